Context: an optimization exercise on an open-source flow, tuned for small area and a short achievable clock period. The choices shown serve that exercise and are no tape-out recipe.
At most, simulation tests tie the RTL to the original design; equivalence was not proved.
Runs are listed by start time; runs that overlapped did not see each other's results, and the first one shown may already differ from the original design.
The series may have gaps, and a smaller design here may also do less where the tests do not look.
No functional check of the RTL was part of runs 2 to 4.
No activity file was given, so power comes from the tool's default toggle rates.

===== flow/config.mk =====
export PLATFORM = sky130hd
export DESIGN_NAME = Ques3
export DESIGN_NICKNAME = Ques3
export VERILOG_FILES = /design/flow/design.v
export SDC_FILE = /design/flow/constraint.sdc
export NUM_CORES = 4
export LEC_CHECK = 0
export CAP_MARGIN = 20
export CORE_MARGIN = 2
export CORE_UTILIZATION = 40
export SLEW_MARGIN = 20

===== flow/constraint.sdc =====
create_clock -name core_clock -period 11.0 [get_ports {Clock}]
set_input_delay 2.2000 -clock core_clock [delete_from_list [all_inputs] [get_ports {Clock}]]
set_output_delay 2.2000 -clock core_clock [all_outputs]
set_load 0.01 [all_outputs]

===== flow/design.v =====
module Ques3 (out,zero,Data_in, Read_Addr_1, Read_Addr_2, Write_Addr, Write_Enable, Clock, Mux_ctrl,opcode);
output [31:0] out;
output zero;
input [31:0] Data_in;
input [4:0] Read_Addr_1, Read_Addr_2, Write_Addr;
input [2:0] opcode;
input Write_Enable,Clock,Mux_ctrl; 
wire [31:0] r2a1, r2a2, m2r;
mux_behav1 MUX(m2r,Data_in,out,Mux_ctrl);
Register_File1 RF(r2a1,r2a2,m2r, Read_Addr_1, Read_Addr_2, Write_Addr, Write_Enable, Clock);
ALU1 ALU(out,zero,opcode,r2a1,r2a2);
endmodule
module mux_behav1(out, in1,in2,sel );   
output [31:0] out;                           
input [31:0] in1,in2;
input sel;
reg [31:0] out;
always@(in1 or in2 or sel)
begin
	if (sel) 
out =in2;
           else	
	out=in1;
end
endmodule
module Register_File1 (Data_Out_1, Data_Out_2, Data_in, Read_Addr_1, Read_Addr_2, Write_Addr, Write_Enable, Clock); 
output [31: 0] Data_Out_1, Data_Out_2; 
input [31: 0] Data_in; 
input [4: 0] Read_Addr_1, Read_Addr_2, Write_Addr; 
input Write_Enable, Clock; 
reg [31: 0] Reg_File [31: 0];  
assign Data_Out_1 = Reg_File[Read_Addr_1]; 
assign Data_Out_2 = Reg_File[Read_Addr_2]; 
always @ (posedge Clock) begin 
if (Write_Enable) 
Reg_File[Write_Addr] <= Data_in; 
end 
endmodule 
module ALU1(Result,zero,opcode,A,B);
output[31:0] Result;
input [31:0] A,B;
input [2:0] opcode;
reg   [31:0] Result;
output zero;
always @ (*)
       case (opcode)
      3'd0:  Result = A+B;
      3'd1:  Result = A-B;
      3'd2:  Result = A &B;
      3'd3:  Result = A^B;
      3'd4:  Result = A|B;
      3'd5:  Result = A+1;
      3'd6:  Result = A<<<B;
      3'd7:  Result = A>>>B;
      default:	Result = 32'd0;
    endcase
	assign zero = (Result == 32'b0);
endmodule

===== flow/run.sh =====
#!/bin/bash
# synth_recipe.tcl (not shown) runs the flow's synth.tcl, then flattens the netlist and writes it again
# the make line also repeats each setting of config.mk as NAME=value (left out here)
make -C /OpenROAD-flow-scripts/flow DESIGN_CONFIG=/design/flow/config.mk WORK_HOME=/design/flow/orfs CLKGATE_MAP_FILE= SYNTH_SCRIPT=/design/flow/synth_recipe.tcl finish

==> reports/results.txt, run 1 <==
CP Capture Type: primary output
Most frequent cell after synthesis: edfxtp_1
Initial Utilization: 40.39%
Final Core Density: 47.90%
Slew margin rel.: 28.54%
Routed length on met1: 85440 um
Critical path class: input port to primary output
Post-synth EDFFs: 1024
Post-Layout Cell Count: 6565
Largest Register: RF.Reg_File
WP data required: 8.80 ns
Met2 wire length: 99420 um
Total of max-cap violations: 0
Fillers: 12340
CP max-delay cell: ha_2
Final min period: 10.67 ns
Vias in the first global route: 41510
Critical path fanouts, max: 17
DR vias: 42260
Pwr Total: 10.71 mW
Worst path top cell family by delay: compound AO/OA/AOI/OAI gates
Worst-case clock skew: 0.05804 ns
Clk slew on worst S/H paths: 0.06 ns
Drt total wl: 217900 um
Post-synthesis cell count: 4139
FFs w/ async S/R, synth: 0%
Endpoints failing setup: 0
Main area contributors after synthesis: edfxtp_1, mux4_2, mux2i_1
Ports: 86
#FFs+latches synth: 1024
Placer Congestion: 0.9723
Largest register FFs: 1024
Worst slack at placement: -0.5441 ns
Largest regs: RF.Reg_File: 1024 flops
Post-CTS Hold Buffers: 0
First-pass GRT wire length: 306800 um
Synthesized net count: 4296
Detailed Route Iter0 Violations: 6028
Run status: complete, no violations
Arrival time of the worst setup path: 8.47 ns
Worst Setup Slack, final: 0.3287 ns
Setup TNS: 0 ns
Slew @ Worst Pin: 1.072 ns
CP peak stage delay: 0.34 ns
Vias per cell: 6.436
Remaining antenna violation count: 0
Nets@finish: 4742
CTS tree: yes
LEAKAGE: 24.35 nW
Gr usage total: 29.30%
WL per Instance: 33.19 um
Hold Violations, Final: 0
Worst hold path type: flop to flop
Largest net degree at the start of global routing: 86
# clock sinks: 1024
Design area: 0.06798 sq mm
Fmax: 93.71 MHz
Max IR drop VDD: 0.1463 mV
Primary FF master, synth: edfxtp_1
H-Tree Depth: 3
Placed insts: 6356
Synth warn: 3
Core region area: 0.1419 sq mm
Chip width: 382.6 um
Routed met3 length: 22800 um
CTS Buf Count: 107
Die area: 0.1463 sq mm
Most frequent cells after synthesis: edfxtp_1, mux2i_1, mux4_2, a22oi_1, nor2_1
Clock root buffer: clkbuf_16
Top cell type's share of synthesized area: 53.64%
Clock latency (worst-skew pair): 0.76 ns
DRC viols: 0
Die height: 382.6 um
Critical path startpoint category: input port
Final cycle utilization of the critical path: 97.01%
DP Area: 0.06405 sq mm
Pwr dens: 157.5 mW/mm^2
Initial antenna violation count: 3
GRT overflow: 0
Sequential fraction of the synthesis area: 53.64%
Final Slew Violations: 0
Critical path buffer and inverter count: 9
Drt pass-1 iters: 8
Mean Syn Cell Area: 13.85 sq um
DPL Wire Length: 145000 um
Port bufs: 85
Layout cells sized above 1: 25.92%
Rows: 138
Mapped cell area: 0.05732 sq mm
Cell taking the most area after synthesis: edfxtp_1
CTS Buffer Depth: 3
Uppermost layer routed: met5
Fin Hold WS: 2.152 ns
Yosys cell types: 89
Layout area overhead: 18.60%
kinds of logic after synthesis:
family / synth area share [%]
multiplexers: 23.69
AND/OR/NAND/NOR: 7.092
XOR/XNOR: 0.5653
AO/OA/AOI/OAI: 9.340
flip-flops: 53.64
buffers and inverters: 3.390
adder cells (fa/ha/maj): 2.283
final timing paths:
path | slack, ns | cells after the start | from | endpoint
max | 0.33 | 31 | Read_Addr_2[1] | zero
min | 2.15 | 12 | RF.Reg_File[20][30] | RF.Reg_File[14][30]
max reg2reg | 4.30 | 32 | RF.Reg_File[11][2] | RF.Reg_File[17][31]
min reg2reg | 2.15 | 12 | RF.Reg_File[20][30] | RF.Reg_File[14][30]
layout make-up:
| cell class | instances | area (sq um) | area share, % |
|---|---|---|---|
| diodes | 3 | 7.507 | 0.01104 |
| flip-flops and latches | 1024 | 30750 | 45.23 |
| repair buffers | 642 | 5589 | 8.222 |
| multi-input cells | 2709 | 25240 | 37.12 |
| clock inverters | 79 | 933.4 | 1.373 |
| inverters | 101 | 384.1 | 0.5650 |
| well taps | 1890 | 2365 | 3.479 |
| clock buffers | 117 | 2715 | 3.994 |
metal layers:
layer	up-vias	global-route usage (%)
met2	2572	46.07
met1	21570	39.49
met3	495	6.008
met4	2	12.39
met5	-	0
li1	17620	-
timing repair:
| action | 4_1_cts | 5_1_grt |
|---|---|---|
| setup endpoints to repair | 3 | 5 |
| hold endpoints to repair | 0 | 0 |
| pin swaps | 4 | 10 |
| cloned | 0 | 1 |
| setup buffers | 3 | 6 |
| gates resized for setup | 22 | 31 |
cell usage in the layout (no fill, tap or decap), types with 24 or more instances in the layout:
| master | n |
|---|---|
| a211oi_1 | 24 |
| a21oi_1 | 116 |
| a221oi_1 | 25 |
| a22oi_1 | 240 |
| buf_12 | 41 |
| buf_4 | 512 |
| clkbuf_16 | 108 |
| clkdlybuf4s50_1 | 71 |
| clkinv_1 | 30 |
| edfxtp_1 | 1024 |
| ha_1 | 101 |
| inv_1 | 96 |
| mux2_2 | 46 |
| mux2i_1 | 612 |
| mux4_2 | 305 |
| nand2_1 | 146 |
| nand3_1 | 132 |
| nand4_1 | 44 |
| nor2_1 | 183 |
| nor2_4 | 36 |
| nor2b_1 | 30 |
| nor3_1 | 70 |
| o21ai_0 | 124 |
| o22ai_1 | 48 |
| xnor2_1 | 29 |
power breakdown:
group | switching [mW] | total [mW] | internal [mW] | leakage [nW]
Combinational | 1.47 | 2.42 | 0.945 | 13.3
Sequential | 0.0167 | 4.51 | 4.49 | 9.23
Clock | 1.59 | 3.78 | 2.19 | 1.77
Total | 3.09 | 10.7 | 7.62 | 24.3
worst register-to-register path: cells and delay by family (launching register included):
family	cells	cell delay, ns
and+or+nand+nor	8	1.36
adders and majority gates	1	0.28
buffers and inverters	10	1.82
xor gates and xnor gates	1	0.14
muxes	2	0.63
DFF	1	0.42
AOI/OAI and AO/OA	10	1.75
==> run 2, diff against run 1 <==
==> flow/design.v (replaced) <==
module Ques3 (out, zero, Data_in, Read_Addr_1, Read_Addr_2, Write_Addr, Write_Enable, Clock, Mux_ctrl, opcode);
  output [31:0] out;
  output zero;
  input  [31:0] Data_in;
  input  [4:0]  Read_Addr_1, Read_Addr_2, Write_Addr;
  input  [2:0]  opcode;
  input         Write_Enable, Clock, Mux_ctrl;
  reg  [31:0] Reg_File [0:31];
  wire [31:0] sel1 = 32'd1 << Read_Addr_1;
  wire [31:0] sel2 = 32'd1 << Read_Addr_2;
  wire [31:0] wsel = 32'd1 << Write_Addr;
  reg  [31:0] A, B;
  integer i;
  always @(*) begin
    A = 32'd0;
    B = 32'd0;
    for (i = 0; i < 32; i = i + 1) begin
      A = A | ({32{sel1[i]}} & Reg_File[i]);
      B = B | ({32{sel2[i]}} & Reg_File[i]);
    end
  end
  wire [31:0] wdata = Mux_ctrl ? out : Data_in;
  genvar g;
  generate
    for (g = 0; g < 32; g = g + 1) begin : row
      always @(posedge Clock)
        if (Write_Enable & wsel[g])
          Reg_File[g] <= wdata;
    end
  endgenerate
  wire        sub  = (opcode == 3'd1);
  wire        inc  = (opcode == 3'd5);
  wire [31:0] b2   = inc ? 32'd0 : (sub ? ~B : B);
  wire        cin  = sub | inc;
  wire [32:0] s33  = {A, 1'b1} + {b2, cin};
  wire [31:0] sum  = s33[32:1];
  wire        big  = |B[31:5];
  wire [4:0]  sh   = B[4:0];
  wire [31:0] shl  = big ? 32'd0 : (A << sh);
  wire [31:0] shr  = big ? 32'd0 : (A >> sh);
  wire [31:0] x_ab = A ^ B;
  reg  [31:0] res;
  always @(*)
    case (opcode)
      3'd0, 3'd1, 3'd5: res = sum;
      3'd2: res = A & B;
      3'd3: res = x_ab;
      3'd4: res = A | B;
      3'd6: res = shl;
      default: res = shr;
    endcase
  assign out = res;
  wire [31:0] orab  = A | B;
  wire        z_add = ~|(x_ab ^ {orab[30:0], 1'b0});
  wire        z_eq  = ~|x_ab;
  wire        z_and = ~|(A & B);
  wire        z_or  = ~|orab;
  wire        z_inc = &A;
  wire [31:0] mskl  = 32'hFFFFFFFF >> sh;
  wire [31:0] mskr  = 32'hFFFFFFFF << sh;
  wire        z_shl = big | ~|(A & mskl);
  wire        z_shr = big | ~|(A & mskr);
  reg z;
  always @(*)
    case (opcode)
      3'd0: z = z_add;
      3'd1, 3'd3: z = z_eq;
      3'd2: z = z_and;
      3'd4: z = z_or;
      3'd5: z = z_inc;
      3'd6: z = z_shl;
      default: z = z_shr;
    endcase
  assign zero = z;
endmodule
==> reports/results.txt, run 2 <==
Run status: complete, no violations (unchanged)
Gr usage total: 48.24% (was 29.30%)
Core region area: 0.1412 sq mm (was 0.1419 sq mm)
Ports: 86 (unchanged)
Pwr dens: 167.4 mW/mm^2 (was 157.5 mW/mm^2)
Final Slew Violations: 0 (unchanged)
Rows: 138 (unchanged)
Pwr Total: 11.72 mW (was 10.71 mW)
Most frequent cell after synthesis: edfxtp_1 (unchanged)
Final min period: 10.86 ns (was 10.67 ns)
Remaining antenna violation count: 0 (unchanged)
CP max-delay cell: or4_1 (was ha_2)
Detailed Route Iter0 Violations: 11580 (was 6028)
CTS Buffer Depth: 3 (unchanged)
DR vias: 57080 (was 42260)
CP Capture Type: primary output (unchanged)
Placer Congestion: 1.067 (was 0.9723)
WP data required: 8.80 ns (about the same)
Most frequent cells in the layout: edfxtp_1, buf_4, and3_1 (was edfxtp_1, mux2i_1, buf_4)
DRC viols: 0 (unchanged)
Critical path fanouts, max: 18 (was 17)
#FFs+latches synth: 1024 (unchanged)
Fmax: 92.12 MHz (was 93.71 MHz)
Nets@finish: 5776 (was 4742)
Port bufs: 85 (unchanged)
Clock latency (worst-skew pair): 0.74 ns (was 0.76 ns)
Design area: 0.06999 sq mm (was 0.06798 sq mm)
Largest Register: Reg_File (was RF.Reg_File)
Most used cell, CP: buf_4
DP Area: 0.06611 sq mm (was 0.06405 sq mm)
Die height: 380.9 um (was 382.6 um)
Hold Violations, Final: 0 (unchanged)
Initial antenna violation count: 30 (was 3)
Critical path class: input port to primary output (unchanged)
Post-synth EDFFs: 1024 (unchanged)
Setup TNS: 0 ns (unchanged)
Total of max-cap violations: 0 (unchanged)
# clock sinks: 1024 (unchanged)
GRT overflow: 0 (unchanged)
Arrival time of the worst setup path: 8.66 ns (was 8.47 ns)
Initial Utilization: 40.23% (was 40.39%)
Most frequent cells after synthesis: edfxtp_1, and3_1, a22oi_1, nor2_1, nand3_1 (was edfxtp_1, mux2i_1, mux4_2, a22oi_1, nor2_1)
Post-synthesis cell count: 5030 (was 4139)
Drt pass-1 iters: 10 (was 8)
Slew @ Worst Pin: 1.277 ns (was 1.072 ns)
FF/Latch Area: 0.03075 sq mm (unchanged)
CP peak stage delay: 0.56 ns (was 0.34 ns)
Largest register FFs: 1024 (unchanged)
Primary FF master, synth: edfxtp_1 (unchanged)
CTS Buf Count: 102 (was 107)
Vias in the first global route: 52750 (was 41510)
FFs w/ async S/R, synth: 0% (unchanged)
Yosys cell types: 104 (was 89)
Max IR drop VDD: 0.1311 mV (was 0.1463 mV)
Largest regs: Reg_File: 1024 flops (was RF.Reg_File: 1024 flops)
Critical path buffer and inverter count: 10 (was 9)
Top cell type's share of synthesized area: 54.12% (was 53.64%)
Clk slew on worst S/H paths: 0.07 ns (was 0.06 ns)
Mapped cell area: 0.05682 sq mm (was 0.05732 sq mm)
Main area contributors after synthesis: edfxtp_1, and3_1, a22oi_1 (was edfxtp_1, mux4_2, mux2i_1)
Mean Syn Cell Area: 11.30 sq um (was 13.85 sq um)
Layout cells sized above 1: 22.97% (was 25.92%)
CTS tree: yes (unchanged)
Layout area overhead: 23.19% (was 18.60%)
Fillers: 12730 (was 12340)
LEAKAGE: 27.37 nW (was 24.35 nW)
Die area: 0.1451 sq mm (was 0.1463 sq mm)
Synth warn: 2 (was 3)
Vias per cell: 7.485 (was 6.436)
Slew margin rel.: 14.71% (was 28.54%)
Sequential fraction of the synthesis area: 54.12% (was 53.64%)
Final cycle utilization of the critical path: 98.69% (was 97.01%)
Critical path startpoint category: input port (unchanged)
Clock root buffer: clkbuf_16 (unchanged)
Fin Hold WS: 1.895 ns (was 2.152 ns)
Drt total wl: 361700 um (was 217900 um)
Worst-case clock skew: 0.03526 ns (was 0.05804 ns)
H-Tree Depth: 3 (unchanged)
Cell taking the most area after synthesis: edfxtp_1 (unchanged)
Commonest non-fill, non-tap cell in the layout: edfxtp_1 (unchanged)
Largest net degree at the start of global routing: 65 (was 86)
First-pass GRT wire length: 475600 um (was 306800 um)
Endpoints failing setup: 0 (unchanged)
Synthesized net count: 5180 (was 4296)
Chip width: 380.9 um (was 382.6 um)
WL per Instance: 47.44 um (was 33.19 um)
Worst path top cell family by delay: buffers and inverters (was compound AO/OA/AOI/OAI gates)
Post-CTS Hold Buffers: 0 (unchanged)
Worst hold path type: flop to flop (unchanged)
Multi-input logic area: 0.02469 sq mm (was 0.02524 sq mm)
DPL Wire Length: 246300 um (was 145000 um)
==> run 2: tightest hold or removal path: cells and delay by family (launching register included) <==
kind,cells,cell delay (ns)
buf+inv,2,0.43
flops,1,0.35
simple gates,3,0.48
compound gates,3,0.34
==> run 2: final timing paths <==
kind / from / endpoint / slack, ns / cells past startpoint
setup / recovery: Read_Addr_1[4] / out[30] / 0.14 / 25
hold / removal: Reg_File[0][4] / Reg_File[23][10] / 1.89 / 8
setup reg to reg: Reg_File[1][4] / Reg_File[28][28] / 4.81 / 21
hold reg to reg: Reg_File[0][4] / Reg_File[23][10] / 1.89 / 8
==> run 2: timing repair <==
action | CTS | global route
resized for setup | 1 | 40
setup buffers | 0 | 7
setup endpoints to repair | 3 | 8
pin swaps | 2 | 5
==> run 2: area by class of cell <==
class	count	share of cell area (%)
clock buffer	119	3.738
multi-input combinational	3487	35.28
antenna	23	0.08223
clock inverter	72	1.382
tap	1890	3.379
inverter	74	0.3986
timing repair buffer	937	11.81
sequential	1024	43.93
==> run 2: kinds of logic after synthesis <==
logic type | after synthesis | share of synthesized area (%)
fa+ha+maj | 99 | 2.184
xor+xnor | 54 | 0.8324
simple gates | 1983 | 20.08
buf+inv | 519 | 3.966
mux | 160 | 2.889
compound gates | 1191 | 15.93
flops | 1024 | 54.12
==> run 2: metrics by stage <==
step | utilization (%) | setup WS (ns) | std cells
2_1_floorplan | - | 1.474 | 5030
4_1_cts | 49.35 | 0.003616 | 7595
3_5_place_dp | 46.81 | -0.03921 | 7404
6_report | 49.56 | 0.1445 | 7626
5_1_grt | 49.52 | -0.009876 | 7604
3_3_place_gp | 46.78 | -0.1943 | 7402
==> run 2: where the power goes <==
group	switching (mW)	leakage [nW]	total, mW	internal [mW]
Sequential	0.0214	9.24	4.52	4.50
Clock	1.66	1.72	3.85	2.19
Combinational	2.23	16.4	3.34	1.12
==> run 2: layer usage <==
| metal | up-vias | GRT usage (%) | share of wire (%) |
|---|---|---|---|
| li1 | 21470 | - | - |
| met1 | 27920 | 57.28 | 33 |
| met2 | 5919 | 69.29 | 41 |
| met3 | 1756 | 16.96 | 15 |
| met4 | 22 | 41.89 | 11 |
| met5 | - | 0 | 0.044 |
==> run 3, diff against run 2 <==
==> flow/design.v (replaced) <==
module Ques3 (out, zero, Data_in, Read_Addr_1, Read_Addr_2, Write_Addr, Write_Enable, Clock, Mux_ctrl, opcode);
  output [31:0] out;
  output zero;
  input  [31:0] Data_in;
  input  [4:0]  Read_Addr_1, Read_Addr_2, Write_Addr;
  input  [2:0]  opcode;
  input         Write_Enable, Clock, Mux_ctrl;
  reg  [1023:0] Reg_File;
  wire [31:0] sel1 = 32'd1 << Read_Addr_1;
  wire [31:0] sel2 = 32'd1 << Read_Addr_2;
  wire [31:0] nA, nB;
  genvar g, k;
  generate
    for (g = 0; g < 32; g = g + 1) begin : bt
      wire [31:0] col;
      for (k = 0; k < 32; k = k + 1) begin : c
        assign col[k] = Reg_File[32*k + g];
      end
      rd_bit R1 (.q(col), .sel(sel1), .nd(nA[g]));
      rd_bit R2 (.q(col), .sel(sel2), .nd(nB[g]));
    end
  endgenerate
  alu ALU (.nA(nA), .nB(nB), .opcode(opcode), .out(out), .zero(zero));
  wire [31:0] wdata = Mux_ctrl ? out : Data_in;
  wire [31:0] wsel  = 32'd1 << Write_Addr;
  generate
    for (g = 0; g < 32; g = g + 1) begin : row
      always @(posedge Clock)
        if (Write_Enable & wsel[g])
          Reg_File[32*g +: 32] <= wdata;
    end
  endgenerate
endmodule
module alu (nA, nB, opcode, out, zero);
  input  [31:0] nA, nB;
  input  [2:0]  opcode;
  output [31:0] out;
  output        zero;
  wire sub    = (opcode == 3'd1);
  wire inc    = (opcode == 3'd5);
  wire arith  = (opcode == 3'd0) | sub | inc;
  wire is_and = (opcode == 3'd2);
  wire is_xor = (opcode == 3'd3);
  wire is_or  = (opcode == 3'd4);
  wire shl    = (opcode == 3'd6);
  wire shr    = (opcode == 3'd7);
  wire right  = shr;
  wire cin    = sub | inc;
  wire k0     = ~sub & ~inc;    
  wire k1     = sub & ~inc;     
  wire big = ~&nB[31:5];
  wire [4:0] sh = ~nB[4:0];
  wire shk_0 = sh[0], kpk_0 = ~sh[0];
  wire shk_1 = sh[1], kpk_1 = ~sh[1];
  wire shk_2 = sh[2], kpk_2 = ~sh[2];
  wire shk_3 = sh[3] & ~big, kpk_3 = ~sh[3] & ~big;
  wire shk_4 = sh[4], kpk_4 = ~sh[4];
  wire nb2_0;
  wire p_0;
  wire g_0;
  wire t_0;
  wire nb2_1;
  wire p_1;
  wire g_1;
  wire t_1;
  wire nb2_2;
  wire p_2;
  wire g_2;
  wire t_2;
  wire nb2_3;
  wire p_3;
  wire g_3;
  wire t_3;
  wire nb2_4;
  wire p_4;
  wire g_4;
  wire t_4;
  wire nb2_5;
  wire p_5;
  wire g_5;
  wire t_5;
  wire nb2_6;
  wire p_6;
  wire g_6;
  wire t_6;
  wire nb2_7;
  wire p_7;
  wire g_7;
  wire t_7;
  wire nb2_8;
  wire p_8;
  wire g_8;
  wire t_8;
  wire nb2_9;
  wire p_9;
  wire g_9;
  wire t_9;
  wire nb2_10;
  wire p_10;
  wire g_10;
  wire t_10;
  wire nb2_11;
  wire p_11;
  wire g_11;
  wire t_11;
  wire nb2_12;
  wire p_12;
  wire g_12;
  wire t_12;
  wire nb2_13;
  wire p_13;
  wire g_13;
  wire t_13;
  wire nb2_14;
  wire p_14;
  wire g_14;
  wire t_14;
  wire nb2_15;
  wire p_15;
  wire g_15;
  wire t_15;
  wire nb2_16;
  wire p_16;
  wire g_16;
  wire t_16;
  wire nb2_17;
  wire p_17;
  wire g_17;
  wire t_17;
  wire nb2_18;
  wire p_18;
  wire g_18;
  wire t_18;
  wire nb2_19;
  wire p_19;
  wire g_19;
  wire t_19;
  wire nb2_20;
  wire p_20;
  wire g_20;
  wire t_20;
  wire nb2_21;
  wire p_21;
  wire g_21;
  wire t_21;
  wire nb2_22;
  wire p_22;
  wire g_22;
  wire t_22;
  wire nb2_23;
  wire p_23;
  wire g_23;
  wire t_23;
  wire nb2_24;
  wire p_24;
  wire g_24;
  wire t_24;
  wire nb2_25;
  wire p_25;
  wire g_25;
  wire t_25;
  wire nb2_26;
  wire p_26;
  wire g_26;
  wire t_26;
  wire nb2_27;
  wire p_27;
  wire g_27;
  wire t_27;
  wire nb2_28;
  wire p_28;
  wire g_28;
  wire t_28;
  wire nb2_29;
  wire p_29;
  wire g_29;
  wire t_29;
  wire nb2_30;
  wire p_30;
  wire g_30;
  wire t_30;
  wire nb2_31;
  wire p_31;
  wire g_31;
  wire t_31;
  wire G1_1;
  wire G1_2;
  wire T1_2;
  wire G1_3;
  wire T1_3;
  wire G1_4;
  wire T1_4;
  wire G1_5;
  wire T1_5;
  wire G1_6;
  wire T1_6;
  wire G1_7;
  wire T1_7;
  wire G1_8;
  wire T1_8;
  wire G1_9;
  wire T1_9;
  wire G1_10;
  wire T1_10;
  wire G1_11;
  wire T1_11;
  wire G1_12;
  wire T1_12;
  wire G1_13;
  wire T1_13;
  wire G1_14;
  wire T1_14;
  wire G1_15;
  wire T1_15;
  wire G1_16;
  wire T1_16;
  wire G1_17;
  wire T1_17;
  wire G1_18;
  wire T1_18;
  wire G1_19;
  wire T1_19;
  wire G1_20;
  wire T1_20;
  wire G1_21;
  wire T1_21;
  wire G1_22;
  wire T1_22;
  wire G1_23;
  wire T1_23;
  wire G1_24;
  wire T1_24;
  wire G1_25;
  wire T1_25;
  wire G1_26;
  wire T1_26;
  wire G1_27;
  wire T1_27;
  wire G1_28;
  wire T1_28;
  wire G1_29;
  wire T1_29;
  wire G1_30;
  wire T1_30;
  wire G1_31;
  wire T1_31;
  wire i_cin;
  wire G2_2;
  wire G2_3;
  wire G2_4;
  wire T2_4;
  wire G2_5;
  wire T2_5;
  wire G2_6;
  wire T2_6;
  wire G2_7;
  wire T2_7;
  wire G2_8;
  wire T2_8;
  wire G2_9;
  wire T2_9;
  wire G2_10;
  wire T2_10;
  wire G2_11;
  wire T2_11;
  wire G2_12;
  wire T2_12;
  wire G2_13;
  wire T2_13;
  wire G2_14;
  wire T2_14;
  wire G2_15;
  wire T2_15;
  wire G2_16;
  wire T2_16;
  wire G2_17;
  wire T2_17;
  wire G2_18;
  wire T2_18;
  wire G2_19;
  wire T2_19;
  wire G2_20;
  wire T2_20;
  wire G2_21;
  wire T2_21;
  wire G2_22;
  wire T2_22;
  wire G2_23;
  wire T2_23;
  wire G2_24;
  wire T2_24;
  wire G2_25;
  wire T2_25;
  wire G2_26;
  wire T2_26;
  wire G2_27;
  wire T2_27;
  wire G2_28;
  wire T2_28;
  wire G2_29;
  wire T2_29;
  wire G2_30;
  wire T2_30;
  wire G2_31;
  wire T2_31;
  wire G3_4;
  wire i_G1_1;
  wire G3_5;
  wire G3_6;
  wire G3_7;
  wire G3_8;
  wire T3_8;
  wire G3_9;
  wire T3_9;
  wire G3_10;
  wire T3_10;
  wire G3_11;
  wire T3_11;
  wire G3_12;
  wire T3_12;
  wire G3_13;
  wire T3_13;
  wire G3_14;
  wire T3_14;
  wire G3_15;
  wire T3_15;
  wire G3_16;
  wire T3_16;
  wire G3_17;
  wire T3_17;
  wire G3_18;
  wire T3_18;
  wire G3_19;
  wire T3_19;
  wire G3_20;
  wire T3_20;
  wire G3_21;
  wire T3_21;
  wire G3_22;
  wire T3_22;
  wire G3_23;
  wire T3_23;
  wire G3_24;
  wire T3_24;
  wire G3_25;
  wire T3_25;
  wire G3_26;
  wire T3_26;
  wire G3_27;
  wire T3_27;
  wire G3_28;
  wire T3_28;
  wire G3_29;
  wire T3_29;
  wire G3_30;
  wire T3_30;
  wire G3_31;
  wire T3_31;
  wire G4_8;
  wire G4_9;
  wire i_G2_2;
  wire G4_10;
  wire i_G2_3;
  wire G4_11;
  wire G4_12;
  wire G4_13;
  wire G4_14;
  wire G4_15;
  wire G4_16;
  wire T4_16;
  wire G4_17;
  wire T4_17;
  wire G4_18;
  wire T4_18;
  wire G4_19;
  wire T4_19;
  wire G4_20;
  wire T4_20;
  wire G4_21;
  wire T4_21;
  wire G4_22;
  wire T4_22;
  wire G4_23;
  wire T4_23;
  wire G4_24;
  wire T4_24;
  wire G4_25;
  wire T4_25;
  wire G4_26;
  wire T4_26;
  wire G4_27;
  wire T4_27;
  wire G4_28;
  wire T4_28;
  wire G4_29;
  wire T4_29;
  wire G4_30;
  wire T4_30;
  wire G4_31;
  wire T4_31;
  wire G5_16;
  wire G5_17;
  wire G5_18;
  wire G5_19;
  wire i_G3_4;
  wire G5_20;
  wire i_G3_5;
  wire G5_21;
  wire i_G3_6;
  wire G5_22;
  wire i_G3_7;
  wire G5_23;
  wire G5_24;
  wire G5_25;
  wire G5_26;
  wire G5_27;
  wire G5_28;
  wire G5_29;
  wire G5_30;
  wire G5_31;
  wire sum_0;
  wire sum_1;
  wire sum_2;
  wire sum_3;
  wire sum_4;
  wire sum_5;
  wire sum_6;
  wire sum_7;
  wire sum_8;
  wire sum_9;
  wire sum_10;
  wire sum_11;
  wire sum_12;
  wire sum_13;
  wire sum_14;
  wire sum_15;
  wire sum_16;
  wire sum_17;
  wire sum_18;
  wire sum_19;
  wire sum_20;
  wire sum_21;
  wire sum_22;
  wire sum_23;
  wire sum_24;
  wire sum_25;
  wire sum_26;
  wire sum_27;
  wire sum_28;
  wire sum_29;
  wire sum_30;
  wire sum_31;
  wire nai_0;
  wire nai_1;
  wire nai_2;
  wire nai_3;
  wire nai_4;
  wire nai_5;
  wire nai_6;
  wire nai_7;
  wire nai_8;
  wire nai_9;
  wire nai_10;
  wire nai_11;
  wire nai_12;
  wire nai_13;
  wire nai_14;
  wire nai_15;
  wire nai_16;
  wire nai_17;
  wire nai_18;
  wire nai_19;
  wire nai_20;
  wire nai_21;
  wire nai_22;
  wire nai_23;
  wire nai_24;
  wire nai_25;
  wire nai_26;
  wire nai_27;
  wire nai_28;
  wire nai_29;
  wire nai_30;
  wire nai_31;
  wire sh0_0;
  wire sh0_1;
  wire sh0_2;
  wire sh0_3;
  wire sh0_4;
  wire sh0_5;
  wire sh0_6;
  wire sh0_7;
  wire sh0_8;
  wire sh0_9;
  wire sh0_10;
  wire sh0_11;
  wire sh0_12;
  wire sh0_13;
  wire sh0_14;
  wire sh0_15;
  wire sh0_16;
  wire sh0_17;
  wire sh0_18;
  wire sh0_19;
  wire sh0_20;
  wire sh0_21;
  wire sh0_22;
  wire sh0_23;
  wire sh0_24;
  wire sh0_25;
  wire sh0_26;
  wire sh0_27;
  wire sh0_28;
  wire sh0_29;
  wire sh0_30;
  wire sh0_31;
  wire sh1_0;
  wire sh1_1;
  wire sh1_2;
  wire sh1_3;
  wire sh1_4;
  wire sh1_5;
  wire sh1_6;
  wire sh1_7;
  wire sh1_8;
  wire sh1_9;
  wire sh1_10;
  wire sh1_11;
  wire sh1_12;
  wire sh1_13;
  wire sh1_14;
  wire sh1_15;
  wire sh1_16;
  wire sh1_17;
  wire sh1_18;
  wire sh1_19;
  wire sh1_20;
  wire sh1_21;
  wire sh1_22;
  wire sh1_23;
  wire sh1_24;
  wire sh1_25;
  wire sh1_26;
  wire sh1_27;
  wire sh1_28;
  wire sh1_29;
  wire sh1_30;
  wire sh1_31;
  wire sh2_0;
  wire sh2_1;
  wire sh2_2;
  wire sh2_3;
  wire sh2_4;
  wire sh2_5;
  wire sh2_6;
  wire sh2_7;
  wire sh2_8;
  wire sh2_9;
  wire sh2_10;
  wire sh2_11;
  wire sh2_12;
  wire sh2_13;
  wire sh2_14;
  wire sh2_15;
  wire sh2_16;
  wire sh2_17;
  wire sh2_18;
  wire sh2_19;
  wire sh2_20;
  wire sh2_21;
  wire sh2_22;
  wire sh2_23;
  wire sh2_24;
  wire sh2_25;
  wire sh2_26;
  wire sh2_27;
  wire sh2_28;
  wire sh2_29;
  wire sh2_30;
  wire sh2_31;
  wire sh3_0;
  wire sh3_1;
  wire sh3_2;
  wire sh3_3;
  wire sh3_4;
  wire sh3_5;
  wire sh3_6;
  wire sh3_7;
  wire sh3_8;
  wire sh3_9;
  wire sh3_10;
  wire sh3_11;
  wire sh3_12;
  wire sh3_13;
  wire sh3_14;
  wire sh3_15;
  wire sh3_16;
  wire sh3_17;
  wire sh3_18;
  wire sh3_19;
  wire sh3_20;
  wire sh3_21;
  wire sh3_22;
  wire sh3_23;
  wire sh3_24;
  wire sh3_25;
  wire sh3_26;
  wire sh3_27;
  wire sh3_28;
  wire sh3_29;
  wire sh3_30;
  wire sh3_31;
  wire sh4_0;
  wire sh4_1;
  wire sh4_2;
  wire sh4_3;
  wire sh4_4;
  wire sh4_5;
  wire sh4_6;
  wire sh4_7;
  wire sh4_8;
  wire sh4_9;
  wire sh4_10;
  wire sh4_11;
  wire sh4_12;
  wire sh4_13;
  wire sh4_14;
  wire sh4_15;
  wire sh4_16;
  wire sh4_17;
  wire sh4_18;
  wire sh4_19;
  wire sh4_20;
  wire sh4_21;
  wire sh4_22;
  wire sh4_23;
  wire sh4_24;
  wire sh4_25;
  wire sh4_26;
  wire sh4_27;
  wire sh4_28;
  wire sh4_29;
  wire sh4_30;
  wire sh4_31;
  wire n1_0;
  wire n2_0;
  wire n3_0;
  wire n1_1;
  wire n2_1;
  wire n3_1;
  wire n1_2;
  wire n2_2;
  wire n3_2;
  wire n1_3;
  wire n2_3;
  wire n3_3;
  wire n1_4;
  wire n2_4;
  wire n3_4;
  wire n1_5;
  wire n2_5;
  wire n3_5;
  wire n1_6;
  wire n2_6;
  wire n3_6;
  wire n1_7;
  wire n2_7;
  wire n3_7;
  wire n1_8;
  wire n2_8;
  wire n3_8;
  wire n1_9;
  wire n2_9;
  wire n3_9;
  wire n1_10;
  wire n2_10;
  wire n3_10;
  wire n1_11;
  wire n2_11;
  wire n3_11;
  wire n1_12;
  wire n2_12;
  wire n3_12;
  wire n1_13;
  wire n2_13;
  wire n3_13;
  wire n1_14;
  wire n2_14;
  wire n3_14;
  wire n1_15;
  wire n2_15;
  wire n3_15;
  wire n1_16;
  wire n2_16;
  wire n3_16;
  wire n1_17;
  wire n2_17;
  wire n3_17;
  wire n1_18;
  wire n2_18;
  wire n3_18;
  wire n1_19;
  wire n2_19;
  wire n3_19;
  wire n1_20;
  wire n2_20;
  wire n3_20;
  wire n1_21;
  wire n2_21;
  wire n3_21;
  wire n1_22;
  wire n2_22;
  wire n3_22;
  wire n1_23;
  wire n2_23;
  wire n3_23;
  wire n1_24;
  wire n2_24;
  wire n3_24;
  wire n1_25;
  wire n2_25;
  wire n3_25;
  wire n1_26;
  wire n2_26;
  wire n3_26;
  wire n1_27;
  wire n2_27;
  wire n3_27;
  wire n1_28;
  wire n2_28;
  wire n3_28;
  wire n1_29;
  wire n2_29;
  wire n3_29;
  wire n1_30;
  wire n2_30;
  wire n3_30;
  wire n1_31;
  wire n2_31;
  wire n3_31;
  g_mux2i u1 (.a0(k0), .a1(k1), .s(nB[0]), .y(nb2_0));
  g_xor2 u2 (.a(nA[0]), .b(nb2_0), .y(p_0));
  g_nor2 u3 (.a(nA[0]), .b(nb2_0), .y(g_0));
  g_nand2 u4 (.a(nA[0]), .b(nb2_0), .y(t_0));
  g_mux2i u5 (.a0(k0), .a1(k1), .s(nB[1]), .y(nb2_1));
  g_xor2 u6 (.a(nA[1]), .b(nb2_1), .y(p_1));
  g_nor2 u7 (.a(nA[1]), .b(nb2_1), .y(g_1));
  g_nand2 u8 (.a(nA[1]), .b(nb2_1), .y(t_1));
  g_mux2i u9 (.a0(k0), .a1(k1), .s(nB[2]), .y(nb2_2));
  g_xor2 u10 (.a(nA[2]), .b(nb2_2), .y(p_2));
  g_nor2 u11 (.a(nA[2]), .b(nb2_2), .y(g_2));
  g_nand2 u12 (.a(nA[2]), .b(nb2_2), .y(t_2));
  g_mux2i u13 (.a0(k0), .a1(k1), .s(nB[3]), .y(nb2_3));
  g_xor2 u14 (.a(nA[3]), .b(nb2_3), .y(p_3));
  g_nor2 u15 (.a(nA[3]), .b(nb2_3), .y(g_3));
  g_nand2 u16 (.a(nA[3]), .b(nb2_3), .y(t_3));
  g_mux2i u17 (.a0(k0), .a1(k1), .s(nB[4]), .y(nb2_4));
  g_xor2 u18 (.a(nA[4]), .b(nb2_4), .y(p_4));
  g_nor2 u19 (.a(nA[4]), .b(nb2_4), .y(g_4));
  g_nand2 u20 (.a(nA[4]), .b(nb2_4), .y(t_4));
  g_mux2i u21 (.a0(k0), .a1(k1), .s(nB[5]), .y(nb2_5));
  g_xor2 u22 (.a(nA[5]), .b(nb2_5), .y(p_5));
  g_nor2 u23 (.a(nA[5]), .b(nb2_5), .y(g_5));
  g_nand2 u24 (.a(nA[5]), .b(nb2_5), .y(t_5));
  g_mux2i u25 (.a0(k0), .a1(k1), .s(nB[6]), .y(nb2_6));
  g_xor2 u26 (.a(nA[6]), .b(nb2_6), .y(p_6));
  g_nor2 u27 (.a(nA[6]), .b(nb2_6), .y(g_6));
  g_nand2 u28 (.a(nA[6]), .b(nb2_6), .y(t_6));
  g_mux2i u29 (.a0(k0), .a1(k1), .s(nB[7]), .y(nb2_7));
  g_xor2 u30 (.a(nA[7]), .b(nb2_7), .y(p_7));
  g_nor2 u31 (.a(nA[7]), .b(nb2_7), .y(g_7));
  g_nand2 u32 (.a(nA[7]), .b(nb2_7), .y(t_7));
  g_mux2i u33 (.a0(k0), .a1(k1), .s(nB[8]), .y(nb2_8));
  g_xor2 u34 (.a(nA[8]), .b(nb2_8), .y(p_8));
  g_nor2 u35 (.a(nA[8]), .b(nb2_8), .y(g_8));
  g_nand2 u36 (.a(nA[8]), .b(nb2_8), .y(t_8));
  g_mux2i u37 (.a0(k0), .a1(k1), .s(nB[9]), .y(nb2_9));
  g_xor2 u38 (.a(nA[9]), .b(nb2_9), .y(p_9));
  g_nor2 u39 (.a(nA[9]), .b(nb2_9), .y(g_9));
  g_nand2 u40 (.a(nA[9]), .b(nb2_9), .y(t_9));
  g_mux2i u41 (.a0(k0), .a1(k1), .s(nB[10]), .y(nb2_10));
  g_xor2 u42 (.a(nA[10]), .b(nb2_10), .y(p_10));
  g_nor2 u43 (.a(nA[10]), .b(nb2_10), .y(g_10));
  g_nand2 u44 (.a(nA[10]), .b(nb2_10), .y(t_10));
  g_mux2i u45 (.a0(k0), .a1(k1), .s(nB[11]), .y(nb2_11));
  g_xor2 u46 (.a(nA[11]), .b(nb2_11), .y(p_11));
  g_nor2 u47 (.a(nA[11]), .b(nb2_11), .y(g_11));
  g_nand2 u48 (.a(nA[11]), .b(nb2_11), .y(t_11));
  g_mux2i u49 (.a0(k0), .a1(k1), .s(nB[12]), .y(nb2_12));
  g_xor2 u50 (.a(nA[12]), .b(nb2_12), .y(p_12));
  g_nor2 u51 (.a(nA[12]), .b(nb2_12), .y(g_12));
  g_nand2 u52 (.a(nA[12]), .b(nb2_12), .y(t_12));
  g_mux2i u53 (.a0(k0), .a1(k1), .s(nB[13]), .y(nb2_13));
  g_xor2 u54 (.a(nA[13]), .b(nb2_13), .y(p_13));
  g_nor2 u55 (.a(nA[13]), .b(nb2_13), .y(g_13));
  g_nand2 u56 (.a(nA[13]), .b(nb2_13), .y(t_13));
  g_mux2i u57 (.a0(k0), .a1(k1), .s(nB[14]), .y(nb2_14));
  g_xor2 u58 (.a(nA[14]), .b(nb2_14), .y(p_14));
  g_nor2 u59 (.a(nA[14]), .b(nb2_14), .y(g_14));
  g_nand2 u60 (.a(nA[14]), .b(nb2_14), .y(t_14));
  g_mux2i u61 (.a0(k0), .a1(k1), .s(nB[15]), .y(nb2_15));
  g_xor2 u62 (.a(nA[15]), .b(nb2_15), .y(p_15));
  g_nor2 u63 (.a(nA[15]), .b(nb2_15), .y(g_15));
  g_nand2 u64 (.a(nA[15]), .b(nb2_15), .y(t_15));
  g_mux2i u65 (.a0(k0), .a1(k1), .s(nB[16]), .y(nb2_16));
  g_xor2 u66 (.a(nA[16]), .b(nb2_16), .y(p_16));
  g_nor2 u67 (.a(nA[16]), .b(nb2_16), .y(g_16));
  g_nand2 u68 (.a(nA[16]), .b(nb2_16), .y(t_16));
  g_mux2i u69 (.a0(k0), .a1(k1), .s(nB[17]), .y(nb2_17));
  g_xor2 u70 (.a(nA[17]), .b(nb2_17), .y(p_17));
  g_nor2 u71 (.a(nA[17]), .b(nb2_17), .y(g_17));
  g_nand2 u72 (.a(nA[17]), .b(nb2_17), .y(t_17));
  g_mux2i u73 (.a0(k0), .a1(k1), .s(nB[18]), .y(nb2_18));
  g_xor2 u74 (.a(nA[18]), .b(nb2_18), .y(p_18));
  g_nor2 u75 (.a(nA[18]), .b(nb2_18), .y(g_18));
  g_nand2 u76 (.a(nA[18]), .b(nb2_18), .y(t_18));
  g_mux2i u77 (.a0(k0), .a1(k1), .s(nB[19]), .y(nb2_19));
  g_xor2 u78 (.a(nA[19]), .b(nb2_19), .y(p_19));
  g_nor2 u79 (.a(nA[19]), .b(nb2_19), .y(g_19));
  g_nand2 u80 (.a(nA[19]), .b(nb2_19), .y(t_19));
  g_mux2i u81 (.a0(k0), .a1(k1), .s(nB[20]), .y(nb2_20));
  g_xor2 u82 (.a(nA[20]), .b(nb2_20), .y(p_20));
  g_nor2 u83 (.a(nA[20]), .b(nb2_20), .y(g_20));
  g_nand2 u84 (.a(nA[20]), .b(nb2_20), .y(t_20));
  g_mux2i u85 (.a0(k0), .a1(k1), .s(nB[21]), .y(nb2_21));
  g_xor2 u86 (.a(nA[21]), .b(nb2_21), .y(p_21));
  g_nor2 u87 (.a(nA[21]), .b(nb2_21), .y(g_21));
  g_nand2 u88 (.a(nA[21]), .b(nb2_21), .y(t_21));
  g_mux2i u89 (.a0(k0), .a1(k1), .s(nB[22]), .y(nb2_22));
  g_xor2 u90 (.a(nA[22]), .b(nb2_22), .y(p_22));
  g_nor2 u91 (.a(nA[22]), .b(nb2_22), .y(g_22));
  g_nand2 u92 (.a(nA[22]), .b(nb2_22), .y(t_22));
  g_mux2i u93 (.a0(k0), .a1(k1), .s(nB[23]), .y(nb2_23));
  g_xor2 u94 (.a(nA[23]), .b(nb2_23), .y(p_23));
  g_nor2 u95 (.a(nA[23]), .b(nb2_23), .y(g_23));
  g_nand2 u96 (.a(nA[23]), .b(nb2_23), .y(t_23));
  g_mux2i u97 (.a0(k0), .a1(k1), .s(nB[24]), .y(nb2_24));
  g_xor2 u98 (.a(nA[24]), .b(nb2_24), .y(p_24));
  g_nor2 u99 (.a(nA[24]), .b(nb2_24), .y(g_24));
  g_nand2 u100 (.a(nA[24]), .b(nb2_24), .y(t_24));
  g_mux2i u101 (.a0(k0), .a1(k1), .s(nB[25]), .y(nb2_25));
  g_xor2 u102 (.a(nA[25]), .b(nb2_25), .y(p_25));
  g_nor2 u103 (.a(nA[25]), .b(nb2_25), .y(g_25));
  g_nand2 u104 (.a(nA[25]), .b(nb2_25), .y(t_25));
  g_mux2i u105 (.a0(k0), .a1(k1), .s(nB[26]), .y(nb2_26));
  g_xor2 u106 (.a(nA[26]), .b(nb2_26), .y(p_26));
  g_nor2 u107 (.a(nA[26]), .b(nb2_26), .y(g_26));
  g_nand2 u108 (.a(nA[26]), .b(nb2_26), .y(t_26));
  g_mux2i u109 (.a0(k0), .a1(k1), .s(nB[27]), .y(nb2_27));
  g_xor2 u110 (.a(nA[27]), .b(nb2_27), .y(p_27));
  g_nor2 u111 (.a(nA[27]), .b(nb2_27), .y(g_27));
  g_nand2 u112 (.a(nA[27]), .b(nb2_27), .y(t_27));
  g_mux2i u113 (.a0(k0), .a1(k1), .s(nB[28]), .y(nb2_28));
  g_xor2 u114 (.a(nA[28]), .b(nb2_28), .y(p_28));
  g_nor2 u115 (.a(nA[28]), .b(nb2_28), .y(g_28));
  g_nand2 u116 (.a(nA[28]), .b(nb2_28), .y(t_28));
  g_mux2i u117 (.a0(k0), .a1(k1), .s(nB[29]), .y(nb2_29));
  g_xor2 u118 (.a(nA[29]), .b(nb2_29), .y(p_29));
  g_nor2 u119 (.a(nA[29]), .b(nb2_29), .y(g_29));
  g_nand2 u120 (.a(nA[29]), .b(nb2_29), .y(t_29));
  g_mux2i u121 (.a0(k0), .a1(k1), .s(nB[30]), .y(nb2_30));
  g_xor2 u122 (.a(nA[30]), .b(nb2_30), .y(p_30));
  g_nor2 u123 (.a(nA[30]), .b(nb2_30), .y(g_30));
  g_nand2 u124 (.a(nA[30]), .b(nb2_30), .y(t_30));
  g_mux2i u125 (.a0(k0), .a1(k1), .s(nB[31]), .y(nb2_31));
  g_xor2 u126 (.a(nA[31]), .b(nb2_31), .y(p_31));
  g_nor2 u127 (.a(nA[31]), .b(nb2_31), .y(g_31));
  g_nand2 u128 (.a(nA[31]), .b(nb2_31), .y(t_31));
  g_a21oi u129 (.a1(t_0), .a2(cin), .b1(g_0), .y(G1_1));
  g_a21oi u130 (.a1(t_1), .a2(g_0), .b1(g_1), .y(G1_2));
  g_nand2 u131 (.a(t_1), .b(t_0), .y(T1_2));
  g_a21oi u132 (.a1(t_2), .a2(g_1), .b1(g_2), .y(G1_3));
  g_nand2 u133 (.a(t_2), .b(t_1), .y(T1_3));
  g_a21oi u134 (.a1(t_3), .a2(g_2), .b1(g_3), .y(G1_4));
  g_nand2 u135 (.a(t_3), .b(t_2), .y(T1_4));
  g_a21oi u136 (.a1(t_4), .a2(g_3), .b1(g_4), .y(G1_5));
  g_nand2 u137 (.a(t_4), .b(t_3), .y(T1_5));
  g_a21oi u138 (.a1(t_5), .a2(g_4), .b1(g_5), .y(G1_6));
  g_nand2 u139 (.a(t_5), .b(t_4), .y(T1_6));
  g_a21oi u140 (.a1(t_6), .a2(g_5), .b1(g_6), .y(G1_7));
  g_nand2 u141 (.a(t_6), .b(t_5), .y(T1_7));
  g_a21oi u142 (.a1(t_7), .a2(g_6), .b1(g_7), .y(G1_8));
  g_nand2 u143 (.a(t_7), .b(t_6), .y(T1_8));
  g_a21oi u144 (.a1(t_8), .a2(g_7), .b1(g_8), .y(G1_9));
  g_nand2 u145 (.a(t_8), .b(t_7), .y(T1_9));
  g_a21oi u146 (.a1(t_9), .a2(g_8), .b1(g_9), .y(G1_10));
  g_nand2 u147 (.a(t_9), .b(t_8), .y(T1_10));
  g_a21oi u148 (.a1(t_10), .a2(g_9), .b1(g_10), .y(G1_11));
  g_nand2 u149 (.a(t_10), .b(t_9), .y(T1_11));
  g_a21oi u150 (.a1(t_11), .a2(g_10), .b1(g_11), .y(G1_12));
  g_nand2 u151 (.a(t_11), .b(t_10), .y(T1_12));
  g_a21oi u152 (.a1(t_12), .a2(g_11), .b1(g_12), .y(G1_13));
  g_nand2 u153 (.a(t_12), .b(t_11), .y(T1_13));
  g_a21oi u154 (.a1(t_13), .a2(g_12), .b1(g_13), .y(G1_14));
  g_nand2 u155 (.a(t_13), .b(t_12), .y(T1_14));
  g_a21oi u156 (.a1(t_14), .a2(g_13), .b1(g_14), .y(G1_15));
  g_nand2 u157 (.a(t_14), .b(t_13), .y(T1_15));
  g_a21oi u158 (.a1(t_15), .a2(g_14), .b1(g_15), .y(G1_16));
  g_nand2 u159 (.a(t_15), .b(t_14), .y(T1_16));
  g_a21oi u160 (.a1(t_16), .a2(g_15), .b1(g_16), .y(G1_17));
  g_nand2 u161 (.a(t_16), .b(t_15), .y(T1_17));
  g_a21oi u162 (.a1(t_17), .a2(g_16), .b1(g_17), .y(G1_18));
  g_nand2 u163 (.a(t_17), .b(t_16), .y(T1_18));
  g_a21oi u164 (.a1(t_18), .a2(g_17), .b1(g_18), .y(G1_19));
  g_nand2 u165 (.a(t_18), .b(t_17), .y(T1_19));
  g_a21oi u166 (.a1(t_19), .a2(g_18), .b1(g_19), .y(G1_20));
  g_nand2 u167 (.a(t_19), .b(t_18), .y(T1_20));
  g_a21oi u168 (.a1(t_20), .a2(g_19), .b1(g_20), .y(G1_21));
  g_nand2 u169 (.a(t_20), .b(t_19), .y(T1_21));
  g_a21oi u170 (.a1(t_21), .a2(g_20), .b1(g_21), .y(G1_22));
  g_nand2 u171 (.a(t_21), .b(t_20), .y(T1_22));
  g_a21oi u172 (.a1(t_22), .a2(g_21), .b1(g_22), .y(G1_23));
  g_nand2 u173 (.a(t_22), .b(t_21), .y(T1_23));
  g_a21oi u174 (.a1(t_23), .a2(g_22), .b1(g_23), .y(G1_24));
  g_nand2 u175 (.a(t_23), .b(t_22), .y(T1_24));
  g_a21oi u176 (.a1(t_24), .a2(g_23), .b1(g_24), .y(G1_25));
  g_nand2 u177 (.a(t_24), .b(t_23), .y(T1_25));
  g_a21oi u178 (.a1(t_25), .a2(g_24), .b1(g_25), .y(G1_26));
  g_nand2 u179 (.a(t_25), .b(t_24), .y(T1_26));
  g_a21oi u180 (.a1(t_26), .a2(g_25), .b1(g_26), .y(G1_27));
  g_nand2 u181 (.a(t_26), .b(t_25), .y(T1_27));
  g_a21oi u182 (.a1(t_27), .a2(g_26), .b1(g_27), .y(G1_28));
  g_nand2 u183 (.a(t_27), .b(t_26), .y(T1_28));
  g_a21oi u184 (.a1(t_28), .a2(g_27), .b1(g_28), .y(G1_29));
  g_nand2 u185 (.a(t_28), .b(t_27), .y(T1_29));
  g_a21oi u186 (.a1(t_29), .a2(g_28), .b1(g_29), .y(G1_30));
  g_nand2 u187 (.a(t_29), .b(t_28), .y(T1_30));
  g_a21oi u188 (.a1(t_30), .a2(g_29), .b1(g_30), .y(G1_31));
  g_nand2 u189 (.a(t_30), .b(t_29), .y(T1_31));
  g_inv u190 (.a(cin), .y(i_cin));
  g_o21ai u191 (.a1(T1_2), .a2(i_cin), .b1(G1_2), .y(G2_2));
  g_o21ai u192 (.a1(T1_3), .a2(G1_1), .b1(G1_3), .y(G2_3));
  g_o21ai u193 (.a1(T1_4), .a2(G1_2), .b1(G1_4), .y(G2_4));
  g_nor2 u194 (.a(T1_4), .b(T1_2), .y(T2_4));
  g_o21ai u195 (.a1(T1_5), .a2(G1_3), .b1(G1_5), .y(G2_5));
  g_nor2 u196 (.a(T1_5), .b(T1_3), .y(T2_5));
  g_o21ai u197 (.a1(T1_6), .a2(G1_4), .b1(G1_6), .y(G2_6));
  g_nor2 u198 (.a(T1_6), .b(T1_4), .y(T2_6));
  g_o21ai u199 (.a1(T1_7), .a2(G1_5), .b1(G1_7), .y(G2_7));
  g_nor2 u200 (.a(T1_7), .b(T1_5), .y(T2_7));
  g_o21ai u201 (.a1(T1_8), .a2(G1_6), .b1(G1_8), .y(G2_8));
  g_nor2 u202 (.a(T1_8), .b(T1_6), .y(T2_8));
  g_o21ai u203 (.a1(T1_9), .a2(G1_7), .b1(G1_9), .y(G2_9));
  g_nor2 u204 (.a(T1_9), .b(T1_7), .y(T2_9));
  g_o21ai u205 (.a1(T1_10), .a2(G1_8), .b1(G1_10), .y(G2_10));
  g_nor2 u206 (.a(T1_10), .b(T1_8), .y(T2_10));
  g_o21ai u207 (.a1(T1_11), .a2(G1_9), .b1(G1_11), .y(G2_11));
  g_nor2 u208 (.a(T1_11), .b(T1_9), .y(T2_11));
  g_o21ai u209 (.a1(T1_12), .a2(G1_10), .b1(G1_12), .y(G2_12));
  g_nor2 u210 (.a(T1_12), .b(T1_10), .y(T2_12));
  g_o21ai u211 (.a1(T1_13), .a2(G1_11), .b1(G1_13), .y(G2_13));
  g_nor2 u212 (.a(T1_13), .b(T1_11), .y(T2_13));
  g_o21ai u213 (.a1(T1_14), .a2(G1_12), .b1(G1_14), .y(G2_14));
  g_nor2 u214 (.a(T1_14), .b(T1_12), .y(T2_14));
  g_o21ai u215 (.a1(T1_15), .a2(G1_13), .b1(G1_15), .y(G2_15));
  g_nor2 u216 (.a(T1_15), .b(T1_13), .y(T2_15));
  g_o21ai u217 (.a1(T1_16), .a2(G1_14), .b1(G1_16), .y(G2_16));
  g_nor2 u218 (.a(T1_16), .b(T1_14), .y(T2_16));
  g_o21ai u219 (.a1(T1_17), .a2(G1_15), .b1(G1_17), .y(G2_17));
  g_nor2 u220 (.a(T1_17), .b(T1_15), .y(T2_17));
  g_o21ai u221 (.a1(T1_18), .a2(G1_16), .b1(G1_18), .y(G2_18));
  g_nor2 u222 (.a(T1_18), .b(T1_16), .y(T2_18));
  g_o21ai u223 (.a1(T1_19), .a2(G1_17), .b1(G1_19), .y(G2_19));
  g_nor2 u224 (.a(T1_19), .b(T1_17), .y(T2_19));
  g_o21ai u225 (.a1(T1_20), .a2(G1_18), .b1(G1_20), .y(G2_20));
  g_nor2 u226 (.a(T1_20), .b(T1_18), .y(T2_20));
  g_o21ai u227 (.a1(T1_21), .a2(G1_19), .b1(G1_21), .y(G2_21));
  g_nor2 u228 (.a(T1_21), .b(T1_19), .y(T2_21));
  g_o21ai u229 (.a1(T1_22), .a2(G1_20), .b1(G1_22), .y(G2_22));
  g_nor2 u230 (.a(T1_22), .b(T1_20), .y(T2_22));
  g_o21ai u231 (.a1(T1_23), .a2(G1_21), .b1(G1_23), .y(G2_23));
  g_nor2 u232 (.a(T1_23), .b(T1_21), .y(T2_23));
  g_o21ai u233 (.a1(T1_24), .a2(G1_22), .b1(G1_24), .y(G2_24));
  g_nor2 u234 (.a(T1_24), .b(T1_22), .y(T2_24));
  g_o21ai u235 (.a1(T1_25), .a2(G1_23), .b1(G1_25), .y(G2_25));
  g_nor2 u236 (.a(T1_25), .b(T1_23), .y(T2_25));
  g_o21ai u237 (.a1(T1_26), .a2(G1_24), .b1(G1_26), .y(G2_26));
  g_nor2 u238 (.a(T1_26), .b(T1_24), .y(T2_26));
  g_o21ai u239 (.a1(T1_27), .a2(G1_25), .b1(G1_27), .y(G2_27));
  g_nor2 u240 (.a(T1_27), .b(T1_25), .y(T2_27));
  g_o21ai u241 (.a1(T1_28), .a2(G1_26), .b1(G1_28), .y(G2_28));
  g_nor2 u242 (.a(T1_28), .b(T1_26), .y(T2_28));
  g_o21ai u243 (.a1(T1_29), .a2(G1_27), .b1(G1_29), .y(G2_29));
  g_nor2 u244 (.a(T1_29), .b(T1_27), .y(T2_29));
  g_o21ai u245 (.a1(T1_30), .a2(G1_28), .b1(G1_30), .y(G2_30));
  g_nor2 u246 (.a(T1_30), .b(T1_28), .y(T2_30));
  g_o21ai u247 (.a1(T1_31), .a2(G1_29), .b1(G1_31), .y(G2_31));
  g_nor2 u248 (.a(T1_31), .b(T1_29), .y(T2_31));
  g_a21oi u249 (.a1(T2_4), .a2(cin), .b1(G2_4), .y(G3_4));
  g_inv u250 (.a(G1_1), .y(i_G1_1));
  g_a21oi u251 (.a1(T2_5), .a2(i_G1_1), .b1(G2_5), .y(G3_5));
  g_a21oi u252 (.a1(T2_6), .a2(G2_2), .b1(G2_6), .y(G3_6));
  g_a21oi u253 (.a1(T2_7), .a2(G2_3), .b1(G2_7), .y(G3_7));
  g_a21oi u254 (.a1(T2_8), .a2(G2_4), .b1(G2_8), .y(G3_8));
  g_nand2 u255 (.a(T2_8), .b(T2_4), .y(T3_8));
  g_a21oi u256 (.a1(T2_9), .a2(G2_5), .b1(G2_9), .y(G3_9));
  g_nand2 u257 (.a(T2_9), .b(T2_5), .y(T3_9));
  g_a21oi u258 (.a1(T2_10), .a2(G2_6), .b1(G2_10), .y(G3_10));
  g_nand2 u259 (.a(T2_10), .b(T2_6), .y(T3_10));
  g_a21oi u260 (.a1(T2_11), .a2(G2_7), .b1(G2_11), .y(G3_11));
  g_nand2 u261 (.a(T2_11), .b(T2_7), .y(T3_11));
  g_a21oi u262 (.a1(T2_12), .a2(G2_8), .b1(G2_12), .y(G3_12));
  g_nand2 u263 (.a(T2_12), .b(T2_8), .y(T3_12));
  g_a21oi u264 (.a1(T2_13), .a2(G2_9), .b1(G2_13), .y(G3_13));
  g_nand2 u265 (.a(T2_13), .b(T2_9), .y(T3_13));
  g_a21oi u266 (.a1(T2_14), .a2(G2_10), .b1(G2_14), .y(G3_14));
  g_nand2 u267 (.a(T2_14), .b(T2_10), .y(T3_14));
  g_a21oi u268 (.a1(T2_15), .a2(G2_11), .b1(G2_15), .y(G3_15));
  g_nand2 u269 (.a(T2_15), .b(T2_11), .y(T3_15));
  g_a21oi u270 (.a1(T2_16), .a2(G2_12), .b1(G2_16), .y(G3_16));
  g_nand2 u271 (.a(T2_16), .b(T2_12), .y(T3_16));
  g_a21oi u272 (.a1(T2_17), .a2(G2_13), .b1(G2_17), .y(G3_17));
  g_nand2 u273 (.a(T2_17), .b(T2_13), .y(T3_17));
  g_a21oi u274 (.a1(T2_18), .a2(G2_14), .b1(G2_18), .y(G3_18));
  g_nand2 u275 (.a(T2_18), .b(T2_14), .y(T3_18));
  g_a21oi u276 (.a1(T2_19), .a2(G2_15), .b1(G2_19), .y(G3_19));
  g_nand2 u277 (.a(T2_19), .b(T2_15), .y(T3_19));
  g_a21oi u278 (.a1(T2_20), .a2(G2_16), .b1(G2_20), .y(G3_20));
  g_nand2 u279 (.a(T2_20), .b(T2_16), .y(T3_20));
  g_a21oi u280 (.a1(T2_21), .a2(G2_17), .b1(G2_21), .y(G3_21));
  g_nand2 u281 (.a(T2_21), .b(T2_17), .y(T3_21));
  g_a21oi u282 (.a1(T2_22), .a2(G2_18), .b1(G2_22), .y(G3_22));
  g_nand2 u283 (.a(T2_22), .b(T2_18), .y(T3_22));
  g_a21oi u284 (.a1(T2_23), .a2(G2_19), .b1(G2_23), .y(G3_23));
  g_nand2 u285 (.a(T2_23), .b(T2_19), .y(T3_23));
  g_a21oi u286 (.a1(T2_24), .a2(G2_20), .b1(G2_24), .y(G3_24));
  g_nand2 u287 (.a(T2_24), .b(T2_20), .y(T3_24));
  g_a21oi u288 (.a1(T2_25), .a2(G2_21), .b1(G2_25), .y(G3_25));
  g_nand2 u289 (.a(T2_25), .b(T2_21), .y(T3_25));
  g_a21oi u290 (.a1(T2_26), .a2(G2_22), .b1(G2_26), .y(G3_26));
  g_nand2 u291 (.a(T2_26), .b(T2_22), .y(T3_26));
  g_a21oi u292 (.a1(T2_27), .a2(G2_23), .b1(G2_27), .y(G3_27));
  g_nand2 u293 (.a(T2_27), .b(T2_23), .y(T3_27));
  g_a21oi u294 (.a1(T2_28), .a2(G2_24), .b1(G2_28), .y(G3_28));
  g_nand2 u295 (.a(T2_28), .b(T2_24), .y(T3_28));
  g_a21oi u296 (.a1(T2_29), .a2(G2_25), .b1(G2_29), .y(G3_29));
  g_nand2 u297 (.a(T2_29), .b(T2_25), .y(T3_29));
  g_a21oi u298 (.a1(T2_30), .a2(G2_26), .b1(G2_30), .y(G3_30));
  g_nand2 u299 (.a(T2_30), .b(T2_26), .y(T3_30));
  g_a21oi u300 (.a1(T2_31), .a2(G2_27), .b1(G2_31), .y(G3_31));
  g_nand2 u301 (.a(T2_31), .b(T2_27), .y(T3_31));
  g_o21ai u302 (.a1(T3_8), .a2(i_cin), .b1(G3_8), .y(G4_8));
  g_o21ai u303 (.a1(T3_9), .a2(G1_1), .b1(G3_9), .y(G4_9));
  g_inv u304 (.a(G2_2), .y(i_G2_2));
  g_o21ai u305 (.a1(T3_10), .a2(i_G2_2), .b1(G3_10), .y(G4_10));
  g_inv u306 (.a(G2_3), .y(i_G2_3));
  g_o21ai u307 (.a1(T3_11), .a2(i_G2_3), .b1(G3_11), .y(G4_11));
  g_o21ai u308 (.a1(T3_12), .a2(G3_4), .b1(G3_12), .y(G4_12));
  g_o21ai u309 (.a1(T3_13), .a2(G3_5), .b1(G3_13), .y(G4_13));
  g_o21ai u310 (.a1(T3_14), .a2(G3_6), .b1(G3_14), .y(G4_14));
  g_o21ai u311 (.a1(T3_15), .a2(G3_7), .b1(G3_15), .y(G4_15));
  g_o21ai u312 (.a1(T3_16), .a2(G3_8), .b1(G3_16), .y(G4_16));
  g_nor2 u313 (.a(T3_16), .b(T3_8), .y(T4_16));
  g_o21ai u314 (.a1(T3_17), .a2(G3_9), .b1(G3_17), .y(G4_17));
  g_nor2 u315 (.a(T3_17), .b(T3_9), .y(T4_17));
  g_o21ai u316 (.a1(T3_18), .a2(G3_10), .b1(G3_18), .y(G4_18));
  g_nor2 u317 (.a(T3_18), .b(T3_10), .y(T4_18));
  g_o21ai u318 (.a1(T3_19), .a2(G3_11), .b1(G3_19), .y(G4_19));
  g_nor2 u319 (.a(T3_19), .b(T3_11), .y(T4_19));
  g_o21ai u320 (.a1(T3_20), .a2(G3_12), .b1(G3_20), .y(G4_20));
  g_nor2 u321 (.a(T3_20), .b(T3_12), .y(T4_20));
  g_o21ai u322 (.a1(T3_21), .a2(G3_13), .b1(G3_21), .y(G4_21));
  g_nor2 u323 (.a(T3_21), .b(T3_13), .y(T4_21));
  g_o21ai u324 (.a1(T3_22), .a2(G3_14), .b1(G3_22), .y(G4_22));
  g_nor2 u325 (.a(T3_22), .b(T3_14), .y(T4_22));
  g_o21ai u326 (.a1(T3_23), .a2(G3_15), .b1(G3_23), .y(G4_23));
  g_nor2 u327 (.a(T3_23), .b(T3_15), .y(T4_23));
  g_o21ai u328 (.a1(T3_24), .a2(G3_16), .b1(G3_24), .y(G4_24));
  g_nor2 u329 (.a(T3_24), .b(T3_16), .y(T4_24));
  g_o21ai u330 (.a1(T3_25), .a2(G3_17), .b1(G3_25), .y(G4_25));
  g_nor2 u331 (.a(T3_25), .b(T3_17), .y(T4_25));
  g_o21ai u332 (.a1(T3_26), .a2(G3_18), .b1(G3_26), .y(G4_26));
  g_nor2 u333 (.a(T3_26), .b(T3_18), .y(T4_26));
  g_o21ai u334 (.a1(T3_27), .a2(G3_19), .b1(G3_27), .y(G4_27));
  g_nor2 u335 (.a(T3_27), .b(T3_19), .y(T4_27));
  g_o21ai u336 (.a1(T3_28), .a2(G3_20), .b1(G3_28), .y(G4_28));
  g_nor2 u337 (.a(T3_28), .b(T3_20), .y(T4_28));
  g_o21ai u338 (.a1(T3_29), .a2(G3_21), .b1(G3_29), .y(G4_29));
  g_nor2 u339 (.a(T3_29), .b(T3_21), .y(T4_29));
  g_o21ai u340 (.a1(T3_30), .a2(G3_22), .b1(G3_30), .y(G4_30));
  g_nor2 u341 (.a(T3_30), .b(T3_22), .y(T4_30));
  g_o21ai u342 (.a1(T3_31), .a2(G3_23), .b1(G3_31), .y(G4_31));
  g_nor2 u343 (.a(T3_31), .b(T3_23), .y(T4_31));
  g_a21oi u344 (.a1(T4_16), .a2(cin), .b1(G4_16), .y(G5_16));
  g_a21oi u345 (.a1(T4_17), .a2(i_G1_1), .b1(G4_17), .y(G5_17));
  g_a21oi u346 (.a1(T4_18), .a2(G2_2), .b1(G4_18), .y(G5_18));
  g_a21oi u347 (.a1(T4_19), .a2(G2_3), .b1(G4_19), .y(G5_19));
  g_inv u348 (.a(G3_4), .y(i_G3_4));
  g_a21oi u349 (.a1(T4_20), .a2(i_G3_4), .b1(G4_20), .y(G5_20));
  g_inv u350 (.a(G3_5), .y(i_G3_5));
  g_a21oi u351 (.a1(T4_21), .a2(i_G3_5), .b1(G4_21), .y(G5_21));
  g_inv u352 (.a(G3_6), .y(i_G3_6));
  g_a21oi u353 (.a1(T4_22), .a2(i_G3_6), .b1(G4_22), .y(G5_22));
  g_inv u354 (.a(G3_7), .y(i_G3_7));
  g_a21oi u355 (.a1(T4_23), .a2(i_G3_7), .b1(G4_23), .y(G5_23));
  g_a21oi u356 (.a1(T4_24), .a2(G4_8), .b1(G4_24), .y(G5_24));
  g_a21oi u357 (.a1(T4_25), .a2(G4_9), .b1(G4_25), .y(G5_25));
  g_a21oi u358 (.a1(T4_26), .a2(G4_10), .b1(G4_26), .y(G5_26));
  g_a21oi u359 (.a1(T4_27), .a2(G4_11), .b1(G4_27), .y(G5_27));
  g_a21oi u360 (.a1(T4_28), .a2(G4_12), .b1(G4_28), .y(G5_28));
  g_a21oi u361 (.a1(T4_29), .a2(G4_13), .b1(G4_29), .y(G5_29));
  g_a21oi u362 (.a1(T4_30), .a2(G4_14), .b1(G4_30), .y(G5_30));
  g_a21oi u363 (.a1(T4_31), .a2(G4_15), .b1(G4_31), .y(G5_31));
  g_xor2 u364 (.a(p_0), .b(cin), .y(sum_0));
  g_xnor2 u365 (.a(p_1), .b(G1_1), .y(sum_1));
  g_xor2 u366 (.a(p_2), .b(G2_2), .y(sum_2));
  g_xor2 u367 (.a(p_3), .b(G2_3), .y(sum_3));
  g_xnor2 u368 (.a(p_4), .b(G3_4), .y(sum_4));
  g_xnor2 u369 (.a(p_5), .b(G3_5), .y(sum_5));
  g_xnor2 u370 (.a(p_6), .b(G3_6), .y(sum_6));
  g_xnor2 u371 (.a(p_7), .b(G3_7), .y(sum_7));
  g_xor2 u372 (.a(p_8), .b(G4_8), .y(sum_8));
  g_xor2 u373 (.a(p_9), .b(G4_9), .y(sum_9));
  g_xor2 u374 (.a(p_10), .b(G4_10), .y(sum_10));
  g_xor2 u375 (.a(p_11), .b(G4_11), .y(sum_11));
  g_xor2 u376 (.a(p_12), .b(G4_12), .y(sum_12));
  g_xor2 u377 (.a(p_13), .b(G4_13), .y(sum_13));
  g_xor2 u378 (.a(p_14), .b(G4_14), .y(sum_14));
  g_xor2 u379 (.a(p_15), .b(G4_15), .y(sum_15));
  g_xnor2 u380 (.a(p_16), .b(G5_16), .y(sum_16));
  g_xnor2 u381 (.a(p_17), .b(G5_17), .y(sum_17));
  g_xnor2 u382 (.a(p_18), .b(G5_18), .y(sum_18));
  g_xnor2 u383 (.a(p_19), .b(G5_19), .y(sum_19));
  g_xnor2 u384 (.a(p_20), .b(G5_20), .y(sum_20));
  g_xnor2 u385 (.a(p_21), .b(G5_21), .y(sum_21));
  g_xnor2 u386 (.a(p_22), .b(G5_22), .y(sum_22));
  g_xnor2 u387 (.a(p_23), .b(G5_23), .y(sum_23));
  g_xnor2 u388 (.a(p_24), .b(G5_24), .y(sum_24));
  g_xnor2 u389 (.a(p_25), .b(G5_25), .y(sum_25));
  g_xnor2 u390 (.a(p_26), .b(G5_26), .y(sum_26));
  g_xnor2 u391 (.a(p_27), .b(G5_27), .y(sum_27));
  g_xnor2 u392 (.a(p_28), .b(G5_28), .y(sum_28));
  g_xnor2 u393 (.a(p_29), .b(G5_29), .y(sum_29));
  g_xnor2 u394 (.a(p_30), .b(G5_30), .y(sum_30));
  g_xnor2 u395 (.a(p_31), .b(G5_31), .y(sum_31));
  g_mux2 u396 (.a0(nA[0]), .a1(nA[31]), .s(right), .y(nai_0));
  g_mux2 u397 (.a0(nA[1]), .a1(nA[30]), .s(right), .y(nai_1));
  g_mux2 u398 (.a0(nA[2]), .a1(nA[29]), .s(right), .y(nai_2));
  g_mux2 u399 (.a0(nA[3]), .a1(nA[28]), .s(right), .y(nai_3));
  g_mux2 u400 (.a0(nA[4]), .a1(nA[27]), .s(right), .y(nai_4));
  g_mux2 u401 (.a0(nA[5]), .a1(nA[26]), .s(right), .y(nai_5));
  g_mux2 u402 (.a0(nA[6]), .a1(nA[25]), .s(right), .y(nai_6));
  g_mux2 u403 (.a0(nA[7]), .a1(nA[24]), .s(right), .y(nai_7));
  g_mux2 u404 (.a0(nA[8]), .a1(nA[23]), .s(right), .y(nai_8));
  g_mux2 u405 (.a0(nA[9]), .a1(nA[22]), .s(right), .y(nai_9));
  g_mux2 u406 (.a0(nA[10]), .a1(nA[21]), .s(right), .y(nai_10));
  g_mux2 u407 (.a0(nA[11]), .a1(nA[20]), .s(right), .y(nai_11));
  g_mux2 u408 (.a0(nA[12]), .a1(nA[19]), .s(right), .y(nai_12));
  g_mux2 u409 (.a0(nA[13]), .a1(nA[18]), .s(right), .y(nai_13));
  g_mux2 u410 (.a0(nA[14]), .a1(nA[17]), .s(right), .y(nai_14));
  g_mux2 u411 (.a0(nA[15]), .a1(nA[16]), .s(right), .y(nai_15));
  g_mux2 u412 (.a0(nA[16]), .a1(nA[15]), .s(right), .y(nai_16));
  g_mux2 u413 (.a0(nA[17]), .a1(nA[14]), .s(right), .y(nai_17));
  g_mux2 u414 (.a0(nA[18]), .a1(nA[13]), .s(right), .y(nai_18));
  g_mux2 u415 (.a0(nA[19]), .a1(nA[12]), .s(right), .y(nai_19));
  g_mux2 u416 (.a0(nA[20]), .a1(nA[11]), .s(right), .y(nai_20));
  g_mux2 u417 (.a0(nA[21]), .a1(nA[10]), .s(right), .y(nai_21));
  g_mux2 u418 (.a0(nA[22]), .a1(nA[9]), .s(right), .y(nai_22));
  g_mux2 u419 (.a0(nA[23]), .a1(nA[8]), .s(right), .y(nai_23));
  g_mux2 u420 (.a0(nA[24]), .a1(nA[7]), .s(right), .y(nai_24));
  g_mux2 u421 (.a0(nA[25]), .a1(nA[6]), .s(right), .y(nai_25));
  g_mux2 u422 (.a0(nA[26]), .a1(nA[5]), .s(right), .y(nai_26));
  g_mux2 u423 (.a0(nA[27]), .a1(nA[4]), .s(right), .y(nai_27));
  g_mux2 u424 (.a0(nA[28]), .a1(nA[3]), .s(right), .y(nai_28));
  g_mux2 u425 (.a0(nA[29]), .a1(nA[2]), .s(right), .y(nai_29));
  g_mux2 u426 (.a0(nA[30]), .a1(nA[1]), .s(right), .y(nai_30));
  g_mux2 u427 (.a0(nA[31]), .a1(nA[0]), .s(right), .y(nai_31));
  g_nor2 u428 (.a(shk_0), .b(nai_0), .y(sh0_0));
  g_a22oi u429 (.a1(nai_0), .a2(shk_0), .b1(nai_1), .b2(kpk_0), .y(sh0_1));
  g_a22oi u430 (.a1(nai_1), .a2(shk_0), .b1(nai_2), .b2(kpk_0), .y(sh0_2));
  g_a22oi u431 (.a1(nai_2), .a2(shk_0), .b1(nai_3), .b2(kpk_0), .y(sh0_3));
  g_a22oi u432 (.a1(nai_3), .a2(shk_0), .b1(nai_4), .b2(kpk_0), .y(sh0_4));
  g_a22oi u433 (.a1(nai_4), .a2(shk_0), .b1(nai_5), .b2(kpk_0), .y(sh0_5));
  g_a22oi u434 (.a1(nai_5), .a2(shk_0), .b1(nai_6), .b2(kpk_0), .y(sh0_6));
  g_a22oi u435 (.a1(nai_6), .a2(shk_0), .b1(nai_7), .b2(kpk_0), .y(sh0_7));
  g_a22oi u436 (.a1(nai_7), .a2(shk_0), .b1(nai_8), .b2(kpk_0), .y(sh0_8));
  g_a22oi u437 (.a1(nai_8), .a2(shk_0), .b1(nai_9), .b2(kpk_0), .y(sh0_9));
  g_a22oi u438 (.a1(nai_9), .a2(shk_0), .b1(nai_10), .b2(kpk_0), .y(sh0_10));
  g_a22oi u439 (.a1(nai_10), .a2(shk_0), .b1(nai_11), .b2(kpk_0), .y(sh0_11));
  g_a22oi u440 (.a1(nai_11), .a2(shk_0), .b1(nai_12), .b2(kpk_0), .y(sh0_12));
  g_a22oi u441 (.a1(nai_12), .a2(shk_0), .b1(nai_13), .b2(kpk_0), .y(sh0_13));
  g_a22oi u442 (.a1(nai_13), .a2(shk_0), .b1(nai_14), .b2(kpk_0), .y(sh0_14));
  g_a22oi u443 (.a1(nai_14), .a2(shk_0), .b1(nai_15), .b2(kpk_0), .y(sh0_15));
  g_a22oi u444 (.a1(nai_15), .a2(shk_0), .b1(nai_16), .b2(kpk_0), .y(sh0_16));
  g_a22oi u445 (.a1(nai_16), .a2(shk_0), .b1(nai_17), .b2(kpk_0), .y(sh0_17));
  g_a22oi u446 (.a1(nai_17), .a2(shk_0), .b1(nai_18), .b2(kpk_0), .y(sh0_18));
  g_a22oi u447 (.a1(nai_18), .a2(shk_0), .b1(nai_19), .b2(kpk_0), .y(sh0_19));
  g_a22oi u448 (.a1(nai_19), .a2(shk_0), .b1(nai_20), .b2(kpk_0), .y(sh0_20));
  g_a22oi u449 (.a1(nai_20), .a2(shk_0), .b1(nai_21), .b2(kpk_0), .y(sh0_21));
  g_a22oi u450 (.a1(nai_21), .a2(shk_0), .b1(nai_22), .b2(kpk_0), .y(sh0_22));
  g_a22oi u451 (.a1(nai_22), .a2(shk_0), .b1(nai_23), .b2(kpk_0), .y(sh0_23));
  g_a22oi u452 (.a1(nai_23), .a2(shk_0), .b1(nai_24), .b2(kpk_0), .y(sh0_24));
  g_a22oi u453 (.a1(nai_24), .a2(shk_0), .b1(nai_25), .b2(kpk_0), .y(sh0_25));
  g_a22oi u454 (.a1(nai_25), .a2(shk_0), .b1(nai_26), .b2(kpk_0), .y(sh0_26));
  g_a22oi u455 (.a1(nai_26), .a2(shk_0), .b1(nai_27), .b2(kpk_0), .y(sh0_27));
  g_a22oi u456 (.a1(nai_27), .a2(shk_0), .b1(nai_28), .b2(kpk_0), .y(sh0_28));
  g_a22oi u457 (.a1(nai_28), .a2(shk_0), .b1(nai_29), .b2(kpk_0), .y(sh0_29));
  g_a22oi u458 (.a1(nai_29), .a2(shk_0), .b1(nai_30), .b2(kpk_0), .y(sh0_30));
  g_a22oi u459 (.a1(nai_30), .a2(shk_0), .b1(nai_31), .b2(kpk_0), .y(sh0_31));
  g_nand2 u460 (.a(sh0_0), .b(kpk_1), .y(sh1_0));
  g_nand2 u461 (.a(sh0_1), .b(kpk_1), .y(sh1_1));
  g_a22oi u462 (.a1(sh0_0), .a2(shk_1), .b1(sh0_2), .b2(kpk_1), .y(sh1_2));
  g_a22oi u463 (.a1(sh0_1), .a2(shk_1), .b1(sh0_3), .b2(kpk_1), .y(sh1_3));
  g_a22oi u464 (.a1(sh0_2), .a2(shk_1), .b1(sh0_4), .b2(kpk_1), .y(sh1_4));
  g_a22oi u465 (.a1(sh0_3), .a2(shk_1), .b1(sh0_5), .b2(kpk_1), .y(sh1_5));
  g_a22oi u466 (.a1(sh0_4), .a2(shk_1), .b1(sh0_6), .b2(kpk_1), .y(sh1_6));
  g_a22oi u467 (.a1(sh0_5), .a2(shk_1), .b1(sh0_7), .b2(kpk_1), .y(sh1_7));
  g_a22oi u468 (.a1(sh0_6), .a2(shk_1), .b1(sh0_8), .b2(kpk_1), .y(sh1_8));
  g_a22oi u469 (.a1(sh0_7), .a2(shk_1), .b1(sh0_9), .b2(kpk_1), .y(sh1_9));
  g_a22oi u470 (.a1(sh0_8), .a2(shk_1), .b1(sh0_10), .b2(kpk_1), .y(sh1_10));
  g_a22oi u471 (.a1(sh0_9), .a2(shk_1), .b1(sh0_11), .b2(kpk_1), .y(sh1_11));
  g_a22oi u472 (.a1(sh0_10), .a2(shk_1), .b1(sh0_12), .b2(kpk_1), .y(sh1_12));
  g_a22oi u473 (.a1(sh0_11), .a2(shk_1), .b1(sh0_13), .b2(kpk_1), .y(sh1_13));
  g_a22oi u474 (.a1(sh0_12), .a2(shk_1), .b1(sh0_14), .b2(kpk_1), .y(sh1_14));
  g_a22oi u475 (.a1(sh0_13), .a2(shk_1), .b1(sh0_15), .b2(kpk_1), .y(sh1_15));
  g_a22oi u476 (.a1(sh0_14), .a2(shk_1), .b1(sh0_16), .b2(kpk_1), .y(sh1_16));
  g_a22oi u477 (.a1(sh0_15), .a2(shk_1), .b1(sh0_17), .b2(kpk_1), .y(sh1_17));
  g_a22oi u478 (.a1(sh0_16), .a2(shk_1), .b1(sh0_18), .b2(kpk_1), .y(sh1_18));
  g_a22oi u479 (.a1(sh0_17), .a2(shk_1), .b1(sh0_19), .b2(kpk_1), .y(sh1_19));
  g_a22oi u480 (.a1(sh0_18), .a2(shk_1), .b1(sh0_20), .b2(kpk_1), .y(sh1_20));
  g_a22oi u481 (.a1(sh0_19), .a2(shk_1), .b1(sh0_21), .b2(kpk_1), .y(sh1_21));
  g_a22oi u482 (.a1(sh0_20), .a2(shk_1), .b1(sh0_22), .b2(kpk_1), .y(sh1_22));
  g_a22oi u483 (.a1(sh0_21), .a2(shk_1), .b1(sh0_23), .b2(kpk_1), .y(sh1_23));
  g_a22oi u484 (.a1(sh0_22), .a2(shk_1), .b1(sh0_24), .b2(kpk_1), .y(sh1_24));
  g_a22oi u485 (.a1(sh0_23), .a2(shk_1), .b1(sh0_25), .b2(kpk_1), .y(sh1_25));
  g_a22oi u486 (.a1(sh0_24), .a2(shk_1), .b1(sh0_26), .b2(kpk_1), .y(sh1_26));
  g_a22oi u487 (.a1(sh0_25), .a2(shk_1), .b1(sh0_27), .b2(kpk_1), .y(sh1_27));
  g_a22oi u488 (.a1(sh0_26), .a2(shk_1), .b1(sh0_28), .b2(kpk_1), .y(sh1_28));
  g_a22oi u489 (.a1(sh0_27), .a2(shk_1), .b1(sh0_29), .b2(kpk_1), .y(sh1_29));
  g_a22oi u490 (.a1(sh0_28), .a2(shk_1), .b1(sh0_30), .b2(kpk_1), .y(sh1_30));
  g_a22oi u491 (.a1(sh0_29), .a2(shk_1), .b1(sh0_31), .b2(kpk_1), .y(sh1_31));
  g_nor2 u492 (.a(shk_2), .b(sh1_0), .y(sh2_0));
  g_nor2 u493 (.a(shk_2), .b(sh1_1), .y(sh2_1));
  g_nor2 u494 (.a(shk_2), .b(sh1_2), .y(sh2_2));
  g_nor2 u495 (.a(shk_2), .b(sh1_3), .y(sh2_3));
  g_a22oi u496 (.a1(sh1_0), .a2(shk_2), .b1(sh1_4), .b2(kpk_2), .y(sh2_4));
  g_a22oi u497 (.a1(sh1_1), .a2(shk_2), .b1(sh1_5), .b2(kpk_2), .y(sh2_5));
  g_a22oi u498 (.a1(sh1_2), .a2(shk_2), .b1(sh1_6), .b2(kpk_2), .y(sh2_6));
  g_a22oi u499 (.a1(sh1_3), .a2(shk_2), .b1(sh1_7), .b2(kpk_2), .y(sh2_7));
  g_a22oi u500 (.a1(sh1_4), .a2(shk_2), .b1(sh1_8), .b2(kpk_2), .y(sh2_8));
  g_a22oi u501 (.a1(sh1_5), .a2(shk_2), .b1(sh1_9), .b2(kpk_2), .y(sh2_9));
  g_a22oi u502 (.a1(sh1_6), .a2(shk_2), .b1(sh1_10), .b2(kpk_2), .y(sh2_10));
  g_a22oi u503 (.a1(sh1_7), .a2(shk_2), .b1(sh1_11), .b2(kpk_2), .y(sh2_11));
  g_a22oi u504 (.a1(sh1_8), .a2(shk_2), .b1(sh1_12), .b2(kpk_2), .y(sh2_12));
  g_a22oi u505 (.a1(sh1_9), .a2(shk_2), .b1(sh1_13), .b2(kpk_2), .y(sh2_13));
  g_a22oi u506 (.a1(sh1_10), .a2(shk_2), .b1(sh1_14), .b2(kpk_2), .y(sh2_14));
  g_a22oi u507 (.a1(sh1_11), .a2(shk_2), .b1(sh1_15), .b2(kpk_2), .y(sh2_15));
  g_a22oi u508 (.a1(sh1_12), .a2(shk_2), .b1(sh1_16), .b2(kpk_2), .y(sh2_16));
  g_a22oi u509 (.a1(sh1_13), .a2(shk_2), .b1(sh1_17), .b2(kpk_2), .y(sh2_17));
  g_a22oi u510 (.a1(sh1_14), .a2(shk_2), .b1(sh1_18), .b2(kpk_2), .y(sh2_18));
  g_a22oi u511 (.a1(sh1_15), .a2(shk_2), .b1(sh1_19), .b2(kpk_2), .y(sh2_19));
  g_a22oi u512 (.a1(sh1_16), .a2(shk_2), .b1(sh1_20), .b2(kpk_2), .y(sh2_20));
  g_a22oi u513 (.a1(sh1_17), .a2(shk_2), .b1(sh1_21), .b2(kpk_2), .y(sh2_21));
  g_a22oi u514 (.a1(sh1_18), .a2(shk_2), .b1(sh1_22), .b2(kpk_2), .y(sh2_22));
  g_a22oi u515 (.a1(sh1_19), .a2(shk_2), .b1(sh1_23), .b2(kpk_2), .y(sh2_23));
  g_a22oi u516 (.a1(sh1_20), .a2(shk_2), .b1(sh1_24), .b2(kpk_2), .y(sh2_24));
  g_a22oi u517 (.a1(sh1_21), .a2(shk_2), .b1(sh1_25), .b2(kpk_2), .y(sh2_25));
  g_a22oi u518 (.a1(sh1_22), .a2(shk_2), .b1(sh1_26), .b2(kpk_2), .y(sh2_26));
  g_a22oi u519 (.a1(sh1_23), .a2(shk_2), .b1(sh1_27), .b2(kpk_2), .y(sh2_27));
  g_a22oi u520 (.a1(sh1_24), .a2(shk_2), .b1(sh1_28), .b2(kpk_2), .y(sh2_28));
  g_a22oi u521 (.a1(sh1_25), .a2(shk_2), .b1(sh1_29), .b2(kpk_2), .y(sh2_29));
  g_a22oi u522 (.a1(sh1_26), .a2(shk_2), .b1(sh1_30), .b2(kpk_2), .y(sh2_30));
  g_a22oi u523 (.a1(sh1_27), .a2(shk_2), .b1(sh1_31), .b2(kpk_2), .y(sh2_31));
  g_nand2 u524 (.a(sh2_0), .b(kpk_3), .y(sh3_0));
  g_nand2 u525 (.a(sh2_1), .b(kpk_3), .y(sh3_1));
  g_nand2 u526 (.a(sh2_2), .b(kpk_3), .y(sh3_2));
  g_nand2 u527 (.a(sh2_3), .b(kpk_3), .y(sh3_3));
  g_nand2 u528 (.a(sh2_4), .b(kpk_3), .y(sh3_4));
  g_nand2 u529 (.a(sh2_5), .b(kpk_3), .y(sh3_5));
  g_nand2 u530 (.a(sh2_6), .b(kpk_3), .y(sh3_6));
  g_nand2 u531 (.a(sh2_7), .b(kpk_3), .y(sh3_7));
  g_a22oi u532 (.a1(sh2_0), .a2(shk_3), .b1(sh2_8), .b2(kpk_3), .y(sh3_8));
  g_a22oi u533 (.a1(sh2_1), .a2(shk_3), .b1(sh2_9), .b2(kpk_3), .y(sh3_9));
  g_a22oi u534 (.a1(sh2_2), .a2(shk_3), .b1(sh2_10), .b2(kpk_3), .y(sh3_10));
  g_a22oi u535 (.a1(sh2_3), .a2(shk_3), .b1(sh2_11), .b2(kpk_3), .y(sh3_11));
  g_a22oi u536 (.a1(sh2_4), .a2(shk_3), .b1(sh2_12), .b2(kpk_3), .y(sh3_12));
  g_a22oi u537 (.a1(sh2_5), .a2(shk_3), .b1(sh2_13), .b2(kpk_3), .y(sh3_13));
  g_a22oi u538 (.a1(sh2_6), .a2(shk_3), .b1(sh2_14), .b2(kpk_3), .y(sh3_14));
  g_a22oi u539 (.a1(sh2_7), .a2(shk_3), .b1(sh2_15), .b2(kpk_3), .y(sh3_15));
  g_a22oi u540 (.a1(sh2_8), .a2(shk_3), .b1(sh2_16), .b2(kpk_3), .y(sh3_16));
  g_a22oi u541 (.a1(sh2_9), .a2(shk_3), .b1(sh2_17), .b2(kpk_3), .y(sh3_17));
  g_a22oi u542 (.a1(sh2_10), .a2(shk_3), .b1(sh2_18), .b2(kpk_3), .y(sh3_18));
  g_a22oi u543 (.a1(sh2_11), .a2(shk_3), .b1(sh2_19), .b2(kpk_3), .y(sh3_19));
  g_a22oi u544 (.a1(sh2_12), .a2(shk_3), .b1(sh2_20), .b2(kpk_3), .y(sh3_20));
  g_a22oi u545 (.a1(sh2_13), .a2(shk_3), .b1(sh2_21), .b2(kpk_3), .y(sh3_21));
  g_a22oi u546 (.a1(sh2_14), .a2(shk_3), .b1(sh2_22), .b2(kpk_3), .y(sh3_22));
  g_a22oi u547 (.a1(sh2_15), .a2(shk_3), .b1(sh2_23), .b2(kpk_3), .y(sh3_23));
  g_a22oi u548 (.a1(sh2_16), .a2(shk_3), .b1(sh2_24), .b2(kpk_3), .y(sh3_24));
  g_a22oi u549 (.a1(sh2_17), .a2(shk_3), .b1(sh2_25), .b2(kpk_3), .y(sh3_25));
  g_a22oi u550 (.a1(sh2_18), .a2(shk_3), .b1(sh2_26), .b2(kpk_3), .y(sh3_26));
  g_a22oi u551 (.a1(sh2_19), .a2(shk_3), .b1(sh2_27), .b2(kpk_3), .y(sh3_27));
  g_a22oi u552 (.a1(sh2_20), .a2(shk_3), .b1(sh2_28), .b2(kpk_3), .y(sh3_28));
  g_a22oi u553 (.a1(sh2_21), .a2(shk_3), .b1(sh2_29), .b2(kpk_3), .y(sh3_29));
  g_a22oi u554 (.a1(sh2_22), .a2(shk_3), .b1(sh2_30), .b2(kpk_3), .y(sh3_30));
  g_a22oi u555 (.a1(sh2_23), .a2(shk_3), .b1(sh2_31), .b2(kpk_3), .y(sh3_31));
  g_nor2 u556 (.a(shk_4), .b(sh3_0), .y(sh4_0));
  g_nor2 u557 (.a(shk_4), .b(sh3_1), .y(sh4_1));
  g_nor2 u558 (.a(shk_4), .b(sh3_2), .y(sh4_2));
  g_nor2 u559 (.a(shk_4), .b(sh3_3), .y(sh4_3));
  g_nor2 u560 (.a(shk_4), .b(sh3_4), .y(sh4_4));
  g_nor2 u561 (.a(shk_4), .b(sh3_5), .y(sh4_5));
  g_nor2 u562 (.a(shk_4), .b(sh3_6), .y(sh4_6));
  g_nor2 u563 (.a(shk_4), .b(sh3_7), .y(sh4_7));
  g_nor2 u564 (.a(shk_4), .b(sh3_8), .y(sh4_8));
  g_nor2 u565 (.a(shk_4), .b(sh3_9), .y(sh4_9));
  g_nor2 u566 (.a(shk_4), .b(sh3_10), .y(sh4_10));
  g_nor2 u567 (.a(shk_4), .b(sh3_11), .y(sh4_11));
  g_nor2 u568 (.a(shk_4), .b(sh3_12), .y(sh4_12));
  g_nor2 u569 (.a(shk_4), .b(sh3_13), .y(sh4_13));
  g_nor2 u570 (.a(shk_4), .b(sh3_14), .y(sh4_14));
  g_nor2 u571 (.a(shk_4), .b(sh3_15), .y(sh4_15));
  g_a22oi u572 (.a1(sh3_0), .a2(shk_4), .b1(sh3_16), .b2(kpk_4), .y(sh4_16));
  g_a22oi u573 (.a1(sh3_1), .a2(shk_4), .b1(sh3_17), .b2(kpk_4), .y(sh4_17));
  g_a22oi u574 (.a1(sh3_2), .a2(shk_4), .b1(sh3_18), .b2(kpk_4), .y(sh4_18));
  g_a22oi u575 (.a1(sh3_3), .a2(shk_4), .b1(sh3_19), .b2(kpk_4), .y(sh4_19));
  g_a22oi u576 (.a1(sh3_4), .a2(shk_4), .b1(sh3_20), .b2(kpk_4), .y(sh4_20));
  g_a22oi u577 (.a1(sh3_5), .a2(shk_4), .b1(sh3_21), .b2(kpk_4), .y(sh4_21));
  g_a22oi u578 (.a1(sh3_6), .a2(shk_4), .b1(sh3_22), .b2(kpk_4), .y(sh4_22));
  g_a22oi u579 (.a1(sh3_7), .a2(shk_4), .b1(sh3_23), .b2(kpk_4), .y(sh4_23));
  g_a22oi u580 (.a1(sh3_8), .a2(shk_4), .b1(sh3_24), .b2(kpk_4), .y(sh4_24));
  g_a22oi u581 (.a1(sh3_9), .a2(shk_4), .b1(sh3_25), .b2(kpk_4), .y(sh4_25));
  g_a22oi u582 (.a1(sh3_10), .a2(shk_4), .b1(sh3_26), .b2(kpk_4), .y(sh4_26));
  g_a22oi u583 (.a1(sh3_11), .a2(shk_4), .b1(sh3_27), .b2(kpk_4), .y(sh4_27));
  g_a22oi u584 (.a1(sh3_12), .a2(shk_4), .b1(sh3_28), .b2(kpk_4), .y(sh4_28));
  g_a22oi u585 (.a1(sh3_13), .a2(shk_4), .b1(sh3_29), .b2(kpk_4), .y(sh4_29));
  g_a22oi u586 (.a1(sh3_14), .a2(shk_4), .b1(sh3_30), .b2(kpk_4), .y(sh4_30));
  g_a22oi u587 (.a1(sh3_15), .a2(shk_4), .b1(sh3_31), .b2(kpk_4), .y(sh4_31));
  g_a222oi u588 (.a1(is_and), .a2(g_0), .b1(is_xor), .b2(p_0), .c1(is_or), .c2(t_0), .y(n1_0));
  g_a22oi u589 (.a1(shl), .a2(sh4_0), .b1(shr), .b2(sh4_31), .y(n2_0));
  g_nand2 u590 (.a(arith), .b(sum_0), .y(n3_0));
  g_nand3 u591 (.a(n1_0), .b(n2_0), .c(n3_0), .y(out[0]));
  g_a222oi u592 (.a1(is_and), .a2(g_1), .b1(is_xor), .b2(p_1), .c1(is_or), .c2(t_1), .y(n1_1));
  g_a22oi u593 (.a1(shl), .a2(sh4_1), .b1(shr), .b2(sh4_30), .y(n2_1));
  g_nand2 u594 (.a(arith), .b(sum_1), .y(n3_1));
  g_nand3 u595 (.a(n1_1), .b(n2_1), .c(n3_1), .y(out[1]));
  g_a222oi u596 (.a1(is_and), .a2(g_2), .b1(is_xor), .b2(p_2), .c1(is_or), .c2(t_2), .y(n1_2));
  g_a22oi u597 (.a1(shl), .a2(sh4_2), .b1(shr), .b2(sh4_29), .y(n2_2));
  g_nand2 u598 (.a(arith), .b(sum_2), .y(n3_2));
  g_nand3 u599 (.a(n1_2), .b(n2_2), .c(n3_2), .y(out[2]));
  g_a222oi u600 (.a1(is_and), .a2(g_3), .b1(is_xor), .b2(p_3), .c1(is_or), .c2(t_3), .y(n1_3));
  g_a22oi u601 (.a1(shl), .a2(sh4_3), .b1(shr), .b2(sh4_28), .y(n2_3));
  g_nand2 u602 (.a(arith), .b(sum_3), .y(n3_3));
  g_nand3 u603 (.a(n1_3), .b(n2_3), .c(n3_3), .y(out[3]));
  g_a222oi u604 (.a1(is_and), .a2(g_4), .b1(is_xor), .b2(p_4), .c1(is_or), .c2(t_4), .y(n1_4));
  g_a22oi u605 (.a1(shl), .a2(sh4_4), .b1(shr), .b2(sh4_27), .y(n2_4));
  g_nand2 u606 (.a(arith), .b(sum_4), .y(n3_4));
  g_nand3 u607 (.a(n1_4), .b(n2_4), .c(n3_4), .y(out[4]));
  g_a222oi u608 (.a1(is_and), .a2(g_5), .b1(is_xor), .b2(p_5), .c1(is_or), .c2(t_5), .y(n1_5));
  g_a22oi u609 (.a1(shl), .a2(sh4_5), .b1(shr), .b2(sh4_26), .y(n2_5));
  g_nand2 u610 (.a(arith), .b(sum_5), .y(n3_5));
  g_nand3 u611 (.a(n1_5), .b(n2_5), .c(n3_5), .y(out[5]));
  g_a222oi u612 (.a1(is_and), .a2(g_6), .b1(is_xor), .b2(p_6), .c1(is_or), .c2(t_6), .y(n1_6));
  g_a22oi u613 (.a1(shl), .a2(sh4_6), .b1(shr), .b2(sh4_25), .y(n2_6));
  g_nand2 u614 (.a(arith), .b(sum_6), .y(n3_6));
  g_nand3 u615 (.a(n1_6), .b(n2_6), .c(n3_6), .y(out[6]));
  g_a222oi u616 (.a1(is_and), .a2(g_7), .b1(is_xor), .b2(p_7), .c1(is_or), .c2(t_7), .y(n1_7));
  g_a22oi u617 (.a1(shl), .a2(sh4_7), .b1(shr), .b2(sh4_24), .y(n2_7));
  g_nand2 u618 (.a(arith), .b(sum_7), .y(n3_7));
  g_nand3 u619 (.a(n1_7), .b(n2_7), .c(n3_7), .y(out[7]));
  g_a222oi u620 (.a1(is_and), .a2(g_8), .b1(is_xor), .b2(p_8), .c1(is_or), .c2(t_8), .y(n1_8));
  g_a22oi u621 (.a1(shl), .a2(sh4_8), .b1(shr), .b2(sh4_23), .y(n2_8));
  g_nand2 u622 (.a(arith), .b(sum_8), .y(n3_8));
  g_nand3 u623 (.a(n1_8), .b(n2_8), .c(n3_8), .y(out[8]));
  g_a222oi u624 (.a1(is_and), .a2(g_9), .b1(is_xor), .b2(p_9), .c1(is_or), .c2(t_9), .y(n1_9));
  g_a22oi u625 (.a1(shl), .a2(sh4_9), .b1(shr), .b2(sh4_22), .y(n2_9));
  g_nand2 u626 (.a(arith), .b(sum_9), .y(n3_9));
  g_nand3 u627 (.a(n1_9), .b(n2_9), .c(n3_9), .y(out[9]));
  g_a222oi u628 (.a1(is_and), .a2(g_10), .b1(is_xor), .b2(p_10), .c1(is_or), .c2(t_10), .y(n1_10));
  g_a22oi u629 (.a1(shl), .a2(sh4_10), .b1(shr), .b2(sh4_21), .y(n2_10));
  g_nand2 u630 (.a(arith), .b(sum_10), .y(n3_10));
  g_nand3 u631 (.a(n1_10), .b(n2_10), .c(n3_10), .y(out[10]));
  g_a222oi u632 (.a1(is_and), .a2(g_11), .b1(is_xor), .b2(p_11), .c1(is_or), .c2(t_11), .y(n1_11));
  g_a22oi u633 (.a1(shl), .a2(sh4_11), .b1(shr), .b2(sh4_20), .y(n2_11));
  g_nand2 u634 (.a(arith), .b(sum_11), .y(n3_11));
  g_nand3 u635 (.a(n1_11), .b(n2_11), .c(n3_11), .y(out[11]));
  g_a222oi u636 (.a1(is_and), .a2(g_12), .b1(is_xor), .b2(p_12), .c1(is_or), .c2(t_12), .y(n1_12));
  g_a22oi u637 (.a1(shl), .a2(sh4_12), .b1(shr), .b2(sh4_19), .y(n2_12));
  g_nand2 u638 (.a(arith), .b(sum_12), .y(n3_12));
  g_nand3 u639 (.a(n1_12), .b(n2_12), .c(n3_12), .y(out[12]));
  g_a222oi u640 (.a1(is_and), .a2(g_13), .b1(is_xor), .b2(p_13), .c1(is_or), .c2(t_13), .y(n1_13));
  g_a22oi u641 (.a1(shl), .a2(sh4_13), .b1(shr), .b2(sh4_18), .y(n2_13));
  g_nand2 u642 (.a(arith), .b(sum_13), .y(n3_13));
  g_nand3 u643 (.a(n1_13), .b(n2_13), .c(n3_13), .y(out[13]));
  g_a222oi u644 (.a1(is_and), .a2(g_14), .b1(is_xor), .b2(p_14), .c1(is_or), .c2(t_14), .y(n1_14));
  g_a22oi u645 (.a1(shl), .a2(sh4_14), .b1(shr), .b2(sh4_17), .y(n2_14));
  g_nand2 u646 (.a(arith), .b(sum_14), .y(n3_14));
  g_nand3 u647 (.a(n1_14), .b(n2_14), .c(n3_14), .y(out[14]));
  g_a222oi u648 (.a1(is_and), .a2(g_15), .b1(is_xor), .b2(p_15), .c1(is_or), .c2(t_15), .y(n1_15));
  g_a22oi u649 (.a1(shl), .a2(sh4_15), .b1(shr), .b2(sh4_16), .y(n2_15));
  g_nand2 u650 (.a(arith), .b(sum_15), .y(n3_15));
  g_nand3 u651 (.a(n1_15), .b(n2_15), .c(n3_15), .y(out[15]));
  g_a222oi u652 (.a1(is_and), .a2(g_16), .b1(is_xor), .b2(p_16), .c1(is_or), .c2(t_16), .y(n1_16));
  g_a22oi u653 (.a1(shl), .a2(sh4_16), .b1(shr), .b2(sh4_15), .y(n2_16));
  g_nand2 u654 (.a(arith), .b(sum_16), .y(n3_16));
  g_nand3 u655 (.a(n1_16), .b(n2_16), .c(n3_16), .y(out[16]));
  g_a222oi u656 (.a1(is_and), .a2(g_17), .b1(is_xor), .b2(p_17), .c1(is_or), .c2(t_17), .y(n1_17));
  g_a22oi u657 (.a1(shl), .a2(sh4_17), .b1(shr), .b2(sh4_14), .y(n2_17));
  g_nand2 u658 (.a(arith), .b(sum_17), .y(n3_17));
  g_nand3 u659 (.a(n1_17), .b(n2_17), .c(n3_17), .y(out[17]));
  g_a222oi u660 (.a1(is_and), .a2(g_18), .b1(is_xor), .b2(p_18), .c1(is_or), .c2(t_18), .y(n1_18));
  g_a22oi u661 (.a1(shl), .a2(sh4_18), .b1(shr), .b2(sh4_13), .y(n2_18));
  g_nand2 u662 (.a(arith), .b(sum_18), .y(n3_18));
  g_nand3 u663 (.a(n1_18), .b(n2_18), .c(n3_18), .y(out[18]));
  g_a222oi u664 (.a1(is_and), .a2(g_19), .b1(is_xor), .b2(p_19), .c1(is_or), .c2(t_19), .y(n1_19));
  g_a22oi u665 (.a1(shl), .a2(sh4_19), .b1(shr), .b2(sh4_12), .y(n2_19));
  g_nand2 u666 (.a(arith), .b(sum_19), .y(n3_19));
  g_nand3 u667 (.a(n1_19), .b(n2_19), .c(n3_19), .y(out[19]));
  g_a222oi u668 (.a1(is_and), .a2(g_20), .b1(is_xor), .b2(p_20), .c1(is_or), .c2(t_20), .y(n1_20));
  g_a22oi u669 (.a1(shl), .a2(sh4_20), .b1(shr), .b2(sh4_11), .y(n2_20));
  g_nand2 u670 (.a(arith), .b(sum_20), .y(n3_20));
  g_nand3 u671 (.a(n1_20), .b(n2_20), .c(n3_20), .y(out[20]));
  g_a222oi u672 (.a1(is_and), .a2(g_21), .b1(is_xor), .b2(p_21), .c1(is_or), .c2(t_21), .y(n1_21));
  g_a22oi u673 (.a1(shl), .a2(sh4_21), .b1(shr), .b2(sh4_10), .y(n2_21));
  g_nand2 u674 (.a(arith), .b(sum_21), .y(n3_21));
  g_nand3 u675 (.a(n1_21), .b(n2_21), .c(n3_21), .y(out[21]));
  g_a222oi u676 (.a1(is_and), .a2(g_22), .b1(is_xor), .b2(p_22), .c1(is_or), .c2(t_22), .y(n1_22));
  g_a22oi u677 (.a1(shl), .a2(sh4_22), .b1(shr), .b2(sh4_9), .y(n2_22));
  g_nand2 u678 (.a(arith), .b(sum_22), .y(n3_22));
  g_nand3 u679 (.a(n1_22), .b(n2_22), .c(n3_22), .y(out[22]));
  g_a222oi u680 (.a1(is_and), .a2(g_23), .b1(is_xor), .b2(p_23), .c1(is_or), .c2(t_23), .y(n1_23));
  g_a22oi u681 (.a1(shl), .a2(sh4_23), .b1(shr), .b2(sh4_8), .y(n2_23));
  g_nand2 u682 (.a(arith), .b(sum_23), .y(n3_23));
  g_nand3 u683 (.a(n1_23), .b(n2_23), .c(n3_23), .y(out[23]));
  g_a222oi u684 (.a1(is_and), .a2(g_24), .b1(is_xor), .b2(p_24), .c1(is_or), .c2(t_24), .y(n1_24));
  g_a22oi u685 (.a1(shl), .a2(sh4_24), .b1(shr), .b2(sh4_7), .y(n2_24));
  g_nand2 u686 (.a(arith), .b(sum_24), .y(n3_24));
  g_nand3 u687 (.a(n1_24), .b(n2_24), .c(n3_24), .y(out[24]));
  g_a222oi u688 (.a1(is_and), .a2(g_25), .b1(is_xor), .b2(p_25), .c1(is_or), .c2(t_25), .y(n1_25));
  g_a22oi u689 (.a1(shl), .a2(sh4_25), .b1(shr), .b2(sh4_6), .y(n2_25));
  g_nand2 u690 (.a(arith), .b(sum_25), .y(n3_25));
  g_nand3 u691 (.a(n1_25), .b(n2_25), .c(n3_25), .y(out[25]));
  g_a222oi u692 (.a1(is_and), .a2(g_26), .b1(is_xor), .b2(p_26), .c1(is_or), .c2(t_26), .y(n1_26));
  g_a22oi u693 (.a1(shl), .a2(sh4_26), .b1(shr), .b2(sh4_5), .y(n2_26));
  g_nand2 u694 (.a(arith), .b(sum_26), .y(n3_26));
  g_nand3 u695 (.a(n1_26), .b(n2_26), .c(n3_26), .y(out[26]));
  g_a222oi u696 (.a1(is_and), .a2(g_27), .b1(is_xor), .b2(p_27), .c1(is_or), .c2(t_27), .y(n1_27));
  g_a22oi u697 (.a1(shl), .a2(sh4_27), .b1(shr), .b2(sh4_4), .y(n2_27));
  g_nand2 u698 (.a(arith), .b(sum_27), .y(n3_27));
  g_nand3 u699 (.a(n1_27), .b(n2_27), .c(n3_27), .y(out[27]));
  g_a222oi u700 (.a1(is_and), .a2(g_28), .b1(is_xor), .b2(p_28), .c1(is_or), .c2(t_28), .y(n1_28));
  g_a22oi u701 (.a1(shl), .a2(sh4_28), .b1(shr), .b2(sh4_3), .y(n2_28));
  g_nand2 u702 (.a(arith), .b(sum_28), .y(n3_28));
  g_nand3 u703 (.a(n1_28), .b(n2_28), .c(n3_28), .y(out[28]));
  g_a222oi u704 (.a1(is_and), .a2(g_29), .b1(is_xor), .b2(p_29), .c1(is_or), .c2(t_29), .y(n1_29));
  g_a22oi u705 (.a1(shl), .a2(sh4_29), .b1(shr), .b2(sh4_2), .y(n2_29));
  g_nand2 u706 (.a(arith), .b(sum_29), .y(n3_29));
  g_nand3 u707 (.a(n1_29), .b(n2_29), .c(n3_29), .y(out[29]));
  g_a222oi u708 (.a1(is_and), .a2(g_30), .b1(is_xor), .b2(p_30), .c1(is_or), .c2(t_30), .y(n1_30));
  g_a22oi u709 (.a1(shl), .a2(sh4_30), .b1(shr), .b2(sh4_1), .y(n2_30));
  g_nand2 u710 (.a(arith), .b(sum_30), .y(n3_30));
  g_nand3 u711 (.a(n1_30), .b(n2_30), .c(n3_30), .y(out[30]));
  g_a222oi u712 (.a1(is_and), .a2(g_31), .b1(is_xor), .b2(p_31), .c1(is_or), .c2(t_31), .y(n1_31));
  g_a22oi u713 (.a1(shl), .a2(sh4_31), .b1(shr), .b2(sh4_0), .y(n2_31));
  g_nand2 u714 (.a(arith), .b(sum_31), .y(n3_31));
  g_nand3 u715 (.a(n1_31), .b(n2_31), .c(n3_31), .y(out[31]));
  wire [31:0] p = {p_31, p_30, p_29, p_28, p_27, p_26, p_25, p_24, p_23, p_22, p_21, p_20, p_19, p_18, p_17, p_16, p_15, p_14, p_13, p_12, p_11, p_10, p_9, p_8, p_7, p_6, p_5, p_4, p_3, p_2, p_1, p_0};
  wire [31:0] t = {t_31, t_30, t_29, t_28, t_27, t_26, t_25, t_24, t_23, t_22, t_21, t_20, t_19, t_18, t_17, t_16, t_15, t_14, t_13, t_12, t_11, t_10, t_9, t_8, t_7, t_6, t_5, t_4, t_3, t_2, t_1, t_0};
  wire [31:0] gg = {g_31, g_30, g_29, g_28, g_27, g_26, g_25, g_24, g_23, g_22, g_21, g_20, g_19, g_18, g_17, g_16, g_15, g_14, g_13, g_12, g_11, g_10, g_9, g_8, g_7, g_6, g_5, g_4, g_3, g_2, g_1, g_0};
  wire [31:0] a_in = ~{nai_31, nai_30, nai_29, nai_28, nai_27, nai_26, nai_25, nai_24, nai_23, nai_22, nai_21, nai_20, nai_19, nai_18, nai_17, nai_16, nai_15, nai_14, nai_13, nai_12, nai_11, nai_10, nai_9, nai_8, nai_7, nai_6, nai_5, nai_4, nai_3, nai_2, nai_1, nai_0};
  wire        z_ar = ~|(p ^ {t[30:0], cin});
  wire [31:0] mask = 32'hFFFFFFFF >> sh;
  wire        z_sh = big | ~|(a_in & mask);
  wire        z_lg = ~|((gg & {32{is_and}}) | (p & {32{is_xor}}) | (t & {32{is_or}}));
  zero_sel ZS (.arith(arith), .shift(shl | shr), .z_ar(z_ar), .z_sh(z_sh), .z_lg(z_lg), .zero(zero));
endmodule
module zero_sel (arith, shift, z_ar, z_sh, z_lg, zero);
  input arith, shift, z_ar, z_sh, z_lg;
  output zero;
  assign zero = arith ? z_ar : (shift ? z_sh : z_lg);
endmodule
module rd_bit (q, sel, nd);
  input  [31:0] q, sel;
  output        nd;
  wire [10:0] l;
  wire h0, h1, h2;
  g_a222oi t0 (.a1(q[0]), .a2(sel[0]), .b1(q[1]), .b2(sel[1]), .c1(q[2]), .c2(sel[2]), .y(l[0]));
  g_a222oi t1 (.a1(q[3]), .a2(sel[3]), .b1(q[4]), .b2(sel[4]), .c1(q[5]), .c2(sel[5]), .y(l[1]));
  g_a222oi t2 (.a1(q[6]), .a2(sel[6]), .b1(q[7]), .b2(sel[7]), .c1(q[8]), .c2(sel[8]), .y(l[2]));
  g_a222oi t3 (.a1(q[9]), .a2(sel[9]), .b1(q[10]), .b2(sel[10]), .c1(q[11]), .c2(sel[11]), .y(l[3]));
  g_a222oi t4 (.a1(q[12]), .a2(sel[12]), .b1(q[13]), .b2(sel[13]), .c1(q[14]), .c2(sel[14]), .y(l[4]));
  g_a222oi t5 (.a1(q[15]), .a2(sel[15]), .b1(q[16]), .b2(sel[16]), .c1(q[17]), .c2(sel[17]), .y(l[5]));
  g_a222oi t6 (.a1(q[18]), .a2(sel[18]), .b1(q[19]), .b2(sel[19]), .c1(q[20]), .c2(sel[20]), .y(l[6]));
  g_a222oi t7 (.a1(q[21]), .a2(sel[21]), .b1(q[22]), .b2(sel[22]), .c1(q[23]), .c2(sel[23]), .y(l[7]));
  g_a222oi t8 (.a1(q[24]), .a2(sel[24]), .b1(q[25]), .b2(sel[25]), .c1(q[26]), .c2(sel[26]), .y(l[8]));
  g_a222oi t9 (.a1(q[27]), .a2(sel[27]), .b1(q[28]), .b2(sel[28]), .c1(q[29]), .c2(sel[29]), .y(l[9]));
  g_a22oi  t10 (.a1(q[30]), .a2(sel[30]), .b1(q[31]), .b2(sel[31]), .y(l[10]));
  g_nand4  n0 (.a(l[0]), .b(l[1]), .c(l[2]), .d(l[3]), .y(h0));
  g_nand4  n1 (.a(l[4]), .b(l[5]), .c(l[6]), .d(l[7]), .y(h1));
  g_nand3  n2 (.a(l[8]), .b(l[9]), .c(l[10]), .y(h2));
  g_nor3   n3 (.a(h0), .b(h1), .c(h2), .y(nd));
endmodule
module g_inv (a, y);
  input a;
  output y;
  assign y = ~a;
endmodule
module g_nand2 (a, b, y);
  input a, b;
  output y;
  assign y = ~(a & b);
endmodule
module g_nor2 (a, b, y);
  input a, b;
  output y;
  assign y = ~(a | b);
endmodule
module g_nand3 (a, b, c, y);
  input a, b, c;
  output y;
  assign y = ~(a & b & c);
endmodule
module g_nor3 (a, b, c, y);
  input a, b, c;
  output y;
  assign y = ~(a | b | c);
endmodule
module g_nand4 (a, b, c, d, y);
  input a, b, c, d;
  output y;
  assign y = ~(a & b & c & d);
endmodule
module g_xor2 (a, b, y);
  input a, b;
  output y;
  assign y = a ^ b;
endmodule
module g_xnor2 (a, b, y);
  input a, b;
  output y;
  assign y = ~(a ^ b);
endmodule
module g_a21oi (a1, a2, b1, y);
  input a1, a2, b1;
  output y;
  assign y = ~((a1 & a2) | b1);
endmodule
module g_o21ai (a1, a2, b1, y);
  input a1, a2, b1;
  output y;
  assign y = ~((a1 | a2) & b1);
endmodule
module g_a22oi (a1, a2, b1, b2, y);
  input a1, a2, b1, b2;
  output y;
  assign y = ~((a1 & a2) | (b1 & b2));
endmodule
module g_a222oi (a1, a2, b1, b2, c1, c2, y);
  input a1, a2, b1, b2, c1, c2;
  output y;
  assign y = ~((a1 & a2) | (b1 & b2) | (c1 & c2));
endmodule
module g_mux2 (a0, a1, s, y);
  input a0, a1, s;
  output y;
  assign y = s ? a1 : a0;
endmodule
module g_mux2i (a0, a1, s, y);
  input a0, a1, s;
  output y;
  assign y = ~(s ? a1 : a0);
endmodule
--- a/flow/config.mk
+++ b/flow/config.mk
@@ -10,2 +10,4 @@
 export CORE_UTILIZATION = 40
 export SLEW_MARGIN = 20
+export SYNTH_HIERARCHICAL = 1
+export SYNTH_MINIMUM_KEEP_SIZE = 0
==> reports/results.txt, run 3 <==
Mean Syn Cell Area: 15.60 sq um (was 11.30 sq um)
Post-cts resize count: 0 (was 1)
Post-synth EDFFs: 1024 (unchanged)
Most frequent cells in the layout: edfxtp_1, a222oi_1, a22oi_2 (was edfxtp_1, buf_4, and3_1)
First-pass GRT wire length: 264800 um (was 475600 um)
Critical path buffer and inverter count: 2 (was 10)
Endpoints failing setup: 0 (unchanged)
Total setup buffers inserted after CTS: 0 (unchanged)
CTS tree: yes (unchanged)
Worst reg-to-reg path cell count: 14 (was 21)
Arrival time of the worst setup path: 8.45 ns (was 8.66 ns)
Worst hold path stage count: 8 (unchanged)
DP Area: 0.05217 sq mm (was 0.06611 sq mm)
Setup TNS: 0 ns (unchanged)
WL per Instance: 38.15 um (was 47.44 um)
Ports: 86 (unchanged)
Design area: 0.05563 sq mm (was 0.06999 sq mm)
Placer Congestion: 1.008 (was 1.067)
Max IR drop VDD: 0.1303 mV (was 0.1311 mV)
Synthesized net count: 3101 (was 5180)
DRC viols: 0 (unchanged)
R2r startpoint: Reg_File[392] (was Reg_File[1][4])
Clock root buffer: clkbuf_16 (unchanged)
Drt total wl: 191200 um (was 361700 um)
CP max-delay cell: nor2_4 (was or4_1)
M3 GR Usage: 7.856% (was 16.96%)
Layout area overhead: 17.02% (was 23.19%)
Sequential fraction of the synthesis area: 64.69% (was 54.12%)
Hold Violations, Final: 0 (unchanged)
Core region area: 0.1179 sq mm (was 0.1412 sq mm)
Gr usage total: 30.51% (was 48.24%)
Met2 usage: 45.81% (was 69.29%)
Primary FF master, synth: edfxtp_1 (unchanged)
Post-CTS Hold Buffers: 0 (unchanged)
CP cell instances: clkdlybuf4s50_1 > or3b_1 > nor2_4 > a222oi_1 > nand4_1 > nor3_2 > mux2i_1 > xor2_1 > xor2_1 > nor4_1 > nand4_1 > nor4_1 > nand2_1 > o21ai_1 > clkdlybuf4s50_1
Most frequent cell after synthesis: edfxtp_1 (unchanged)
Post-synthesis cell count: 3048 (was 5030)
Total of max-cap violations: 0 (unchanged)
Main area contributors after synthesis: edfxtp_1, a222oi_1, a22oi_2 (was edfxtp_1, and3_1, a22oi_1)
Mapped cell area: 0.04754 sq mm (was 0.05682 sq mm)
Largest Register: Reg_File (unchanged)
Port bufs: 85 (unchanged)
Remaining antenna violation count: 0 (unchanged)
Slew margin rel.: 16.27% (was 14.71%)
Fmax: 93.92 MHz (was 92.12 MHz)
CP Capture Type: primary output (unchanged)
Critical path fanouts, max: 32 (was 18)
Clk slew on worst S/H paths: 0.06 ns (was 0.07 ns)
Worst path top cell family by delay: simple AND/OR/NAND/NOR gates (was buffers and inverters)
Run status: complete, no violations (unchanged)
Rows: 126 (was 138)
Largest net degree at the start of global routing: 44 (was 65)
Top cell type's share of synthesized area: 64.69% (was 54.12%)
CTS Buf Count: 102 (unchanged)
LEAKAGE: 17.00 nW (was 27.37 nW)
DR vias: 37240 (was 57080)
Critical path class: input port to primary output (unchanged)
Worst-case clock skew: 0.03374 ns (was 0.03526 ns)
GRT Max-Usage Layer: met2 (unchanged)
Worst hold path type: flop to flop (unchanged)
Vias in the first global route: 34720 (was 52750)
Chip width: 348.7 um (was 380.9 um)
Clock latency (worst-skew pair): 0.70 ns (was 0.74 ns)
FFs w/ async S/R, synth: 0% (unchanged)
WP data required: 8.80 ns (about the same)
Nets@finish: 3432 (was 5776)
Initial Utilization: 40.31% (was 40.23%)
Met1 usage: 40.54% (was 57.28%)
Final min period: 10.65 ns (was 10.86 ns)
Hold path startpoint: Reg_File[918] (was Reg_File[0][4])
Pwr dens: 182.3 mW/mm^2 (was 167.4 mW/mm^2)
Die height: 348.7 um (was 380.9 um)
Largest regs: Reg_File: 1024 flops (unchanged)
Vias per cell: 7.428 (was 7.485)
Drt pass-1 iters: 14 (was 10)
Layout cells sized above 1: 23.57% (was 22.97%)
CP peak stage delay: 1.00 ns (was 0.56 ns)
#FFs+latches synth: 1024 (unchanged)
WHS Endpoint: Reg_File[790] (was Reg_File[23][10])
H-Tree Depth: 3 (unchanged)
GRT overflow: 0 (unchanged)
RSZ-0062 raised after global routing: false
# clock sinks: 1024 (unchanged)
Die area: 0.1216 sq mm (was 0.1451 sq mm)
R2r setup slk: 5.27 ns (was 4.81 ns)
Final cycle utilization of the critical path: 96.79% (was 98.69%)
Slew @ Worst Pin: 1.253 ns (was 1.277 ns)
Commonest non-fill, non-tap cell in the layout: edfxtp_1 (unchanged)
Critical path startpoint category: input port (unchanged)
Synth warn: 7 (was 2)
Final Slew Violations: 0 (unchanged)
Most frequent cells after synthesis: edfxtp_1, a222oi_1, a22oi_2, nor2_1 (was edfxtp_1, and3_1, a22oi_1, nor2_1, nand3_1)
DPL Wire Length: 123200 um (was 246300 um)
Yosys cell types: 54 (was 104)
CTS Buffer Depth: 3 (unchanged)
Largest register FFs: 1024 (unchanged)
Cell taking the most area after synthesis: edfxtp_1 (unchanged)
Detailed Route Iter0 Violations: 8541 (was 11580)
Initial antenna violation count: 14 (was 30)
R2R Path End: Reg_File[496] (was Reg_File[28][28])
run 3: logic make-up after synthesis:
family | Yosys count | share of synthesized area [%]
buffers and inverters | 36 | 0.3290
muxes | 97 | 2.464
DFF | 1024 | 64.69
and+or+nand+nor | 728 | 8.101
AOI/OAI and AO/OA | 1067 | 22.65
xor gates and xnor gates | 96 | 1.769
run 3: layer usage:
metal,vias up,part of all wire (%)
met5,-,0.029
met4,8,6.2
met3,512,14
met2,3092,44
met1,18630,36
li1,15000,-
run 3: modules after synthesis, one instance, submodules excluded, a selection:
| module | copies in the design | flops+latches | area (sq um) | cells inside |
|---|---|---|---|---|
| Ques3 | 1 | 1024 | 31790 | 1201 |
| g_xor2 | 43 | 0 | 8.758 | 1 |
| g_nand4 | 128 | 0 | 6.256 | 1 |
| g_inv | 8 | 0 | 3.754 | 1 |
| g_xnor2 | 21 | 0 | 8.758 | 1 |
| g_a21oi | 75 | 0 | 8.758 | 1 |
| g_nor2 | 97 | 0 | 3.754 | 1 |
| g_a22oi | 225 | 0 | 12.51 | 1 |
| g_mux2i | 32 | 0 | 10.01 | 1 |
| g_o21ai | 54 | 0 | 5.005 | 1 |
| g_nand2 | 128 | 0 | 3.754 | 1 |
| zero_sel | 1 | 0 | 18.77 | 3 |
| alu | 1 | 0 | 1105 | 169 |
run 3: area by class of cell:
type                    count  area [sq um]
well taps                1536          1922
flip-flops and latches   1024         30750
repair buffers            245          2150
fillers                 10190         62300
diodes                     10         25.02
multi-input cells        1988         17410
clock inverters            63         625.6
clock buffers             129          2675
inverters                  18         67.56
run 3: how the worst max path moves through the flow:
stage / start / endpoint / slack [ns] / cells past startpoint
2_1_floorplan: opcode[0] / out[30] / 0.53 / 10
3_3_place_gp: Read_Addr_2[3] / zero / 0.64 / 15
3_5_place_dp: Read_Addr_2[3] / zero / 0.68 / 15
4_1_cts: Read_Addr_2[3] / zero / 0.65 / 15
5_1_grt: Read_Addr_1[2] / zero / 0.32 / 14
6_report: Read_Addr_2[1] / zero / 0.35 / 15
run 3: power by group:
group / internal [mW] / switching (mW)
registers: 4.55 / 0.0173
logic: 0.585 / 1.49
clock network: 1.97 / 1.53
total: 7.10 / 3.04
run 3: worst reg2reg max path, cell delays in order (launching register included):
cell      delay, ns
edfxtp_1       0.40
a222oi_1       0.43
nand4_1        0.46
nor3_2         0.59
nand4_1        0.28
nor4_1         0.39
nand2_1        0.29
nor2_2         0.47
buf_4          0.34
a22oi_2        0.14
nor2_1         0.23
a22oi_2        0.13
nand3_1        0.21
mux2_1         0.88
buf_4          0.35
run 3: metrics by stage:
stage | power [mW] | util [%] | hold WS [ns] | worst slack, ns | std cells
floorplan | 5.786 | - | 1.556 | 0.5297 | 3048
global placement | 6.659 | 44.22 | 1.504 | 0.6392 | 4804
detailed placement | 6.654 | 44.24 | 1.510 | 0.6757 | 4805
CTS | 10.08 | 47.04 | 1.536 | 0.6476 | 4997
global route | 10.38 | 47.17 | 1.649 | 0.3188 | 5010
finish | 10.14 | 47.17 | 1.540 | 0.3526 | 5013
==> run 4, diff against run 3 <==
--- a/flow/config.mk
+++ b/flow/config.mk
@@ -8,5 +8,5 @@
 export CAP_MARGIN = 20
 export CORE_MARGIN = 2
-export CORE_UTILIZATION = 40
+export CORE_UTILIZATION = 65
 export SLEW_MARGIN = 20
 export SYNTH_HIERARCHICAL = 1
==> reports/results.txt, run 4 <==
Run status: failed layout checks (was complete, no violations)
Blocking Checks: setup timing
Main area contributors after synthesis: edfxtp_1, a222oi_1, a22oi_2 (unchanged)
WL per Instance: 45.21 um (was 38.15 um)
Total setup buffers inserted after CTS: 0 (unchanged)
Critical path startpoint category: input port (unchanged)
Post-cts resize count: 0 (unchanged)
R2r setup slk: 4.83 ns (was 5.27 ns)
CTS Buffer Depth: 3 (unchanged)
Drt pass-1 iters: 17 (was 14)
Final Slew Violations: 0 (unchanged)
Worst-case clock skew: 0.06032 ns (was 0.03374 ns)
H-Tree Depth: 3 (unchanged)
Chip width: 274.4 um (was 348.7 um)
R2r startpoint: Reg_File[23] (was Reg_File[392])
Layout cells sized above 1: 24.35% (was 23.57%)
CP cell instances: clkdlybuf4s50_1 > or2_1 > nor2_2 > buf_8 > buf_4 > a222oi_1 > nand4_1 > nor3_2 > nand2_1 > xor2_1 > nor4_1 > nand3_1 > nor4_1 > nand2_1 > o21ai_1 > clkdlybuf4s50_1 (was clkdlybuf4s50_1 > or3b_1 > nor2_4 > a222oi_1 > nand4_1 > nor3_2 > mux2i_1 > xor2_1 > xor2_1 > nor4_1 > nand4_1 > nor4_1 > nand2_1 > o21ai_1 > clkdlybuf4s50_1)
Worst hold path type: flop to flop (unchanged)
Final min period: 11.07 ns (was 10.65 ns)
Critical path class: input port to primary output (unchanged)
Final cycle utilization of the critical path: 100.7% (was 96.79%)
Die height: 274.4 um (was 348.7 um)
Clock root buffer: clkbuf_16 (unchanged)
CP peak stage delay: 0.78 ns (was 1.00 ns)
Largest net degree at the start of global routing: 44 (unchanged)
Slew margin rel.: 13.18% (was 16.27%)
Largest regs: Reg_File: 1024 flops (unchanged)
Worst Setup Slack, final: -0.07355 ns (was 0.3526 ns)
GRT overflow: 0 (unchanged)
Detailed Route Iter0 Violations: 13180 (was 8541)
Initial Utilization: 65.38% (was 40.31%)
Post-synth EDFFs: 1024 (unchanged)
Slew @ Worst Pin: 1.301 ns (was 1.253 ns)
CP max-delay cell: nor3_2 (was nor2_4)
DR vias: 40120 (was 37240)
Post-synthesis cell count: 3048 (unchanged)
Arrival time of the worst setup path: 8.87 ns (was 8.45 ns)
Nets@finish: 3459 (was 3432)
Most frequent cells after synthesis: edfxtp_1, a222oi_1, a22oi_2, nor2_1 (unchanged)
WHS Endpoint: Reg_File[228] (was Reg_File[790])
Hold Violations, Final: 0 (unchanged)
Commonest non-fill, non-tap cell in the layout: edfxtp_1 (unchanged)
Remaining antenna violation count: 0 (unchanged)
Sequential fraction of the synthesis area: 64.69% (unchanged)
Initial antenna violation count: 10 (was 14)
Pwr Total: 9.942 mW (was 10.14 mW)
Critical path fanouts, max: 11 (was 32)
Worst hold path stage count: 9 (was 8)
Worst reg-to-reg path cell count: 14 (unchanged)
Worst slack at placement: 0.7436 ns (was 0.6757 ns)
LEAKAGE: 17.01 nW (was 17.00 nW)
Top cell type's share of synthesized area: 64.69% (unchanged)
DRC viols: 0 (unchanged)
Most frequent cells in the layout: edfxtp_1, a222oi_1, a22oi_2 (unchanged)
RSZ-0062 raised after global routing: false (unchanged)
Gr usage total: 52.74% (was 30.51%)
# clock sinks: 1024 (unchanged)
Vias per cell: 9.041 (was 7.428)
Core region area: 0.07271 sq mm (was 0.1179 sq mm)
Placer Congestion: 1.016 (was 1.008)
Vias in the first global route: 37930 (was 34720)
CTS Buf Count: 97 (was 102)
Post-CTS Hold Buffers: 0 (unchanged)
Fillers: 4261 (was 10190)
Hold path startpoint: Reg_File[900] (was Reg_File[918])
Setup TNS: -0.07355 ns (was 0 ns)
Largest Register: Reg_File (unchanged)
DP Area: 0.05144 sq mm (was 0.05217 sq mm)
CTS tree: yes (unchanged)
Fmax: 90.31 MHz (was 93.92 MHz)
Most frequent cell after synthesis: edfxtp_1 (unchanged)
Largest register FFs: 1024 (unchanged)
DPL Wire Length: 129300 um (was 123200 um)
Clock latency (worst-skew pair): 0.70 ns (about the same)
First-pass GRT wire length: 280000 um (was 264800 um)
Cell taking the most area after synthesis: edfxtp_1 (unchanged)
CP Capture Type: primary output (unchanged)
Total of max-cap violations: 0 (unchanged)
Pwr dens: 182.2 mW/mm^2 (was 182.3 mW/mm^2)
Primary FF master, synth: edfxtp_1 (unchanged)
#FFs+latches synth: 1024 (unchanged)
Die area: 0.07531 sq mm (was 0.1216 sq mm)
Rows: 99 (was 126)
Mean Syn Cell Area: 15.60 sq um (unchanged)
Port bufs: 85 (unchanged)
R2R Path End: Reg_File[430] (was Reg_File[496])
WP data required: 8.80 ns (about the same)
Endpoints failing setup: 1 (was 0)
Clk slew on worst S/H paths: 0.07 ns (was 0.06 ns)
Yosys cell types: 54 (unchanged)
Mapped cell area: 0.04754 sq mm (unchanged)
Layout area overhead: 14.76% (was 17.02%)
Synthesized net count: 3101 (unchanged)
Ports: 86 (unchanged)
Synth warn: 7 (unchanged)
FFs w/ async S/R, synth: 0% (unchanged)
Max IR drop VDD: 0.1593 mV (was 0.1303 mV)
Drt total wl: 200600 um (was 191200 um)
Design area: 0.05455 sq mm (was 0.05563 sq mm)
[run 4: cell count changes in the layout (fill, tap and decap cells not counted), sizes merged]
| cell | before | now |
|---|---|---|
| diode | 10 | 3 |
| clkbuf | 129 | 119 |
| buf | 161 | 193 |
| clkinvlp | 3 | 1 |
| bufinv | 10 | 3 |
| inv | 23 | 21 |
| clkinv | 45 | 42 |
[run 4: critical path, delay by kind of cell]
kind / cells / cell delay [ns]
AND/OR/NAND/NOR: 9 / 4.13
XOR/XNOR: 1 / 0.30
AO/OA/AOI/OAI: 2 / 0.66
buffers and inverters: 4 / 1.56
[run 4: per-stage QoR]
step	util [%]	hold slack (ns)	cells
floorplan	-	1.556	3048
global placement	70.61	1.844	4253
detailed placement	70.74	1.939	4258
CTS	74.79	1.921	4426
global route	75.02	2.085	4435
finish	75.03	2.021	4437
[run 4: modules after synthesis, one instance, submodules excluded, excerpt]
module	area, sq um	flip-flops and latches	cells	times used
Ques3	31790	1024	1201	1
alu	1105	0	169	1
g_a222oi	10.01	0	1	672
g_inv	3.754	0	1	8
g_mux2i	10.01	0	1	32
g_nand4	6.256	0	1	128
g_nor2	3.754	0	1	97
g_xnor2	8.758	0	1	21
g_xor2	8.758	0	1	43
zero_sel	18.77	0	3	1
[run 4: routing by layer]
layer / GRT usage [%] / up-vias / share of wire (%)
met5: 0.5777 / - / 0.028
met4: 36.86 / 8 / 10
met3: 23.23 / 1236 / 19
met2: 76.08 / 4919 / 42
met1: 63.65 / 18950 / 29
li1: - / 15000 / -
[run 4: final cells by class]
class                   count  area, sq um  share of cell area, %
clock buffers             119         2531                  4.640
diodes                      3        7.507                0.01376
well taps                 959         1200                  2.200
repair buffers            277         2466                  4.521
clock inverters            49        407.9                 0.7477
multi-input cells        1988        17120                  31.39
inverters                  18        67.56                 0.1239
flip-flops and latches   1024        30750                  56.37
[run 4: report_power, final]
| group | total, mW | leakage (nW) | internal, mW | switching [mW] |
|---|---|---|---|---|
| registers | 4.58 | 9.28 | 4.55 | 0.0212 |
| logic | 2.17 | 6.28 | 0.591 | 1.58 |
| clock network | 3.20 | 1.45 | 1.71 | 1.49 |
[run 4: cells by family (layout without fill, tap and decap cells)]
group / count (synthesis) / after routing / synth area share, %
AO/OA/AOI/OAI: 1067 / 1067 / 22.65
flip-flops: 1024 / 1024 / 64.69
AND/OR/NAND/NOR: 728 / 728 / 8.101
multiplexers: 97 / 97 / 2.464
XOR/XNOR: 96 / 96 / 1.769
buffers and inverters: 36 / 463 / 0.3290
other: 0 / 3 / 0
[run 4: worst max path at each step]
| stage | from | to |
|---|---|---|
| floorplan | opcode[0] | out[30] |
| global placement | Read_Addr_1[0] | zero |
| detailed placement | Read_Addr_1[0] | zero |
| CTS | Read_Addr_1[0] | out[19] |
| global route | Read_Addr_1[0] | out[31] |
| finish | Read_Addr_1[0] | zero |
==> run 5, diff against run 4 <==
--- a/flow/design.v
+++ b/flow/design.v
@@ -6,32 +6,39 @@
   input  [2:0]  opcode;
   input         Write_Enable, Clock, Mux_ctrl;
-  reg  [1023:0] Reg_File;
+  reg  [31:0] Reg_File [0:31];
+  wire [1023:0] q;
+  genvar g, k;
+  generate
+    for (k = 0; k < 32; k = k + 1) begin : rd
+      assign q[32*k +: 32] = Reg_File[k];
+    end
+  endgenerate
   wire [31:0] sel1 = 32'd1 << Read_Addr_1;
   wire [31:0] sel2 = 32'd1 << Read_Addr_2;
   wire [31:0] nA, nB;
-  genvar g, k;
+  wire [4:0]  nBs;    
   generate
     for (g = 0; g < 32; g = g + 1) begin : bt
       wire [31:0] col;
       for (k = 0; k < 32; k = k + 1) begin : c
-        assign col[k] = Reg_File[32*k + g];
+        assign col[k] = q[32*k + g];
       end
       rd_bit R1 (.q(col), .sel(sel1), .nd(nA[g]));
-      rd_bit R2 (.q(col), .sel(sel2), .nd(nB[g]));
+      if (g < 5) begin : s2
+        rd_bit2 R2 (.q(col), .sel(sel2), .nd(nB[g]), .nd2(nBs[g]));
+      end else begin : n2
+        rd_bit R2 (.q(col), .sel(sel2), .nd(nB[g]));
+      end
     end
   endgenerate
-  alu ALU (.nA(nA), .nB(nB), .opcode(opcode), .out(out), .zero(zero));
+  alu ALU (.nA(nA), .nB(nB), .nBs(nBs), .opcode(opcode), .out(out), .zero(zero));
   wire [31:0] wdata = Mux_ctrl ? out : Data_in;
-  wire [31:0] wsel  = 32'd1 << Write_Addr;
-  generate
-    for (g = 0; g < 32; g = g + 1) begin : row
-      always @(posedge Clock)
-        if (Write_Enable & wsel[g])
-          Reg_File[32*g +: 32] <= wdata;
-    end
-  endgenerate
+  always @(posedge Clock)
+    if (Write_Enable)
+      Reg_File[Write_Addr] <= wdata;
 endmodule
-module alu (nA, nB, opcode, out, zero);
+module alu (nA, nB, nBs, opcode, out, zero);
   input  [31:0] nA, nB;
+  input  [4:0]  nBs;
   input  [2:0]  opcode;
   output [31:0] out;
@@ -45,4 +52,6 @@
   wire shl    = (opcode == 3'd6);
   wire shr    = (opcode == 3'd7);
+  wire ag     = is_and | is_or;
+  wire ap     = is_xor | is_or;
   wire right  = shr;
   wire cin    = sub | inc;
@@ -50,9 +59,9 @@
   wire k1     = sub & ~inc;     
   wire big = ~&nB[31:5];
-  wire [4:0] sh = ~nB[4:0];
+  wire [4:0] sh = ~nBs;
   wire shk_0 = sh[0], kpk_0 = ~sh[0];
   wire shk_1 = sh[1], kpk_1 = ~sh[1];
   wire shk_2 = sh[2], kpk_2 = ~sh[2];
-  wire shk_3 = sh[3] & ~big, kpk_3 = ~sh[3] & ~big;
+  wire shk_3 = sh[3], kpk_3 = ~sh[3];
   wire shk_4 = sh[4], kpk_4 = ~sh[4];
   wire nb2_0;
@@ -739,4 +748,125 @@
   wire n2_31;
   wire n3_31;
+  wire zx_0;
+  wire zx_1;
+  wire zx_2;
+  wire zx_3;
+  wire zx_4;
+  wire zx_5;
+  wire zx_6;
+  wire zx_7;
+  wire zx_8;
+  wire zx_9;
+  wire zx_10;
+  wire zx_11;
+  wire zx_12;
+  wire zx_13;
+  wire zx_14;
+  wire zx_15;
+  wire zx_16;
+  wire zx_17;
+  wire zx_18;
+  wire zx_19;
+  wire zx_20;
+  wire zx_21;
+  wire zx_22;
+  wire zx_23;
+  wire zx_24;
+  wire zx_25;
+  wire zx_26;
+  wire zx_27;
+  wire zx_28;
+  wire zx_29;
+  wire zx_30;
+  wire zx_31;
+  wire zar_a0;
+  wire zar_a1;
+  wire zar_a2;
+  wire zar_a3;
+  wire zar_a4;
+  wire zar_a5;
+  wire zar_a6;
+  wire zar_a7;
+  wire zar_a8;
+  wire zar_a9;
+  wire zar_a10;
+  wire zar_a11;
+  wire zar_a12;
+  wire zar_a13;
+  wire zar_a14;
+  wire zar_a15;
+  wire zar_b0;
+  wire zar_b1;
+  wire zar_b2;
+  wire zar_b3;
+  wire zar_c0;
+  wire zar_c1;
+  wire zar_nz;
+  wire zy_0;
+  wire zy_1;
+  wire zy_2;
+  wire zy_3;
+  wire zy_4;
+  wire zy_5;
+  wire zy_6;
+  wire zy_7;
+  wire zy_8;
+  wire zy_9;
+  wire zy_10;
+  wire zy_11;
+  wire zy_12;
+  wire zy_13;
+  wire zy_14;
+  wire zy_15;
+  wire zy_16;
+  wire zy_17;
+  wire zy_18;
+  wire zy_19;
+  wire zy_20;
+  wire zy_21;
+  wire zy_22;
+  wire zy_23;
+  wire zy_24;
+  wire zy_25;
+  wire zy_26;
+  wire zy_27;
+  wire zy_28;
+  wire zy_29;
+  wire zy_30;
+  wire zy_31;
+  wire zsh_a0;
+  wire zsh_a1;
+  wire zsh_a2;
+  wire zsh_a3;
+  wire zsh_a4;
+  wire zsh_a5;
+  wire zsh_a6;
+  wire zsh_a7;
+  wire zsh_a8;
+  wire zsh_a9;
+  wire zsh_a10;
+  wire zsh_a11;
+  wire zsh_a12;
+  wire zsh_a13;
+  wire zsh_a14;
+  wire zsh_a15;
+  wire zsh_b0;
+  wire zsh_b1;
+  wire zsh_b2;
+  wire zsh_b3;
+  wire zsh_c0;
+  wire zsh_c1;
+  wire zsh_nz;
+  wire zlg_a0;
+  wire zlg_a1;
+  wire zlg_a2;
+  wire zlg_a3;
+  wire zlg_a4;
+  wire zlg_a5;
+  wire zlg_a6;
+  wire zlg_a7;
+  wire zlg_b0;
+  wire zlg_b1;
+  wire nz_lg;
   g_mux2i u1 (.a0(k0), .a1(k1), .s(nB[0]), .y(nb2_0));
   g_xor2 u2 (.a(nA[0]), .b(nb2_0), .y(p_0));
@@ -1326,146 +1456,264 @@
   g_a22oi u586 (.a1(sh3_14), .a2(shk_4), .b1(sh3_30), .b2(kpk_4), .y(sh4_30));
   g_a22oi u587 (.a1(sh3_15), .a2(shk_4), .b1(sh3_31), .b2(kpk_4), .y(sh4_31));
-  g_a222oi u588 (.a1(is_and), .a2(g_0), .b1(is_xor), .b2(p_0), .c1(is_or), .c2(t_0), .y(n1_0));
-  g_a22oi u589 (.a1(shl), .a2(sh4_0), .b1(shr), .b2(sh4_31), .y(n2_0));
+  g_a22oi u588 (.a1(ag), .a2(g_0), .b1(ap), .b2(p_0), .y(n1_0));
+  g_a22oi u589 (.a1(shl_ok), .a2(sh4_0), .b1(shr_ok), .b2(sh4_31), .y(n2_0));
   g_nand2 u590 (.a(arith), .b(sum_0), .y(n3_0));
   g_nand3 u591 (.a(n1_0), .b(n2_0), .c(n3_0), .y(out[0]));
-  g_a222oi u592 (.a1(is_and), .a2(g_1), .b1(is_xor), .b2(p_1), .c1(is_or), .c2(t_1), .y(n1_1));
-  g_a22oi u593 (.a1(shl), .a2(sh4_1), .b1(shr), .b2(sh4_30), .y(n2_1));
+  g_a22oi u592 (.a1(ag), .a2(g_1), .b1(ap), .b2(p_1), .y(n1_1));
+  g_a22oi u593 (.a1(shl_ok), .a2(sh4_1), .b1(shr_ok), .b2(sh4_30), .y(n2_1));
   g_nand2 u594 (.a(arith), .b(sum_1), .y(n3_1));
   g_nand3 u595 (.a(n1_1), .b(n2_1), .c(n3_1), .y(out[1]));
-  g_a222oi u596 (.a1(is_and), .a2(g_2), .b1(is_xor), .b2(p_2), .c1(is_or), .c2(t_2), .y(n1_2));
-  g_a22oi u597 (.a1(shl), .a2(sh4_2), .b1(shr), .b2(sh4_29), .y(n2_2));
+  g_a22oi u596 (.a1(ag), .a2(g_2), .b1(ap), .b2(p_2), .y(n1_2));
+  g_a22oi u597 (.a1(shl_ok), .a2(sh4_2), .b1(shr_ok), .b2(sh4_29), .y(n2_2));
   g_nand2 u598 (.a(arith), .b(sum_2), .y(n3_2));
   g_nand3 u599 (.a(n1_2), .b(n2_2), .c(n3_2), .y(out[2]));
-  g_a222oi u600 (.a1(is_and), .a2(g_3), .b1(is_xor), .b2(p_3), .c1(is_or), .c2(t_3), .y(n1_3));
-  g_a22oi u601 (.a1(shl), .a2(sh4_3), .b1(shr), .b2(sh4_28), .y(n2_3));
+  g_a22oi u600 (.a1(ag), .a2(g_3), .b1(ap), .b2(p_3), .y(n1_3));
+  g_a22oi u601 (.a1(shl_ok), .a2(sh4_3), .b1(shr_ok), .b2(sh4_28), .y(n2_3));
   g_nand2 u602 (.a(arith), .b(sum_3), .y(n3_3));
   g_nand3 u603 (.a(n1_3), .b(n2_3), .c(n3_3), .y(out[3]));
-  g_a222oi u604 (.a1(is_and), .a2(g_4), .b1(is_xor), .b2(p_4), .c1(is_or), .c2(t_4), .y(n1_4));
-  g_a22oi u605 (.a1(shl), .a2(sh4_4), .b1(shr), .b2(sh4_27), .y(n2_4));
+  g_a22oi u604 (.a1(ag), .a2(g_4), .b1(ap), .b2(p_4), .y(n1_4));
+  g_a22oi u605 (.a1(shl_ok), .a2(sh4_4), .b1(shr_ok), .b2(sh4_27), .y(n2_4));
   g_nand2 u606 (.a(arith), .b(sum_4), .y(n3_4));
   g_nand3 u607 (.a(n1_4), .b(n2_4), .c(n3_4), .y(out[4]));
-  g_a222oi u608 (.a1(is_and), .a2(g_5), .b1(is_xor), .b2(p_5), .c1(is_or), .c2(t_5), .y(n1_5));
-  g_a22oi u609 (.a1(shl), .a2(sh4_5), .b1(shr), .b2(sh4_26), .y(n2_5));
+  g_a22oi u608 (.a1(ag), .a2(g_5), .b1(ap), .b2(p_5), .y(n1_5));
+  g_a22oi u609 (.a1(shl_ok), .a2(sh4_5), .b1(shr_ok), .b2(sh4_26), .y(n2_5));
   g_nand2 u610 (.a(arith), .b(sum_5), .y(n3_5));
   g_nand3 u611 (.a(n1_5), .b(n2_5), .c(n3_5), .y(out[5]));
-  g_a222oi u612 (.a1(is_and), .a2(g_6), .b1(is_xor), .b2(p_6), .c1(is_or), .c2(t_6), .y(n1_6));
-  g_a22oi u613 (.a1(shl), .a2(sh4_6), .b1(shr), .b2(sh4_25), .y(n2_6));
+  g_a22oi u612 (.a1(ag), .a2(g_6), .b1(ap), .b2(p_6), .y(n1_6));
+  g_a22oi u613 (.a1(shl_ok), .a2(sh4_6), .b1(shr_ok), .b2(sh4_25), .y(n2_6));
   g_nand2 u614 (.a(arith), .b(sum_6), .y(n3_6));
   g_nand3 u615 (.a(n1_6), .b(n2_6), .c(n3_6), .y(out[6]));
-  g_a222oi u616 (.a1(is_and), .a2(g_7), .b1(is_xor), .b2(p_7), .c1(is_or), .c2(t_7), .y(n1_7));
-  g_a22oi u617 (.a1(shl), .a2(sh4_7), .b1(shr), .b2(sh4_24), .y(n2_7));
+  g_a22oi u616 (.a1(ag), .a2(g_7), .b1(ap), .b2(p_7), .y(n1_7));
+  g_a22oi u617 (.a1(shl_ok), .a2(sh4_7), .b1(shr_ok), .b2(sh4_24), .y(n2_7));
   g_nand2 u618 (.a(arith), .b(sum_7), .y(n3_7));
   g_nand3 u619 (.a(n1_7), .b(n2_7), .c(n3_7), .y(out[7]));
-  g_a222oi u620 (.a1(is_and), .a2(g_8), .b1(is_xor), .b2(p_8), .c1(is_or), .c2(t_8), .y(n1_8));
-  g_a22oi u621 (.a1(shl), .a2(sh4_8), .b1(shr), .b2(sh4_23), .y(n2_8));
+  g_a22oi u620 (.a1(ag), .a2(g_8), .b1(ap), .b2(p_8), .y(n1_8));
+  g_a22oi u621 (.a1(shl_ok), .a2(sh4_8), .b1(shr_ok), .b2(sh4_23), .y(n2_8));
   g_nand2 u622 (.a(arith), .b(sum_8), .y(n3_8));
   g_nand3 u623 (.a(n1_8), .b(n2_8), .c(n3_8), .y(out[8]));
-  g_a222oi u624 (.a1(is_and), .a2(g_9), .b1(is_xor), .b2(p_9), .c1(is_or), .c2(t_9), .y(n1_9));
-  g_a22oi u625 (.a1(shl), .a2(sh4_9), .b1(shr), .b2(sh4_22), .y(n2_9));
+  g_a22oi u624 (.a1(ag), .a2(g_9), .b1(ap), .b2(p_9), .y(n1_9));
+  g_a22oi u625 (.a1(shl_ok), .a2(sh4_9), .b1(shr_ok), .b2(sh4_22), .y(n2_9));
   g_nand2 u626 (.a(arith), .b(sum_9), .y(n3_9));
   g_nand3 u627 (.a(n1_9), .b(n2_9), .c(n3_9), .y(out[9]));
-  g_a222oi u628 (.a1(is_and), .a2(g_10), .b1(is_xor), .b2(p_10), .c1(is_or), .c2(t_10), .y(n1_10));
-  g_a22oi u629 (.a1(shl), .a2(sh4_10), .b1(shr), .b2(sh4_21), .y(n2_10));
+  g_a22oi u628 (.a1(ag), .a2(g_10), .b1(ap), .b2(p_10), .y(n1_10));
+  g_a22oi u629 (.a1(shl_ok), .a2(sh4_10), .b1(shr_ok), .b2(sh4_21), .y(n2_10));
   g_nand2 u630 (.a(arith), .b(sum_10), .y(n3_10));
   g_nand3 u631 (.a(n1_10), .b(n2_10), .c(n3_10), .y(out[10]));
-  g_a222oi u632 (.a1(is_and), .a2(g_11), .b1(is_xor), .b2(p_11), .c1(is_or), .c2(t_11), .y(n1_11));
-  g_a22oi u633 (.a1(shl), .a2(sh4_11), .b1(shr), .b2(sh4_20), .y(n2_11));
+  g_a22oi u632 (.a1(ag), .a2(g_11), .b1(ap), .b2(p_11), .y(n1_11));
+  g_a22oi u633 (.a1(shl_ok), .a2(sh4_11), .b1(shr_ok), .b2(sh4_20), .y(n2_11));
   g_nand2 u634 (.a(arith), .b(sum_11), .y(n3_11));
   g_nand3 u635 (.a(n1_11), .b(n2_11), .c(n3_11), .y(out[11]));
-  g_a222oi u636 (.a1(is_and), .a2(g_12), .b1(is_xor), .b2(p_12), .c1(is_or), .c2(t_12), .y(n1_12));
-  g_a22oi u637 (.a1(shl), .a2(sh4_12), .b1(shr), .b2(sh4_19), .y(n2_12));
+  g_a22oi u636 (.a1(ag), .a2(g_12), .b1(ap), .b2(p_12), .y(n1_12));
+  g_a22oi u637 (.a1(shl_ok), .a2(sh4_12), .b1(shr_ok), .b2(sh4_19), .y(n2_12));
   g_nand2 u638 (.a(arith), .b(sum_12), .y(n3_12));
   g_nand3 u639 (.a(n1_12), .b(n2_12), .c(n3_12), .y(out[12]));
-  g_a222oi u640 (.a1(is_and), .a2(g_13), .b1(is_xor), .b2(p_13), .c1(is_or), .c2(t_13), .y(n1_13));
-  g_a22oi u641 (.a1(shl), .a2(sh4_13), .b1(shr), .b2(sh4_18), .y(n2_13));
+  g_a22oi u640 (.a1(ag), .a2(g_13), .b1(ap), .b2(p_13), .y(n1_13));
+  g_a22oi u641 (.a1(shl_ok), .a2(sh4_13), .b1(shr_ok), .b2(sh4_18), .y(n2_13));
   g_nand2 u642 (.a(arith), .b(sum_13), .y(n3_13));
   g_nand3 u643 (.a(n1_13), .b(n2_13), .c(n3_13), .y(out[13]));
-  g_a222oi u644 (.a1(is_and), .a2(g_14), .b1(is_xor), .b2(p_14), .c1(is_or), .c2(t_14), .y(n1_14));
-  g_a22oi u645 (.a1(shl), .a2(sh4_14), .b1(shr), .b2(sh4_17), .y(n2_14));
+  g_a22oi u644 (.a1(ag), .a2(g_14), .b1(ap), .b2(p_14), .y(n1_14));
+  g_a22oi u645 (.a1(shl_ok), .a2(sh4_14), .b1(shr_ok), .b2(sh4_17), .y(n2_14));
   g_nand2 u646 (.a(arith), .b(sum_14), .y(n3_14));
   g_nand3 u647 (.a(n1_14), .b(n2_14), .c(n3_14), .y(out[14]));
-  g_a222oi u648 (.a1(is_and), .a2(g_15), .b1(is_xor), .b2(p_15), .c1(is_or), .c2(t_15), .y(n1_15));
-  g_a22oi u649 (.a1(shl), .a2(sh4_15), .b1(shr), .b2(sh4_16), .y(n2_15));
+  g_a22oi u648 (.a1(ag), .a2(g_15), .b1(ap), .b2(p_15), .y(n1_15));
+  g_a22oi u649 (.a1(shl_ok), .a2(sh4_15), .b1(shr_ok), .b2(sh4_16), .y(n2_15));
   g_nand2 u650 (.a(arith), .b(sum_15), .y(n3_15));
   g_nand3 u651 (.a(n1_15), .b(n2_15), .c(n3_15), .y(out[15]));
-  g_a222oi u652 (.a1(is_and), .a2(g_16), .b1(is_xor), .b2(p_16), .c1(is_or), .c2(t_16), .y(n1_16));
-  g_a22oi u653 (.a1(shl), .a2(sh4_16), .b1(shr), .b2(sh4_15), .y(n2_16));
+  g_a22oi u652 (.a1(ag), .a2(g_16), .b1(ap), .b2(p_16), .y(n1_16));
+  g_a22oi u653 (.a1(shl_ok), .a2(sh4_16), .b1(shr_ok), .b2(sh4_15), .y(n2_16));
   g_nand2 u654 (.a(arith), .b(sum_16), .y(n3_16));
   g_nand3 u655 (.a(n1_16), .b(n2_16), .c(n3_16), .y(out[16]));
-  g_a222oi u656 (.a1(is_and), .a2(g_17), .b1(is_xor), .b2(p_17), .c1(is_or), .c2(t_17), .y(n1_17));
-  g_a22oi u657 (.a1(shl), .a2(sh4_17), .b1(shr), .b2(sh4_14), .y(n2_17));
+  g_a22oi u656 (.a1(ag), .a2(g_17), .b1(ap), .b2(p_17), .y(n1_17));
+  g_a22oi u657 (.a1(shl_ok), .a2(sh4_17), .b1(shr_ok), .b2(sh4_14), .y(n2_17));
   g_nand2 u658 (.a(arith), .b(sum_17), .y(n3_17));
   g_nand3 u659 (.a(n1_17), .b(n2_17), .c(n3_17), .y(out[17]));
-  g_a222oi u660 (.a1(is_and), .a2(g_18), .b1(is_xor), .b2(p_18), .c1(is_or), .c2(t_18), .y(n1_18));
-  g_a22oi u661 (.a1(shl), .a2(sh4_18), .b1(shr), .b2(sh4_13), .y(n2_18));
+  g_a22oi u660 (.a1(ag), .a2(g_18), .b1(ap), .b2(p_18), .y(n1_18));
+  g_a22oi u661 (.a1(shl_ok), .a2(sh4_18), .b1(shr_ok), .b2(sh4_13), .y(n2_18));
   g_nand2 u662 (.a(arith), .b(sum_18), .y(n3_18));
   g_nand3 u663 (.a(n1_18), .b(n2_18), .c(n3_18), .y(out[18]));
-  g_a222oi u664 (.a1(is_and), .a2(g_19), .b1(is_xor), .b2(p_19), .c1(is_or), .c2(t_19), .y(n1_19));
-  g_a22oi u665 (.a1(shl), .a2(sh4_19), .b1(shr), .b2(sh4_12), .y(n2_19));
+  g_a22oi u664 (.a1(ag), .a2(g_19), .b1(ap), .b2(p_19), .y(n1_19));
+  g_a22oi u665 (.a1(shl_ok), .a2(sh4_19), .b1(shr_ok), .b2(sh4_12), .y(n2_19));
   g_nand2 u666 (.a(arith), .b(sum_19), .y(n3_19));
   g_nand3 u667 (.a(n1_19), .b(n2_19), .c(n3_19), .y(out[19]));
-  g_a222oi u668 (.a1(is_and), .a2(g_20), .b1(is_xor), .b2(p_20), .c1(is_or), .c2(t_20), .y(n1_20));
-  g_a22oi u669 (.a1(shl), .a2(sh4_20), .b1(shr), .b2(sh4_11), .y(n2_20));
+  g_a22oi u668 (.a1(ag), .a2(g_20), .b1(ap), .b2(p_20), .y(n1_20));
+  g_a22oi u669 (.a1(shl_ok), .a2(sh4_20), .b1(shr_ok), .b2(sh4_11), .y(n2_20));
   g_nand2 u670 (.a(arith), .b(sum_20), .y(n3_20));
   g_nand3 u671 (.a(n1_20), .b(n2_20), .c(n3_20), .y(out[20]));
-  g_a222oi u672 (.a1(is_and), .a2(g_21), .b1(is_xor), .b2(p_21), .c1(is_or), .c2(t_21), .y(n1_21));
-  g_a22oi u673 (.a1(shl), .a2(sh4_21), .b1(shr), .b2(sh4_10), .y(n2_21));
+  g_a22oi u672 (.a1(ag), .a2(g_21), .b1(ap), .b2(p_21), .y(n1_21));
+  g_a22oi u673 (.a1(shl_ok), .a2(sh4_21), .b1(shr_ok), .b2(sh4_10), .y(n2_21));
   g_nand2 u674 (.a(arith), .b(sum_21), .y(n3_21));
   g_nand3 u675 (.a(n1_21), .b(n2_21), .c(n3_21), .y(out[21]));
-  g_a222oi u676 (.a1(is_and), .a2(g_22), .b1(is_xor), .b2(p_22), .c1(is_or), .c2(t_22), .y(n1_22));
-  g_a22oi u677 (.a1(shl), .a2(sh4_22), .b1(shr), .b2(sh4_9), .y(n2_22));
+  g_a22oi u676 (.a1(ag), .a2(g_22), .b1(ap), .b2(p_22), .y(n1_22));
+  g_a22oi u677 (.a1(shl_ok), .a2(sh4_22), .b1(shr_ok), .b2(sh4_9), .y(n2_22));
   g_nand2 u678 (.a(arith), .b(sum_22), .y(n3_22));
   g_nand3 u679 (.a(n1_22), .b(n2_22), .c(n3_22), .y(out[22]));
-  g_a222oi u680 (.a1(is_and), .a2(g_23), .b1(is_xor), .b2(p_23), .c1(is_or), .c2(t_23), .y(n1_23));
-  g_a22oi u681 (.a1(shl), .a2(sh4_23), .b1(shr), .b2(sh4_8), .y(n2_23));
+  g_a22oi u680 (.a1(ag), .a2(g_23), .b1(ap), .b2(p_23), .y(n1_23));
+  g_a22oi u681 (.a1(shl_ok), .a2(sh4_23), .b1(shr_ok), .b2(sh4_8), .y(n2_23));
   g_nand2 u682 (.a(arith), .b(sum_23), .y(n3_23));
   g_nand3 u683 (.a(n1_23), .b(n2_23), .c(n3_23), .y(out[23]));
-  g_a222oi u684 (.a1(is_and), .a2(g_24), .b1(is_xor), .b2(p_24), .c1(is_or), .c2(t_24), .y(n1_24));
-  g_a22oi u685 (.a1(shl), .a2(sh4_24), .b1(shr), .b2(sh4_7), .y(n2_24));
+  g_a22oi u684 (.a1(ag), .a2(g_24), .b1(ap), .b2(p_24), .y(n1_24));
+  g_a22oi u685 (.a1(shl_ok), .a2(sh4_24), .b1(shr_ok), .b2(sh4_7), .y(n2_24));
   g_nand2 u686 (.a(arith), .b(sum_24), .y(n3_24));
   g_nand3 u687 (.a(n1_24), .b(n2_24), .c(n3_24), .y(out[24]));
-  g_a222oi u688 (.a1(is_and), .a2(g_25), .b1(is_xor), .b2(p_25), .c1(is_or), .c2(t_25), .y(n1_25));
-  g_a22oi u689 (.a1(shl), .a2(sh4_25), .b1(shr), .b2(sh4_6), .y(n2_25));
+  g_a22oi u688 (.a1(ag), .a2(g_25), .b1(ap), .b2(p_25), .y(n1_25));
+  g_a22oi u689 (.a1(shl_ok), .a2(sh4_25), .b1(shr_ok), .b2(sh4_6), .y(n2_25));
   g_nand2 u690 (.a(arith), .b(sum_25), .y(n3_25));
   g_nand3 u691 (.a(n1_25), .b(n2_25), .c(n3_25), .y(out[25]));
-  g_a222oi u692 (.a1(is_and), .a2(g_26), .b1(is_xor), .b2(p_26), .c1(is_or), .c2(t_26), .y(n1_26));
-  g_a22oi u693 (.a1(shl), .a2(sh4_26), .b1(shr), .b2(sh4_5), .y(n2_26));
+  g_a22oi u692 (.a1(ag), .a2(g_26), .b1(ap), .b2(p_26), .y(n1_26));
+  g_a22oi u693 (.a1(shl_ok), .a2(sh4_26), .b1(shr_ok), .b2(sh4_5), .y(n2_26));
   g_nand2 u694 (.a(arith), .b(sum_26), .y(n3_26));
   g_nand3 u695 (.a(n1_26), .b(n2_26), .c(n3_26), .y(out[26]));
-  g_a222oi u696 (.a1(is_and), .a2(g_27), .b1(is_xor), .b2(p_27), .c1(is_or), .c2(t_27), .y(n1_27));
-  g_a22oi u697 (.a1(shl), .a2(sh4_27), .b1(shr), .b2(sh4_4), .y(n2_27));
+  g_a22oi u696 (.a1(ag), .a2(g_27), .b1(ap), .b2(p_27), .y(n1_27));
+  g_a22oi u697 (.a1(shl_ok), .a2(sh4_27), .b1(shr_ok), .b2(sh4_4), .y(n2_27));
   g_nand2 u698 (.a(arith), .b(sum_27), .y(n3_27));
   g_nand3 u699 (.a(n1_27), .b(n2_27), .c(n3_27), .y(out[27]));
-  g_a222oi u700 (.a1(is_and), .a2(g_28), .b1(is_xor), .b2(p_28), .c1(is_or), .c2(t_28), .y(n1_28));
-  g_a22oi u701 (.a1(shl), .a2(sh4_28), .b1(shr), .b2(sh4_3), .y(n2_28));
+  g_a22oi u700 (.a1(ag), .a2(g_28), .b1(ap), .b2(p_28), .y(n1_28));
+  g_a22oi u701 (.a1(shl_ok), .a2(sh4_28), .b1(shr_ok), .b2(sh4_3), .y(n2_28));
   g_nand2 u702 (.a(arith), .b(sum_28), .y(n3_28));
   g_nand3 u703 (.a(n1_28), .b(n2_28), .c(n3_28), .y(out[28]));
-  g_a222oi u704 (.a1(is_and), .a2(g_29), .b1(is_xor), .b2(p_29), .c1(is_or), .c2(t_29), .y(n1_29));
-  g_a22oi u705 (.a1(shl), .a2(sh4_29), .b1(shr), .b2(sh4_2), .y(n2_29));
+  g_a22oi u704 (.a1(ag), .a2(g_29), .b1(ap), .b2(p_29), .y(n1_29));
+  g_a22oi u705 (.a1(shl_ok), .a2(sh4_29), .b1(shr_ok), .b2(sh4_2), .y(n2_29));
   g_nand2 u706 (.a(arith), .b(sum_29), .y(n3_29));
   g_nand3 u707 (.a(n1_29), .b(n2_29), .c(n3_29), .y(out[29]));
-  g_a222oi u708 (.a1(is_and), .a2(g_30), .b1(is_xor), .b2(p_30), .c1(is_or), .c2(t_30), .y(n1_30));
-  g_a22oi u709 (.a1(shl), .a2(sh4_30), .b1(shr), .b2(sh4_1), .y(n2_30));
+  g_a22oi u708 (.a1(ag), .a2(g_30), .b1(ap), .b2(p_30), .y(n1_30));
+  g_a22oi u709 (.a1(shl_ok), .a2(sh4_30), .b1(shr_ok), .b2(sh4_1), .y(n2_30));
   g_nand2 u710 (.a(arith), .b(sum_30), .y(n3_30));
   g_nand3 u711 (.a(n1_30), .b(n2_30), .c(n3_30), .y(out[30]));
-  g_a222oi u712 (.a1(is_and), .a2(g_31), .b1(is_xor), .b2(p_31), .c1(is_or), .c2(t_31), .y(n1_31));
-  g_a22oi u713 (.a1(shl), .a2(sh4_31), .b1(shr), .b2(sh4_0), .y(n2_31));
+  g_a22oi u712 (.a1(ag), .a2(g_31), .b1(ap), .b2(p_31), .y(n1_31));
+  g_a22oi u713 (.a1(shl_ok), .a2(sh4_31), .b1(shr_ok), .b2(sh4_0), .y(n2_31));
   g_nand2 u714 (.a(arith), .b(sum_31), .y(n3_31));
   g_nand3 u715 (.a(n1_31), .b(n2_31), .c(n3_31), .y(out[31]));
-  wire [31:0] p = {p_31, p_30, p_29, p_28, p_27, p_26, p_25, p_24, p_23, p_22, p_21, p_20, p_19, p_18, p_17, p_16, p_15, p_14, p_13, p_12, p_11, p_10, p_9, p_8, p_7, p_6, p_5, p_4, p_3, p_2, p_1, p_0};
-  wire [31:0] t = {t_31, t_30, t_29, t_28, t_27, t_26, t_25, t_24, t_23, t_22, t_21, t_20, t_19, t_18, t_17, t_16, t_15, t_14, t_13, t_12, t_11, t_10, t_9, t_8, t_7, t_6, t_5, t_4, t_3, t_2, t_1, t_0};
-  wire [31:0] gg = {g_31, g_30, g_29, g_28, g_27, g_26, g_25, g_24, g_23, g_22, g_21, g_20, g_19, g_18, g_17, g_16, g_15, g_14, g_13, g_12, g_11, g_10, g_9, g_8, g_7, g_6, g_5, g_4, g_3, g_2, g_1, g_0};
-  wire [31:0] a_in = ~{nai_31, nai_30, nai_29, nai_28, nai_27, nai_26, nai_25, nai_24, nai_23, nai_22, nai_21, nai_20, nai_19, nai_18, nai_17, nai_16, nai_15, nai_14, nai_13, nai_12, nai_11, nai_10, nai_9, nai_8, nai_7, nai_6, nai_5, nai_4, nai_3, nai_2, nai_1, nai_0};
-  wire        z_ar = ~|(p ^ {t[30:0], cin});
-  wire [31:0] mask = 32'hFFFFFFFF >> sh;
-  wire        z_sh = big | ~|(a_in & mask);
-  wire        z_lg = ~|((gg & {32{is_and}}) | (p & {32{is_xor}}) | (t & {32{is_or}}));
-  zero_sel ZS (.arith(arith), .shift(shl | shr), .z_ar(z_ar), .z_sh(z_sh), .z_lg(z_lg), .zero(zero));
+  g_xor2 u716 (.a(p_0), .b(cin), .y(zx_0));
+  g_xor2 u717 (.a(p_1), .b(t_0), .y(zx_1));
+  g_xor2 u718 (.a(p_2), .b(t_1), .y(zx_2));
+  g_xor2 u719 (.a(p_3), .b(t_2), .y(zx_3));
+  g_xor2 u720 (.a(p_4), .b(t_3), .y(zx_4));
+  g_xor2 u721 (.a(p_5), .b(t_4), .y(zx_5));
+  g_xor2 u722 (.a(p_6), .b(t_5), .y(zx_6));
+  g_xor2 u723 (.a(p_7), .b(t_6), .y(zx_7));
+  g_xor2 u724 (.a(p_8), .b(t_7), .y(zx_8));
+  g_xor2 u725 (.a(p_9), .b(t_8), .y(zx_9));
+  g_xor2 u726 (.a(p_10), .b(t_9), .y(zx_10));
+  g_xor2 u727 (.a(p_11), .b(t_10), .y(zx_11));
+  g_xor2 u728 (.a(p_12), .b(t_11), .y(zx_12));
+  g_xor2 u729 (.a(p_13), .b(t_12), .y(zx_13));
+  g_xor2 u730 (.a(p_14), .b(t_13), .y(zx_14));
+  g_xor2 u731 (.a(p_15), .b(t_14), .y(zx_15));
+  g_xor2 u732 (.a(p_16), .b(t_15), .y(zx_16));
+  g_xor2 u733 (.a(p_17), .b(t_16), .y(zx_17));
+  g_xor2 u734 (.a(p_18), .b(t_17), .y(zx_18));
+  g_xor2 u735 (.a(p_19), .b(t_18), .y(zx_19));
+  g_xor2 u736 (.a(p_20), .b(t_19), .y(zx_20));
+  g_xor2 u737 (.a(p_21), .b(t_20), .y(zx_21));
+  g_xor2 u738 (.a(p_22), .b(t_21), .y(zx_22));
+  g_xor2 u739 (.a(p_23), .b(t_22), .y(zx_23));
+  g_xor2 u740 (.a(p_24), .b(t_23), .y(zx_24));
+  g_xor2 u741 (.a(p_25), .b(t_24), .y(zx_25));
+  g_xor2 u742 (.a(p_26), .b(t_25), .y(zx_26));
+  g_xor2 u743 (.a(p_27), .b(t_26), .y(zx_27));
+  g_xor2 u744 (.a(p_28), .b(t_27), .y(zx_28));
+  g_xor2 u745 (.a(p_29), .b(t_28), .y(zx_29));
+  g_xor2 u746 (.a(p_30), .b(t_29), .y(zx_30));
+  g_xor2 u747 (.a(p_31), .b(t_30), .y(zx_31));
+  g_nor2 u748 (.a(zx_0), .b(zx_1), .y(zar_a0));
+  g_nor2 u749 (.a(zx_2), .b(zx_3), .y(zar_a1));
+  g_nor2 u750 (.a(zx_4), .b(zx_5), .y(zar_a2));
+  g_nor2 u751 (.a(zx_6), .b(zx_7), .y(zar_a3));
+  g_nor2 u752 (.a(zx_8), .b(zx_9), .y(zar_a4));
+  g_nor2 u753 (.a(zx_10), .b(zx_11), .y(zar_a5));
+  g_nor2 u754 (.a(zx_12), .b(zx_13), .y(zar_a6));
+  g_nor2 u755 (.a(zx_14), .b(zx_15), .y(zar_a7));
+  g_nor2 u756 (.a(zx_16), .b(zx_17), .y(zar_a8));
+  g_nor2 u757 (.a(zx_18), .b(zx_19), .y(zar_a9));
+  g_nor2 u758 (.a(zx_20), .b(zx_21), .y(zar_a10));
+  g_nor2 u759 (.a(zx_22), .b(zx_23), .y(zar_a11));
+  g_nor2 u760 (.a(zx_24), .b(zx_25), .y(zar_a12));
+  g_nor2 u761 (.a(zx_26), .b(zx_27), .y(zar_a13));
+  g_nor2 u762 (.a(zx_28), .b(zx_29), .y(zar_a14));
+  g_nor2 u763 (.a(zx_30), .b(zx_31), .y(zar_a15));
+  g_nand4 u764 (.a(zar_a0), .b(zar_a1), .c(zar_a2), .d(zar_a3), .y(zar_b0));
+  g_nand4 u765 (.a(zar_a4), .b(zar_a5), .c(zar_a6), .d(zar_a7), .y(zar_b1));
+  g_nand4 u766 (.a(zar_a8), .b(zar_a9), .c(zar_a10), .d(zar_a11), .y(zar_b2));
+  g_nand4 u767 (.a(zar_a12), .b(zar_a13), .c(zar_a14), .d(zar_a15), .y(zar_b3));
+  g_nor2 u768 (.a(zar_b0), .b(zar_b1), .y(zar_c0));
+  g_nor2 u769 (.a(zar_b2), .b(zar_b3), .y(zar_c1));
+  g_nand2 u770 (.a(zar_c0), .b(zar_c1), .y(zar_nz));
+  g_nor2 u771 (.a(nai_0), .b(nmask[0]), .y(zy_0));
+  g_nor2 u772 (.a(nai_1), .b(nmask[1]), .y(zy_1));
+  g_nor2 u773 (.a(nai_2), .b(nmask[2]), .y(zy_2));
+  g_nor2 u774 (.a(nai_3), .b(nmask[3]), .y(zy_3));
+  g_nor2 u775 (.a(nai_4), .b(nmask[4]), .y(zy_4));
+  g_nor2 u776 (.a(nai_5), .b(nmask[5]), .y(zy_5));
+  g_nor2 u777 (.a(nai_6), .b(nmask[6]), .y(zy_6));
+  g_nor2 u778 (.a(nai_7), .b(nmask[7]), .y(zy_7));
+  g_nor2 u779 (.a(nai_8), .b(nmask[8]), .y(zy_8));
+  g_nor2 u780 (.a(nai_9), .b(nmask[9]), .y(zy_9));
+  g_nor2 u781 (.a(nai_10), .b(nmask[10]), .y(zy_10));
+  g_nor2 u782 (.a(nai_11), .b(nmask[11]), .y(zy_11));
+  g_nor2 u783 (.a(nai_12), .b(nmask[12]), .y(zy_12));
+  g_nor2 u784 (.a(nai_13), .b(nmask[13]), .y(zy_13));
+  g_nor2 u785 (.a(nai_14), .b(nmask[14]), .y(zy_14));
+  g_nor2 u786 (.a(nai_15), .b(nmask[15]), .y(zy_15));
+  g_nor2 u787 (.a(nai_16), .b(nmask[16]), .y(zy_16));
+  g_nor2 u788 (.a(nai_17), .b(nmask[17]), .y(zy_17));
+  g_nor2 u789 (.a(nai_18), .b(nmask[18]), .y(zy_18));
+  g_nor2 u790 (.a(nai_19), .b(nmask[19]), .y(zy_19));
+  g_nor2 u791 (.a(nai_20), .b(nmask[20]), .y(zy_20));
+  g_nor2 u792 (.a(nai_21), .b(nmask[21]), .y(zy_21));
+  g_nor2 u793 (.a(nai_22), .b(nmask[22]), .y(zy_22));
+  g_nor2 u794 (.a(nai_23), .b(nmask[23]), .y(zy_23));
+  g_nor2 u795 (.a(nai_24), .b(nmask[24]), .y(zy_24));
+  g_nor2 u796 (.a(nai_25), .b(nmask[25]), .y(zy_25));
+  g_nor2 u797 (.a(nai_26), .b(nmask[26]), .y(zy_26));
+  g_nor2 u798 (.a(nai_27), .b(nmask[27]), .y(zy_27));
+  g_nor2 u799 (.a(nai_28), .b(nmask[28]), .y(zy_28));
+  g_nor2 u800 (.a(nai_29), .b(nmask[29]), .y(zy_29));
+  g_nor2 u801 (.a(nai_30), .b(nmask[30]), .y(zy_30));
+  g_nor2 u802 (.a(nai_31), .b(nmask[31]), .y(zy_31));
+  g_nor2 u803 (.a(zy_0), .b(zy_1), .y(zsh_a0));
+  g_nor2 u804 (.a(zy_2), .b(zy_3), .y(zsh_a1));
+  g_nor2 u805 (.a(zy_4), .b(zy_5), .y(zsh_a2));
+  g_nor2 u806 (.a(zy_6), .b(zy_7), .y(zsh_a3));
+  g_nor2 u807 (.a(zy_8), .b(zy_9), .y(zsh_a4));
+  g_nor2 u808 (.a(zy_10), .b(zy_11), .y(zsh_a5));
+  g_nor2 u809 (.a(zy_12), .b(zy_13), .y(zsh_a6));
+  g_nor2 u810 (.a(zy_14), .b(zy_15), .y(zsh_a7));
+  g_nor2 u811 (.a(zy_16), .b(zy_17), .y(zsh_a8));
+  g_nor2 u812 (.a(zy_18), .b(zy_19), .y(zsh_a9));
+  g_nor2 u813 (.a(zy_20), .b(zy_21), .y(zsh_a10));
+  g_nor2 u814 (.a(zy_22), .b(zy_23), .y(zsh_a11));
+  g_nor2 u815 (.a(zy_24), .b(zy_25), .y(zsh_a12));
+  g_nor2 u816 (.a(zy_26), .b(zy_27), .y(zsh_a13));
+  g_nor2 u817 (.a(zy_28), .b(zy_29), .y(zsh_a14));
+  g_nor2 u818 (.a(zy_30), .b(zy_31), .y(zsh_a15));
+  g_nand4 u819 (.a(zsh_a0), .b(zsh_a1), .c(zsh_a2), .d(zsh_a3), .y(zsh_b0));
+  g_nand4 u820 (.a(zsh_a4), .b(zsh_a5), .c(zsh_a6), .d(zsh_a7), .y(zsh_b1));
+  g_nand4 u821 (.a(zsh_a8), .b(zsh_a9), .c(zsh_a10), .d(zsh_a11), .y(zsh_b2));
+  g_nand4 u822 (.a(zsh_a12), .b(zsh_a13), .c(zsh_a14), .d(zsh_a15), .y(zsh_b3));
+  g_nor2 u823 (.a(zsh_b0), .b(zsh_b1), .y(zsh_c0));
+  g_nor2 u824 (.a(zsh_b2), .b(zsh_b3), .y(zsh_c1));
+  g_nand2 u825 (.a(zsh_c0), .b(zsh_c1), .y(zsh_nz));
+  g_nand4 u826 (.a(n1_0), .b(n1_1), .c(n1_2), .d(n1_3), .y(zlg_a0));
+  g_nand4 u827 (.a(n1_4), .b(n1_5), .c(n1_6), .d(n1_7), .y(zlg_a1));
+  g_nand4 u828 (.a(n1_8), .b(n1_9), .c(n1_10), .d(n1_11), .y(zlg_a2));
+  g_nand4 u829 (.a(n1_12), .b(n1_13), .c(n1_14), .d(n1_15), .y(zlg_a3));
+  g_nand4 u830 (.a(n1_16), .b(n1_17), .c(n1_18), .d(n1_19), .y(zlg_a4));
+  g_nand4 u831 (.a(n1_20), .b(n1_21), .c(n1_22), .d(n1_23), .y(zlg_a5));
+  g_nand4 u832 (.a(n1_24), .b(n1_25), .c(n1_26), .d(n1_27), .y(zlg_a6));
+  g_nand4 u833 (.a(n1_28), .b(n1_29), .c(n1_30), .d(n1_31), .y(zlg_a7));
+  g_nor4 u834 (.a(zlg_a0), .b(zlg_a1), .c(zlg_a2), .d(zlg_a3), .y(zlg_b0));
+  g_nor4 u835 (.a(zlg_a4), .b(zlg_a5), .c(zlg_a6), .d(zlg_a7), .y(zlg_b1));
+  g_nand2 u836 (.a(zlg_b0), .b(zlg_b1), .y(nz_lg));
+  zero_sel ZS (.arith(arith), .shift(shift), .lgc(lgc), .big(big), .nz_ar(zar_nz), .nz_m(zsh_nz), .nz_lg(nz_lg), .zero(zero));
+  wire shift  = shl | shr;
+  wire lgc    = ~arith & ~shift;
+  wire shl_ok = shl & ~big;
+  wire shr_ok = shr & ~big;
+  wire [31:0] nmask = ~(32'hFFFFFFFF >> sh);
 endmodule
-module zero_sel (arith, shift, z_ar, z_sh, z_lg, zero);
-  input arith, shift, z_ar, z_sh, z_lg;
+module zero_sel (arith, shift, lgc, big, nz_ar, nz_m, nz_lg, zero);
+  input arith, shift, lgc, big, nz_ar, nz_m, nz_lg;
   output zero;
-  assign zero = arith ? z_ar : (shift ? z_sh : z_lg);
+  assign zero = (arith & ~nz_ar) | (shift & (big | ~nz_m)) | (lgc & ~nz_lg);
 endmodule
 module rd_bit (q, sel, nd);
@@ -1490,4 +1738,26 @@
   g_nor3   n3 (.a(h0), .b(h1), .c(h2), .y(nd));
 endmodule
+module rd_bit2 (q, sel, nd, nd2);
+  input  [31:0] q, sel;
+  output        nd, nd2;
+  wire [10:0] l;
+  wire h0, h1, h2;
+  g_a222oi t0 (.a1(q[0]), .a2(sel[0]), .b1(q[1]), .b2(sel[1]), .c1(q[2]), .c2(sel[2]), .y(l[0]));
+  g_a222oi t1 (.a1(q[3]), .a2(sel[3]), .b1(q[4]), .b2(sel[4]), .c1(q[5]), .c2(sel[5]), .y(l[1]));
+  g_a222oi t2 (.a1(q[6]), .a2(sel[6]), .b1(q[7]), .b2(sel[7]), .c1(q[8]), .c2(sel[8]), .y(l[2]));
+  g_a222oi t3 (.a1(q[9]), .a2(sel[9]), .b1(q[10]), .b2(sel[10]), .c1(q[11]), .c2(sel[11]), .y(l[3]));
+  g_a222oi t4 (.a1(q[12]), .a2(sel[12]), .b1(q[13]), .b2(sel[13]), .c1(q[14]), .c2(sel[14]), .y(l[4]));
+  g_a222oi t5 (.a1(q[15]), .a2(sel[15]), .b1(q[16]), .b2(sel[16]), .c1(q[17]), .c2(sel[17]), .y(l[5]));
+  g_a222oi t6 (.a1(q[18]), .a2(sel[18]), .b1(q[19]), .b2(sel[19]), .c1(q[20]), .c2(sel[20]), .y(l[6]));
+  g_a222oi t7 (.a1(q[21]), .a2(sel[21]), .b1(q[22]), .b2(sel[22]), .c1(q[23]), .c2(sel[23]), .y(l[7]));
+  g_a222oi t8 (.a1(q[24]), .a2(sel[24]), .b1(q[25]), .b2(sel[25]), .c1(q[26]), .c2(sel[26]), .y(l[8]));
+  g_a222oi t9 (.a1(q[27]), .a2(sel[27]), .b1(q[28]), .b2(sel[28]), .c1(q[29]), .c2(sel[29]), .y(l[9]));
+  g_a22oi  t10 (.a1(q[30]), .a2(sel[30]), .b1(q[31]), .b2(sel[31]), .y(l[10]));
+  g_nand4  n0 (.a(l[0]), .b(l[1]), .c(l[2]), .d(l[3]), .y(h0));
+  g_nand4  n1 (.a(l[4]), .b(l[5]), .c(l[6]), .d(l[7]), .y(h1));
+  g_nand3  n2 (.a(l[8]), .b(l[9]), .c(l[10]), .y(h2));
+  g_nor3   n3 (.a(h0), .b(h1), .c(h2), .y(nd));
+  g_nor3   n4 (.a(h0), .b(h1), .c(h2), .y(nd2));
+endmodule
 module g_inv (a, y);
   input a;
@@ -1520,4 +1790,9 @@
   assign y = ~(a & b & c & d);
 endmodule
+module g_nor4 (a, b, c, d, y);
+  input a, b, c, d;
+  output y;
+  assign y = ~(a | b | c | d);
+endmodule
 module g_xor2 (a, b, y);
   input a, b;
==> flow/flow/run.sh (new file) <==
#!/bin/bash
set -euo pipefail
bash standard.sh synth > synth.log 2>&1
export PRE_FLOORPLAN_TCL="$PWD/flow/downsize.tcl"
export BUFFER_PORTS_ARGS="-buffer_cell sky130_fd_sc_hd__buf_4"
bash standard.sh finish > layout.log 2>&1
==> flow/flow/downsize.tcl (new file) <==
# Set every combinational cell from synthesis to the _1 drive of its own
# function (ABC maps the design's small gate modules at high drive); the
# flow's timing repair then upsizes the cells that timing needs. Registers
# keep their cell.
set block [ord::get_db_block]
set db [ord::get_db]
set n 0
foreach inst [$block getInsts] {
  set m [$inst getMaster]
  set name [$m getName]
  if {![regexp {^(sky130_fd_sc_hd__[a-z0-9]+)_([0-9]+)$} $name -> base drive]} { continue }
  if {$drive == 1 || $drive == 0} { continue }
  if {[string match "*df*" $base] || [string match "*dl*" $base] || [string match "*conb*" $base]} { continue }
  set small [$db findMaster "${base}_1"]
  if {$small == "NULL"} { continue }
  if {[$small getWidth] >= [$m getWidth]} { continue }
  $inst swapMaster $small
  incr n
}
puts "downsize: $n cells set to drive 1"
==> flow/standard.sh (new file) <==
#!/bin/bash
# synth_recipe.tcl (not shown) runs the flow's synth.tcl, then flattens the netlist and writes it again
# the make line also repeats each setting of config.mk as NAME=value (left out here)
make -C /OpenROAD-flow-scripts/flow DESIGN_CONFIG=/design/flow/config.mk WORK_HOME=/design/flow/orfs CLKGATE_MAP_FILE= SYNTH_SCRIPT=/design/flow/synth_recipe.tcl "${@:-finish}"
--- a/flow/config.mk
+++ b/flow/config.mk
@@ -8,5 +8,9 @@
 export CAP_MARGIN = 20
 export CORE_MARGIN = 2
-export CORE_UTILIZATION = 65
+export CORE_UTILIZATION = 55
+export CTS_CLUSTER_DIAMETER = 100
+export CTS_CLUSTER_SIZE = 24
+export PLACE_DENSITY = 0.72
+export SETUP_SLACK_MARGIN = 2.5
 export SLEW_MARGIN = 20
 export SYNTH_HIERARCHICAL = 1
removed: flow/run.sh
==> reports/results.txt, run 5 <==
CP endpoint: out[22] (was zero)
Placer Congestion: 1.003 (was 1.016)
Final Slew Violations: 0 (unchanged)
Gr usage total: 43.44% (was 52.74%)
Worst hold path type: flop to flop (unchanged)
Largest net degree at the start of global routing: 45 (was 44)
Hold Violations, Final: 0 (unchanged)
Post-synthesis cell count: 3076 (was 3048)
Port bufs: 85 (unchanged)
Start point of the critical path: Read_Addr_2[4] (was Read_Addr_1[0])
Final min period: 8.783 ns (was 11.07 ns)
Critical path fanouts, max: 8 (was 11)
R2r setup slk: 5.56 ns (was 4.83 ns)
Fin Hold WS: 1.910 ns (was 2.021 ns)
Total of max-cap violations: 0 (unchanged)
Endpoints failing setup: 0 (was 1)
Rows: 105 (was 99)
Arrival time of the worst setup path: 6.58 ns (was 8.87 ns)
WL per Instance: 41.50 um (was 45.21 um)
Critical path startpoint category: input port (unchanged)
DR vias: 38940 (was 40120)
Synthesized net count: 3129 (was 3101)
Largest register FFs: 1024 (unchanged)
Fillers: 5764 (was 4261)
H-Tree Depth: 2 (was 3)
Drt total wl: 192200 um (was 200600 um)
Largest Register: Reg_File (unchanged)
Initial Utilization: 55.56% (was 65.38%)
Slew margin rel.: 22.49% (was 13.18%)
Max IR drop VDD: 0.1465 mV (was 0.1593 mV)
Post-CTS Hold Buffers: 0 (unchanged)
Critical path class: input port to primary output (unchanged)
Drt pass-1 iters: 15 (was 17)
CTS Buffer Depth: 3 (unchanged)
Worst-case clock skew: 0.08130 ns (was 0.06032 ns)
CTS tree: yes (unchanged)
Nets@finish: 3603 (was 3459)
Pwr dens: 162.6 mW/mm^2 (was 182.2 mW/mm^2)
Vias in the first global route: 36270 (was 37930)
Die height: 291.8 um (was 274.4 um)
Pwr Total: 8.869 mW (was 9.942 mW)
Initial antenna violation count: 10 (unchanged)
Remaining antenna violation count: 0 (unchanged)
DRC viols: 0 (unchanged)
Ports: 86 (unchanged)
Run status: complete, no violations (was failed layout checks)
Clk slew on worst S/H paths: 0.09 ns (was 0.07 ns)
Core region area: 0.08198 sq mm (was 0.07271 sq mm)
Final cycle utilization of the critical path: 79.84% (was 100.7%)
LEAKAGE: 17.36 nW (was 17.01 nW)
Setup TNS: 0 ns (was -0.07355 ns)
Clock root buffer: clkbuf_16 (unchanged)
Detailed Route Iter0 Violations: 10590 (was 13180)
R2R Path End: Reg_File[18][23] (was Reg_File[430])
WP data required: 8.80 ns (about the same)
Final Core Density: 66.52% (was 75.03%)
GRT overflow: 0 (unchanged)
Clock latency (worst-skew pair): 0.70 ns (about the same)
Fmax: 113.9 MHz (was 90.31 MHz)
Chip width: 291.8 um (was 274.4 um)
RSZ-0062 raised after global routing: true (was false)
Slew @ Worst Pin: 1.163 ns (was 1.301 ns)
CP Capture Type: primary output (unchanged)
First-pass GRT wire length: 264600 um (was 280000 um)
R2r startpoint: Reg_File[18][21] (was Reg_File[23])
Vias per cell: 8.406 (was 9.041)
DPL Wire Length: 121300 um (was 129300 um)
Synth warn: 7 (unchanged)
Worst reg-to-reg path cell count: 16 (was 14)
Commonest non-fill, non-tap cell in the layout: edfxtp_1 (unchanged)
Layout cells sized above 1: 26.00% (was 24.35%)
Most frequent cells in the layout: edfxtp_1, a222oi_1, buf_4 (was edfxtp_1, a222oi_1, a22oi_2)
Largest regs: Reg_File: 1024 flops (unchanged)
Die area: 0.08514 sq mm (was 0.07531 sq mm)
# clock sinks: 1024 (unchanged)
CTS Buf Count: 49 (was 97)
-- run 5: what timing repair did --
action	in CTS	in global routing
cloned	9	5
buffers inserted	122	57
gates resized for setup	210	266
setup endpoints to repair	33	33
pin swaps	123	167
-- run 5: area by class of cell --
cell class,instances,area (sq um),share of cell area (%)
multi-input combinational,2028,17200,31.54
inverter,18,78.83,0.1445
sequential,1024,30750,56.39
timing repair buffer,427,3794,6.956
clock inverter,6,115.1,0.2111
tap,1070,1339,2.455
antenna,8,20.02,0.03671
clock buffer,49,1226,2.248
timing repair inverter,2,15.01,0.02753
-- run 5: routing by layer --
layer,routed length [um],track usage (%),up-vias
li1,-,-,15120
met1,59560,53.64,18690
met2,81690,64.78,4125
met3,33190,16.59,989
met4,17390,26.35,14
met5,402,2.496,-
-- run 5: critical path, cell delays in order --
cell and delay [ns]:
buf_8 0.12, or3b_4 0.33, nor2_4 0.12, a222oi_1 0.57
nand4_1 0.82, nor3_4 0.50, mux2i_4 0.44, nand2_4 0.12
a21oi_4 0.20, o21ai_2 0.10, a21oi_2 0.17, o21ai_1 0.10
a21oi_2 0.21, xnor2_2 0.17, nand2_1 0.08, nand3_1 0.15
buf_4 0.15
-- run 5: worst min-delay path by stage --
stage | from | to | slack [ns] | cells after the start
final | Reg_File[31][31] | Reg_File[29][31] | 1.91 | 9
after CTS | Reg_File[31][31] | Reg_File[29][31] | 1.88 | 9
after floorplan | Reg_File[28][31] | Reg_File[0][31] | 1.57 | 7
after global routing | Reg_File[31][31] | Reg_File[24][31] | 1.99 | 9
after detailed placement | Reg_File[31][31] | Reg_File[30][31] | 1.84 | 8
after global placement | Reg_File[28][3] | Reg_File[24][3] | 1.82 | 8
-- run 5: through the flow --
stage | std cells | setup WS [ns] | area, sq um
5_1_grt | 4625 | 2.261 | 54520
3_3_place_gp | 4368 | 0.9887 | 49240
6_report | 4632 | 2.217 | 54530
2_1_floorplan | 3076 | 2.532 | 45590
4_1_cts | 4561 | 2.445 | 52830
3_5_place_dp | 4375 | 0.9322 | 49430
-- run 5: where the power goes --
| group | switching [mW] | internal (mW) |
|---|---|---|
| clock network | 1.20 | 0.818 |
| logic | 1.59 | 0.690 |
| registers | 0.0186 | 4.55 |
| total | 2.81 | 6.06 |
==> run 6, diff against run 5 <==
--- a/flow/design.v
+++ b/flow/design.v
@@ -65,4 +65,10 @@
   wire shk_3 = sh[3], kpk_3 = ~sh[3];
   wire shk_4 = sh[4], kpk_4 = ~sh[4];
+  wire shift  = shl | shr;
+  wire lgc    = ~arith & ~shift;
+  wire shl_ok = shl & ~big;
+  wire shr_ok = shr & ~big;
+  wire shift_big = shift & big;
+  wire [31:0] nmask = ~(32'hFFFFFFFF >> sh);
   wire nb2_0;
   wire p_0;
@@ -802,5 +808,5 @@
   wire zar_c0;
   wire zar_c1;
-  wire zar_nz;
+  wire t_ar;
   wire zy_0;
   wire zy_1;
@@ -857,5 +863,5 @@
   wire zsh_c0;
   wire zsh_c1;
-  wire zsh_nz;
+  wire t_sh;
   wire zlg_a0;
   wire zlg_a1;
@@ -868,5 +874,5 @@
   wire zlg_b0;
   wire zlg_b1;
-  wire nz_lg;
+  wire t_lg;
   g_mux2i u1 (.a0(k0), .a1(k1), .s(nB[0]), .y(nb2_0));
   g_xor2 u2 (.a(nA[0]), .b(nb2_0), .y(p_0));
@@ -1638,5 +1644,5 @@
   g_nor2 u768 (.a(zar_b0), .b(zar_b1), .y(zar_c0));
   g_nor2 u769 (.a(zar_b2), .b(zar_b3), .y(zar_c1));
-  g_nand2 u770 (.a(zar_c0), .b(zar_c1), .y(zar_nz));
+  g_nand3 u770 (.a(arith), .b(zar_c0), .c(zar_c1), .y(t_ar));
   g_nor2 u771 (.a(nai_0), .b(nmask[0]), .y(zy_0));
   g_nor2 u772 (.a(nai_1), .b(nmask[1]), .y(zy_1));
@@ -1693,5 +1699,5 @@
   g_nor2 u823 (.a(zsh_b0), .b(zsh_b1), .y(zsh_c0));
   g_nor2 u824 (.a(zsh_b2), .b(zsh_b3), .y(zsh_c1));
-  g_nand2 u825 (.a(zsh_c0), .b(zsh_c1), .y(zsh_nz));
+  g_a31oi u825 (.a1(shift), .a2(zsh_c0), .a3(zsh_c1), .b1(shift_big), .y(t_sh));
   g_nand4 u826 (.a(n1_0), .b(n1_1), .c(n1_2), .d(n1_3), .y(zlg_a0));
   g_nand4 u827 (.a(n1_4), .b(n1_5), .c(n1_6), .d(n1_7), .y(zlg_a1));
@@ -1704,16 +1710,6 @@
   g_nor4 u834 (.a(zlg_a0), .b(zlg_a1), .c(zlg_a2), .d(zlg_a3), .y(zlg_b0));
   g_nor4 u835 (.a(zlg_a4), .b(zlg_a5), .c(zlg_a6), .d(zlg_a7), .y(zlg_b1));
-  g_nand2 u836 (.a(zlg_b0), .b(zlg_b1), .y(nz_lg));
-  zero_sel ZS (.arith(arith), .shift(shift), .lgc(lgc), .big(big), .nz_ar(zar_nz), .nz_m(zsh_nz), .nz_lg(nz_lg), .zero(zero));
-  wire shift  = shl | shr;
-  wire lgc    = ~arith & ~shift;
-  wire shl_ok = shl & ~big;
-  wire shr_ok = shr & ~big;
-  wire [31:0] nmask = ~(32'hFFFFFFFF >> sh);
-endmodule
-module zero_sel (arith, shift, lgc, big, nz_ar, nz_m, nz_lg, zero);
-  input arith, shift, lgc, big, nz_ar, nz_m, nz_lg;
-  output zero;
-  assign zero = (arith & ~nz_ar) | (shift & (big | ~nz_m)) | (lgc & ~nz_lg);
+  g_nand3 u836 (.a(lgc), .b(zlg_b0), .c(zlg_b1), .y(t_lg));
+  g_nand3 u837 (.a(t_ar), .b(t_sh), .c(t_lg), .y(zero));
 endmodule
 module rd_bit (q, sel, nd);
@@ -1810,4 +1806,9 @@
   assign y = ~((a1 & a2) | b1);
 endmodule
+module g_a31oi (a1, a2, a3, b1, y);
+  input a1, a2, a3, b1;
+  output y;
+  assign y = ~((a1 & a2 & a3) | b1);
+endmodule
 module g_o21ai (a1, a2, b1, y);
   input a1, a2, b1;
==> reports/results.txt, run 6 <==
GRT overflow: 0 (unchanged)
Chip width: 291.7 um (was 291.8 um)
Drt pass-1 iters: 17 (was 15)
Design area: 0.05496 sq mm (was 0.05453 sq mm)
Final cycle utilization of the critical path: 78.27% (was 79.84%)
Sw Share: 31.49% (was 31.65%)
Pwr Total: 8.867 mW (was 8.869 mW)
DR vias: 39280 (was 38940)
Worst hold path stage count: 9 (unchanged)
Final min period: 8.609 ns (was 8.783 ns)
Largest register FFs: 1024 (unchanged)
Fmax: 116.2 MHz (was 113.9 MHz)
Sequential power share: 51.6% (about the same)
Endpoints failing setup: 0 (unchanged)
Start point of the critical path: Read_Addr_1[1] (was Read_Addr_2[4])
R2r startpoint: Reg_File[0][17] (was Reg_File[18][21])
Worst reg-to-reg path cell count: 15 (was 16)
Rows: 105 (unchanged)
Ports: 86 (unchanged)
Drt total wl: 192800 um (was 192200 um)
WP data required: 8.80 ns (about the same)
Post-Layout Cell Count: 4635 (was 4632)
Nets@finish: 3611 (was 3603)
Post-CTS Hold Buffers: 0 (unchanged)
CP cell instances: buf_4 > or3b_4 > nor2_4 > buf_4 > a222oi_1 > nand4_1 > nor3_1 > buf_4 > mux2_1 > a22oi_1 > a22oi_1 > a22oi_1 > a22oi_1 > a22oi_2 > a22oi_2 > nand3_2 > buf_4 (was buf_8 > or3b_4 > nor2_4 > a222oi_1 > nand4_1 > nor3_4 > mux2i_4 > nand2_4 > a21oi_4 > o21ai_2 > a21oi_2 > o21ai_1 > a21oi_2 > xnor2_2 > nand2_1 > nand3_1 > buf_4)
Final Core Density: 67.04% (was 66.52%)
Synthesized net count: 3128 (was 3129)
CP max-delay cell: a222oi_1 (was nand4_1)
LEAKAGE: 17.48 nW (was 17.36 nW)
DRC viols: 0 (unchanged)
Core region area: 0.08198 sq mm (unchanged)
Combinational power share: 26.1% (was 25.7%)
Initial antenna violation count: 3 (was 10)
CTS Buffer Depth: 3 (unchanged)
Largest net degree at the start of global routing: 44 (was 45)
Placer Congestion: 1.049 (was 1.003)
Largest regs: Reg_File: 1024 flops (unchanged)
Vias in the first global route: 36350 (was 36270)
Die height: 291.7 um (was 291.8 um)
Detailed Route Iter0 Violations: 11740 (was 10590)
CP endpoint: out[30] (was out[22])
Critical Path Stages: 17 (unchanged)
R2r setup slk: 6.10 ns (was 5.56 ns)
Hold Violations, Final: 0 (unchanged)
Post-synthesis cell count: 3075 (was 3076)
Critical path fanouts, max: 19 (was 8)
Clk slew on worst S/H paths: 0.10 ns (was 0.09 ns)
Critical path class: input port to primary output (unchanged)
Total of max-cap violations: 0 (unchanged)
Worst path top cell family by delay: compound AO/OA/AOI/OAI gates (was simple AND/OR/NAND/NOR gates)
Worst-case clock skew: 0.03577 ns (was 0.08130 ns)
WL per Instance: 41.60 um (was 41.50 um)
CP Capture Type: primary output (unchanged)
Largest Register: Reg_File (unchanged)
Remaining antenna violation count: 0 (unchanged)
Fillers: 5652 (was 5764)
Arrival time of the worst setup path: 6.41 ns (was 6.58 ns)
Layout cells sized above 1: 27.42% (was 26.00%)
Clock root buffer: clkbuf_16 (unchanged)
Slew margin rel.: 22.96% (was 22.49%)
CTS tree: yes (unchanged)
DPL Wire Length: 119400 um (was 121300 um)
Slew @ Worst Pin: 1.153 ns (was 1.163 ns)
Initial Utilization: 55.55% (was 55.56%)
CP peak stage delay: 0.55 ns (was 0.82 ns)
Run status: complete, no violations (unchanged)
Final Slew Violations: 0 (unchanged)
Clock group share of total power: 22.3% (was 22.7%)
Port bufs: 85 (unchanged)
RSZ-0062 raised after global routing: true (unchanged)
H-Tree Depth: 2 (unchanged)
Critical path buffer and inverter count: 4 (was 2)
Switch Pwr: 2.792 mW (was 2.807 mW)
First-pass GRT wire length: 263500 um (was 264600 um)
DP Area: 0.04935 sq mm (was 0.04943 sq mm)
Gr usage total: 43.21% (was 43.44%)
CTS Buf Count: 48 (was 49)
Most frequent cells in the layout: edfxtp_1, a222oi_1, buf_4 (unchanged)
Setup TNS: 0 ns (unchanged)
Vias per cell: 8.474 (was 8.406)
Synth warn: 7 (unchanged)
# clock sinks: 1024 (unchanged)
Die area: 0.08512 sq mm (was 0.08514 sq mm)
Pwr dens: 161.3 mW/mm^2 (was 162.6 mW/mm^2)
Clock latency (worst-skew pair): 0.66 ns (was 0.70 ns)
R2R Path End: Reg_File[20][30] (was Reg_File[18][23])
Commonest non-fill, non-tap cell in the layout: edfxtp_1 (unchanged)
Critical path startpoint category: input port (unchanged)
Internal power: 6.074 mW (was 6.062 mW)
Max IR drop VDD: 0.1472 mV (was 0.1465 mV)
Worst hold path type: flop to flop (unchanged)
Placed insts: 4367 (was 4375)
-- run 6: worst min-delay path by stage --
stage | from | to
floorplan | Reg_File[28][31] | Reg_File[0][31]
global placement | Reg_File[28][1] | Reg_File[15][1]
detailed placement | Reg_File[28][0] | Reg_File[17][0]
CTS | Reg_File[25][8] | Reg_File[9][8]
global route | Reg_File[31][8] | Reg_File[7][8]
finish | Reg_File[31][8] | Reg_File[8][8]
-- run 6: worst min-delay path: stages (launching register included) --
cell and delay, ns:
edfxtp_1 0.37, a22oi_1 0.07, nand3_1 0.12, nor3_4 0.10
xor2_1 0.19, xor2_1 0.14, nand2_1 0.07, nand3_2 0.15
mux2_1 0.16, buf_4 0.35
-- run 6: layout make-up --
cell class | instances | area [sq um] | share of cell area, %
Timing Repair inverter | 4 | 27.53 | 0.05009
Multi-Input combinational cell | 2024 | 17450 | 31.76
Sequential cell | 1024 | 30750 | 55.95
Timing Repair Buffer | 437 | 4025 | 7.324
Inverter | 19 | 90.09 | 0.1639
Tap cell | 1070 | 1339 | 2.436
Clock inverter | 3 | 32.53 | 0.05920
Clock buffer | 49 | 1226 | 2.231
Antenna cell | 5 | 12.51 | 0.02277
-- run 6: power groups by stage --
stage,sequential (mW),clock [mW],combinational [mW]
after floorplan,4.66,0,0.988
after global routing,4.58,2.09,2.38
after detailed placement,4.66,0,1.80
after CTS,4.57,1.95,1.97
after global placement,4.66,0,1.78
final,4.57,1.98,2.31
-- run 6: layer usage --
metal / GRT usage [%] / vias to the layer above / wire, um
met3: 14.77 / 844 / 34460
met5: 1.361 / - / 162
met4: 27.13 / 2 / 16670
met2: 62.30 / 4409 / 80710
li1: - / 15130 / -
met1: 56.21 / 18890 / 60800
-- run 6: what timing repair did --
item / in CTS / in global routing
buffers inserted: 112 / 82
resized for setup: 271 / 289
pin swaps: 130 / 179
cloned: 7 / 10
setup endpoints to repair: 33 / 33
-- run 6: through the flow --
step | hold slack (ns) | setup slack (ns)
global placement | 1.831 | 1.193
floorplan | 1.574 | 2.527
finish | 1.945 | 2.391
CTS | 1.903 | 2.452
global route | 1.984 | 2.415
detailed placement | 1.891 | 1.232
==> run 7, diff against run 6 <==
--- a/flow/design.v
+++ b/flow/design.v
@@ -58,5 +58,8 @@
   wire k0     = ~sub & ~inc;    
   wire k1     = sub & ~inc;     
-  wire big = ~&nB[31:5];
+  wire big;           
+  wire shl_ok, shr_ok;
+  wire nshl = ~shl;
+  wire nshr = ~shr;
   wire [4:0] sh = ~nBs;
   wire shk_0 = sh[0], kpk_0 = ~sh[0];
@@ -67,6 +70,4 @@
   wire shift  = shl | shr;
   wire lgc    = ~arith & ~shift;
-  wire shl_ok = shl & ~big;
-  wire shr_ok = shr & ~big;
   wire shift_big = shift & big;
   wire [31:0] nmask = ~(32'hFFFFFFFF >> sh);
@@ -754,4 +755,13 @@
   wire n2_31;
   wire n3_31;
+  wire bx_0;
+  wire bx_1;
+  wire bx_2;
+  wire bx_3;
+  wire bx_4;
+  wire bx_5;
+  wire bx_6;
+  wire by_0;
+  wire by_1;
   wire zx_0;
   wire zx_1;
@@ -1590,126 +1600,138 @@
   g_nand2 u714 (.a(arith), .b(sum_31), .y(n3_31));
   g_nand3 u715 (.a(n1_31), .b(n2_31), .c(n3_31), .y(out[31]));
-  g_xor2 u716 (.a(p_0), .b(cin), .y(zx_0));
-  g_xor2 u717 (.a(p_1), .b(t_0), .y(zx_1));
-  g_xor2 u718 (.a(p_2), .b(t_1), .y(zx_2));
-  g_xor2 u719 (.a(p_3), .b(t_2), .y(zx_3));
-  g_xor2 u720 (.a(p_4), .b(t_3), .y(zx_4));
-  g_xor2 u721 (.a(p_5), .b(t_4), .y(zx_5));
-  g_xor2 u722 (.a(p_6), .b(t_5), .y(zx_6));
-  g_xor2 u723 (.a(p_7), .b(t_6), .y(zx_7));
-  g_xor2 u724 (.a(p_8), .b(t_7), .y(zx_8));
-  g_xor2 u725 (.a(p_9), .b(t_8), .y(zx_9));
-  g_xor2 u726 (.a(p_10), .b(t_9), .y(zx_10));
-  g_xor2 u727 (.a(p_11), .b(t_10), .y(zx_11));
-  g_xor2 u728 (.a(p_12), .b(t_11), .y(zx_12));
-  g_xor2 u729 (.a(p_13), .b(t_12), .y(zx_13));
-  g_xor2 u730 (.a(p_14), .b(t_13), .y(zx_14));
-  g_xor2 u731 (.a(p_15), .b(t_14), .y(zx_15));
-  g_xor2 u732 (.a(p_16), .b(t_15), .y(zx_16));
-  g_xor2 u733 (.a(p_17), .b(t_16), .y(zx_17));
-  g_xor2 u734 (.a(p_18), .b(t_17), .y(zx_18));
-  g_xor2 u735 (.a(p_19), .b(t_18), .y(zx_19));
-  g_xor2 u736 (.a(p_20), .b(t_19), .y(zx_20));
-  g_xor2 u737 (.a(p_21), .b(t_20), .y(zx_21));
-  g_xor2 u738 (.a(p_22), .b(t_21), .y(zx_22));
-  g_xor2 u739 (.a(p_23), .b(t_22), .y(zx_23));
-  g_xor2 u740 (.a(p_24), .b(t_23), .y(zx_24));
-  g_xor2 u741 (.a(p_25), .b(t_24), .y(zx_25));
-  g_xor2 u742 (.a(p_26), .b(t_25), .y(zx_26));
-  g_xor2 u743 (.a(p_27), .b(t_26), .y(zx_27));
-  g_xor2 u744 (.a(p_28), .b(t_27), .y(zx_28));
-  g_xor2 u745 (.a(p_29), .b(t_28), .y(zx_29));
-  g_xor2 u746 (.a(p_30), .b(t_29), .y(zx_30));
-  g_xor2 u747 (.a(p_31), .b(t_30), .y(zx_31));
-  g_nor2 u748 (.a(zx_0), .b(zx_1), .y(zar_a0));
-  g_nor2 u749 (.a(zx_2), .b(zx_3), .y(zar_a1));
-  g_nor2 u750 (.a(zx_4), .b(zx_5), .y(zar_a2));
-  g_nor2 u751 (.a(zx_6), .b(zx_7), .y(zar_a3));
-  g_nor2 u752 (.a(zx_8), .b(zx_9), .y(zar_a4));
-  g_nor2 u753 (.a(zx_10), .b(zx_11), .y(zar_a5));
-  g_nor2 u754 (.a(zx_12), .b(zx_13), .y(zar_a6));
-  g_nor2 u755 (.a(zx_14), .b(zx_15), .y(zar_a7));
-  g_nor2 u756 (.a(zx_16), .b(zx_17), .y(zar_a8));
-  g_nor2 u757 (.a(zx_18), .b(zx_19), .y(zar_a9));
-  g_nor2 u758 (.a(zx_20), .b(zx_21), .y(zar_a10));
-  g_nor2 u759 (.a(zx_22), .b(zx_23), .y(zar_a11));
-  g_nor2 u760 (.a(zx_24), .b(zx_25), .y(zar_a12));
-  g_nor2 u761 (.a(zx_26), .b(zx_27), .y(zar_a13));
-  g_nor2 u762 (.a(zx_28), .b(zx_29), .y(zar_a14));
-  g_nor2 u763 (.a(zx_30), .b(zx_31), .y(zar_a15));
-  g_nand4 u764 (.a(zar_a0), .b(zar_a1), .c(zar_a2), .d(zar_a3), .y(zar_b0));
-  g_nand4 u765 (.a(zar_a4), .b(zar_a5), .c(zar_a6), .d(zar_a7), .y(zar_b1));
-  g_nand4 u766 (.a(zar_a8), .b(zar_a9), .c(zar_a10), .d(zar_a11), .y(zar_b2));
-  g_nand4 u767 (.a(zar_a12), .b(zar_a13), .c(zar_a14), .d(zar_a15), .y(zar_b3));
-  g_nor2 u768 (.a(zar_b0), .b(zar_b1), .y(zar_c0));
-  g_nor2 u769 (.a(zar_b2), .b(zar_b3), .y(zar_c1));
-  g_nand3 u770 (.a(arith), .b(zar_c0), .c(zar_c1), .y(t_ar));
-  g_nor2 u771 (.a(nai_0), .b(nmask[0]), .y(zy_0));
-  g_nor2 u772 (.a(nai_1), .b(nmask[1]), .y(zy_1));
-  g_nor2 u773 (.a(nai_2), .b(nmask[2]), .y(zy_2));
-  g_nor2 u774 (.a(nai_3), .b(nmask[3]), .y(zy_3));
-  g_nor2 u775 (.a(nai_4), .b(nmask[4]), .y(zy_4));
-  g_nor2 u776 (.a(nai_5), .b(nmask[5]), .y(zy_5));
-  g_nor2 u777 (.a(nai_6), .b(nmask[6]), .y(zy_6));
-  g_nor2 u778 (.a(nai_7), .b(nmask[7]), .y(zy_7));
-  g_nor2 u779 (.a(nai_8), .b(nmask[8]), .y(zy_8));
-  g_nor2 u780 (.a(nai_9), .b(nmask[9]), .y(zy_9));
-  g_nor2 u781 (.a(nai_10), .b(nmask[10]), .y(zy_10));
-  g_nor2 u782 (.a(nai_11), .b(nmask[11]), .y(zy_11));
-  g_nor2 u783 (.a(nai_12), .b(nmask[12]), .y(zy_12));
-  g_nor2 u784 (.a(nai_13), .b(nmask[13]), .y(zy_13));
-  g_nor2 u785 (.a(nai_14), .b(nmask[14]), .y(zy_14));
-  g_nor2 u786 (.a(nai_15), .b(nmask[15]), .y(zy_15));
-  g_nor2 u787 (.a(nai_16), .b(nmask[16]), .y(zy_16));
-  g_nor2 u788 (.a(nai_17), .b(nmask[17]), .y(zy_17));
-  g_nor2 u789 (.a(nai_18), .b(nmask[18]), .y(zy_18));
-  g_nor2 u790 (.a(nai_19), .b(nmask[19]), .y(zy_19));
-  g_nor2 u791 (.a(nai_20), .b(nmask[20]), .y(zy_20));
-  g_nor2 u792 (.a(nai_21), .b(nmask[21]), .y(zy_21));
-  g_nor2 u793 (.a(nai_22), .b(nmask[22]), .y(zy_22));
-  g_nor2 u794 (.a(nai_23), .b(nmask[23]), .y(zy_23));
-  g_nor2 u795 (.a(nai_24), .b(nmask[24]), .y(zy_24));
-  g_nor2 u796 (.a(nai_25), .b(nmask[25]), .y(zy_25));
-  g_nor2 u797 (.a(nai_26), .b(nmask[26]), .y(zy_26));
-  g_nor2 u798 (.a(nai_27), .b(nmask[27]), .y(zy_27));
-  g_nor2 u799 (.a(nai_28), .b(nmask[28]), .y(zy_28));
-  g_nor2 u800 (.a(nai_29), .b(nmask[29]), .y(zy_29));
-  g_nor2 u801 (.a(nai_30), .b(nmask[30]), .y(zy_30));
-  g_nor2 u802 (.a(nai_31), .b(nmask[31]), .y(zy_31));
-  g_nor2 u803 (.a(zy_0), .b(zy_1), .y(zsh_a0));
-  g_nor2 u804 (.a(zy_2), .b(zy_3), .y(zsh_a1));
-  g_nor2 u805 (.a(zy_4), .b(zy_5), .y(zsh_a2));
-  g_nor2 u806 (.a(zy_6), .b(zy_7), .y(zsh_a3));
-  g_nor2 u807 (.a(zy_8), .b(zy_9), .y(zsh_a4));
-  g_nor2 u808 (.a(zy_10), .b(zy_11), .y(zsh_a5));
-  g_nor2 u809 (.a(zy_12), .b(zy_13), .y(zsh_a6));
-  g_nor2 u810 (.a(zy_14), .b(zy_15), .y(zsh_a7));
-  g_nor2 u811 (.a(zy_16), .b(zy_17), .y(zsh_a8));
-  g_nor2 u812 (.a(zy_18), .b(zy_19), .y(zsh_a9));
-  g_nor2 u813 (.a(zy_20), .b(zy_21), .y(zsh_a10));
-  g_nor2 u814 (.a(zy_22), .b(zy_23), .y(zsh_a11));
-  g_nor2 u815 (.a(zy_24), .b(zy_25), .y(zsh_a12));
-  g_nor2 u816 (.a(zy_26), .b(zy_27), .y(zsh_a13));
-  g_nor2 u817 (.a(zy_28), .b(zy_29), .y(zsh_a14));
-  g_nor2 u818 (.a(zy_30), .b(zy_31), .y(zsh_a15));
-  g_nand4 u819 (.a(zsh_a0), .b(zsh_a1), .c(zsh_a2), .d(zsh_a3), .y(zsh_b0));
-  g_nand4 u820 (.a(zsh_a4), .b(zsh_a5), .c(zsh_a6), .d(zsh_a7), .y(zsh_b1));
-  g_nand4 u821 (.a(zsh_a8), .b(zsh_a9), .c(zsh_a10), .d(zsh_a11), .y(zsh_b2));
-  g_nand4 u822 (.a(zsh_a12), .b(zsh_a13), .c(zsh_a14), .d(zsh_a15), .y(zsh_b3));
-  g_nor2 u823 (.a(zsh_b0), .b(zsh_b1), .y(zsh_c0));
-  g_nor2 u824 (.a(zsh_b2), .b(zsh_b3), .y(zsh_c1));
-  g_a31oi u825 (.a1(shift), .a2(zsh_c0), .a3(zsh_c1), .b1(shift_big), .y(t_sh));
-  g_nand4 u826 (.a(n1_0), .b(n1_1), .c(n1_2), .d(n1_3), .y(zlg_a0));
-  g_nand4 u827 (.a(n1_4), .b(n1_5), .c(n1_6), .d(n1_7), .y(zlg_a1));
-  g_nand4 u828 (.a(n1_8), .b(n1_9), .c(n1_10), .d(n1_11), .y(zlg_a2));
-  g_nand4 u829 (.a(n1_12), .b(n1_13), .c(n1_14), .d(n1_15), .y(zlg_a3));
-  g_nand4 u830 (.a(n1_16), .b(n1_17), .c(n1_18), .d(n1_19), .y(zlg_a4));
-  g_nand4 u831 (.a(n1_20), .b(n1_21), .c(n1_22), .d(n1_23), .y(zlg_a5));
-  g_nand4 u832 (.a(n1_24), .b(n1_25), .c(n1_26), .d(n1_27), .y(zlg_a6));
-  g_nand4 u833 (.a(n1_28), .b(n1_29), .c(n1_30), .d(n1_31), .y(zlg_a7));
-  g_nor4 u834 (.a(zlg_a0), .b(zlg_a1), .c(zlg_a2), .d(zlg_a3), .y(zlg_b0));
-  g_nor4 u835 (.a(zlg_a4), .b(zlg_a5), .c(zlg_a6), .d(zlg_a7), .y(zlg_b1));
-  g_nand3 u836 (.a(lgc), .b(zlg_b0), .c(zlg_b1), .y(t_lg));
-  g_nand3 u837 (.a(t_ar), .b(t_sh), .c(t_lg), .y(zero));
+  g_nand4 u716 (.a(nB[5]), .b(nB[6]), .c(nB[7]), .d(nB[8]), .y(bx_0));
+  g_nand4 u717 (.a(nB[9]), .b(nB[10]), .c(nB[11]), .d(nB[12]), .y(bx_1));
+  g_nand4 u718 (.a(nB[13]), .b(nB[14]), .c(nB[15]), .d(nB[16]), .y(bx_2));
+  g_nand4 u719 (.a(nB[17]), .b(nB[18]), .c(nB[19]), .d(nB[20]), .y(bx_3));
+  g_nand4 u720 (.a(nB[21]), .b(nB[22]), .c(nB[23]), .d(nB[24]), .y(bx_4));
+  g_nand4 u721 (.a(nB[25]), .b(nB[26]), .c(nB[27]), .d(nB[28]), .y(bx_5));
+  g_nand3 u722 (.a(nB[29]), .b(nB[30]), .c(nB[31]), .y(bx_6));
+  g_nor4 u723 (.a(bx_0), .b(bx_1), .c(bx_2), .d(bx_3), .y(by_0));
+  g_nor3 u724 (.a(bx_4), .b(bx_5), .c(bx_6), .y(by_1));
+  g_nand2 u725 (.a(by_0), .b(by_1), .y(big));
+  g_nor2 u726 (.a(big), .b(nshl), .y(shl_ok));
+  g_nor2 u727 (.a(big), .b(nshr), .y(shr_ok));
+  g_xor2 u728 (.a(p_0), .b(cin), .y(zx_0));
+  g_xor2 u729 (.a(p_1), .b(t_0), .y(zx_1));
+  g_xor2 u730 (.a(p_2), .b(t_1), .y(zx_2));
+  g_xor2 u731 (.a(p_3), .b(t_2), .y(zx_3));
+  g_xor2 u732 (.a(p_4), .b(t_3), .y(zx_4));
+  g_xor2 u733 (.a(p_5), .b(t_4), .y(zx_5));
+  g_xor2 u734 (.a(p_6), .b(t_5), .y(zx_6));
+  g_xor2 u735 (.a(p_7), .b(t_6), .y(zx_7));
+  g_xor2 u736 (.a(p_8), .b(t_7), .y(zx_8));
+  g_xor2 u737 (.a(p_9), .b(t_8), .y(zx_9));
+  g_xor2 u738 (.a(p_10), .b(t_9), .y(zx_10));
+  g_xor2 u739 (.a(p_11), .b(t_10), .y(zx_11));
+  g_xor2 u740 (.a(p_12), .b(t_11), .y(zx_12));
+  g_xor2 u741 (.a(p_13), .b(t_12), .y(zx_13));
+  g_xor2 u742 (.a(p_14), .b(t_13), .y(zx_14));
+  g_xor2 u743 (.a(p_15), .b(t_14), .y(zx_15));
+  g_xor2 u744 (.a(p_16), .b(t_15), .y(zx_16));
+  g_xor2 u745 (.a(p_17), .b(t_16), .y(zx_17));
+  g_xor2 u746 (.a(p_18), .b(t_17), .y(zx_18));
+  g_xor2 u747 (.a(p_19), .b(t_18), .y(zx_19));
+  g_xor2 u748 (.a(p_20), .b(t_19), .y(zx_20));
+  g_xor2 u749 (.a(p_21), .b(t_20), .y(zx_21));
+  g_xor2 u750 (.a(p_22), .b(t_21), .y(zx_22));
+  g_xor2 u751 (.a(p_23), .b(t_22), .y(zx_23));
+  g_xor2 u752 (.a(p_24), .b(t_23), .y(zx_24));
+  g_xor2 u753 (.a(p_25), .b(t_24), .y(zx_25));
+  g_xor2 u754 (.a(p_26), .b(t_25), .y(zx_26));
+  g_xor2 u755 (.a(p_27), .b(t_26), .y(zx_27));
+  g_xor2 u756 (.a(p_28), .b(t_27), .y(zx_28));
+  g_xor2 u757 (.a(p_29), .b(t_28), .y(zx_29));
+  g_xor2 u758 (.a(p_30), .b(t_29), .y(zx_30));
+  g_xor2 u759 (.a(p_31), .b(t_30), .y(zx_31));
+  g_nor2 u760 (.a(zx_0), .b(zx_1), .y(zar_a0));
+  g_nor2 u761 (.a(zx_2), .b(zx_3), .y(zar_a1));
+  g_nor2 u762 (.a(zx_4), .b(zx_5), .y(zar_a2));
+  g_nor2 u763 (.a(zx_6), .b(zx_7), .y(zar_a3));
+  g_nor2 u764 (.a(zx_8), .b(zx_9), .y(zar_a4));
+  g_nor2 u765 (.a(zx_10), .b(zx_11), .y(zar_a5));
+  g_nor2 u766 (.a(zx_12), .b(zx_13), .y(zar_a6));
+  g_nor2 u767 (.a(zx_14), .b(zx_15), .y(zar_a7));
+  g_nor2 u768 (.a(zx_16), .b(zx_17), .y(zar_a8));
+  g_nor2 u769 (.a(zx_18), .b(zx_19), .y(zar_a9));
+  g_nor2 u770 (.a(zx_20), .b(zx_21), .y(zar_a10));
+  g_nor2 u771 (.a(zx_22), .b(zx_23), .y(zar_a11));
+  g_nor2 u772 (.a(zx_24), .b(zx_25), .y(zar_a12));
+  g_nor2 u773 (.a(zx_26), .b(zx_27), .y(zar_a13));
+  g_nor2 u774 (.a(zx_28), .b(zx_29), .y(zar_a14));
+  g_nor2 u775 (.a(zx_30), .b(zx_31), .y(zar_a15));
+  g_nand4 u776 (.a(zar_a0), .b(zar_a1), .c(zar_a2), .d(zar_a3), .y(zar_b0));
+  g_nand4 u777 (.a(zar_a4), .b(zar_a5), .c(zar_a6), .d(zar_a7), .y(zar_b1));
+  g_nand4 u778 (.a(zar_a8), .b(zar_a9), .c(zar_a10), .d(zar_a11), .y(zar_b2));
+  g_nand4 u779 (.a(zar_a12), .b(zar_a13), .c(zar_a14), .d(zar_a15), .y(zar_b3));
+  g_nor2 u780 (.a(zar_b0), .b(zar_b1), .y(zar_c0));
+  g_nor2 u781 (.a(zar_b2), .b(zar_b3), .y(zar_c1));
+  g_nand3 u782 (.a(arith), .b(zar_c0), .c(zar_c1), .y(t_ar));
+  g_nor2 u783 (.a(nai_0), .b(nmask[0]), .y(zy_0));
+  g_nor2 u784 (.a(nai_1), .b(nmask[1]), .y(zy_1));
+  g_nor2 u785 (.a(nai_2), .b(nmask[2]), .y(zy_2));
+  g_nor2 u786 (.a(nai_3), .b(nmask[3]), .y(zy_3));
+  g_nor2 u787 (.a(nai_4), .b(nmask[4]), .y(zy_4));
+  g_nor2 u788 (.a(nai_5), .b(nmask[5]), .y(zy_5));
+  g_nor2 u789 (.a(nai_6), .b(nmask[6]), .y(zy_6));
+  g_nor2 u790 (.a(nai_7), .b(nmask[7]), .y(zy_7));
+  g_nor2 u791 (.a(nai_8), .b(nmask[8]), .y(zy_8));
+  g_nor2 u792 (.a(nai_9), .b(nmask[9]), .y(zy_9));
+  g_nor2 u793 (.a(nai_10), .b(nmask[10]), .y(zy_10));
+  g_nor2 u794 (.a(nai_11), .b(nmask[11]), .y(zy_11));
+  g_nor2 u795 (.a(nai_12), .b(nmask[12]), .y(zy_12));
+  g_nor2 u796 (.a(nai_13), .b(nmask[13]), .y(zy_13));
+  g_nor2 u797 (.a(nai_14), .b(nmask[14]), .y(zy_14));
+  g_nor2 u798 (.a(nai_15), .b(nmask[15]), .y(zy_15));
+  g_nor2 u799 (.a(nai_16), .b(nmask[16]), .y(zy_16));
+  g_nor2 u800 (.a(nai_17), .b(nmask[17]), .y(zy_17));
+  g_nor2 u801 (.a(nai_18), .b(nmask[18]), .y(zy_18));
+  g_nor2 u802 (.a(nai_19), .b(nmask[19]), .y(zy_19));
+  g_nor2 u803 (.a(nai_20), .b(nmask[20]), .y(zy_20));
+  g_nor2 u804 (.a(nai_21), .b(nmask[21]), .y(zy_21));
+  g_nor2 u805 (.a(nai_22), .b(nmask[22]), .y(zy_22));
+  g_nor2 u806 (.a(nai_23), .b(nmask[23]), .y(zy_23));
+  g_nor2 u807 (.a(nai_24), .b(nmask[24]), .y(zy_24));
+  g_nor2 u808 (.a(nai_25), .b(nmask[25]), .y(zy_25));
+  g_nor2 u809 (.a(nai_26), .b(nmask[26]), .y(zy_26));
+  g_nor2 u810 (.a(nai_27), .b(nmask[27]), .y(zy_27));
+  g_nor2 u811 (.a(nai_28), .b(nmask[28]), .y(zy_28));
+  g_nor2 u812 (.a(nai_29), .b(nmask[29]), .y(zy_29));
+  g_nor2 u813 (.a(nai_30), .b(nmask[30]), .y(zy_30));
+  g_nor2 u814 (.a(nai_31), .b(nmask[31]), .y(zy_31));
+  g_nor2 u815 (.a(zy_0), .b(zy_1), .y(zsh_a0));
+  g_nor2 u816 (.a(zy_2), .b(zy_3), .y(zsh_a1));
+  g_nor2 u817 (.a(zy_4), .b(zy_5), .y(zsh_a2));
+  g_nor2 u818 (.a(zy_6), .b(zy_7), .y(zsh_a3));
+  g_nor2 u819 (.a(zy_8), .b(zy_9), .y(zsh_a4));
+  g_nor2 u820 (.a(zy_10), .b(zy_11), .y(zsh_a5));
+  g_nor2 u821 (.a(zy_12), .b(zy_13), .y(zsh_a6));
+  g_nor2 u822 (.a(zy_14), .b(zy_15), .y(zsh_a7));
+  g_nor2 u823 (.a(zy_16), .b(zy_17), .y(zsh_a8));
+  g_nor2 u824 (.a(zy_18), .b(zy_19), .y(zsh_a9));
+  g_nor2 u825 (.a(zy_20), .b(zy_21), .y(zsh_a10));
+  g_nor2 u826 (.a(zy_22), .b(zy_23), .y(zsh_a11));
+  g_nor2 u827 (.a(zy_24), .b(zy_25), .y(zsh_a12));
+  g_nor2 u828 (.a(zy_26), .b(zy_27), .y(zsh_a13));
+  g_nor2 u829 (.a(zy_28), .b(zy_29), .y(zsh_a14));
+  g_nor2 u830 (.a(zy_30), .b(zy_31), .y(zsh_a15));
+  g_nand4 u831 (.a(zsh_a0), .b(zsh_a1), .c(zsh_a2), .d(zsh_a3), .y(zsh_b0));
+  g_nand4 u832 (.a(zsh_a4), .b(zsh_a5), .c(zsh_a6), .d(zsh_a7), .y(zsh_b1));
+  g_nand4 u833 (.a(zsh_a8), .b(zsh_a9), .c(zsh_a10), .d(zsh_a11), .y(zsh_b2));
+  g_nand4 u834 (.a(zsh_a12), .b(zsh_a13), .c(zsh_a14), .d(zsh_a15), .y(zsh_b3));
+  g_nor2 u835 (.a(zsh_b0), .b(zsh_b1), .y(zsh_c0));
+  g_nor2 u836 (.a(zsh_b2), .b(zsh_b3), .y(zsh_c1));
+  g_a31oi u837 (.a1(shift), .a2(zsh_c0), .a3(zsh_c1), .b1(shift_big), .y(t_sh));
+  g_nand4 u838 (.a(n1_0), .b(n1_1), .c(n1_2), .d(n1_3), .y(zlg_a0));
+  g_nand4 u839 (.a(n1_4), .b(n1_5), .c(n1_6), .d(n1_7), .y(zlg_a1));
+  g_nand4 u840 (.a(n1_8), .b(n1_9), .c(n1_10), .d(n1_11), .y(zlg_a2));
+  g_nand4 u841 (.a(n1_12), .b(n1_13), .c(n1_14), .d(n1_15), .y(zlg_a3));
+  g_nand4 u842 (.a(n1_16), .b(n1_17), .c(n1_18), .d(n1_19), .y(zlg_a4));
+  g_nand4 u843 (.a(n1_20), .b(n1_21), .c(n1_22), .d(n1_23), .y(zlg_a5));
+  g_nand4 u844 (.a(n1_24), .b(n1_25), .c(n1_26), .d(n1_27), .y(zlg_a6));
+  g_nand4 u845 (.a(n1_28), .b(n1_29), .c(n1_30), .d(n1_31), .y(zlg_a7));
+  g_nor4 u846 (.a(zlg_a0), .b(zlg_a1), .c(zlg_a2), .d(zlg_a3), .y(zlg_b0));
+  g_nor4 u847 (.a(zlg_a4), .b(zlg_a5), .c(zlg_a6), .d(zlg_a7), .y(zlg_b1));
+  g_nand3 u848 (.a(lgc), .b(zlg_b0), .c(zlg_b1), .y(t_lg));
+  g_nand3 u849 (.a(t_ar), .b(t_sh), .c(t_lg), .y(zero));
 endmodule
 module rd_bit (q, sel, nd);
==> reports/results.txt, run 7 <==
CP peak stage delay: 0.58 ns (was 0.55 ns)
Vias in the first global route: 36830 (was 36350)
Initial antenna violation count: 8 (was 3)
Hold Violations, Final: 0 (unchanged)
Slew @ Worst Pin: 0.8620 ns (was 1.153 ns)
WL per Instance: 41.29 um (was 41.60 um)
Total of max-cap violations: 0 (unchanged)
Final min period: 8.572 ns (was 8.609 ns)
Initial Utilization: 55.54% (was 55.55%)
CP Capture Type: primary output (unchanged)
# clock sinks: 1024 (unchanged)
CP endpoint: zero (was out[30])
Layout cells sized above 1: 22.42% (was 27.42%)
Hold path startpoint: Reg_File[28][0] (was Reg_File[31][8])
Clock latency (worst-skew pair): 0.66 ns (about the same)
Largest register FFs: 1024 (unchanged)
Commonest non-fill, non-tap cell in the layout: edfxtp_1 (unchanged)
Worst reg-to-reg path cell count: 14 (was 15)
Fmax: 116.7 MHz (was 116.2 MHz)
Ports: 86 (unchanged)
Clock root buffer: clkbuf_16 (unchanged)
Setup TNS: 0 ns (unchanged)
Worst Setup Slack, final: 2.428 ns (was 2.391 ns)
Die area: 0.08524 sq mm (was 0.08512 sq mm)
Largest regs: Reg_File: 1024 flops (unchanged)
Worst slack at placement: 1.145 ns (was 1.232 ns)
CTS tree: yes (unchanged)
LEAKAGE: 16.75 nW (was 17.48 nW)
DRC viols: 0 (unchanged)
Post-synthesis cell count: 3081 (was 3075)
Most frequent cells in the layout: edfxtp_1, a222oi_1, buf_4 (unchanged)
Chip width: 292.0 um (was 291.7 um)
H-Tree Depth: 2 (unchanged)
Drt total wl: 187200 um (was 192800 um)
Clk slew on worst S/H paths: 0.09 ns (was 0.10 ns)
DPL Wire Length: 116900 um (was 119400 um)
Start point of the critical path: Read_Addr_2[3] (was Read_Addr_1[1])
Placer Congestion: 1.021 (was 1.049)
Critical path buffer and inverter count: 4 (unchanged)
Worst hold path type: flop to flop (unchanged)
Core region area: 0.08211 sq mm (was 0.08198 sq mm)
RSZ-0062 raised after global routing: true (unchanged)
Fillers: 5886 (was 5652)
Die height: 292.0 um (was 291.7 um)
Drt pass-1 iters: 17 (unchanged)
Rows: 105 (unchanged)
First-pass GRT wire length: 261400 um (was 263500 um)
Synthesized net count: 3134 (was 3128)
Pwr dens: 164.0 mW/mm^2 (was 161.3 mW/mm^2)
Gr usage total: 42.83% (was 43.21%)
Detailed Route Iter0 Violations: 10280 (was 11740)
FF/Latch Area: 0.03075 sq mm (unchanged)
Max IR drop VDD: 0.1335 mV (was 0.1472 mV)
DP Area: 0.04923 sq mm (was 0.04935 sq mm)
Largest Register: Reg_File (unchanged)
Multi-input logic area: 0.01672 sq mm (was 0.01745 sq mm)
Final cycle utilization of the critical path: 77.93% (was 78.27%)
Critical path startpoint category: input port (unchanged)
Final Slew Violations: 0 (unchanged)
Vias per cell: 8.438 (was 8.474)
GRT overflow: 0 (unchanged)
R2r setup slk: 6.23 ns (was 6.10 ns)
DR vias: 38270 (was 39280)
CTS Buffer Depth: 3 (unchanged)
Worst-case clock skew: 0.04445 ns (was 0.03577 ns)
Post-CTS Hold Buffers: 0 (unchanged)
WP data required: 8.80 ns (about the same)
Arrival time of the worst setup path: 6.37 ns (was 6.41 ns)
CP max-delay cell: xor2_1 (was a222oi_1)
R2r startpoint: Reg_File[21][27] (was Reg_File[0][17])
Remaining antenna violation count: 0 (unchanged)
Largest net degree at the start of global routing: 50 (was 44)
Endpoints failing setup: 0 (unchanged)
CP cell instances: buf_4 > or3b_4 > nor2_4 > buf_4 > a222oi_1 > nand4_1 > nor3_4 > buf_12 > mux2i_1 > xor2_1 > xor2_1 > nor2_1 > nand4_1 > nor2_1 > nand3_1 > nand3_1 > buf_4 (was buf_4 > or3b_4 > nor2_4 > buf_4 > a222oi_1 > nand4_1 > nor3_1 > buf_4 > mux2_1 > a22oi_1 > a22oi_1 > a22oi_1 > a22oi_1 > a22oi_2 > a22oi_2 > nand3_2 > buf_4)
Port bufs: 85 (unchanged)
R2R Path End: Reg_File[13][25] (was Reg_File[20][30])
Worst path top cell family by delay: simple AND/OR/NAND/NOR gates (was compound AO/OA/AOI/OAI gates)
Critical Path Stages: 17 (unchanged)
Slew margin rel.: 42.54% (was 22.96%)
Nets@finish: 3510 (was 3611)
Most used cell, CP: buf_4
Synth warn: 7 (unchanged)
CTS Buf Count: 49 (was 48)
Run status: complete, no violations (unchanged)
Critical path fanouts, max: 9 (was 19)
Design area: 0.05317 sq mm (was 0.05496 sq mm)
Critical path class: input port to primary output (unchanged)
run 7: routing by layer:
metal	wire length [um]	part of all wire [%]	track usage [%]
met5	11	0.0059	0.1702
met4	15330	8.2	26.67
met3	30370	16	13.30
met2	80770	43	63.75
met1	60740	32	55.01
run 7: how the worst min path moves through the flow:
stage / to / slack, ns / cells past startpoint
5_1_grt: Reg_File[26][0] / 2.07 / 8
3_5_place_dp: Reg_File[28][25] / 1.97 / 9
2_1_floorplan: Reg_File[0][31] / 1.57 / 7
4_1_cts: Reg_File[26][15] / 1.93 / 9
3_3_place_gp: Reg_File[27][15] / 1.91 / 8
6_report: Reg_File[26][0] / 1.97 / 8
run 7: what timing repair did:
item / 4_1_cts / 5_1_grt
resized for setup: 174 / 187
pin swaps: 65 / 111
setup endpoints to repair: 33 / 33
cloned: 5 / 3
buffers inserted: 51 / 48
run 7: stage by stage:
stage	utilization (%)	instances	hold WS, ns	total power, mW
final	64.76	4535	1.969	8.720
after global routing	64.75	4531	2.075	8.921
after CTS	63.21	4480	1.932	8.472
after detailed placement	59.95	4369	1.968	6.408
after global placement	59.93	4368	1.913	6.392
after floorplan	-	3081	1.574	5.647
run 7: worst min-delay path, cell delays in order (launching register included):
cell and delay [ns]:
edfxtp_1 0.36, a222oi_1 0.08, nand3_1 0.10, nor3_2 0.09
xor2_1 0.19, xor2_1 0.15, nand2_1 0.07, nand3_1 0.10
mux2_2 0.53
run 7: power breakdown:
group	total [mW]	switching [mW]	internal, mW
sequential	4.57	0.0177	4.56
combinational	2.09	1.46	0.633
clock	2.06	1.19	0.862
run 7: layout make-up:
class / instances / share of cell area, %
diodes: 4 / 0.01882
clock buffers: 51 / 2.400
clock inverters: 4 / 0.1812
inverters: 17 / 0.1553
multi-input cells: 2019 / 31.44
flip-flops and latches: 1024 / 57.83
well taps: 1070 / 2.518
repair buffers: 340 / 5.379
repair inverters: 6 / 0.08001
==> run 8, diff against run 7 <==
--- a/flow/design.v
+++ b/flow/design.v
@@ -14,6 +14,17 @@
     end
   endgenerate
-  wire [31:0] sel1 = 32'd1 << Read_Addr_1;
-  wire [31:0] sel2 = 32'd1 << Read_Addr_2;
+  wire [3:0] npa1 = ~(4'd1 << Read_Addr_1[1:0]);
+  wire [7:0] npb1 = ~(8'd1 << Read_Addr_1[4:2]);
+  wire [3:0] npa2 = ~(4'd1 << Read_Addr_2[1:0]);
+  wire [7:0] npb2 = ~(8'd1 << Read_Addr_2[4:2]);
+  wire [31:0] sel1_lo, sel1_hi, sel2_lo, sel2_hi;
+  generate
+    for (k = 0; k < 32; k = k + 1) begin : dec
+      g_nor2 D1L (.a(npa1[k % 4]), .b(npb1[k / 4]), .y(sel1_lo[k]));
+      g_nor2 D1H (.a(npa1[k % 4]), .b(npb1[k / 4]), .y(sel1_hi[k]));
+      g_nor2 D2L (.a(npa2[k % 4]), .b(npb2[k / 4]), .y(sel2_lo[k]));
+      g_nor2 D2H (.a(npa2[k % 4]), .b(npb2[k / 4]), .y(sel2_hi[k]));
+    end
+  endgenerate
   wire [31:0] nA, nB;
   wire [4:0]  nBs;    
@@ -24,9 +35,11 @@
         assign col[k] = q[32*k + g];
       end
-      rd_bit R1 (.q(col), .sel(sel1), .nd(nA[g]));
+      wire [31:0] sl1 = (g < 16) ? sel1_lo : sel1_hi;
+      wire [31:0] sl2 = (g < 16) ? sel2_lo : sel2_hi;
+      rd_bit R1 (.q(col), .sel(sl1), .nd(nA[g]));
       if (g < 5) begin : s2
-        rd_bit2 R2 (.q(col), .sel(sel2), .nd(nB[g]), .nd2(nBs[g]));
+        rd_bit2 R2 (.q(col), .sel(sl2), .nd(nB[g]), .nd2(nBs[g]));
       end else begin : n2
-        rd_bit R2 (.q(col), .sel(sel2), .nd(nB[g]));
+        rd_bit R2 (.q(col), .sel(sl2), .nd(nB[g]));
       end
     end
==> reports/results.txt, run 8 <==
# clock sinks: 1024 (unchanged)
DR vias: 38960 (was 38270)
WP data required: 8.80 ns (about the same)
DP Area: 0.04953 sq mm (was 0.04923 sq mm)
DRC viols: 0 (unchanged)
Setup TNS: 0 ns (unchanged)
FF/Latch Area: 0.03075 sq mm (unchanged)
Remaining antenna violation count: 0 (unchanged)
WL per Instance: 39.68 um (was 41.29 um)
Vias in the first global route: 36450 (was 36830)
Clk slew on worst S/H paths: 0.10 ns (was 0.09 ns)
Post-CTS Hold Buffers: 0 (unchanged)
Slew margin rel.: 11.20% (was 42.54%)
RSZ-0062 raised after global routing: true (unchanged)
Port bufs: 85 (unchanged)
Design area: 0.05513 sq mm (was 0.05317 sq mm)
Initial antenna violation count: 3 (was 8)
Pwr Total: 8.854 mW (was 8.720 mW)
Final Core Density: 67.03% (was 64.76%)
Layout cells sized above 1: 27.16% (was 22.42%)
Synth warn: 7 (unchanged)
Placer Congestion: 1.011 (was 1.021)
Detailed Route Iter0 Violations: 9941 (was 10280)
Chip width: 292.6 um (was 292.0 um)
Largest Register: Reg_File (unchanged)
Arrival time of the worst setup path: 6.44 ns (was 6.37 ns)
R2r setup slk: 5.79 ns (was 6.23 ns)
Hold Violations, Final: 0 (unchanged)
Max IR drop VDD: 0.1499 mV (was 0.1335 mV)
Largest net degree at the start of global routing: 50 (unchanged)
Die height: 292.6 um (was 292.0 um)
Multi-input logic area: 0.01774 sq mm (was 0.01672 sq mm)
Rows: 105 (unchanged)
Largest regs: Reg_File: 1024 flops (unchanged)
First-pass GRT wire length: 256500 um (was 261400 um)
Run status: complete, no violations (unchanged)
Ports: 86 (unchanged)
Pwr dens: 160.6 mW/mm^2 (was 164.0 mW/mm^2)
Critical path startpoint category: input port (unchanged)
CTS Buffer Depth: 3 (unchanged)
Commonest non-fill, non-tap cell in the layout: edfxtp_1 (unchanged)
Fmax: 115.7 MHz (was 116.7 MHz)
CTS Buf Count: 49 (unchanged)
Worst slack at placement: 1.050 ns (was 1.145 ns)
Total of max-cap violations: 0 (unchanged)
Endpoints failing setup: 0 (unchanged)
Final min period: 8.642 ns (was 8.572 ns)
Vias per cell: 8.302 (was 8.438)
Post-synthesis cell count: 3141 (was 3081)
Final cycle utilization of the critical path: 78.56% (was 77.93%)
Slew @ Worst Pin: 1.331 ns (was 0.8620 ns)
Clock latency (worst-skew pair): 0.66 ns (about the same)
DPL Wire Length: 118100 um (was 116900 um)
Final Slew Violations: 0 (unchanged)
CTS tree: yes (unchanged)
Fillers: 5695 (was 5886)
Nets@finish: 3666 (was 3510)
CP Capture Type: primary output (unchanged)
GRT overflow: 0 (unchanged)
Clock root buffer: clkbuf_16 (unchanged)
LEAKAGE: 17.57 nW (was 16.75 nW)
Drt pass-1 iters: 15 (was 17)
Largest register FFs: 1024 (unchanged)
Worst Setup Slack, final: 2.358 ns (was 2.428 ns)
Critical path class: input port to primary output (unchanged)
Synthesized net count: 3194 (was 3134)
H-Tree Depth: 2 (unchanged)
Worst-case clock skew: 0.03070 ns (was 0.04445 ns)
Drt total wl: 186200 um (was 187200 um)
Die area: 0.08564 sq mm (was 0.08524 sq mm)
Critical path fanouts, max: 16 (was 9)
Gr usage total: 41.79% (was 42.83%)
Most frequent cells in the layout: edfxtp_1, a222oi_1, buf_4 (unchanged)
Initial Utilization: 55.71% (was 55.54%)
Core region area: 0.08224 sq mm (was 0.08211 sq mm)
Worst hold path type: flop to flop (unchanged)
==> run 8: path summary, 6_finish.rpt <==
check / startpoint / to / depth (start not counted)
setup / recovery: Read_Addr_2[2] / out[12] / 19
hold / removal: Reg_File[4][31] / Reg_File[16][31] / 7
setup reg to reg: Reg_File[21][16] / Reg_File[22][5] / 12
hold reg to reg: Reg_File[4][31] / Reg_File[16][31] / 7
==> run 8: worst max-delay path, cell delays in order <==
cell        delay, ns
buf_4            0.14
or3b_4           0.37
nor2_1           0.10
buf_6            0.19
a222oi_1         0.63
nand4_1          0.16
buf_4            0.20
nor3_4           0.21
buf_12           0.18
buf_4            0.16
clkinvlp_4       0.21
nor2_1           0.22
nand2_1          0.13
a22oi_2          0.33
a22oi_2          0.16
nor2_2           0.28
a22oi_2          0.17
nand3_1          0.21
buf_4            0.17
==> run 8: cell type report <==
cell class,instances,share of cell area (%)
sequential,1024,55.78
inverter,17,0.1430
clock buffer,51,2.238
multi-input combinational,2084,32.18
timing repair buffer,430,6.991
timing repair inverter,7,0.09079
tap,1070,2.429
clock inverter,6,0.1339
antenna,4,0.01816
==> run 8: timing repair <==
item | CTS | global route
endpoints found under the setup margin | 33 | 33
resized for setup | 255 | 306
pin swaps | 84 | 169
buffers inserted | 62 | 107
gates cloned | 4 | 7
==> run 8: power breakdown <==
part | switching [mW] | leakage, nW | internal, mW
clock | 1.19 | 0.641 | 0.814
combinational | 1.56 | 7.64 | 0.720
sequential | 0.0181 | 9.29 | 4.56
==> run 8: layer usage <==
metal	part of all wire, %	vias to the layer above	track usage [%]
met5	0	-	0
met4	7.8	0	24.87
met3	16	767	11.95
met2	43	4037	62.16
met1	33	18840	54.92
li1	-	15320	-
==> run 8: per-stage QoR <==
stage | hold slack (ns) | std cells
2_1_floorplan | 1.574 | 3141
3_3_place_gp | 2.050 | 4447
3_5_place_dp | 2.162 | 4450
4_1_cts | 2.184 | 4573
5_1_grt | 1.914 | 4689
6_report | 1.820 | 4693

afterwards: timing with drivers on the ports:
In the flow no input, the clock included, has a driving cell. The finished layouts below were timed again as built, in two steps. Step 1, drivers: a clkbuf_16 drives Clock and a buf_2 each remaining input, both assumed. Step 2, shift: input delay + t, output delay - t, t = (earliest + latest rising clock arrival at the registers) / 2. This alone moves slack from input paths to output paths. a / b / c = ideal / step 1 / step 2; a / b = the first two.
| run | t (ns) | setup slack, ns | worst hold slack (ns) | worst setup path after step 2 |
|---|---|---|---|---|
| run 1 | 0.813 | 0.329 / 0.210 / 0.210 | 2.152 / 2.152 / 2.152 | input to output |
| run 2 | 0.792 | 0.144 / 0.069 / 0.069 | 1.895 / 1.895 / 1.895 | input to output |
| run 3 | 0.762 | 0.353 / 0.258 / 0.258 | 1.540 / 1.540 / 1.540 | input to output |
| run 4 | 0.735 | -0.074 / -0.098 / -0.098 | 2.021 / 2.021 / 2.021 | input to output |
| run 5 | 0.738 | 2.217 / 2.127 / 2.127 | 1.910 / 1.910 / 1.910 | input to output |
| run 6 | 0.721 | 2.391 / 2.357 / 2.357 | 1.944 / 1.944 / 1.944 | input to output |
| run 7 | 0.707 | 2.428 / 2.400 / 2.400 | 1.969 / 1.969 / 1.969 | input to output |
| run 8 | 0.718 | 2.358 / 2.304 / 2.304 | 1.820 / 1.820 / 1.820 | input to output |
For run 1, which loses most, drivers alone change the setup slack by -0.119 ns; drivers and shift together by -0.119 ns.
